This design comes from an exercise in tuning for a short achievable clock period and few clock cycles on the open sky130 flow, not from production work.
At most, simulation tests tie the RTL to the original design; equivalence was not proved.
Runs are listed by start time; runs that overlapped did not see each other's results, and the first one shown may already differ from the original design.
Not every run is shown, and edits may drop behaviour that the tests do not exercise.
For runs 4 and 5, only the layout was checked, not whether the RTL still works.
Power is estimated from default activity; no workload was simulated.

## design/flow/constraint.sdc

```tcl
create_clock -name core_clock -period 6.5 [get_ports {clk}]
set_input_delay 1.3000 -clock core_clock [delete_from_list [all_inputs] [get_ports {clk}]]
set_output_delay 1.3000 -clock core_clock [all_outputs]
set_load 0.01 [all_outputs]
```

## design/flow/config.mk

```make
export PLATFORM = sky130hd
export DESIGN_NAME = PipelineCPU
export DESIGN_NICKNAME = PipelineCPU
export VERILOG_FILES = /design/flow/design.v
export SDC_FILE = /design/flow/constraint.sdc
export NUM_CORES = 4
export LEC_CHECK = 0
export CAP_MARGIN = 20
export CORE_MARGIN = 2
export CORE_UTILIZATION = 40
export SETUP_SLACK_MARGIN = 0.4
export SLEW_MARGIN = 20
```

## design/flow/design.v

```verilog
module ALU#(
  parameter WIDTH = 32
)(
  input [WIDTH - 1:0] a, b,
  input [2:0] m,
  output reg [WIDTH - 1:0] y,
  output reg cf, of, zf
);
  always @(*) begin
    case (m)
      3'b000: y = a + b;
      3'b001: y = a - b;
      3'b010: y = a & b;
      3'b011: y = a | b;
      3'b100: y = a ^ b;
      default: y = 0;
    endcase
  end
  always @(*) begin
    case ({m[0], a[WIDTH - 1], b[WIDTH - 1], y[WIDTH - 1]})
      4'b0111, 4'b0010, 4'b0100, 4'b1111, 4'b1001, 4'b1010: cf = 1;
      default: cf = 0;
    endcase
  end
  always @(*) begin
    case ({m[0], a[WIDTH - 1], b[WIDTH - 1], y[WIDTH - 1]})
      4'b0001, 4'b0110, 4'b1011, 4'b1100: of = 1;
      default: of = 0;
    endcase
  end
  always @(*) begin
    zf = ~(| y[0]);
  end
endmodule
module RegFile#(
  parameter WIDTH = 32
)(
  input clk, rst, we,
  input [4:0] ra0, ra1, wa,
  input [WIDTH - 1:0] wd,
  output reg [WIDTH - 1:0] rd0, rd1
);
  reg [WIDTH - 1:0] regvec[31:0];
  always @(*) begin
    rd0 = (we & (wa == ra0) & (| ra0)) ? wd : regvec[ra0];
    rd1 = (we & (wa == ra1) & (| ra1)) ? wd : regvec[ra1];
  end
  integer i;
  always @(posedge clk) begin
    if (rst) begin
      for (i = 0; i < 32; i = i + 1) begin
        regvec[i] <= 0;
      end
    end else begin
      if (we) begin
        if (wa != 0) begin
          regvec[wa] <= wd;
        end
      end
    end
  end
endmodule
module Ctl(
  input clk, rst,
  input [31:0] ins,
  output f_jmp, f_branch, f_rd, f_rw, f_m2r, f_mw, f_alus, f_aluo, f_choke
);
  wire [5:0] op;
  assign op = ins[31:26];
  wire [4:0] ra0;
  assign ra0 = ins[25:21];
  wire [4:0] ra1;
  assign ra1 = ins[20:16];
  reg [31:0] pre_ins;
  wire [5:0] pre_op;
  assign pre_op = pre_ins[31:26];
  wire [4:0] pre_wa;
  assign pre_wa = pre_ins[20:16];
  assign f_choke = (pre_op == 6'b000100) || (
    (pre_op == 6'b100011) && (| pre_wa) && (
      (
        (op != 6'b000010) && (ra0 == pre_wa)
      ) || (
        ((op == 6'b000000) || (op == 6'b000100) || (op == 6'b101011)) && (ra1 == pre_wa)
      )
    )
  );
  assign f_jmp = f_choke ? 0 : op == 6'b000010;
  always @(posedge clk) begin
    if (rst) begin
      pre_ins <= 0;
    end else begin
      pre_ins <= f_choke ? 0 : ins;
    end
  end
  reg ifid_branch, ifid_rd, ifid_rw, ifid_m2r, ifid_mw, ifid_alus, ifid_aluo;
  always @(posedge clk) begin
    if (f_choke || rst) begin
      ifid_branch <= 0;
      ifid_rw <= 0;
      ifid_m2r <= 0;
      ifid_mw <= 0;
      ifid_alus <= 0;
      ifid_aluo <= 0;
      ifid_rd <= 0;
    end else begin
      ifid_rw <= (op == 6'b000000) || (op == 6'b001000) || (op == 6'b100011);
      ifid_m2r <= op == 6'b100011;
      ifid_mw <= op == 6'b101011;
      ifid_alus <= (op == 6'b001000) || (op == 6'b100011) || (op == 6'b101011);
      ifid_aluo <= op == 6'b000100;
      ifid_branch <= op == 6'b000100;
      ifid_rd <= op == 6'b000000;
    end
  end
  assign f_rd = ifid_rd;
  assign f_branch = ifid_branch;
  reg idex_rw, idex_m2r, idex_mw, idex_alus, idex_aluo;
  always @(posedge clk) begin
    if (rst) begin
      idex_rw <= 0;
      idex_m2r <= 0;
      idex_mw <= 0;
      idex_alus <= 0;
      idex_aluo <= 0;
    end else begin
      idex_rw <= ifid_rw;
      idex_m2r <= ifid_m2r;
      idex_mw <= ifid_mw;
      idex_alus <= ifid_alus;
      idex_aluo <= ifid_aluo;
    end
  end
  assign f_alus = idex_alus;
  assign f_aluo = idex_aluo;
  reg exmem_rw, exmem_m2r, exmem_mw;
  always @(posedge clk) begin
    if (rst) begin
      exmem_rw <= 0;
      exmem_m2r <= 0;
      exmem_mw <= 0;
    end else begin
      exmem_rw <= idex_rw;
      exmem_m2r <= idex_m2r;
      exmem_mw <= idex_mw;
    end
  end
  assign f_mw = exmem_mw;
  reg memwb_rw, memwb_m2r;
  always @(posedge clk) begin
    if (rst) begin
      memwb_m2r <= 0;
      memwb_rw <= 0;
    end else begin
      memwb_m2r <= exmem_m2r;
      memwb_rw <= exmem_rw;
    end
  end
  assign f_m2r = memwb_m2r;
  assign f_rw = memwb_rw;
endmodule
module PipelineCPU(
  input clk, rst,
  output [8:0] imem_addr,
  input [31:0] imem_data,
  output [8:0] dmem_addr,
  output [31:0] dmem_wdata,
  output dmem_we,
  input [31:0] dmem_rdata
);
  wire [8:0] ins_a;
  wire [31:0] ins_spo;
  wire reg_we;
  wire [4:0] ra0, ra1, wa;
  wire [31:0] rd0, rd1, wd;
  RegFile#(.WIDTH(32)) reg_file(
    .clk(clk), .rst(rst), .we(reg_we), .ra0(ra0), .ra1(ra1), .wa(wa), .wd(wd),.rd0(rd0), .rd1(rd1));
  wire [31:0] a, b, y;
  wire [2:0] m;
  wire zf;
  ALU#(.WIDTH(32)) alu(.a(a), .b(b), .m(m), .y(y), .zf(zf));
  wire mem_we;
  wire [8:0] mem_a;
  wire [31:0] mem_d, mem_spo;
  assign imem_addr = ins_a;
  assign ins_spo = imem_data;
  assign dmem_addr = mem_a;
  assign dmem_wdata = mem_d;
  assign dmem_we = mem_we;
  assign mem_spo = dmem_rdata;
  wire [5:0] op;
  wire f_jmp, f_branch, f_rd, f_rw, f_m2r, f_mw, f_alus, f_aluo;
  wire f_choke;
  Ctl ctl(
    .clk(clk), .rst(rst), .ins(ins_spo),
    .f_jmp(f_jmp), .f_branch(f_branch), .f_rd(f_rd), .f_rw(f_rw),
    .f_m2r(f_m2r), .f_mw(f_mw), .f_alus(f_alus), .f_aluo(f_aluo),
    .f_choke(f_choke));
  reg [31:0] pc;
  assign ins_a = pc[10:0] >> 2;
  wire [31:0] npc_ser;
  assign npc_ser = pc + 4;
  wire [31:0] npc_j;
  assign npc_j = {npc_ser[31:28], ins_spo[25:0] << 2};
  assign op = ins_spo[31:26];
  reg [31:0] ifid_ins, ifid_npc_ser;
  reg ifid_valid;
  always @(posedge clk) begin
    if (rst) begin
      ifid_ins <= 0;
      ifid_valid <= 0;
    end else begin
      ifid_ins <= ins_spo;
      ifid_valid <= ~f_choke;
    end
    ifid_npc_ser <= npc_ser;
  end
  assign ra0 = ifid_ins[25:21];
  assign ra1 = ifid_ins[20:16];
  wire [4:0] wa_pre;
  assign wa_pre = f_rd ? ifid_ins[15:11] : ifid_ins[20:16];
  wire [31:0] imm;
  assign imm = {{16{ifid_ins[15]}}, ifid_ins[15:0]};
  wire w_ex2wb;
  assign w_ex2wb = ifid_valid && (((ifid_ins[31:26] == 6'b000000) && (| ifid_ins[15:11]))
    || ((ifid_ins[31:26] == 6'b001000) && (| ifid_ins[20:16])));
  wire w_mem2wb;
  assign w_mem2wb = ifid_valid && (ifid_ins[31:26] == 6'b100011) && (| ifid_ins[20:16]);
  reg [31:0] idex_rd0, idex_rd1, idex_imm, idex_npc_ser;
  reg [31:0] exmem_y;
  reg [4:0] idex_wa, exmem_wa;
  reg idex_w_ex2wb, exmem_w_ex2wb;
  reg idex_w_mem2wb, exmem_w_mem2wb;
  wire [31:0] rd0_bypass, rd1_bypass;
  assign rd0_bypass = (| ra0) ? (
    idex_w_ex2wb && (ra0 == idex_wa) ? y : (
      exmem_w_mem2wb && (ra0 == exmem_wa) ? mem_spo : (
        exmem_w_ex2wb && (ra0 == exmem_wa) ? exmem_y : rd0
      )
    )
  ) : 0;
  assign rd1_bypass = (| ra1) ? (
    idex_w_ex2wb && (ra1 == idex_wa) ? y : (
      exmem_w_mem2wb && (ra1 == exmem_wa) ? mem_spo : (
        exmem_w_ex2wb && (ra1 == exmem_wa) ? exmem_y : rd1
      )
    )
  ) : 0;
  wire [31:0] npc_beq;
  assign npc_beq = ifid_npc_ser + (imm << 2);
  wire beq_zf;
  assign beq_zf = rd0_bypass == rd1_bypass;
  wire [31:0] npc;
  assign npc = rst ? 0 : (
    f_jmp ? npc_j : (
      f_branch & beq_zf ? npc_beq : (
        f_choke ? pc : npc_ser
      )
    )
  );
  always @(posedge clk) begin
    idex_rd0 <= rd0_bypass;
    idex_rd1 <= rd1_bypass;
    idex_imm <= imm;
    idex_npc_ser <= ifid_npc_ser;
    idex_wa <= wa_pre;
    if (rst) begin
      idex_w_ex2wb <= 0;
      idex_w_mem2wb <= 0;
    end else begin
      idex_w_ex2wb <= w_ex2wb;
      idex_w_mem2wb <= w_mem2wb;
    end
  end
  assign a = idex_rd0;
  assign b = f_alus ? idex_imm : idex_rd1;
  assign m = f_aluo;
  always @(posedge clk) begin
    pc <= npc;
  end
  reg [31:0] exmem_mem_d;
  always @(posedge clk) begin
    exmem_y <= y;
    exmem_mem_d <= idex_rd1;
    exmem_wa <= idex_wa;
    if (rst) begin
      exmem_w_ex2wb <= 0;
      exmem_w_mem2wb <= 0;
    end else begin
      exmem_w_ex2wb <= idex_w_ex2wb;
      exmem_w_mem2wb <= idex_w_mem2wb;
    end
  end
  assign mem_a = exmem_y[10:0] >> 2;
  assign mem_d = exmem_mem_d;
  assign mem_we = f_mw;
  reg [31:0] memwb_mem_spo, memwb_y;
  reg [4:0] memwb_wa;
  always @(posedge clk) begin
    memwb_mem_spo <= mem_spo;
    memwb_y <= exmem_y;
    memwb_wa <= exmem_wa;
  end
  assign wa = memwb_wa;
  assign wd = f_m2r ? memwb_mem_spo : memwb_y;
  assign reg_we = f_rw;
endmodule
```

## design/flow/run.sh

```bash
#!/bin/bash
# synth_recipe.tcl (not shown) runs the flow's synth.tcl, then flattens the netlist and writes it again
# the make line also repeats each setting of config.mk as NAME=value (left out here)
make -C /OpenROAD-flow-scripts/flow DESIGN_CONFIG=/design/flow/config.mk WORK_HOME=/design/flow/orfs CLKGATE_MAP_FILE= SYNTH_SCRIPT=/design/flow/synth_recipe.tcl finish
```

==> summary.md, run 1 <==
| Metric | Value |
|---|---|
| Status | no timing/DRC/antenna violations |
| Placed cell area | 72000 sq um |
| Vias in the first global route | 49357 |
| Count of final hold-check violations | 0 |
| Yosys top cell area share | 45.6% |
| Warnings from Yosys | 4 |
| Via/cell ratio | 6.55 |
| Slew Viols, Final | 0 |
| Critical path peak fanout | 45 |
| Grt ovf | 0 |
| Ordered list of cells on the worst path | buf_12 -> nand3b_1 -> buf_4 -> o22ai_1 -> nor4_1 -> nor3_1 -> o22ai_1 -> xor2_1 -> a2111oi_4 -> nand4_1 -> nor4_4 -> nand3_2 -> nor4b_4 -> buf_12 -> buf_12 -> a2111oi_4 -> a221o_1 |
| Pre-antenna DRT Iters | 8 |
| I/O pin cnt | 117 |
| Cell with the most instances after synthesis | nor2_1 |
| Max-cap viol count | 0 |
| Total core area | 167000 sq um |
| Mapped Avg Cell Area | 12.5 sq um |
| Vias | 51199 |
| Syn Inst Count | 5390 |
| Unrepaired setup endpoints after global routing | true |
| Clock Latency Late Sink | 0.81 ns |
| F_max | 0.168 GHz |
| Clock Sinks | 1329 |
| Inserted Clock Buffers | 144 |
| Die Ht | 414 um |
| Synth top cells by count | nor2_1, edfxtp_1, mux4_2, clkbuf_1, dfxtp_1 |
| Routed wire per std cell | 35.0 um |
| Starting density of the core | 40.3% |
| Worst Hold Class | flop to flop |
| Die area | 172000 sq um |
| Most frequent CP cell | buf_12 |
| DRC | 0 |
| Maximum vdd drop | 0.301 mV |
| Rel. slew slack | 19.5% |
| Post-Synthesis Cell Area | 67400 sq um |
| Pin count of the biggest net entering global routing | 121 |
| Die width | 414 um |
| HPWL after DPL | 180000 um |
| Initial antenna violation count | 15 |
| Clock root cell | clkbuf_16 |
| Util after Layout | 46.2% |
| Overall Global Routing Usage | 31.1% |
| Share of cells above drive strength 1 | 21.0% |
| CTS clk-pin slew, worst paths | 0.06 ns |
| Worst Tran Pin Value | 1.21 ns |
| CP Data Required Time | 7.19 ns |
| WP data arrival | 6.63 ns |
| Reg-to-reg startpoint | ifid_ins[17] |
| Delay-heaviest family, CP | simple AND/OR/NAND/NOR gates |
| Critical path class | flop to flop |
| IO buf count | 116 |
| FF+latch count, synth | 1329 |
| Detailed Route Iter0 Violations | 8522 |
| Final Wtd Congestion | 0.979 |
| Synth area leaders | edfxtp_1, mux4_2, dfxtp_1, nor2_1, mux2i_1 |
| Final instance area | 77300 sq um |
| Post-synth EDFFs | 1024 |
| Placement row count | 150 |
| WP buf/inv | 4 |
| Primary FF master, synth | edfxtp_1 |
| H-tree depth | 4 |
| Crit path largest cell delay | 0.89 ns |
| Critical path launch point type | flop |
| Fin crit share | 91.4% |
| Crit. End Element | flop |
| Critical path startpoint | ifid_ins[17] |
| Antenna viol nets, final | 0 |
| Nets@finish | 5602 |
| Setup Viol. Count Final | 0 |
| Hold Startpoint | ifid_ins[10] |
| Minimum clock period | 5.94 ns |
| P&R area growth vs syn | 14.6% |
| Yosys cell types | 97 |
| First-pass GRT wire length | 381000 um |
| Clk_skew | 0.0254 ns |
| Max clock buf depth | 3 |
| Static Leak | 27.5 nW |
| WL final | 273000 um |
| Slowest stage cell, crit path | dfxtp_4 |
| Async SR Flop Fraction | 0% |
| CTS tree | done |
| Post-synthesis sequential area ratio | 54.7% |
| Synth area leader | edfxtp_1 |
| PwrDens | 303 nW/um^2 |
==> routing by layer <==
layer  vias to the layer above  GRT usage, %  part of all wire, %
met5                         -             0                0.019
li1                      20492             -                    -
met1                     26166          41.4                   37
met2                      3784          46.2                   44
met4                         8          17.7                  6.3
met3                       749          8.29                   12
==> layout make-up <==
cell class | instances | area [sq um]
fillers | 14878 | 90000
flip-flops and latches | 1329 | 36900
well taps | 2204 | 2760
inverters | 55 | 206
repair buffers | 418 | 3810
multi-input cells | 3545 | 29000
clock buffers | 186 | 3890
clock inverters | 71 | 618
diodes | 11 | 27.5
==> state kept, by name, indices dropped and copies added, names as in the netlist, 5 cells and up <==
register	cells
memwb_y	32
exmem_wa	5
idex_rd0	32
idex_wa	5
idex_rd1	32
exmem_mem_d	32
memwb_mem_spo	32
ifid_ins	32
memwb_wa	5
reg_file.regvec	1024
pc	9
exmem_y	32
ctl.pre_ins	11
ifid_npc_ser	9
idex_imm	16
==> logic make-up (layout without fill, tap and decap cells) <==
family / after synthesis / in the layout / share of synthesized area [%]
AOI/OAI and AO/OA: 774 / 774 / 8.02
DFF: 1329 / 1329 / 54.7
adders and majority gates: 43 / 43 / 0.821
buffers and inverters: 547 / 730 / 3.91
xor gates and xnor gates: 136 / 136 / 1.77
muxes: 732 / 732 / 18.9
and+or+nand+nor: 1828 / 1828 / 11.9
other: 1 / 43 / 0.00557
==> final timing paths <==
kind	end	slack (ns)	cells past startpoint
setup / recovery	pc[7]	0.56	17
setup reg to reg	pc[7]	0.56	17
hold reg to reg	idex_imm[10]	0.32	0
hold / removal	idex_imm[10]	0.32	0
==> layout by cell type, fill, tap and decap left out, types with 39 or more instances in the layout <==
cell | Yosys | final
buf_4 | 46 | 273
a22oi_1 | 61 | 61
nor2b_1 | 77 | 76
xor2_1 | 57 | 55
dfxtp_1 | 305 | 293
nand3_1 | 68 | 66
xnor2_1 | 79 | 71
nand2_1 | 208 | 174
a21oi_1 | 130 | 128
clkdlybuf4s50_1 | 0 | 115
clkbuf_16 | 0 | 149
o22ai_1 | 82 | 78
nor2_1 | 1162 | 1160
inv_1 | 52 | 52
o211ai_1 | 48 | 48
mux2i_1 | 249 | 215
mux2_2 | 61 | 61
o21ai_0 | 130 | 120
nand2b_1 | 70 | 39
edfxtp_1 | 1024 | 1024
mux4_2 | 402 | 402
nor3_1 | 61 | 54
==> stage by stage <==
stage	setup WS, ns	cells	hold WS (ns)	power [mW]	TNS [ns]
2_1_floorplan	0.412	5421	0.310	12.9	0
3_3_place_gp	-0.0236	7519	0.316	15.1	-0.0236
3_5_place_dp	-0.122	7520	0.316	15.1	-0.345
4_1_cts	0.402	7797	0.326	23.1	0
5_1_grt	0.283	7811	0.331	24.0	0
6_report	0.556	7819	0.323	23.4	0
==> where the power goes <==
group,switching (mW),internal (mW)
registers,0.567,9.72
clock network,3.55,4.55
logic,3.40,1.62
total,7.52,15.9
==> what timing repair did <==
item | in CTS | in global routing
gates resized for setup | 35 | 49
setup endpoints to repair | 9 | 9
pin swaps | 22 | 38
hold buffers | 0 | 0
gates cloned | 0 | 1
setup buffers | 20 | 7
Testbench counts, summed over its fixed seeds: cycles 79,718.
==> run 2, diff against run 1 <==
==> design/flow/design.v (replaced) <==
module ALU(
  input [31:0] a, b,
  output [31:0] y
);
  assign y = a + b;
endmodule
module RegFile(
  input clk, rst, we,
  input [4:0] ra0, ra1, wa,
  input [31:0] wd,
  output [31:0] rd0, rd1
);
  reg [31:0] regvec[31:1];
  assign rd0 = (ra0 == 5'd0) ? 32'd0 : regvec[ra0];
  assign rd1 = (ra1 == 5'd0) ? 32'd0 : regvec[ra1];
  integer i;
  always @(posedge clk) begin
    if (rst) begin
      for (i = 1; i < 32; i = i + 1) regvec[i] <= 32'd0;
    end else if (we && wa != 5'd0) begin
      regvec[wa] <= wd;
    end
  end
endmodule
module Ctl(
  input [5:0] op,
  output is_add, is_addi, is_lw, is_sw, is_beq, is_j
);
  assign is_add = op == 6'b000000;
  assign is_addi = op == 6'b001000;
  assign is_lw = op == 6'b100011;
  assign is_sw = op == 6'b101011;
  assign is_beq = op == 6'b000100;
  assign is_j = op == 6'b000010;
endmodule
module PipelineCPU(
  input clk, rst,
  output [8:0] imem_addr,
  input [31:0] imem_data,
  output [8:0] dmem_addr,
  output [31:0] dmem_wdata,
  output dmem_we,
  input [31:0] dmem_rdata
);
  reg [8:0] pc;
  assign imem_addr = pc;
  wire [31:0] ins = imem_data;
  wire [4:0] rs = ins[25:21];
  wire [4:0] rt = ins[20:16];
  wire d_add, d_addi, d_lw, d_sw, d_beq, d_j;
  Ctl ctl(.op(ins[31:26]), .is_add(d_add), .is_addi(d_addi), .is_lw(d_lw),
          .is_sw(d_sw), .is_beq(d_beq), .is_j(d_j));
  wire beq_always = d_beq & (rs == rt);
  wire beq_cond = d_beq & (rs != rt);
  wire use_rs = d_add | d_addi | d_lw | d_sw | beq_cond;
  wire use_rt = d_add | beq_cond;
  wire [4:0] dest = d_add ? ins[15:11] : rt;
  wire dest_nz = |dest;
  wire [31:0] rf_a, rf_b;
  reg ex_alu, ex_ld, ex_st, ex_br, ex_imm_sel;
  reg [4:0] ex_rs, ex_rt, ex_dest;
  reg [31:0] ex_a, ex_b, ex_imm;
  reg [8:0] ex_tgt;
  reg mem_alu, mem_ld, mem_st;
  reg [4:0] mem_dest;
  reg [31:0] mem_y, mem_wd;
  reg wb_wr;
  reg [4:0] wb_dest;
  reg [31:0] wb_val;
  wire taken;
  wire stall = ex_ld & ((use_rs & (rs == ex_dest)) | (use_rt & (rt == ex_dest)));
  wire issue = ~taken & ~stall;
  wire [8:0] pc1 = pc + 9'd1;
  wire [8:0] btgt = pc1 + ins[8:0];
  always @(posedge clk) begin
    if (rst) pc <= 9'd0;
    else if (taken) pc <= ex_tgt;
    else if (stall) pc <= pc;
    else if (d_j) pc <= ins[8:0];
    else if (beq_always) pc <= btgt;
    else pc <= pc1;
  end
  always @(posedge clk) begin
    if (rst | ~issue) begin
      ex_alu <= 1'b0;
      ex_ld <= 1'b0;
      ex_st <= 1'b0;
      ex_br <= 1'b0;
    end else begin
      ex_alu <= (d_add | d_addi) & dest_nz;
      ex_ld <= d_lw & dest_nz;
      ex_st <= d_sw;
      ex_br <= beq_cond;
    end
    ex_imm_sel <= ~d_add;
    ex_rs <= rs;
    ex_rt <= rt;
    ex_dest <= dest;
    ex_a <= rf_a;
    ex_b <= rf_b;
    ex_imm <= {{16{ins[15]}}, ins[15:0]};
    ex_tgt <= btgt;
  end
  wire a_m = mem_alu & (ex_rs == mem_dest);
  wire a_w = wb_wr & (ex_rs == wb_dest);
  wire b_m = mem_alu & (ex_rt == mem_dest);
  wire b_w = wb_wr & (ex_rt == wb_dest);
  wire [31:0] a = a_m ? mem_y : a_w ? wb_val : ex_a;
  wire [31:0] b = b_m ? mem_y : b_w ? wb_val : ex_b;
  wire [31:0] y;
  ALU alu(.a(a), .b(ex_imm_sel ? ex_imm : b), .y(y));
  assign taken = ex_br & (a == b);
  wire s_ld = mem_ld & (ex_rt == mem_dest);
  wire [31:0] sd = s_ld ? dmem_rdata : b;
  always @(posedge clk) begin
    if (rst) begin
      mem_alu <= 1'b0;
      mem_ld <= 1'b0;
      mem_st <= 1'b0;
    end else begin
      mem_alu <= ex_alu;
      mem_ld <= ex_ld;
      mem_st <= ex_st;
    end
    mem_dest <= ex_dest;
    mem_y <= y;
    mem_wd <= sd;
  end
  assign dmem_addr = mem_y[10:2];
  assign dmem_wdata = mem_wd;
  assign dmem_we = mem_st;
  wire wr = mem_alu | mem_ld;
  wire [31:0] wd = mem_ld ? dmem_rdata : mem_y;
  always @(posedge clk) begin
    wb_wr <= ~rst & wr;
    wb_dest <= mem_dest;
    wb_val <= wd;
  end
  RegFile reg_file(.clk(clk), .rst(rst), .we(wr), .wa(mem_dest), .wd(wd),
                   .ra0(rs), .ra1(rt), .rd0(rf_a), .rd1(rf_b));
endmodule
==> run 2 against run 1 <==
Still clean; synthesized area decreased by 7.6%; synthesized cell count decreased by 19%; clock power decreased by 4.3%; wire length decreased by 24%; die area decreased by 7.6%; via count decreased by 21%; worst setup slack improved by 0.67 ns; critical endpoint is now mem_y[28]; largest cell class unchanged; highest routed layer is now met4.
==> summary.md, run 2 <==
| Metric | Value |
|---|---|
| Clock Sinks | 1252 |
| Overall Global Routing Usage | 26.0% |
| Initial antenna violation count | 3 |
| F_max | 0.190 GHz |
| Total core area | 154000 sq um |
| CTS clk-pin slew, worst paths | 0.07 ns |
| CP Data Required Time | 7.20 ns |
| Status | no timing/DRC/antenna violations |
| Async SR Flop Fraction | 0% |
| Most frequent cells in the layout | nor2_1, edfxtp_1, mux4_2 |
| Max clock buf depth | 3 |
| HPWL after DPL | 127000 um |
| Main combinational cell family by area after synthesis | multiplexers |
| Pre-antenna DRT Iters | 6 |
| Clk_skew | 0.0308 ns |
| Placement row count | 144 |
| Post CTS Setup Buffer Count | 0 |
| Met2 wire length | 95800 um |
| Synth Area in XOR/XNOR | 1.53% |
| Most common cell after layout, fill and taps aside | nor2_1 |
| Detailed Route Iter0 Violations | 5736 |
| Slew Viols, Final | 0 |
| Critical path class | flop to flop |
| Post-synthesis sequential area ratio | 56.7% |
| First-pass GRT wire length | 293000 um |
| Warnings from Yosys | 2 |
| Routed wire per std cell | 31.7 um |
| Power, Total | 21.5 mW |
| Nets@finish | 4499 |
| Via/cell ratio | 6.20 |
| Mapped Avg Cell Area | 14.2 sq um |
| Placed cells | 6294 |
| WL met3 | 24900 um |
| Primary FF master, synth | edfxtp_1 |
| Share of cells above drive strength 1 | 25.1% |
| Hold Buf Count CTS | 0 |
| Vias | 40594 |
| Synth Area in Compound Gates | 3.19% |
| Grt ovf | 0 |
| Final Wtd Congestion | 0.911 |
| Met1 WL | 80900 um |
| Post-Synth Adder-Cell Area | 0.868% |
| Cell with the most instances after synthesis | nor2_1 |
| FF+latch count, synth | 1252 |
| CTS tree | done |
| Yosys top cell area share | 49.4% |
| Crit. End Element | flop |
| Min-Delay Path Depth | 0 |
| Count of final hold-check violations | 0 |
| P&R area growth vs syn | 13.9% |
| Synth top cells by count | nor2_1, edfxtp_1, mux4_2, clkbuf_1, dfxtp_1 |
| Delay-heaviest family, CP | compound AO/OA/AOI/OAI gates |
| Register-to-Register Path Depth | 19 |
| Yosys cell types | 72 |
| I/O pin cnt | 117 |
| Die Ht | 398 um |
| Post-Place Worst Slack | 1.31 ns |
| Worst Hold Class | flop to flop |
| Critical path peak fanout | 25 |
| Post-synthesis simple-gate area fraction | 9.04% |
| PwrDens | 303 nW/um^2 |
| Rel. slew slack | 22.1% |
| Static Leak | 25.7 nW |
| Ordered list of cells on the worst path | xor2_1 -> or2b_2 -> nor2_2 -> buf_4 -> mux2i_1 -> nand2_1 -> o21ai_0 -> o21ai_0 -> fa_1 -> a211oi_1 -> o211ai_1 -> a41oi_1 -> nor2_1 -> o21a_1 -> a22oi_1 -> a21oi_1 -> a41oi_1 -> nor2b_1 -> xnor2_1 |
| WL final | 207000 um |
| Max FFs per register | 1024 |
| Fin crit share | 81.1% |
| Critical path launch point type | flop |
| Clock root cell | clkbuf_16 |
| Unrepaired setup endpoints after global routing | false |
| Max-cap viol count | 0 |
| Util after Layout | 46.0% |
| Slowest stage cell, crit path | or2b_2 |
| Starting density of the core | 40.4% |
| Die area | 159000 sq um |
| Syn Inst Count | 4375 |
| H-tree depth | 4 |
| DRC | 0 |
| WP data arrival | 5.97 ns |
| Post-synth EDFFs | 1024 |
| Minimum clock period | 5.27 ns |
| Setup Viol. Count Final | 0 |
| Vias in the first global route | 39973 |
| IO buf count | 116 |
| Synth area leader | edfxtp_1 |
| Uppermost layer routed | met4 |
| Maximum vdd drop | 0.298 mV |
| Setup ws final | 1.23 ns |
| Die width | 398 um |
| Antenna viol nets, final | 0 |
| Layout Cells excl Fill | 6545 |
| Pin count of the biggest net entering global routing | 76 |
| Clock Latency Late Sink | 0.79 ns |
| Post-Synthesis Cell Area | 62200 sq um |
| Crit path largest cell delay | 0.50 ns |
| WP depth | 19 |
| WP buf/inv | 1 |
| Most flops, register | reg_file.regvec |
| Post-cts resize count | 0 |
| Mux cell area share after synthesis | 25.7% |
| Setup_tns | 0 ns |
| Inserted Clock Buffers | 134 |
| Worst Tran Pin Value | 1.17 ns |
| Synth area leaders | edfxtp_1, mux4_2, dfxtp_1, nor2_1, mux2i_1 |
run 2: cell count changes in the layout (fill, tap and decap cells not counted), sizes merged, moves of 47 or more:
cell,delta
nand3,-52
mux2,-48
nand2,-73
mux2i,-112
a22oi,-60
o22ai,-82
nor2b,-60
mux4,+221
nor3,-51
buf,-143
dfxtp,-77
o211ai,-47
run 2: worst register-to-register path: cells and delay by family (launching register included):
kind / cells / cell delay (ns)
compound gates: 9 / 2.26
xor+xnor: 2 / 0.28
fa+ha+maj: 1 / 0.50
buf+inv: 1 / 0.27
flops: 1 / 0.33
mux: 1 / 0.44
simple gates: 5 / 1.10
run 2: logic make-up after synthesis:
| group | Yosys count |
|---|---|
| and+or+nand+nor | 1400 |
| DFF | 1252 |
| muxes | 793 |
| buffers and inverters | 458 |
| AOI/OAI and AO/OA | 320 |
| xor gates and xnor gates | 109 |
| adders and majority gates | 42 |
| other | 1 |
run 2: metal layers:
metal | vias to the layer above | GRT usage, %
met4 | 0 | 7.47
met5 | - | 0
met1 | 21116 | 35.9
met2 | 2561 | 40.4
li1 | 16570 | -
met3 | 347 | 7.10
run 2: where the power goes:
part | internal, mW | leakage (nW) | switching (mW)
registers | 9.24 | 12.5 | 0.487
logic | 1.49 | 11.1 | 2.54
clock network | 4.47 | 2.16 | 3.28
total | 15.2 | 25.7 | 6.31
run 2: area by class of cell:
cell class                 instances  area, sq um
multi-input combinational       2696        25800
clock inverter                    61          582
fill                           13533        83400
sequential                      1252        35300
clock buffer                     183         3810
antenna                            2         5.00
timing repair buffer             265         2630
tap                             2044         2560
inverter                          42          158
run 2: worst paths after layout:
check                                 from          end  slack, ns
worst max-delay path            wb_dest[1]    mem_y[28]       1.23
worst min register to register  ex_dest[1]  mem_dest[1]       0.43
worst max register to register  wb_dest[1]    mem_y[28]       1.23
worst min-delay path            ex_dest[1]  mem_dest[1]       0.43
run 2: through the flow:
stage                     cell area, sq um  hold slack [ns]
after detailed placement             66400            0.406
after CTS                            70800            0.432
after floorplan                      62400            0.326
after global routing                 70900            0.446
after global placement               66100            0.421
final                                70900            0.429
Testbench counts for the RTL of run 2, summed over its fixed seeds: cycles 71,745.
==> run 3, diff against run 2 <==
--- a/design/flow/config.mk
+++ b/design/flow/config.mk
@@ -8,5 +8,5 @@
 export CAP_MARGIN = 20
 export CORE_MARGIN = 2
 export CORE_UTILIZATION = 40
-export SETUP_SLACK_MARGIN = 0.4
+export SETUP_SLACK_MARGIN = 4.3
 export SLEW_MARGIN = 20
==> run 3 against run 2 <==
Still clean on timing, DRC and antenna; count of clock-buffer cells in the layout rose by 20; cell count rose by 11%; maximum frequency rose by 26%; register-to-register slack improved by 1.1 ns; sequential cell count did not move; cell area rose by 25%; synthesized area did not move; total power rose by 12%; critical path depth fell by 3; clock power rose by 4.6%; non-clock buffer count rose by 614; first-iteration DRC count rose by 76%.
==> summary.md, run 3 <==
| Metric | Value |
|---|---|
| Setup Viol. Count Final | 0 |
| CTS tree | done |
| Total core area | 154000 sq um |
| Clock Sinks | 1252 |
| DRC | 0 |
| FF+latch count, synth | 1252 |
| Clk_skew | 0.0397 ns |
| Primary FF master, synth | edfxtp_1 |
| Yosys top cell area share | 49.4% |
| Most frequent cells in the layout | edfxtp_1, nor2_1, mux4_2 |
| Most common cell after layout, fill and taps aside | edfxtp_1 |
| F_max | 0.239 GHz |
| P&R area growth vs syn | 41.9% |
| Most flops, register | reg_file.regvec |
| Cell with the most instances after synthesis | nor2_1 |
| Max-cap viol count | 0 |
| # fillers | 11286 |
| Starting density of the core | 40.4% |
| Minimum clock period | 4.18 ns |
| Max FFs per register | 1024 |
| Nets@finish | 5196 |
| Clock Latency Late Sink | 0.81 ns |
| Post-Synthesis Cell Area | 62200 sq um |
| Slew Viols, Final | 0 |
| Post-synth EDFFs | 1024 |
| Final Wtd Congestion | 0.940 |
| Fin crit share | 64.3% |
| Count of final hold-check violations | 0 |
| Overall Global Routing Usage | 32.8% |
| Share of cells above drive strength 1 | 48.6% |
| Grt ovf | 0 |
| I/O pin cnt | 117 |
| Register area | 35400 sq um |
| Setup_tns | 0 ns |
| First-pass GRT wire length | 358000 um |
| Multi-input combinational cell area | 31700 sq um |
| Max clock buf depth | 3 |
| Critical path class | flop to flop |
| Crit. End Element | flop |
| Post-synthesis sequential area ratio | 56.7% |
| WL final | 310000 um |
| Vias | 50521 |
| Pin count of the biggest net entering global routing | 83 |
| CP Data Required Time | 7.22 ns |
| H-tree depth | 4 |
| Maximum vdd drop | 0.269 mV |
| Synth area leaders | edfxtp_1, mux4_2, dfxtp_1, nor2_1, mux2i_1 |
| Routed wire per std cell | 42.7 um |
| Util after Layout | 57.3% |
| Vias in the first global route | 45155 |
| Mapped Avg Cell Area | 14.2 sq um |
| Detailed Route Iter0 Violations | 10099 |
| Critical path launch point type | flop |
| WP data arrival | 4.90 ns |
| Placement row count | 144 |
| Async SR Flop Fraction | 0% |
| Yosys cell types | 72 |
| Synth area leader | edfxtp_1 |
| Die width | 398 um |
| Worst Tran Pin Value | 1.11 ns |
| Status | no timing/DRC/antenna violations |
| Worst Hold Class | flop to flop |
| Initial antenna violation count | 15 |
| Antenna viol nets, final | 0 |
| Die area | 159000 sq um |
| Via/cell ratio | 6.97 |
| Rel. slew slack | 26.1% |
| Syn Inst Count | 4375 |
| PwrDens | 272 nW/um^2 |
| Unrepaired setup endpoints after global routing | true |
| CTS clk-pin slew, worst paths | 0.06 ns |
| Clock root cell | clkbuf_16 |
| Warnings from Yosys | 2 |
| Critical path peak fanout | 17 |
| Static Leak | 32.4 nW |
| Inserted Clock Buffers | 140 |
| IO buf count | 116 |
| Synth top cells by count | nor2_1, edfxtp_1, mux4_2, clkbuf_1, dfxtp_1 |
| Die Ht | 398 um |
| Pre-antenna DRT Iters | 8 |
| HPWL after DPL | 122000 um |
[run 3: cell counts after synthesis]
Identical to the previous run, type by type.
[run 3: critical path: stages (launching register included)]
cell,delay (ns)
dfxtp_1,0.38
xnor2_1,0.31
nand4_1,0.19
buf_4,0.22
nor2_4,0.20
buf_4,0.29
a21oi_1,0.06
a21oi_1,0.31
ha_2,0.40
a2111oi_2,0.32
a21oi_1,0.16
a211o_1,0.36
a22oi_2,0.28
a21oi_2,0.11
a41oi_2,0.22
nor2b_2,0.18
xnor2_1,0.11
[run 3: power breakdown]
| part | total [mW] | internal, mW | switching, mW |
|---|---|---|---|
| Clock | 8.11 | 4.63 | 3.48 |
| Sequential | 9.86 | 9.25 | 0.605 |
| Combinational | 6.01 | 2.28 | 3.73 |
| Total | 24.0 | 16.2 | 7.82 |
[run 3: worst paths after layout]
kind	from	endpoint	slack, ns	depth (start not counted)
min reg2reg	ex_dest[3]	mem_dest[3]	0.40	0
min	ex_dest[3]	mem_dest[3]	0.40	0
max	ex_rs[4]	mem_y[28]	2.32	16
max reg2reg	ex_rs[4]	mem_y[28]	2.32	16
[run 3: metrics by stage]
step	power (mW)	hold slack, ns	cells	cell area [sq um]	setup slack [ns]
after global placement	13.6	0.385	6236	66300	1.41
after CTS	22.6	0.402	6970	80300	2.61
after global routing	24.3	0.412	7245	88300	2.25
final	24.0	0.403	7249	88300	2.32
after floorplan	12.1	0.340	4406	64600	2.83
after detailed placement	13.6	0.384	6238	66400	1.37
[run 3: cell type report]
class	count	area share, %
flip-flops and latches	1252	40.1
multi-input cells	2773	35.9
repair buffers	879	15.8
clock buffers	203	4.66
well taps	2044	2.90
clock inverters	50	0.470
inverters	42	0.179
diodes	6	0.0170
[run 3: cells by family after synthesis]
logic type,synth area share [%]
xor+xnor,1.53
mux,25.7
simple gates,9.04
other cells,0.00602
compound gates,3.19
fa+ha+maj,0.868
buf+inv,2.94
flops,56.7
[run 3: repair_timing]
action,CTS,global route
cloned,145,84
pin swaps,78,82
endpoints found under the setup margin,2172,1626
resized for setup,869,1153
hold buffers,0,0
setup buffers,334,189
[run 3: layer usage]
metal | global-route usage [%] | up-vias | routed length [um]
met4 | 19.9 | 14 | 34400
met3 | 11.1 | 1679 | 53700
met2 | 48.3 | 5549 | 127000
met1 | 42.0 | 25065 | 94700
met5 | 0.878 | - | 132
li1 | - | 18214 | -
==> run 4, diff against run 3 <==
==> design/flow/design.v (replaced) <==
module ALU #(
  parameter W = 16
)(
  input [W-1:0] a, b,
  input ci,
  output [W-1:0] y,
  output co
);
  wire [W-1:0] p = a ^ b;
  wire [W-1:0] t = a | b;
  wire [W-1:0] gl [0:5];
  wire [W-1:0] tl [0:5];
  genvar i, k;
  generate
    for (i = 0; i < W; i = i + 1) begin : l1
      if (i >= 1) begin : s
        assign gl[1][i] = (a[i] & b[i]) | (a[i] & a[i-1] & b[i-1]) | (b[i] & a[i-1] & b[i-1]);
        assign tl[1][i] = t[i] & t[i-1];
      end else begin : n
        assign gl[1][i] = a[i] & b[i];
        assign tl[1][i] = t[i];
      end
    end
    for (k = 1; k < 5; k = k + 1) begin : lk
      for (i = 0; i < W; i = i + 1) begin : b
        if (i >= (1 << k)) begin : s
          assign gl[k+1][i] = gl[k][i] | (tl[k][i] & gl[k][i-(1<<k)]);
          assign tl[k+1][i] = tl[k][i] & tl[k][i-(1<<k)];
        end else begin : n
          assign gl[k+1][i] = gl[k][i];
          assign tl[k+1][i] = tl[k][i];
        end
      end
    end
  endgenerate
  wire [W:0] c = {gl[5] | (tl[5] & {W{ci}}), ci};
  assign y = p ^ c[W-1:0];
  assign co = c[W];
endmodule
module RegFile(
  input clk, rst, we,
  input [4:0] ra0, ra1, wa,
  input [31:0] wd,
  output [31:0] rd0, rd1
);
  reg [31:0] regvec[31:1];
  assign rd0 = (ra0 == 5'd0) ? 32'd0 : regvec[ra0];
  assign rd1 = (ra1 == 5'd0) ? 32'd0 : regvec[ra1];
  integer i;
  always @(posedge clk) begin
    if (rst) begin
      for (i = 1; i < 32; i = i + 1) regvec[i] <= 32'd0;
    end else if (we && wa != 5'd0) begin
      regvec[wa] <= wd;
    end
  end
endmodule
module Ctl(
  input [5:0] op,
  output is_add, is_addi, is_lw, is_sw, is_beq, is_j
);
  assign is_add = op == 6'b000000;
  assign is_addi = op == 6'b001000;
  assign is_lw = op == 6'b100011;
  assign is_sw = op == 6'b101011;
  assign is_beq = op == 6'b000100;
  assign is_j = op == 6'b000010;
endmodule
module PipelineCPU(
  input clk, rst,
  output [8:0] imem_addr,
  input [31:0] imem_data,
  output [8:0] dmem_addr,
  output [31:0] dmem_wdata,
  output dmem_we,
  input [31:0] dmem_rdata
);
  reg [8:0] pc;
  assign imem_addr = pc;
  wire [31:0] ins = imem_data;
  wire [4:0] rs = ins[25:21];
  wire [4:0] rt = ins[20:16];
  wire d_add, d_addi, d_lw, d_sw, d_beq, d_j;
  Ctl ctl(.op(ins[31:26]), .is_add(d_add), .is_addi(d_addi), .is_lw(d_lw),
          .is_sw(d_sw), .is_beq(d_beq), .is_j(d_j));
  wire beq_same = d_beq & (rs == rt);
  wire beq_cond = d_beq & (rs != rt);
  wire [4:0] dest = d_add ? ins[15:11] : rt;
  wire dest_nz = |dest;
  wire wr_alu = (d_add | d_addi) & dest_nz;
  wire wr_ld = d_lw & dest_nz;
  wire skippable = ~(wr_alu | wr_ld | d_sw | beq_cond);
  wire [31:0] rf_a, rf_b;
  reg ex_alu, ex_ld, ex_st, ex_br;
  reg f_am, f_bm, f_al, f_bl, f_sm, f_any;
  reg [4:0] ex_dest;
  reg [31:0] ex_a, ex_bs, ex_sd;
  reg [8:0] ex_tgt;
  reg mem_alu, mem_ld, mem_st, mem_br;
  reg [4:0] mem_dest;
  reg [15:0] mem_ylo, mem_ahi, mem_bhi;
  reg mem_c16, mem_fa, mem_fb, mem_eqlo;
  reg [31:0] mem_wd;
  reg [8:0] mem_tgt;
  reg wb_wr;
  reg [4:0] wb_dest;
  reg [31:0] wb_val;
  wire [15:0] wb_hi = wb_val[31:16];
  wire mem_taken, ex_zero;
  wire [8:0] pc1, btgt, pm1;
  wire pc1_co, btgt_co, pm1_co;
  ALU #(.W(9)) inc(.a(pc), .b(9'd0), .ci(1'b1), .y(pc1), .co(pc1_co));
  ALU #(.W(9)) badd(.a(pc), .b(ins[8:0]), .ci(1'b1), .y(btgt), .co(btgt_co));
  ALU #(.W(9)) dec(.a(pc), .b(9'h1ff), .ci(1'b0), .y(pm1), .co(pm1_co));
  wire [4:0] bz_reg = (rt == 5'd0) ? rs : rt;
  wire bz = beq_cond & ((rt == 5'd0) | (rs == 5'd0)) & ex_alu & ~f_any &
            (bz_reg == ex_dest);
  wire bz_taken = bz & ex_zero;
  reg fv [0:31];
  reg [3:0] ftag [0:31];
  reg [8:0] fsucc [0:31];
  wire fhit = fv[pc[4:0]] & (ftag[pc[4:0]] == pc[8:5]);
  wire [8:0] seqn = fhit ? fsucc[pc[4:0]] : pc1;
  wire [8:0] succ = d_j ? ins[8:0] : beq_same ? btgt : pc1;
  reg fw;
  reg [8:0] fw_key, fw_succ;
  always @(posedge clk) begin
    fw <= ~rst & skippable;
    fw_key <= pm1;
    fw_succ <= succ;
  end
  integer k;
  always @(posedge clk) begin
    if (rst) begin
      for (k = 0; k < 32; k = k + 1) fv[k] <= 1'b0;
    end else if (fw) begin
      fv[fw_key[4:0]] <= 1'b1;
      ftag[fw_key[4:0]] <= fw_key[8:5];
      fsucc[fw_key[4:0]] <= fw_succ;
    end
  end
  always @(posedge clk) begin
    if (rst) pc <= 9'd0;
    else if (mem_taken) pc <= mem_tgt;
    else if (d_j) pc <= ins[8:0];
    else if (beq_same | bz_taken) pc <= btgt;
    else pc <= seqn;
  end
  wire mem_wr = mem_alu | mem_ld;
  wire [15:0] ahi = mem_fa ? wb_hi : mem_ahi;
  wire [15:0] bhi = mem_fb ? wb_hi : mem_bhi;
  wire [15:0] yhi;
  wire co_hi;
  ALU #(.W(16)) alu_hi(.a(ahi), .b(bhi), .ci(mem_c16), .y(yhi), .co(co_hi));
  wire [31:0] mem_val = mem_ld ? dmem_rdata : {yhi, mem_ylo};
  wire [31:0] op_a = (mem_wr & (rs == mem_dest)) ? mem_val :
                     (wb_wr & (rs == wb_dest)) ? wb_val : rf_a;
  wire [31:0] op_b = (mem_wr & (rt == mem_dest)) ? mem_val :
                     (wb_wr & (rt == wb_dest)) ? wb_val : rf_b;
  always @(posedge clk) begin
    if (rst | mem_taken) begin
      ex_alu <= 1'b0;
      ex_ld <= 1'b0;
      ex_st <= 1'b0;
      ex_br <= 1'b0;
    end else begin
      ex_alu <= wr_alu;
      ex_ld <= wr_ld;
      ex_st <= d_sw;
      ex_br <= beq_cond & ~bz;
    end
    f_am <= ex_alu & (rs == ex_dest);
    f_bm <= ex_alu & (rt == ex_dest) & (d_add | d_beq);
    f_al <= ex_ld & (rs == ex_dest);
    f_bl <= ex_ld & (rt == ex_dest) & (d_add | d_beq);
    f_any <= (ex_alu | ex_ld) & ((rs == ex_dest) | (rt == ex_dest) & (d_add | d_beq));
    f_sm <= (ex_alu | ex_ld) & (rt == ex_dest);
    ex_dest <= dest;
    ex_a <= op_a;
    ex_bs <= (d_add | d_beq) ? op_b : {{16{ins[15]}}, ins[15:0]};
    ex_sd <= op_b;
    ex_tgt <= btgt;
  end
  wire [15:0] alo = f_am ? mem_ylo : f_al ? dmem_rdata[15:0] : ex_a[15:0];
  wire [15:0] blo = f_bm ? mem_ylo : f_bl ? dmem_rdata[15:0] : ex_bs[15:0];
  wire [15:0] ylo;
  wire c16;
  ALU #(.W(16)) alu_lo(.a(alo), .b(blo), .ci(1'b0), .y(ylo), .co(c16));
  assign ex_zero = ((ex_a ^ ex_bs) == {ex_a[30:0] | ex_bs[30:0], 1'b0});
  wire [31:0] sd = f_sm ? mem_val : ex_sd;
  always @(posedge clk) begin
    if (rst | mem_taken) begin
      mem_alu <= 1'b0;
      mem_ld <= 1'b0;
      mem_st <= 1'b0;
      mem_br <= 1'b0;
    end else begin
      mem_alu <= ex_alu;
      mem_ld <= ex_ld;
      mem_st <= ex_st;
      mem_br <= ex_br;
    end
    mem_dest <= ex_dest;
    mem_ylo <= ylo;
    mem_c16 <= c16;
    mem_ahi <= ex_a[31:16];
    mem_bhi <= ex_bs[31:16];
    mem_fa <= f_am | f_al;
    mem_fb <= f_bm | f_bl;
    mem_eqlo <= (alo == blo);
    mem_wd <= sd;
    mem_tgt <= ex_tgt;
  end
  assign dmem_addr = mem_ylo[10:2];
  assign dmem_wdata = mem_wd;
  assign dmem_we = mem_st;
  assign mem_taken = mem_br & mem_eqlo & (ahi == bhi);
  always @(posedge clk) begin
    wb_wr <= ~rst & mem_wr;
    wb_dest <= mem_dest;
    wb_val <= mem_val;
  end
  RegFile reg_file(.clk(clk), .rst(rst), .we(wb_wr), .wa(wb_dest), .wd(wb_val),
                   .ra0(rs), .ra1(rt), .rd0(rf_a), .rd1(rf_b));
endmodule
==> run 4 against run 3 <==
Register-to-register slack improved by 0.61 ns; still clean; total power rose by 28%; die area rose by 37%; wire length rose by 9.3%; worst hold slack got worse by 0.074 ns; synthesized cell count rose by 37%; sequential share of layout area rose by 4.3 points.
==> summary.md, run 4 <==
| Metric | Value |
|---|---|
| Synth top cells by count | edfxtp_1, and2_1, mux4_2, clkbuf_1, dfxtp_1 |
| Rel. slew slack | 7.74% |
| Hold Buf Count CTS | 0 |
| Inserted Clock Buffers | 180 |
| IO buf count | 116 |
| Setup ws final | 2.93 ns |
| Unrepaired setup endpoints after global routing | true |
| CP Data Required Time | 7.18 ns |
| Worst Tran Pin Value | 1.38 ns |
| Status | no timing/DRC/antenna violations |
| Post-synth EDFFs | 1440 |
| Nets@finish | 6897 |
| Routed wire per std cell | 34.8 um |
| Vias in the first global route | 59025 |
| Via/cell ratio | 6.25 |
| WP data arrival | 4.25 ns |
| R2r setup slk | 2.93 ns |
| CTS clk-pin slew, worst paths | 0.06 ns |
| Crit path largest cell delay | 0.60 ns |
| Die area | 218000 sq um |
| Primary FF master, synth | edfxtp_1 |
| Die width | 467 um |
| Async SR Flop Fraction | 0% |
| Most frequent cells in the layout | edfxtp_1, and2_1, mux4_2 |
| Post-synthesis simple-gate area fraction | 10.8% |
| Fin crit share | 55.0% |
| Worst Hold Class | flop to flop |
| CTS tree | done |
| Final Wtd Congestion | 0.877 |
| Maximum vdd drop | 0.290 mV |
| Static Leak | 41.2 nW |
| Post-Place Worst Slack | 1.61 ns |
| Critical path peak fanout | 8 |
| Yosys top cell area share | 50.4% |
| Cell with the most instances after synthesis | edfxtp_1 |
| FF+latch count, synth | 1760 |
| Crit. End Element | flop |
| F_max | 0.280 GHz |
| Multi-input combinational cell area | 37900 sq um |
| Vias | 60764 |
| Most flops, register | reg_file.regvec |
| HPWL after DPL | 173000 um |
| Mux cell area share after synthesis | 20.3% |
| Critical path startpoint | mem_fb |
| Critical path class | flop to flop |
| Detailed Route Iter0 Violations | 9119 |
| Max clock buf depth | 3 |
| Max FFs per register | 1024 |
| Reg-to-reg startpoint | mem_fb |
| DRC | 0 |
| Register area | 49800 sq um |
| Share of cells above drive strength 1 | 38.7% |
| Warnings from Yosys | 4 |
| Minimum clock period | 3.57 ns |
| Clock Sinks | 1760 |
| Count of final hold-check violations | 0 |
| PwrDens | 273 nW/um^2 |
| Grt ovf | 0 |
| Most common cell after layout, fill and taps aside | edfxtp_1 |
| Slew Viols, Final | 0 |
| Critical path launch point type | flop |
| First-pass GRT wire length | 456000 um |
| Synth Area in XOR/XNOR | 1.32% |
| Clk_skew | 0.0278 ns |
| Synth area leaders | edfxtp_1, mux4_2, dfxtp_1, and2_1, mux2i_1 |
| I/O pin cnt | 117 |
| # fillers | 17091 |
| Post-synthesis sequential area ratio | 57.9% |
| Ordered list of cells on the worst path | mux2i_4 -> buf_4 -> a211oi_2 -> or4_4 -> or4b_4 -> a311oi_4 -> o31ai_2 -> xnor2_2 -> o21a_1 -> a21oi_1 |
| Die Ht | 467 um |
| P&R area growth vs syn | 30.5% |
| Clock Latency Late Sink | 0.85 ns |
| Setup Viol. Count Final | 0 |
| Mapped Avg Cell Area | 14.4 sq um |
| WL final | 339000 um |
| Total core area | 214000 sq um |
| Post-Synth Adder-Cell Area | 1.63% |
| Main combinational cell family by area after synthesis | multiplexers |
| Hold Startpoint | ex_tgt[8] |
| Syn Inst Count | 5973 |
| Synth Area in Compound Gates | 4.66% |
| Starting density of the core | 40.1% |
| Initial antenna violation count | 36 |
| Max-cap viol count | 0 |
| Antenna viol nets, final | 0 |
| Overall Global Routing Usage | 29.8% |
| Clock root cell | clkbuf_16 |
| Pre-antenna DRT Iters | 6 |
| Util after Layout | 52.3% |
| H-tree depth | 4 |
| Synth area leader | edfxtp_1 |
| Placement row count | 170 |
| Setup_tns | 0 ns |
| Post-Synthesis Cell Area | 85800 sq um |
| Slowest stage cell, crit path | or4b_4 |
| Pin count of the biggest net entering global routing | 59 |
| Yosys cell types | 76 |
[run 4: cell count changes after synthesis, moves of 55 or more]
cell	delta
dfxtp_1	+92
and2_1	+1000
nor2_1	-868
o21ai_0	-85
o22ai_1	+78
inv_1	+175
edfxtp_1	+416
a221oi_1	+55
mux2_2	+76
a21oi_1	+86
buf_2	+72
mux2i_1	+156
ha_1	+70
[run 4: per-layer routing]
metal,share of wire [%],global-route usage [%],up-vias
li1,-,-,24055
met1,36,38.5,31181
met2,45,46.0,4457
met3,12,6.65,1057
met4,7.1,17.7,14
met5,0.045,0,-
[run 4: logic make-up (layout without fill, tap and decap cells)]
family,after synthesis,count (layout)
XOR/XNOR,129,129
AND/OR/NAND/NOR,1660,1693
other,1,47
flip-flops,1760,1760
AO/OA/AOI/OAI,590,590
adder cells (fa/ha/maj),111,111
multiplexers,978,978
buffers and inverters,744,1578
[run 4: final timing paths]
path                     end  depth (start not counted)
setup / recovery  mem_wd[30]                         10
hold / removal    mem_tgt[8]                          0
setup reg to reg  mem_wd[30]                         10
hold reg to reg   mem_tgt[8]                          0
[run 4: timing repair]
item / CTS / global route
resized for setup: 1228 / 280
setup endpoints to repair: 2579 / 1751
gates cloned: 85 / 24
buffers inserted: 485 / 174
hold endpoints to repair: 0 / 0
pin swaps: 208 / 194
[run 4: final cells by class]
class,instances,area share (%)
clock inverters,102,0.795
diodes,15,0.0335
inverters,223,0.814
multi-input cells,3533,33.9
clock buffers,231,4.40
flip-flops and latches,1760,44.5
well taps,2838,3.17
repair buffers,1022,12.4
[run 4: stage by stage]
step | hold slack [ns] | cell area, sq um | std cells | total power [mW]
5_1_grt | 0.337 | 112000 | 9715 | 31.3
3_3_place_gp | 0.310 | 91500 | 8608 | 18.5
2_1_floorplan | 0.310 | 88900 | 6004 | 16.6
6_report | 0.329 | 112000 | 9724 | 30.6
4_1_cts | 0.329 | 108000 | 9511 | 30.1
3_5_place_dp | 0.315 | 91500 | 8608 | 18.6
[run 4: worst max-delay path, delay by kind of cell, from the launching register on]
| kind | cells | cell delay [ns] |
|---|---|---|
| multiplexers | 1 | 0.34 |
| flip-flops | 1 | 0.47 |
| buffers and inverters | 1 | 0.18 |
| XOR/XNOR | 1 | 0.31 |
| AO/OA/AOI/OAI | 5 | 0.99 |
| AND/OR/NAND/NOR | 2 | 1.10 |
[run 4: where the power goes]
group	leakage, nW	internal, mW	switching [mW]	total (mW)
Sequential	17.0	13.0	0.714	13.7
Clock	2.86	5.78	4.65	10.4
Combinational	21.4	2.66	3.77	6.43
==> run 5, diff against run 4 <==
--- a/design/flow/design.v
+++ b/design/flow/design.v
@@ -92,20 +92,21 @@
   wire skippable = ~(wr_alu | wr_ld | d_sw | beq_cond);
   wire [31:0] rf_a, rf_b;
   reg ex_alu, ex_ld, ex_st, ex_br;
-  reg f_am, f_bm, f_al, f_bl, f_sm, f_any;
+  reg f_am, f_bm, f_al, f_bl, f_aw, f_bw, f_sm, f_sw, f_any;
   reg [4:0] ex_dest;
   reg [31:0] ex_a, ex_bs, ex_sd;
   reg [8:0] ex_tgt;
   reg mem_alu, mem_ld, mem_st, mem_br;
   reg [4:0] mem_dest;
   reg [15:0] mem_ylo, mem_ahi, mem_bhi;
-  reg mem_c16, mem_fa, mem_fb, mem_eqlo;
+  reg mem_c16, mem_fa, mem_fb, mem_fa2, mem_fb2, mem_eqlo;
   reg [31:0] mem_wd;
   reg [8:0] mem_tgt;
   reg wb_wr;
   reg [4:0] wb_dest;
   reg [31:0] wb_val;
   wire [15:0] wb_hi = wb_val[31:16];
+  reg [15:0] wb2_hi;
   wire mem_taken, ex_zero;
   wire [8:0] pc1, btgt, pm1;
   wire pc1_co, btgt_co, pm1_co;
@@ -147,16 +148,16 @@
     else pc <= seqn;
   end
   wire mem_wr = mem_alu | mem_ld;
-  wire [15:0] ahi = mem_fa ? wb_hi : mem_ahi;
-  wire [15:0] bhi = mem_fb ? wb_hi : mem_bhi;
+  wire [15:0] ahi = mem_fa ? wb_hi : mem_fa2 ? wb2_hi : mem_ahi;
+  wire [15:0] bhi = mem_fb ? wb_hi : mem_fb2 ? wb2_hi : mem_bhi;
   wire [15:0] yhi;
   wire co_hi;
   ALU #(.W(16)) alu_hi(.a(ahi), .b(bhi), .ci(mem_c16), .y(yhi), .co(co_hi));
   wire [31:0] mem_val = mem_ld ? dmem_rdata : {yhi, mem_ylo};
-  wire [31:0] op_a = (mem_wr & (rs == mem_dest)) ? mem_val :
-                     (wb_wr & (rs == wb_dest)) ? wb_val : rf_a;
-  wire [31:0] op_b = (mem_wr & (rt == mem_dest)) ? mem_val :
-                     (wb_wr & (rt == wb_dest)) ? wb_val : rf_b;
+  wire [31:0] op_a = (wb_wr & (rs == wb_dest)) ? wb_val : rf_a;
+  wire [31:0] op_b = (wb_wr & (rt == wb_dest)) ? wb_val : rf_b;
+  wire ex_wr = ex_alu | ex_ld;
+  wire use_b = d_add | d_beq;
   always @(posedge clk) begin
     if (rst | mem_taken) begin
       ex_alu <= 1'b0;
@@ -170,24 +171,28 @@
       ex_br <= beq_cond & ~bz;
     end
     f_am <= ex_alu & (rs == ex_dest);
-    f_bm <= ex_alu & (rt == ex_dest) & (d_add | d_beq);
+    f_bm <= ex_alu & (rt == ex_dest) & use_b;
     f_al <= ex_ld & (rs == ex_dest);
-    f_bl <= ex_ld & (rt == ex_dest) & (d_add | d_beq);
-    f_any <= (ex_alu | ex_ld) & ((rs == ex_dest) | (rt == ex_dest) & (d_add | d_beq));
-    f_sm <= (ex_alu | ex_ld) & (rt == ex_dest);
+    f_bl <= ex_ld & (rt == ex_dest) & use_b;
+    f_aw <= mem_wr & (rs == mem_dest) & ~(ex_wr & (rs == ex_dest));
+    f_bw <= mem_wr & (rt == mem_dest) & ~(ex_wr & (rt == ex_dest)) & use_b;
+    f_any <= ex_wr & ((rs == ex_dest) | (rt == ex_dest) & use_b) |
+             mem_wr & ((rs == mem_dest) | (rt == mem_dest) & use_b);
+    f_sm <= ex_wr & (rt == ex_dest);
+    f_sw <= mem_wr & (rt == mem_dest) & ~(ex_wr & (rt == ex_dest));
     ex_dest <= dest;
     ex_a <= op_a;
     ex_bs <= (d_add | d_beq) ? op_b : {{16{ins[15]}}, ins[15:0]};
     ex_sd <= op_b;
     ex_tgt <= btgt;
   end
-  wire [15:0] alo = f_am ? mem_ylo : f_al ? dmem_rdata[15:0] : ex_a[15:0];
-  wire [15:0] blo = f_bm ? mem_ylo : f_bl ? dmem_rdata[15:0] : ex_bs[15:0];
+  wire [15:0] alo = f_am ? mem_ylo : f_al ? dmem_rdata[15:0] : f_aw ? wb_val[15:0] : ex_a[15:0];
+  wire [15:0] blo = f_bm ? mem_ylo : f_bl ? dmem_rdata[15:0] : f_bw ? wb_val[15:0] : ex_bs[15:0];
   wire [15:0] ylo;
   wire c16;
   ALU #(.W(16)) alu_lo(.a(alo), .b(blo), .ci(1'b0), .y(ylo), .co(c16));
   assign ex_zero = ((ex_a ^ ex_bs) == {ex_a[30:0] | ex_bs[30:0], 1'b0});
-  wire [31:0] sd = f_sm ? mem_val : ex_sd;
+  wire [31:0] sd = f_sm ? mem_val : f_sw ? wb_val : ex_sd;
   always @(posedge clk) begin
     if (rst | mem_taken) begin
       mem_alu <= 1'b0;
@@ -207,6 +212,8 @@
     mem_bhi <= ex_bs[31:16];
     mem_fa <= f_am | f_al;
     mem_fb <= f_bm | f_bl;
+    mem_fa2 <= f_aw;
+    mem_fb2 <= f_bw;
     mem_eqlo <= (alo == blo);
     mem_wd <= sd;
     mem_tgt <= ex_tgt;
@@ -219,6 +226,7 @@
     wb_wr <= ~rst & mem_wr;
     wb_dest <= mem_dest;
     wb_val <= mem_val;
+    wb2_hi <= wb_hi;
   end
   RegFile reg_file(.clk(clk), .rst(rst), .we(wb_wr), .wa(wb_dest), .wd(wb_val),
                    .ra0(rs), .ra1(rt), .rd0(rf_a), .rd1(rf_b));
==> run 5 against run 4 <==
Synthesized cell count rose by 1.2%; clock skew rose by 0.062 ns; sequential power barely moved; via count rose by 4.7%; global-route usage rose by 0.27 points; combinational power fell by 5.3%; cell count rose by 2.0%; worst hold slack got worse by 0.0068 ns; wire length rose by 8.2%; non-clock buffer count rose by 91; register-to-register slack improved by 0.48 ns; sequential share of layout area fell by 1.5 points; largest cell class unchanged; largest power group unchanged; highest routed layer unchanged.
==> summary.md, run 5 <==
| Metric | Value |
|---|---|
| Post-synth EDFFs | 1440 |
| Post-Synthesis Cell Area | 87000 sq um |
| Warnings from Yosys | 4 |
| Die area | 221000 sq um |
| Synth top cells by count | edfxtp_1, and2_1, mux4_2, clkbuf_1, dfxtp_1 |
| WHS Endpoint | mem_tgt[2] |
| Vias | 63619 |
| Vias in the first global route | 60091 |
| First-pass GRT wire length | 467000 um |
| CTS clk-pin slew, worst paths | 0.07 ns |
| Worst Hold Class | flop to flop |
| I/O pin cnt | 117 |
| Met2 Use GR | 46.2% |
| IO buf count | 116 |
| Grt ovf | 0 |
| Fin crit share | 47.6% |
| Syn Inst Count | 6044 |
| Minimum clock period | 3.09 ns |
| Static Leak | 42.8 nW |
| Min-Delay Path Depth | 0 |
| Placed cells | 8641 |
| Starting density of the core | 40.2% |
| Critical path peak fanout | 7 |
| Rel. slew slack | 27.1% |
| Initial antenna violation count | 48 |
| # fillers | 16810 |
| HPWL after DPL | 166000 um |
| Most used routing layer | met2 |
| Post-synthesis sequential area ratio | 57.5% |
| FF+latch count, synth | 1781 |
| Placement row count | 171 |
| DRC | 0 |
| Slew Viols, Final | 0 |
| WP data arrival | 3.91 ns |
| Register-to-Register Path Depth | 11 |
| Total core area | 217000 sq um |
| Primary FF master, synth | edfxtp_1 |
| Routed wire per std cell | 36.9 um |
| Nets@finish | 7033 |
| WL final | 367000 um |
| Clock Sinks | 1781 |
| Met1 GRT Util | 38.0% |
| Pin count of the biggest net entering global routing | 101 |
| Max clock buf depth | 3 |
| Setup Viol. Count Final | 0 |
| Util after Layout | 54.0% |
| Worst Tran Pin Value | 1.08 ns |
| PwrDens | 261 nW/um^2 |
| Critical path class | flop to flop |
| H-tree depth | 4 |
| Crit. End Element | flop |
| Antenna viol nets, final | 0 |
| Layout Cells excl Fill | 9923 |
| Pre-antenna DRT Iters | 12 |
| Overall Global Routing Usage | 30.0% |
| Maximum vdd drop | 0.301 mV |
| Share of cells above drive strength 1 | 41.2% |
| Hold Buf Count CTS | 0 |
| Count of final hold-check violations | 0 |
| Yosys top cell area share | 49.7% |
| F_max | 0.323 GHz |
| Met3 Use GR | 7.70% |
| Final Wtd Congestion | 0.889 |
| Register area | 50200 sq um |
| Hold Startpoint | ex_tgt[2] |
| Status | no timing/DRC/antenna violations |
| Clock root cell | clkbuf_16 |
| Setup_tns | 0 ns |
| R2r setup slk | 3.41 ns |
| Clk_skew | 0.0894 ns |
| Die width | 470 um |
| Critical path startpoint | ex_a[8] |
| Die Ht | 470 um |
| Synth area leaders | edfxtp_1, mux4_2, dfxtp_1, and2_1, mux2i_1 |
| Unrepaired setup endpoints after global routing | true |
| Detailed Route Iter0 Violations | 10587 |
| Cell with the most instances after synthesis | edfxtp_1 |
| Critical path launch point type | flop |
| Mapped Avg Cell Area | 14.4 sq um |
| Reg-to-reg startpoint | ex_a[8] |
| Via/cell ratio | 6.41 |
| Multi-input combinational cell area | 39400 sq um |
| Post-Place Worst Slack | 1.86 ns |
| CTS tree | done |
| Yosys cell types | 78 |
| Async SR Flop Fraction | 0% |
| RR Endpoint | pc[3] |
| Clock Latency Late Sink | 0.90 ns |
| P&R area growth vs syn | 34.4% |
| Most frequent cells in the layout | edfxtp_1, and2_1, mux4_2 |
| Max-cap viol count | 0 |
| Setup ws final | 3.41 ns |
| Inserted Clock Buffers | 183 |
| Synth area leader | edfxtp_1 |
| Max FFs per register | 1024 |
| CP Data Required Time | 7.32 ns |
| Most common cell after layout, fill and taps aside | edfxtp_1 |
| Most flops, register | reg_file.regvec |
run 5: cell types whose count changed in the layout (fill, tap and decap cells not counted), sizes merged, moves of 25 or more:
cell    delta
nand2     +81
mux2      +25
diode     +40
o21ai     +76
a21oi     -89
o31ai     +50
buf       +54
clkbuf    +55
a211oi    -35
inv       -32
nor2      -41
run 5: critical path: stages (launching register included):
cell and delay (ns):
dfxtp_2 0.41, inv_1 0.08, ha_1 0.30, xnor2_1 0.27
nor4_2 0.41, nand4_1 0.22, nor4_4 0.44, a41o_4 0.37
nand2b_4 0.19, a211o_1 0.13, nand2_1 0.06, o21ai_1 0.12
run 5: stage by stage:
stage	power [mW]	area [sq um]	hold slack, ns
after global placement	18.0	92100	0.310
after CTS	29.9	112000	0.325
after global routing	31.1	117000	0.327
after detailed placement	18.0	92100	0.312
final	30.5	117000	0.322
after floorplan	16.2	89700	0.310
run 5: layer usage:
layer	part of all wire (%)	routed length (um)
met4	7.9	29100
met3	14	51900
met5	0.061	223
met2	44	160000
met1	34	126000
run 5: area by class of cell:
cell class / instances / area share, %
Multi-Input combinational cell: 3583 / 33.6
Timing Repair Buffer: 1113 / 14.4
Clock inverter: 89 / 0.902
Tap cell: 2854 / 3.05
Sequential cell: 1781 / 42.9
Inverter: 194 / 0.679
Clock buffer: 254 / 4.33
Antenna cell: 55 / 0.118
run 5: worst max path at each step:
stage / to / slack, ns / cells past startpoint
2_1_floorplan: ex_bs[11] / 3.25 / 8
3_3_place_gp: ex_bs[2] / 1.89 / 8
3_5_place_dp: ex_bs[2] / 1.86 / 8
4_1_cts: pc[8] / 3.48 / 11
5_1_grt: pc[5] / 3.32 / 12
6_report: pc[3] / 3.41 / 11
run 5: kinds of logic after synthesis:
group | synth area share (%)
other | 0.00431
xor gates and xnor gates | 1.35
and+or+nand+nor | 10.6
buffers and inverters | 3.53
AOI/OAI and AO/OA | 4.40
muxes | 21.0
adders and majority gates | 1.60
DFF | 57.5
run 5: what timing repair did:
action | CTS | global route
endpoints found under the setup margin | 2529 | 1705
buffers inserted | 507 | 192
gates cloned | 125 | 60
pin swaps | 208 | 188
resized for setup | 1312 | 519
run 5: where the power goes:
part / total [mW] / internal (mW) / switching, mW
sequential: 13.5 / 13.0 / 0.494
clock: 10.9 / 6.02 / 4.87
combinational: 6.09 / 2.44 / 3.65
==> run 6, diff against run 5 <==
--- a/design/flow/design.v
+++ b/design/flow/design.v
@@ -107,7 +107,9 @@
   reg [31:0] wb_val;
   wire [15:0] wb_hi = wb_val[31:16];
   reg [15:0] wb2_hi;
-  wire mem_taken, ex_zero;
+  wire ex_zero;
+  reg wb_taken;
+  reg [8:0] wb_tgt;
   wire [8:0] pc1, btgt, pm1;
   wire pc1_co, btgt_co, pm1_co;
   ALU #(.W(9)) inc(.a(pc), .b(9'd0), .ci(1'b1), .y(pc1), .co(pc1_co));
@@ -117,11 +119,11 @@
   wire bz = beq_cond & ((rt == 5'd0) | (rs == 5'd0)) & ex_alu & ~f_any &
             (bz_reg == ex_dest);
   wire bz_taken = bz & ex_zero;
-  reg fv [0:31];
-  reg [3:0] ftag [0:31];
-  reg [8:0] fsucc [0:31];
-  wire fhit = fv[pc[4:0]] & (ftag[pc[4:0]] == pc[8:5]);
-  wire [8:0] seqn = fhit ? fsucc[pc[4:0]] : pc1;
+  reg fv [0:15];
+  reg [4:0] ftag [0:15];
+  reg [8:0] fsucc [0:15];
+  wire fhit = fv[pc[3:0]] & (ftag[pc[3:0]] == pc[8:4]);
+  wire [8:0] seqn = fhit ? fsucc[pc[3:0]] : pc1;
   wire [8:0] succ = d_j ? ins[8:0] : beq_same ? btgt : pc1;
   reg fw;
   reg [8:0] fw_key, fw_succ;
@@ -133,16 +135,16 @@
   integer k;
   always @(posedge clk) begin
     if (rst) begin
-      for (k = 0; k < 32; k = k + 1) fv[k] <= 1'b0;
+      for (k = 0; k < 16; k = k + 1) fv[k] <= 1'b0;
     end else if (fw) begin
-      fv[fw_key[4:0]] <= 1'b1;
-      ftag[fw_key[4:0]] <= fw_key[8:5];
-      fsucc[fw_key[4:0]] <= fw_succ;
+      fv[fw_key[3:0]] <= 1'b1;
+      ftag[fw_key[3:0]] <= fw_key[8:4];
+      fsucc[fw_key[3:0]] <= fw_succ;
     end
   end
   always @(posedge clk) begin
     if (rst) pc <= 9'd0;
-    else if (mem_taken) pc <= mem_tgt;
+    else if (wb_taken) pc <= wb_tgt;
     else if (d_j) pc <= ins[8:0];
     else if (beq_same | bz_taken) pc <= btgt;
     else pc <= seqn;
@@ -159,7 +161,7 @@
   wire ex_wr = ex_alu | ex_ld;
   wire use_b = d_add | d_beq;
   always @(posedge clk) begin
-    if (rst | mem_taken) begin
+    if (rst | wb_taken) begin
       ex_alu <= 1'b0;
       ex_ld <= 1'b0;
       ex_st <= 1'b0;
@@ -194,7 +196,7 @@
   assign ex_zero = ((ex_a ^ ex_bs) == {ex_a[30:0] | ex_bs[30:0], 1'b0});
   wire [31:0] sd = f_sm ? mem_val : f_sw ? wb_val : ex_sd;
   always @(posedge clk) begin
-    if (rst | mem_taken) begin
+    if (rst | wb_taken) begin
       mem_alu <= 1'b0;
       mem_ld <= 1'b0;
       mem_st <= 1'b0;
@@ -220,10 +222,12 @@
   end
   assign dmem_addr = mem_ylo[10:2];
   assign dmem_wdata = mem_wd;
-  assign dmem_we = mem_st;
-  assign mem_taken = mem_br & mem_eqlo & (ahi == bhi);
-  always @(posedge clk) begin
-    wb_wr <= ~rst & mem_wr;
+  assign dmem_we = mem_st & ~wb_taken;
+  wire br_taken = mem_br & mem_eqlo & (ahi == bhi);
+  always @(posedge clk) begin
+    wb_wr <= ~rst & mem_wr & ~wb_taken;
+    wb_taken <= ~rst & br_taken & ~wb_taken;
+    wb_tgt <= mem_tgt;
     wb_dest <= mem_dest;
     wb_val <= mem_val;
     wb2_hi <= wb_hi;
==> run 6 against run 5 <==
Maximum frequency increased by 1.7%; register-to-register slack improved by 0.05 ns; cell count decreased by 7.3%; via count decreased by 9.9%; critical endpoint is now mem_wd[29]; critical path depth increased by 3; worst hold slack got worse by 0.0091 ns; global-route usage increased by 0.12 points; clock skew decreased by 0.010 ns.
==> summary.md, run 6 <==
| Metric | Value |
|---|---|
| Post-synth EDFFs | 1248 |
| Inserted Clock Buffers | 172 |
| Yosys cell types | 77 |
| Hold Startpoint | mem_tgt[8] |
| Slew Viols, Final | 0 |
| Synth area leader | edfxtp_1 |
| First-pass GRT wire length | 424000 um |
| RR Endpoint | mem_wd[29] |
| Synth top cells by count | edfxtp_1, and2_1, mux4_2, clkbuf_1, dfxtp_1 |
| Setup Viol. Count Final | 0 |
| Syn Inst Count | 5639 |
| Reg-to-reg startpoint | mem_fb2 |
| Rel. slew slack | 27.8% |
| Minimum clock period | 3.04 ns |
| Share of cells above drive strength 1 | 41.0% |
| Synth area leaders | edfxtp_1, mux4_2, dfxtp_1, and2_1, mux2i_1 |
| I/O pin cnt | 117 |
| Overall Global Routing Usage | 30.2% |
| PwrDens | 264 nW/um^2 |
| Post-synthesis sequential area ratio | 55.9% |
| Warnings from Yosys | 4 |
| Crit. End Element | flop |
| Worst Hold Class | flop to flop |
| FF+latch count, synth | 1583 |
| HPWL after DPL | 160000 um |
| Most flops, register | reg_file.regvec |
| DRC | 0 |
| Critical path launch point type | flop |
| Pre-antenna DRT Iters | 8 |
| Max-cap viol count | 0 |
| Die Ht | 448 um |
| R2r setup slk | 3.46 ns |
| Routed wire per std cell | 34.7 um |
| Post-Synthesis Cell Area | 79000 sq um |
| Clock root cell | clkbuf_16 |
| Hold slack | 0.313 ns |
| Unrepaired setup endpoints after global routing | true |
| Via/cell ratio | 6.23 |
| H-tree depth | 4 |
| Static Leak | 39.3 nW |
| Starting density of the core | 40.1% |
| CTS clk-pin slew, worst paths | 0.06 ns |
| Die area | 201000 sq um |
| Post-Place Worst Slack | 1.45 ns |
| Min-Delay Path Depth | 0 |
| Clk_skew | 0.0795 ns |
| CP Data Required Time | 7.23 ns |
| F_max | 0.329 GHz |
| Placement row count | 163 |
| Critical path class | flop to flop |
| Worst Tran Pin Value | 1.08 ns |
| Vias in the first global route | 54714 |
| P&R area growth vs syn | 35.2% |
| Most frequent cells in the layout | edfxtp_1, and2_1, mux4_2 |
| Grt ovf | 0 |
| Hold Buf Count CTS | 0 |
| Max clock buf depth | 3 |
| Fin crit share | 46.7% |
| Setup ws final | 3.46 ns |
| Most common cell after layout, fill and taps aside | edfxtp_1 |
| IO buf count | 116 |
| Antenna viol nets, final | 0 |
| Clock Sinks | 1583 |
| Status | no timing/DRC/antenna violations |
| Critical path peak fanout | 7 |
| Initial antenna violation count | 33 |
| WHS Endpoint | wb_tgt[8] |
| Die width | 448 um |
| Setup_tns | 0 ns |
| Max FFs per register | 1024 |
| Clock Latency Late Sink | 0.85 ns |
| Cell with the most instances after synthesis | edfxtp_1 |
| Yosys top cell area share | 47.4% |
| Final Wtd Congestion | 0.882 |
| Async SR Flop Fraction | 0% |
| Vias | 57344 |
| Count of final hold-check violations | 0 |
| WP data arrival | 3.77 ns |
| Maximum vdd drop | 0.283 mV |
| Pin count of the biggest net entering global routing | 67 |
| Total core area | 197000 sq um |
| Detailed Route Iter0 Violations | 8593 |
| Mapped Avg Cell Area | 14.0 sq um |
| Nets@finish | 6578 |
| Primary FF master, synth | edfxtp_1 |
| Register-to-Register Path Depth | 14 |
| WL final | 319000 um |
| CTS tree | done |
run 6: cell count changes in the layout (fill, tap and decap cells not counted), sizes merged, moves of 42 or more:
cell    change
mux2i      -45
clkbuf     -46
mux4       -47
or2        -65
diode      -42
buf        -53
edfxtp    -192
run 6: cell type report:
| cell class | instances | area, sq um |
|---|---|---|
| flip-flops and latches | 1583 | 44400 |
| well taps | 2640 | 3300 |
| multi-input cells | 3428 | 38000 |
| fillers | 15205 | 90000 |
| clock buffers | 227 | 4660 |
| repair inverters | 2 | 17.5 |
| inverters | 170 | 697 |
| diodes | 13 | 32.5 |
| clock inverters | 91 | 925 |
| repair buffers | 1044 | 14800 |
run 6: cell families after synthesis:
group / count (synthesis) / synth area share, %
simple gates: 1639 / 11.5
flops: 1583 / 55.9
mux: 918 / 20.8
buf+inv: 693 / 3.66
compound gates: 565 / 4.94
xor+xnor: 129 / 1.43
fa+ha+maj: 111 / 1.77
other cells: 1 / 0.00475
run 6: how the worst max path moves through the flow:
stage	cells past startpoint	to	start	slack, ns
after floorplan	12	pc[1]	imem_data[23]	3.08
after global placement	9	ex_bs[26]	imem_data[19]	1.00
after detailed placement	10	ex_bs[26]	imem_data[16]	1.45
after CTS	3	dmem_we	wb_taken	3.53
after global routing	12	mem_wd[31]	mem_fa2	3.34
final	14	mem_wd[29]	mem_fb2	3.46
run 6: critical path: stages (launching register included):
cell and delay, ns:
dfxtp_4 0.40, buf_12 0.14, buf_6 0.12, mux2_2 0.36
mux2i_4 0.26, inv_1 0.08, ha_1 0.23, nor3_1 0.25
a31oi_2 0.09, a311oi_2 0.24, buf_4 0.18, buf_12 0.11
xor2_4 0.18, o21ai_2 0.07, a21o_1 0.19
run 6: routing by layer:
layer | wire length (um) | vias up | track usage, %
li1 | - | 22748 | -
met4 | 24900 | 18 | 17.8
met2 | 143000 | 4125 | 46.3
met5 | 118 | - | 0
met3 | 37400 | 1004 | 6.60
met1 | 114000 | 29449 | 39.4
run 6: stage by stage:
stage               power [mW]  cell area, sq um  util, %  cells
global route              28.8            107000     54.2   9188
CTS                       27.6            102000     51.9   8937
global placement          16.4             84100     42.7   8043
floorplan                 14.7             82600        -   5670
finish                    28.2            107000     54.3   9198
detailed placement        16.4             84200     42.8   8046
run 6: repair_timing:
action | CTS | global route
buffers inserted | 465 | 211
pin swaps | 272 | 219
setup endpoints to repair | 2458 | 1340
gates cloned | 108 | 37
gates resized for setup | 1276 | 423
run 6: power by group:
part / internal, mW / switching, mW
logic: 2.49 / 3.55
clock network: 5.43 / 4.43
registers: 11.6 / 0.625
Testbench counts for the RTL of run 6, summed over its fixed seeds: cycles 62,884.
==> run 7, diff against run 6 <==
--- a/design/flow/design.v
+++ b/design/flow/design.v
@@ -115,21 +115,34 @@
   ALU #(.W(9)) inc(.a(pc), .b(9'd0), .ci(1'b1), .y(pc1), .co(pc1_co));
   ALU #(.W(9)) badd(.a(pc), .b(ins[8:0]), .ci(1'b1), .y(btgt), .co(btgt_co));
   ALU #(.W(9)) dec(.a(pc), .b(9'h1ff), .ci(1'b0), .y(pm1), .co(pm1_co));
-  wire [4:0] bz_reg = (rt == 5'd0) ? rs : rt;
-  wire bz = beq_cond & ((rt == 5'd0) | (rs == 5'd0)) & ex_alu & ~f_any &
-            (bz_reg == ex_dest);
+  wire bz = d_beq & ex_alu & ~f_any &
+            (((rt == 5'd0) & (rs == ex_dest)) | ((rs == 5'd0) & (rt == ex_dest)));
   wire bz_taken = bz & ex_zero;
   reg fv [0:15];
   reg [4:0] ftag [0:15];
   reg [8:0] fsucc [0:15];
-  wire fhit = fv[pc[3:0]] & (ftag[pc[3:0]] == pc[8:4]);
-  wire [8:0] seqn = fhit ? fsucc[pc[3:0]] : pc1;
+  reg [15:0] fidx;
+  reg [14:0] fsel;
+  integer e;
+  always @(*) begin
+    fsel = 15'd0;
+    for (e = 0; e < 16; e = e + 1)
+      fsel = fsel | ({15{fidx[e]}} & {fv[e], ftag[e], fsucc[e]});
+  end
+  wire fhit = fsel[14] & (fsel[13:9] == pc[8:4]);
+  wire [8:0] seqn = fhit ? fsel[8:0] : pc1;
   wire [8:0] succ = d_j ? ins[8:0] : beq_same ? btgt : pc1;
+  reg fu;
+  reg [8:0] fu_key;
+  always @(posedge clk) begin
+    fu <= ~rst & ~wb_taken & ~d_j & ~(beq_same | bz_taken) & fhit;
+    fu_key <= pc;
+  end
   reg fw;
   reg [8:0] fw_key, fw_succ;
   always @(posedge clk) begin
     fw <= ~rst & skippable;
-    fw_key <= pm1;
+    fw_key <= fu ? fu_key : pm1;
     fw_succ <= succ;
   end
   integer k;
@@ -142,12 +155,25 @@
       fsucc[fw_key[3:0]] <= fw_succ;
     end
   end
-  always @(posedge clk) begin
-    if (rst) pc <= 9'd0;
-    else if (wb_taken) pc <= wb_tgt;
-    else if (d_j) pc <= ins[8:0];
-    else if (beq_same | bz_taken) pc <= btgt;
-    else pc <= seqn;
+  function [15:0] onehot(input [3:0] v);
+    onehot = 16'd1 << v;
+  endfunction
+  reg [15:0] wb_tgt_oh;
+  wire [8:0] pc_next = wb_taken ? wb_tgt :
+                       d_j ? ins[8:0] :
+                       (beq_same | bz_taken) ? btgt : seqn;
+  wire [15:0] idx_next = wb_taken ? wb_tgt_oh :
+                         d_j ? onehot(ins[3:0]) :
+                         (beq_same | bz_taken) ? onehot(btgt[3:0]) :
+                         fhit ? onehot(fsel[3:0]) : onehot(pc1[3:0]);
+  always @(posedge clk) begin
+    if (rst) begin
+      pc <= 9'd0;
+      fidx <= 16'd1;
+    end else begin
+      pc <= pc_next;
+      fidx <= idx_next;
+    end
   end
   wire mem_wr = mem_alu | mem_ld;
   wire [15:0] ahi = mem_fa ? wb_hi : mem_fa2 ? wb2_hi : mem_ahi;
@@ -228,6 +254,7 @@
     wb_wr <= ~rst & mem_wr & ~wb_taken;
     wb_taken <= ~rst & br_taken & ~wb_taken;
     wb_tgt <= mem_tgt;
+    wb_tgt_oh <= onehot(mem_tgt[3:0]);
     wb_dest <= mem_dest;
     wb_val <= mem_val;
     wb2_hi <= wb_hi;
==> run 7 against run 6 <==
Still clean on timing, DRC and antenna; register-to-register slack got worse by 0.39 ns; wire length grew 7.3%; clock power barely moved; worst hold slack worse by 0.0055 ns; global-route usage rose by 1.3 points; critical path depth shrank 2; non-clock buffer count increased by 106; die area about the same; count of clock-buffer cells in the layout grew 11; first-iteration DRC count increased by 5.9%; critical endpoint is now fidx[8]; largest cell class unchanged.
==> summary.md, run 7 <==
| Metric | Value |
|---|---|
| Status | no timing/DRC/antenna violations |
| PwrDens | 263 nW/um^2 |
| Critical path class | flop to flop |
| Antenna viol nets, final | 0 |
| Most flops, register | reg_file.regvec |
| P&R area growth vs syn | 39.8% |
| WP data arrival | 4.18 ns |
| Clock Sinks | 1625 |
| Grt ovf | 0 |
| Setup Viol. Count Final | 0 |
| Max clock buf depth | 3 |
| Die width | 448 um |
| Vias | 57631 |
| Share of cells above drive strength 1 | 47.2% |
| Clk_skew | 0.0484 ns |
| Crit. End Element | flop |
| Pre-antenna DRT Iters | 8 |
| Critical path launch point type | flop |
| Worst Tran Pin Value | 0.903 ns |
| Max FFs per register | 1024 |
| Hold Startpoint | mem_tgt[7] |
| Vias in the first global route | 54196 |
| Most frequent cells in the layout | edfxtp_1, mux4_2, and2_1 |
| Detailed Route Iter0 Violations | 9097 |
| R2r setup slk | 3.08 ns |
| Rel. slew slack | 39.8% |
| Power, Total | 29.0 mW |
| Fin crit share | 52.7% |
| Util after Layout | 56.1% |
| Post-Synthesis Cell Area | 79000 sq um |
| Minimum clock period | 3.42 ns |
| Syn Inst Count | 5423 |
| Slew Viols, Final | 0 |
| Initial antenna violation count | 22 |
| I/O pin cnt | 117 |
| Post-synthesis sequential area ratio | 57.0% |
| Clock root cell | clkbuf_16 |
| Reg-to-reg startpoint | ex_bs[21] |
| Post-synth EDFFs | 1248 |
| Overall Global Routing Usage | 31.4% |
| IO buf count | 116 |
| Unrepaired setup endpoints after global routing | true |
| Maximum vdd drop | 0.209 mV |
| Via/cell ratio | 6.32 |
| Starting density of the core | 40.1% |
| Most common cell after layout, fill and taps aside | edfxtp_1 |
| Mapped Avg Cell Area | 14.6 sq um |
| First-pass GRT wire length | 435000 um |
| Yosys cell types | 68 |
| Count of final hold-check violations | 0 |
| Placement row count | 163 |
| Hold Buf Count CTS | 0 |
| CP Data Required Time | 7.25 ns |
| Setup_tns | 0 ns |
| Primary FF master, synth | edfxtp_1 |
| Routed wire per std cell | 37.6 um |
| Final Wtd Congestion | 0.849 |
| CTS tree | done |
| DRC | 0 |
| H-tree depth | 4 |
| Critical path peak fanout | 5 |
| HPWL after DPL | 154000 um |
| Register-to-Register Path Depth | 12 |
| Clock Latency Late Sink | 0.86 ns |
| Synth area leaders | edfxtp_1, mux4_2, dfxtp_1, and2_1, mux2i_1 |
| Cell with the most instances after synthesis | edfxtp_1 |
| Pin count of the biggest net entering global routing | 54 |
| Post-Place Worst Slack | 1.65 ns |
| Total core area | 197000 sq um |
| F_max | 0.292 GHz |
| Worst Hold Class | flop to flop |
| WL final | 342000 um |
| Static Leak | 41.3 nW |
| Warnings from Yosys | 4 |
| Yosys top cell area share | 47.5% |
| Synth top cells by count | edfxtp_1, and2_1, mux4_2, dfxtp_1, clkbuf_1 |
| Die area | 201000 sq um |
| Async SR Flop Fraction | 0% |
| Max-cap viol count | 0 |
| Nets@finish | 6493 |
| Setup ws final | 3.08 ns |
| Min-Delay Path Depth | 0 |
| CTS clk-pin slew, worst paths | 0.06 ns |
| Synth area leader | edfxtp_1 |
| FF+latch count, synth | 1625 |
| Die Ht | 448 um |
| Inserted Clock Buffers | 173 |
| RR Endpoint | fidx[8] |
| WHS Endpoint | wb_tgt[7] |
run 7: cells by family (layout without fill, tap and decap cells):
logic type / count (synthesis) / count (layout) / share of synthesized area, %
adder cells (fa/ha/maj): 112 / 112 / 1.78
XOR/XNOR: 124 / 124 / 1.38
other: 1 / 43 / 0.00475
AND/OR/NAND/NOR: 1538 / 1555 / 11.0
multiplexers: 875 / 875 / 21.4
AO/OA/AOI/OAI: 506 / 509 / 4.34
flip-flops: 1625 / 1625 / 57.0
buffers and inverters: 642 / 1633 / 3.12
run 7: metal layers:
layer  global-route usage [%]  vias up  part of all wire (%)
met5                        0        -                 0.027
met4                     19.2       12                   8.7
met3                     9.48     1320                    13
met2                     48.3     4669                    44
met1                     39.1    29278                    34
li1                         -    22352                     -
run 7: power breakdown:
part	total (mW)	switching, mW	internal (mW)
sequential	12.5	0.517	11.9
clock	10.2	4.53	5.72
combinational	6.32	3.75	2.57
total	29.0	8.79	20.2
run 7: how the worst max path moves through the flow:
stage | from | to | slack [ns]
finish | ex_bs[21] | fidx[8] | 3.08
CTS | ex_bs[30] | fidx[2] | 3.11
global placement | imem_data[27] | fidx[1] | 1.70
global route | ex_bs[21] | fidx[7] | 3.12
detailed placement | imem_data[27] | fidx[12] | 1.65
floorplan | imem_data[27] | fidx[14] | 2.55
run 7: worst max-delay path, stage by stage, from the launching register on:
cell and delay, ns:
dfxtp_2 0.35, inv_2 0.05, ha_4 0.25, xnor2_4 0.14
nor4_4 0.45, nand4_1 0.32, or4_4 0.54, o31a_4 0.35
o21ai_2 0.16, o21ba_4 0.19, and3_1 0.19, a32oi_1 0.25
nor2_1 0.07
run 7: metrics by stage:
stage / cell area (sq um) / instances / hold WS, ns
finish: 110000 / 9116 / 0.307
global placement: 84300 / 7883 / 0.310
CTS: 104000 / 8868 / 0.302
global route: 110000 / 9107 / 0.303
floorplan: 82100 / 5454 / 0.310
detailed placement: 84300 / 7886 / 0.313
run 7: final cells by class:
type / count / area [sq um]
repair inverters: 2 / 32.5
repair buffers: 1150 / 18800
fillers: 14521 / 86400
clock inverters: 87 / 917
multi-input cells: 3207 / 36600
diodes: 11 / 27.5
well taps: 2640 / 3300
flip-flops and latches: 1625 / 45200
inverters: 156 / 663
clock buffers: 238 / 4920
run 7: what timing repair did:
item	in CTS	in global routing
hold endpoints to repair	0	0
resized for setup	1340	843
gates cloned	171	60
setup buffers	486	177
pin swaps	193	184
endpoints found under the setup margin	2475	2328
Testbench counts for the RTL of run 7, summed over its fixed seeds: cycles 62,604.
==> run 8, diff against run 7 <==
--- a/design/flow/design.v
+++ b/design/flow/design.v
@@ -92,14 +92,14 @@
   wire skippable = ~(wr_alu | wr_ld | d_sw | beq_cond);
   wire [31:0] rf_a, rf_b;
   reg ex_alu, ex_ld, ex_st, ex_br;
-  reg f_am, f_bm, f_al, f_bl, f_aw, f_bw, f_sm, f_sw, f_any;
+  reg f_am, f_bm, f_al, f_bl, f_aw, f_bw, f_an, f_bn, f_sm, f_sw, f_sn, f_any;
   reg [4:0] ex_dest;
   reg [31:0] ex_a, ex_bs, ex_sd;
   reg [8:0] ex_tgt;
   reg mem_alu, mem_ld, mem_st, mem_br;
   reg [4:0] mem_dest;
   reg [15:0] mem_ylo, mem_ahi, mem_bhi;
-  reg mem_c16, mem_fa, mem_fb, mem_fa2, mem_fb2, mem_eqlo;
+  reg mem_c16, mem_fa, mem_fb, mem_fa2, mem_fb2, mem_fan, mem_fbn, mem_eqlo;
   reg [31:0] mem_wd;
   reg [8:0] mem_tgt;
   reg wb_wr;
@@ -117,25 +117,17 @@
   ALU #(.W(9)) dec(.a(pc), .b(9'h1ff), .ci(1'b0), .y(pm1), .co(pm1_co));
   wire bz = d_beq & ex_alu & ~f_any &
             (((rt == 5'd0) & (rs == ex_dest)) | ((rs == 5'd0) & (rt == ex_dest)));
-  wire bz_taken = bz & ex_zero;
+  wire bz_go = bz & ex_zero & ~wb_taken;
   reg fv [0:15];
   reg [4:0] ftag [0:15];
   reg [8:0] fsucc [0:15];
-  reg [15:0] fidx;
-  reg [14:0] fsel;
-  integer e;
-  always @(*) begin
-    fsel = 15'd0;
-    for (e = 0; e < 16; e = e + 1)
-      fsel = fsel | ({15{fidx[e]}} & {fv[e], ftag[e], fsucc[e]});
-  end
-  wire fhit = fsel[14] & (fsel[13:9] == pc[8:4]);
-  wire [8:0] seqn = fhit ? fsel[8:0] : pc1;
+  wire fhit = fv[pc[3:0]] & (ftag[pc[3:0]] == pc[8:4]);
+  wire [8:0] seqn = fhit ? fsucc[pc[3:0]] : pc1;
   wire [8:0] succ = d_j ? ins[8:0] : beq_same ? btgt : pc1;
   reg fu;
   reg [8:0] fu_key;
   always @(posedge clk) begin
-    fu <= ~rst & ~wb_taken & ~d_j & ~(beq_same | bz_taken) & fhit;
+    fu <= ~rst & ~wb_taken & ~d_j & ~beq_same & ~bz_go & fhit;
     fu_key <= pc;
   end
   reg fw;
@@ -155,29 +147,18 @@
       fsucc[fw_key[3:0]] <= fw_succ;
     end
   end
-  function [15:0] onehot(input [3:0] v);
-    onehot = 16'd1 << v;
-  endfunction
-  reg [15:0] wb_tgt_oh;
-  wire [8:0] pc_next = wb_taken ? wb_tgt :
+  wire [8:0] pc_base = wb_taken ? wb_tgt :
                        d_j ? ins[8:0] :
-                       (beq_same | bz_taken) ? btgt : seqn;
-  wire [15:0] idx_next = wb_taken ? wb_tgt_oh :
-                         d_j ? onehot(ins[3:0]) :
-                         (beq_same | bz_taken) ? onehot(btgt[3:0]) :
-                         fhit ? onehot(fsel[3:0]) : onehot(pc1[3:0]);
-  always @(posedge clk) begin
-    if (rst) begin
-      pc <= 9'd0;
-      fidx <= 16'd1;
-    end else begin
-      pc <= pc_next;
-      fidx <= idx_next;
-    end
+                       beq_same ? btgt : seqn;
+  wire [8:0] pc_next = bz_go ? btgt : pc_base;
+  always @(posedge clk) begin
+    if (rst) pc <= 9'd0;
+    else pc <= pc_next;
   end
   wire mem_wr = mem_alu | mem_ld;
-  wire [15:0] ahi = mem_fa ? wb_hi : mem_fa2 ? wb2_hi : mem_ahi;
-  wire [15:0] bhi = mem_fb ? wb_hi : mem_fb2 ? wb2_hi : mem_bhi;
+  wire [15:0] ahi = {16{mem_fa}} & wb_hi | {16{mem_fa2}} & wb2_hi | {16{mem_fan}} & mem_ahi;
+  wire [15:0] bhi = {16{mem_fb}} & wb_hi | {16{mem_fb2}} & wb2_hi | {16{mem_fbn}} & mem_bhi;
+  wire br_taken = mem_br & mem_eqlo & (ahi == bhi);
   wire [15:0] yhi;
   wire co_hi;
   ALU #(.W(16)) alu_hi(.a(ahi), .b(bhi), .ci(mem_c16), .y(yhi), .co(co_hi));
@@ -206,21 +187,26 @@
     f_bw <= mem_wr & (rt == mem_dest) & ~(ex_wr & (rt == ex_dest)) & use_b;
     f_any <= ex_wr & ((rs == ex_dest) | (rt == ex_dest) & use_b) |
              mem_wr & ((rs == mem_dest) | (rt == mem_dest) & use_b);
+    f_an <= ~(ex_wr & (rs == ex_dest)) & ~(mem_wr & (rs == mem_dest));
+    f_bn <= ~(ex_wr & (rt == ex_dest) & use_b) & ~(mem_wr & (rt == mem_dest) & use_b);
     f_sm <= ex_wr & (rt == ex_dest);
     f_sw <= mem_wr & (rt == mem_dest) & ~(ex_wr & (rt == ex_dest));
+    f_sn <= ~(ex_wr & (rt == ex_dest)) & ~(mem_wr & (rt == mem_dest));
     ex_dest <= dest;
     ex_a <= op_a;
     ex_bs <= (d_add | d_beq) ? op_b : {{16{ins[15]}}, ins[15:0]};
     ex_sd <= op_b;
     ex_tgt <= btgt;
   end
-  wire [15:0] alo = f_am ? mem_ylo : f_al ? dmem_rdata[15:0] : f_aw ? wb_val[15:0] : ex_a[15:0];
-  wire [15:0] blo = f_bm ? mem_ylo : f_bl ? dmem_rdata[15:0] : f_bw ? wb_val[15:0] : ex_bs[15:0];
+  wire [15:0] alo = {16{f_am}} & mem_ylo | {16{f_al}} & dmem_rdata[15:0] |
+                    {16{f_aw}} & wb_val[15:0] | {16{f_an}} & ex_a[15:0];
+  wire [15:0] blo = {16{f_bm}} & mem_ylo | {16{f_bl}} & dmem_rdata[15:0] |
+                    {16{f_bw}} & wb_val[15:0] | {16{f_bn}} & ex_bs[15:0];
   wire [15:0] ylo;
   wire c16;
   ALU #(.W(16)) alu_lo(.a(alo), .b(blo), .ci(1'b0), .y(ylo), .co(c16));
   assign ex_zero = ((ex_a ^ ex_bs) == {ex_a[30:0] | ex_bs[30:0], 1'b0});
-  wire [31:0] sd = f_sm ? mem_val : f_sw ? wb_val : ex_sd;
+  wire [31:0] sd = {32{f_sm}} & mem_val | {32{f_sw}} & wb_val | {32{f_sn}} & ex_sd;
   always @(posedge clk) begin
     if (rst | wb_taken) begin
       mem_alu <= 1'b0;
@@ -230,7 +216,7 @@
     end else begin
       mem_alu <= ex_alu;
       mem_ld <= ex_ld;
-      mem_st <= ex_st;
+      mem_st <= ex_st & ~br_taken;
       mem_br <= ex_br;
     end
     mem_dest <= ex_dest;
@@ -242,19 +228,19 @@
     mem_fb <= f_bm | f_bl;
     mem_fa2 <= f_aw;
     mem_fb2 <= f_bw;
+    mem_fan <= f_an;
+    mem_fbn <= f_bn;
     mem_eqlo <= (alo == blo);
     mem_wd <= sd;
     mem_tgt <= ex_tgt;
   end
   assign dmem_addr = mem_ylo[10:2];
   assign dmem_wdata = mem_wd;
-  assign dmem_we = mem_st & ~wb_taken;
-  wire br_taken = mem_br & mem_eqlo & (ahi == bhi);
+  assign dmem_we = mem_st;
   always @(posedge clk) begin
     wb_wr <= ~rst & mem_wr & ~wb_taken;
     wb_taken <= ~rst & br_taken & ~wb_taken;
     wb_tgt <= mem_tgt;
-    wb_tgt_oh <= onehot(mem_tgt[3:0]);
     wb_dest <= mem_dest;
     wb_val <= mem_val;
     wb2_hi <= wb_hi;
==> run 8 against run 7 <==
Cell count fell by 6.4%; synthesized cell count fell by 4.5%; non-clock buffer count fell by 232; global-route usage fell by 2.5 points; sequential cell count fell by 27; die area fell by 1.3%; synthesized area fell by 1.3%; utilization fell by 3.9 points; largest cell class unchanged; highest routed layer unchanged.
==> summary.md, run 8 <==
| Metric | Value |
|---|---|
| Initial antenna violation count | 25 |
| Post-synthesis sequential area ratio | 57.1% |
| Pin count of the biggest net entering global routing | 53 |
| Max-cap viol count | 0 |
| Synth area leader | edfxtp_1 |
| First-pass GRT wire length | 401000 um |
| Minimum clock period | 3.40 ns |
| Max FFs per register | 1024 |
| Power, Total | 28.0 mW |
| Final Wtd Congestion | 0.933 |
| Status | no timing/DRC/antenna violations |
| Nets@finish | 6006 |
| Post-synthesis simple-gate area fraction | 10.6% |
| Yosys cell types | 79 |
| Maximum vdd drop | 0.236 mV |
| Placed cell area | 82900 sq um |
| Total core area | 194000 sq um |
| WP data arrival | 4.13 ns |
| WL final | 304000 um |
| Worst Hold Class | flop to flop |
| Max clock buf depth | 3 |
| Most common cell after layout, fill and taps aside | edfxtp_1 |
| Placement row count | 162 |
| FF+latch count, synth | 1598 |
| Pre-antenna DRT Iters | 9 |
| P&R area growth vs syn | 30.0% |
| DRC | 0 |
| Critical path peak fanout | 3 |
| I/O pin cnt | 117 |
| Main combinational cell family by area after synthesis | multiplexers |
| Async SR Flop Fraction | 0% |
| Share of cells above drive strength 1 | 38.9% |
| Overall Global Routing Usage | 29.0% |
| Crit. End Element | flop |
| H-tree depth | 4 |
| Die width | 445 um |
| Syn Inst Count | 5180 |
| Rel. slew slack | 21.7% |
| Setup Viol. Count Final | 0 |
| Most frequent cells in the layout | edfxtp_1, and2_1, mux4_2 |
| Warnings from Yosys | 4 |
| Via/cell ratio | 6.21 |
| Inserted Clock Buffers | 175 |
| Post-Synth Adder-Cell Area | 1.74% |
| Count of final hold-check violations | 0 |
| CTS clk-pin slew, worst paths | 0.06 ns |
| Mapped Avg Cell Area | 15.0 sq um |
| Grt ovf | 0 |
| F_max | 0.294 GHz |
| Antenna viol nets, final | 0 |
| Vias in the first global route | 51017 |
| Static Leak | 37.9 nW |
| Fin crit share | 52.3% |
| Routed wire per std cell | 35.6 um |
| Post-Synthesis Cell Area | 77900 sq um |
| Die area | 198000 sq um |
| Starting density of the core | 40.1% |
| Slew Viols, Final | 0 |
| CTS tree | done |
| Worst Tran Pin Value | 1.17 ns |
| Critical path launch point type | flop |
| Critical path class | flop to flop |
| Clk_skew | 0.0737 ns |
| Setup_tns | 0 ns |
| Primary FF master, synth | edfxtp_1 |
| Die Ht | 445 um |
| Register-to-Register Path Depth | 13 |
| Mux cell area share after synthesis | 22.2% |
| Min-Delay Path Depth | 0 |
| Clock root cell | clkbuf_16 |
| Clock Latency Late Sink | 0.86 ns |
| HPWL after DPL | 154000 um |
| Final instance area | 101000 sq um |
| CP Data Required Time | 7.23 ns |
| Vias | 52958 |
| PwrDens | 276 nW/um^2 |
| Most flops, register | reg_file.regvec |
| Yosys top cell area share | 48.1% |
| Post-synth EDFFs | 1248 |
| Synth Area in Compound Gates | 3.73% |
| Synth top cells by count | edfxtp_1, and2_1, mux4_2, clkbuf_1, dfxtp_1 |
| Cell with the most instances after synthesis | edfxtp_1 |
| Detailed Route Iter0 Violations | 7916 |
| Synth area leaders | edfxtp_1, mux4_2, dfxtp_1, and2_1, clkbuf_1 |
| Unrepaired setup endpoints after global routing | true |
| Synth Area in XOR/XNOR | 1.42% |
| Clock Sinks | 1598 |
| IO buf count | 116 |
run 8: cell types whose count changed after synthesis, sizes merged, moves of 22 or more:
| cell | change |
|---|---|
| mux2i | -77 |
| mux4 | +69 |
| a22o | -30 |
| dfxtp | -27 |
| a222oi | +53 |
| nand2 | -36 |
| clkbuf | +23 |
| o21ai | -26 |
| a221oi | -34 |
| mux2 | -33 |
| xor2 | +22 |
| nor2 | -53 |
| a21oi | -36 |
run 8: layer usage:
layer	track usage [%]	vias up	share of wire, %
li1	-	21113	-
met1	37.7	27332	36
met2	44.6	3705	45
met3	5.66	794	11
met4	18.4	14	7.8
met5	0	-	0.032
run 8: area by class of cell:
cell class	instances	area, sq um
Tap cell	2542	3180
Clock buffer	224	4820
Multi-Input combinational cell	2964	33800
Clock inverter	101	951
Sequential cell	1598	44600
Antenna cell	12	30.0
Inverter	173	706
Timing Repair inverter	2	32.5
Fill cell	15406	92900
Timing Repair Buffer	918	13100
run 8: critical path, stage by stage, from the launching register on:
cell and delay (ns):
dfxtp_4 0.35, buf_12 0.12, a222oi_1 0.37, buf_4 0.21, ha_2 0.19, or2_4 0.15
a2111oi_4 0.05, o41ai_4 0.48, o22ai_2 0.19, o31ai_4 0.33, nor3_2 0.07, or3_1 0.31
a31o_1 0.22, a21o_1 0.24
run 8: power by group:
part / internal [mW] / total (mW) / switching, mW
Sequential: 11.7 / 12.3 / 0.541
Combinational: 2.31 / 5.64 / 3.33
Clock: 5.67 / 10.1 / 4.40
Total: 19.7 / 28.0 / 8.26
run 8: path summary, 6_finish.rpt:
kind / end / from / slack (ns)
max reg2reg: mem_wd[30] / wb_val[19] / 3.10
max: mem_wd[30] / wb_val[19] / 3.10
min: wb_tgt[6] / mem_tgt[6] / 0.32
min reg2reg: wb_tgt[6] / mem_tgt[6] / 0.32
run 8: cells by family (layout without fill, tap and decap cells):
logic type | count (synthesis) | in the layout
AO/OA/AOI/OAI | 415 | 419
multiplexers | 834 | 834
flip-flops | 1598 | 1598
buffers and inverters | 668 | 1418
other | 1 | 44
AND/OR/NAND/NOR | 1430 | 1445
XOR/XNOR | 126 | 126
adder cells (fa/ha/maj) | 108 | 108
run 8: timing repair:
action	4_1_cts	5_1_grt
hold endpoints to repair	0	0
setup buffers	379	147
resized for setup	942	302
hold buffers	0	0
pin swaps	202	145
gates cloned	98	57
endpoints found under the setup margin	2472	1176
run 8: per-stage QoR:
step / cells / setup slack (ns) / hold WS, ns / util [%]
after floorplan: 5211 / 3.13 / 0.310 / -
after global placement: 7509 / 1.35 / 0.310 / 42.7
after detailed placement: 7516 / 1.30 / 0.312 / 42.7
after CTS: 8318 / 3.21 / 0.319 / 50.1
after global routing: 8526 / 3.08 / 0.318 / 52.1
final: 8534 / 3.10 / 0.318 / 52.2
Testbench counts for the RTL of run 8, summed over its fixed seeds: cycles 62,604.
==> run 9, diff against run 8 <==
--- a/design/flow/design.v
+++ b/design/flow/design.v
@@ -121,8 +121,16 @@
   reg fv [0:15];
   reg [4:0] ftag [0:15];
   reg [8:0] fsucc [0:15];
-  wire fhit = fv[pc[3:0]] & (ftag[pc[3:0]] == pc[8:4]);
-  wire [8:0] seqn = fhit ? fsucc[pc[3:0]] : pc1;
+  reg [15:0] fidx;
+  reg [14:0] fsel;
+  integer e;
+  always @(*) begin
+    fsel = 15'd0;
+    for (e = 0; e < 16; e = e + 1)
+      fsel = fsel | ({15{fidx[e]}} & {fv[e], ftag[e], fsucc[e]});
+  end
+  wire fhit = fsel[14] & (fsel[13:9] == pc[8:4]);
+  wire [8:0] seqn = fhit ? fsel[8:0] : pc1;
   wire [8:0] succ = d_j ? ins[8:0] : beq_same ? btgt : pc1;
   reg fu;
   reg [8:0] fu_key;
@@ -147,13 +155,27 @@
       fsucc[fw_key[3:0]] <= fw_succ;
     end
   end
+  function [15:0] onehot(input [3:0] v);
+    onehot = 16'd1 << v;
+  endfunction
+  reg [15:0] wb_tgt_oh;
   wire [8:0] pc_base = wb_taken ? wb_tgt :
                        d_j ? ins[8:0] :
                        beq_same ? btgt : seqn;
+  wire [15:0] idx_base = wb_taken ? wb_tgt_oh :
+                         d_j ? onehot(ins[3:0]) :
+                         beq_same ? onehot(btgt[3:0]) :
+                         fhit ? onehot(fsel[3:0]) : onehot(pc1[3:0]);
   wire [8:0] pc_next = bz_go ? btgt : pc_base;
-  always @(posedge clk) begin
-    if (rst) pc <= 9'd0;
-    else pc <= pc_next;
+  wire [15:0] idx_next = bz_go ? onehot(btgt[3:0]) : idx_base;
+  always @(posedge clk) begin
+    if (rst) begin
+      pc <= 9'd0;
+      fidx <= 16'd1;
+    end else begin
+      pc <= pc_next;
+      fidx <= idx_next;
+    end
   end
   wire mem_wr = mem_alu | mem_ld;
   wire [15:0] ahi = {16{mem_fa}} & wb_hi | {16{mem_fa2}} & wb2_hi | {16{mem_fan}} & mem_ahi;
@@ -241,6 +263,7 @@
     wb_wr <= ~rst & mem_wr & ~wb_taken;
     wb_taken <= ~rst & br_taken & ~wb_taken;
     wb_tgt <= mem_tgt;
+    wb_tgt_oh <= onehot(mem_tgt[3:0]);
     wb_dest <= mem_dest;
     wb_val <= mem_val;
     wb2_hi <= wb_hi;
==> run 9 against run 8 <==
Worst setup slack lost 0.059 ns; register-to-register slack lost 0.06 ns; sequential cell count up 32; wire length increased by 5.2%; count of clock-buffer cells in the layout increased by 27; sequential share of layout area shrank 0.43 points; utilization up 0.67 points; synthesized cell count is 5.0% higher; critical endpoint is now fidx[14].
==> summary.md, run 9 <==
| Metric | Value |
|---|---|
| Die width | 448 um |
| R2r setup slk | 3.04 ns |
| Post-Synthesis Cell Area | 78900 sq um |
| Antenna viol nets, final | 0 |
| WL final | 320000 um |
| Warnings from Yosys | 4 |
| Rel. slew slack | 23.7% |
| H-tree depth | 4 |
| Util after Layout | 52.8% |
| Min-Delay Path Depth | 0 |
| P&R area growth vs syn | 31.6% |
| Sw Ratio | 30.2% |
| Maximum vdd drop | 0.236 mV |
| Most frequent cells in the layout | edfxtp_1, and2_1, mux4_2 |
| Reg-to-reg startpoint | fidx[12] |
| Register-to-Register Path Depth | 10 |
| Most frequent CP cell | or4_4 |
| Status | no timing/DRC/antenna violations |
| Hold Startpoint | mem_tgt[4] |
| Initial antenna violation count | 29 |
| Yosys top cell area share | 47.5% |
| Syn Inst Count | 5437 |
| Setup_tns | 0 ns |
| CTS tree | done |
| Post-synthesis sequential area ratio | 57.2% |
| Hold Buf Count CTS | 0 |
| Clk pwr share | 35.0% |
| Critical path launch point type | flop |
| Yosys cell types | 66 |
| Static Leak | 38.6 nW |
| I/O pin cnt | 117 |
| Inserted Clock Buffers | 173 |
| Critical path class | flop to flop |
| Synth top cells by count | edfxtp_1, and2_1, mux4_2, clkbuf_1, dfxtp_1 |
| PwrDens | 272 nW/um^2 |
| Setup Viol. Count Final | 0 |
| Worst Hold Class | flop to flop |
| Die area | 201000 sq um |
| RR Endpoint | fidx[14] |
| Crit path largest cell delay | 0.57 ns |
| Worst Tran Pin Value | 1.14 ns |
| FF+latch count, synth | 1630 |
| Critical path peak fanout | 12 |
| Mapped Avg Cell Area | 14.5 sq um |
| Detailed Route Iter0 Violations | 8804 |
| CTS clk-pin slew, worst paths | 0.06 ns |
| WHS Endpoint | wb_tgt[4] |
| HPWL after DPL | 163000 um |
| Clock Sinks | 1630 |
| IO buf count | 116 |
| Pin count of the biggest net entering global routing | 50 |
| Slew Viols, Final | 0 |
| Max clock buf depth | 3 |
| Nets@finish | 6316 |
| Final Wtd Congestion | 0.918 |
| Total core area | 197000 sq um |
| Share of cells above drive strength 1 | 40.4% |
| Starting density of the core | 40.1% |
| Async SR Flop Fraction | 0% |
| Sequential power share | 44.1% |
| Clock root cell | clkbuf_16 |
| WP data arrival | 4.22 ns |
| CP Data Required Time | 7.26 ns |
| Vias | 56390 |
| Pre-antenna DRT Iters | 9 |
| Placement row count | 163 |
| Unrepaired setup endpoints after global routing | true |
| Max FFs per register | 1024 |
| DRC | 0 |
| Overall Global Routing Usage | 30.3% |
| Synth area leaders | edfxtp_1, mux4_2, dfxtp_1, and2_1, clkbuf_1 |
| Ordered list of cells on the worst path | buf_8 -> a22o_1 -> a221oi_2 -> nand4_1 -> xnor2_2 -> or4_4 -> or4_4 -> a221o_1 -> a211o_1 -> a21oi_2 |
| Slowest stage cell, crit path | or4_4 |
| Crit. End Element | flop |
| Primary FF master, synth | edfxtp_1 |
| Post-synth EDFFs | 1248 |
| Most common cell after layout, fill and taps aside | edfxtp_1 |
| Clk_skew | 0.0745 ns |
| Most flops, register | reg_file.regvec |
| Vias in the first global route | 53880 |
| Grt ovf | 0 |
| Routed wire per std cell | 35.8 um |
| Int Power | 19.7 mW |
| Clock Latency Late Sink | 0.85 ns |
| Cell with the most instances after synthesis | edfxtp_1 |
| Die Ht | 448 um |
| Minimum clock period | 3.46 ns |
| Via/cell ratio | 6.31 |
| Max-cap viol count | 0 |
| Synth area leader | edfxtp_1 |
| Count of final hold-check violations | 0 |
| F_max | 0.289 GHz |
| Fin crit share | 53.2% |
| Gate power share | 20.9% |
| First-pass GRT wire length | 422000 um |
| Sw Pwr | 8.54 mW |
## run 9: cell types whose count changed after synthesis, sizes merged, moves of 32 or more
| cell | previous run | this run |
|---|---|---|
| a22o | 11 | 48 |
| a221oi | 7 | 46 |
| dfxtp | 350 | 382 |
| mux4 | 709 | 640 |
| a22oi | 61 | 107 |
| nor2 | 105 | 141 |
## run 9: per-stage QoR
stage	cells	hold slack (ns)	power [mW]	cell area (sq um)	setup slack (ns)
floorplan	5468	0.310	15.1	81800	3.22
global placement	7880	0.310	16.9	84200	1.63
detailed placement	7884	0.312	16.9	84300	1.65
CTS	8758	0.325	27.8	100000	3.04
global route	8931	0.329	28.9	104000	3.00
finish	8936	0.322	28.3	104000	3.04
## run 9: timing repair
action,CTS,global route
setup buffers,460,123
gates cloned,95,42
setup endpoints to repair,2482,1250
resized for setup,1212,401
pin swaps,241,168
## run 9: how the worst max path moves through the flow
stage / from / endpoint / cells past startpoint
2_1_floorplan: imem_data[16] / ex_bs[11] / 8
3_3_place_gp: imem_data[16] / ex_bs[1] / 8
3_5_place_dp: imem_data[16] / ex_bs[1] / 8
4_1_cts: fidx[10] / fidx[14] / 10
5_1_grt: fidx[4] / fidx[14] / 11
6_report: fidx[12] / fidx[14] / 10
## run 9: cell type report
type                    instances  area [sq um]
diodes                         13          32.5
clock buffers                 251          4970
clock inverters                68           636
fillers                     15606         92700
inverters                     179           712
multi-input cells            3175         35300
flip-flops and latches       1630         45300
well taps                    2640          3300
repair buffers                979         13500
repair inverters                1          8.76
## run 9: worst max-delay path, delay by kind of cell (launching register included)
kind / cells / cell delay, ns
AOI/OAI and AO/OA: 5 / 1.20
buffers and inverters: 1 / 0.17
and+or+nand+nor: 3 / 1.39
DFF: 1 / 0.36
xor gates and xnor gates: 1 / 0.23
## run 9: kinds of logic after synthesis
group / after synthesis / synth area share, %
flops: 1630 / 57.2
compound gates: 600 / 5.49
xor+xnor: 125 / 1.39
simple gates: 1530 / 11.0
buf+inv: 684 / 3.31
fa+ha+maj: 111 / 1.77
other cells: 1 / 0.00475
mux: 756 / 19.8
## run 9: metal layers
| layer | track usage, % | vias to the layer above | wire [um] |
|---|---|---|---|
| met4 | 16.9 | 14 | 23100 |
| met1 | 39.3 | 28851 | 112000 |
| met3 | 7.98 | 996 | 40600 |
| li1 | - | 22191 | - |
| met5 | 0 | - | 229 |
| met2 | 46.3 | 4338 | 143000 |
## run 9: power groups by stage
| stage | Sequential, mW | Clock [mW] | Combinational [mW] |
|---|---|---|---|
| 2_1_floorplan | 12.4 | 0 | 2.65 |
| 3_3_place_gp | 12.7 | 0 | 4.24 |
| 3_5_place_dp | 12.7 | 0 | 4.26 |
| 4_1_cts | 12.4 | 9.94 | 5.38 |
| 5_1_grt | 12.5 | 10.4 | 6.02 |
| 6_report | 12.5 | 9.91 | 5.90 |
Testbench counts for the RTL of run 9, summed over its fixed seeds: cycles 62,604.
==> run 10, diff against run 9 <==
--- a/design/flow/design.v
+++ b/design/flow/design.v
@@ -41,11 +41,20 @@
   input clk, rst, we,
   input [4:0] ra0, ra1, wa,
   input [31:0] wd,
-  output [31:0] rd0, rd1
+  output reg [31:0] rd0, rd1
 );
   reg [31:0] regvec[31:1];
-  assign rd0 = (ra0 == 5'd0) ? 32'd0 : regvec[ra0];
-  assign rd1 = (ra1 == 5'd0) ? 32'd0 : regvec[ra1];
+  wire [31:0] dec0 = 32'd1 << ra0;
+  wire [31:0] dec1 = 32'd1 << ra1;
+  integer r;
+  always @(*) begin
+    rd0 = 32'd0;
+    rd1 = 32'd0;
+    for (r = 1; r < 32; r = r + 1) begin
+      rd0 = rd0 | ({32{dec0[r]}} & regvec[r]);
+      rd1 = rd1 | ({32{dec1[r]}} & regvec[r]);
+    end
+  end
   integer i;
   always @(posedge clk) begin
     if (rst) begin
@@ -92,21 +101,20 @@
   wire skippable = ~(wr_alu | wr_ld | d_sw | beq_cond);
   wire [31:0] rf_a, rf_b;
   reg ex_alu, ex_ld, ex_st, ex_br;
-  reg f_am, f_bm, f_al, f_bl, f_aw, f_bw, f_an, f_bn, f_sm, f_sw, f_sn, f_any;
+  reg f_am, f_bm, f_al, f_bl, f_aw, f_bw, f_an, f_bn, f_sm, f_sw, f_any;
   reg [4:0] ex_dest;
   reg [31:0] ex_a, ex_bs, ex_sd;
   reg [8:0] ex_tgt;
   reg mem_alu, mem_ld, mem_st, mem_br;
   reg [4:0] mem_dest;
   reg [15:0] mem_ylo, mem_ahi, mem_bhi;
-  reg mem_c16, mem_fa, mem_fb, mem_fa2, mem_fb2, mem_fan, mem_fbn, mem_eqlo;
+  reg mem_c16, mem_fa, mem_fb, mem_sfw, mem_eqlo;
   reg [31:0] mem_wd;
   reg [8:0] mem_tgt;
   reg wb_wr;
   reg [4:0] wb_dest;
   reg [31:0] wb_val;
   wire [15:0] wb_hi = wb_val[31:16];
-  reg [15:0] wb2_hi;
   wire ex_zero;
   reg wb_taken;
   reg [8:0] wb_tgt;
@@ -115,19 +123,18 @@
   ALU #(.W(9)) inc(.a(pc), .b(9'd0), .ci(1'b1), .y(pc1), .co(pc1_co));
   ALU #(.W(9)) badd(.a(pc), .b(ins[8:0]), .ci(1'b1), .y(btgt), .co(btgt_co));
   ALU #(.W(9)) dec(.a(pc), .b(9'h1ff), .ci(1'b0), .y(pm1), .co(pm1_co));
-  wire bz = d_beq & ex_alu & ~f_any &
-            (((rt == 5'd0) & (rs == ex_dest)) | ((rs == 5'd0) & (rt == ex_dest)));
+  wire bz = d_beq & ex_alu & ~f_any & (rt == 5'd0) & (rs == ex_dest);
   wire bz_go = bz & ex_zero & ~wb_taken;
   reg fv [0:15];
   reg [4:0] ftag [0:15];
   reg [8:0] fsucc [0:15];
-  reg [15:0] fidx;
+  wire [15:0] fdec = 16'd1 << pc[3:0];
   reg [14:0] fsel;
   integer e;
   always @(*) begin
     fsel = 15'd0;
     for (e = 0; e < 16; e = e + 1)
-      fsel = fsel | ({15{fidx[e]}} & {fv[e], ftag[e], fsucc[e]});
+      fsel = fsel | ({15{fdec[e]}} & {fv[e], ftag[e], fsucc[e]});
   end
   wire fhit = fsel[14] & (fsel[13:9] == pc[8:4]);
   wire [8:0] seqn = fhit ? fsel[8:0] : pc1;
@@ -155,31 +162,17 @@
       fsucc[fw_key[3:0]] <= fw_succ;
     end
   end
-  function [15:0] onehot(input [3:0] v);
-    onehot = 16'd1 << v;
-  endfunction
-  reg [15:0] wb_tgt_oh;
   wire [8:0] pc_base = wb_taken ? wb_tgt :
                        d_j ? ins[8:0] :
                        beq_same ? btgt : seqn;
-  wire [15:0] idx_base = wb_taken ? wb_tgt_oh :
-                         d_j ? onehot(ins[3:0]) :
-                         beq_same ? onehot(btgt[3:0]) :
-                         fhit ? onehot(fsel[3:0]) : onehot(pc1[3:0]);
   wire [8:0] pc_next = bz_go ? btgt : pc_base;
-  wire [15:0] idx_next = bz_go ? onehot(btgt[3:0]) : idx_base;
-  always @(posedge clk) begin
-    if (rst) begin
-      pc <= 9'd0;
-      fidx <= 16'd1;
-    end else begin
-      pc <= pc_next;
-      fidx <= idx_next;
-    end
+  always @(posedge clk) begin
+    if (rst) pc <= 9'd0;
+    else pc <= pc_next;
   end
   wire mem_wr = mem_alu | mem_ld;
-  wire [15:0] ahi = {16{mem_fa}} & wb_hi | {16{mem_fa2}} & wb2_hi | {16{mem_fan}} & mem_ahi;
-  wire [15:0] bhi = {16{mem_fb}} & wb_hi | {16{mem_fb2}} & wb2_hi | {16{mem_fbn}} & mem_bhi;
+  wire [15:0] ahi = mem_fa ? wb_hi : mem_ahi;
+  wire [15:0] bhi = mem_fb ? wb_hi : mem_bhi;
   wire br_taken = mem_br & mem_eqlo & (ahi == bhi);
   wire [15:0] yhi;
   wire co_hi;
@@ -213,7 +206,6 @@
     f_bn <= ~(ex_wr & (rt == ex_dest) & use_b) & ~(mem_wr & (rt == mem_dest) & use_b);
     f_sm <= ex_wr & (rt == ex_dest);
     f_sw <= mem_wr & (rt == mem_dest) & ~(ex_wr & (rt == ex_dest));
-    f_sn <= ~(ex_wr & (rt == ex_dest)) & ~(mem_wr & (rt == mem_dest));
     ex_dest <= dest;
     ex_a <= op_a;
     ex_bs <= (d_add | d_beq) ? op_b : {{16{ins[15]}}, ins[15:0]};
@@ -228,7 +220,7 @@
   wire c16;
   ALU #(.W(16)) alu_lo(.a(alo), .b(blo), .ci(1'b0), .y(ylo), .co(c16));
   assign ex_zero = ((ex_a ^ ex_bs) == {ex_a[30:0] | ex_bs[30:0], 1'b0});
-  wire [31:0] sd = {32{f_sm}} & mem_val | {32{f_sw}} & wb_val | {32{f_sn}} & ex_sd;
+  wire [31:0] sd = f_sw ? wb_val : ex_sd;
   always @(posedge clk) begin
     if (rst | wb_taken) begin
       mem_alu <= 1'b0;
@@ -244,29 +236,24 @@
     mem_dest <= ex_dest;
     mem_ylo <= ylo;
     mem_c16 <= c16;
-    mem_ahi <= ex_a[31:16];
-    mem_bhi <= ex_bs[31:16];
+    mem_ahi <= f_aw ? wb_val[31:16] : ex_a[31:16];
+    mem_bhi <= f_bw ? wb_val[31:16] : ex_bs[31:16];
+    mem_sfw <= f_sm;
     mem_fa <= f_am | f_al;
     mem_fb <= f_bm | f_bl;
-    mem_fa2 <= f_aw;
-    mem_fb2 <= f_bw;
-    mem_fan <= f_an;
-    mem_fbn <= f_bn;
     mem_eqlo <= (alo == blo);
     mem_wd <= sd;
     mem_tgt <= ex_tgt;
   end
   assign dmem_addr = mem_ylo[10:2];
-  assign dmem_wdata = mem_wd;
+  assign dmem_wdata = mem_sfw ? wb_val : mem_wd;
   assign dmem_we = mem_st;
   always @(posedge clk) begin
     wb_wr <= ~rst & mem_wr & ~wb_taken;
     wb_taken <= ~rst & br_taken & ~wb_taken;
     wb_tgt <= mem_tgt;
-    wb_tgt_oh <= onehot(mem_tgt[3:0]);
     wb_dest <= mem_dest;
     wb_val <= mem_val;
-    wb2_hi <= wb_hi;
   end
   RegFile reg_file(.clk(clk), .rst(rst), .we(wb_wr), .wa(wb_dest), .wd(wb_val),
                    .ra0(rs), .ra1(rt), .rd0(rf_a), .rd1(rf_b));
--- a/design/flow/config.mk
+++ b/design/flow/config.mk
@@ -7,6 +7,8 @@
 export LEC_CHECK = 0
 export CAP_MARGIN = 20
 export CORE_MARGIN = 2
-export CORE_UTILIZATION = 40
+export CORE_UTILIZATION = 50
+export PLACE_DENSITY = 0.65
 export SETUP_SLACK_MARGIN = 4.3
 export SLEW_MARGIN = 20
+export TNS_END_PERCENT = 100
==> run 10 against run 9 <==
The flow now stops in 5_1_grt; synthesized area down 8.2%; synthesized cell count up 13%.
==> summary.md, run 10 <==
| Metric | Value |
|---|---|
| Post-synth EDFFs | 1216 |
| Final Wtd Congestion | 1.04 |
| Hold Buf Count CTS | 0 |
| Clock Sinks | 1546 |
| HPWL after DPL | 220000 um |
| Clock root cell | clkbuf_16 |
| Placed cell area | 78200 sq um |
| Die width | 385 um |
| Cell with the most instances after synthesis | edfxtp_1 |
| Warnings from Yosys | 4 |
| Pin count of the biggest net entering global routing | 47 |
| Placement row count | 139 |
| Synth area leader | edfxtp_1 |
| Async SR Flop Fraction | 0% |
| Error Message | [ERROR GRT-0232] Routing congestion too high. Check the congestion heatmap in the GUI. |
| Post-synthesis sequential area ratio | 59.5% |
| IO buf count | 116 |
| Synth top cells by count | edfxtp_1, and2_1, a22oi_1, clkbuf_1, dfxtp_1 |
| Die Ht | 385 um |
| Inserted Clock Buffers | 165 |
| Syn Inst Count | 6145 |
| Yosys cell types | 80 |
| Status | stopped before the end |
| Overall Global Routing Usage | 69.3% |
| Halt Stage | 5_1_grt |
| H-tree depth | 4 |
| Starting density of the core | 50.4% |
| Post-Synthesis Cell Area | 72400 sq um |
| Primary FF master, synth | edfxtp_1 |
| Max clock buf depth | 3 |
| Mapped Avg Cell Area | 11.8 sq um |
| Yosys top cell area share | 50.4% |
| Grt ovf | 3 |
| I/O pin cnt | 117 |
| Synth area leaders | edfxtp_1, dfxtp_1, and2_1, a22oi_1, clkbuf_1 |
| FF+latch count, synth | 1546 |
| Post-Place Worst Slack | 0.752 ns |
run 10: changes by cell type after synthesis, sizes merged, moves of 91 or more:
cell,previous run,this run
a221oi,46,149
a22o,48,146
a22oi,107,708
clkbuf,400,511
mux4,640,0
nand2,179,295
nand4,32,123
nor2,141,245
run 10: power groups by stage:
stage / combinational (mW) / clock (mW) / sequential, mW
after detailed placement: 3.33 / 0 / 12.0
after floorplan: 1.95 / 0 / 11.7
after CTS: 4.54 / 9.50 / 11.8
after global placement: 3.31 / 0 / 12.0
run 10: through the flow:
| step | total power [mW] | hold slack (ns) | utilization, % | std cells |
|---|---|---|---|---|
| floorplan | 13.6 | 0.310 | - | 6145 |
| global placement | 15.3 | 0.310 | 54.4 | 7846 |
| detailed placement | 15.3 | 0.312 | 54.5 | 7852 |
| CTS | 25.9 | 0.315 | 69.8 | 9047 |
run 10: layer usage:
layer	global-route usage [%]	GRT overflow
met5	39.0	0
met4	61.3	2
met3	59.8	0
met2	81.0	1
met1	71.4	0
run 10: timing repair:
item / 4_1_cts
gates cloned: 117
endpoints found under the hold margin: 0
pin swaps: 484
buffers inserted: 774
endpoints found under the setup margin: 2445
gates resized for setup: 1841
run 10: cells by family after synthesis:
family | after synthesis | synth area share (%)
xor+xnor | 122 | 1.48
compound gates | 1475 | 15.4
mux | 176 | 2.64
simple gates | 1984 | 15.1
fa+ha+maj | 116 | 2.01
flops | 1546 | 59.5
buf+inv | 726 | 3.86
run 10: how the worst min path moves through the flow:
stage	from	endpoint	depth (start not counted)
CTS	mem_tgt[1]	wb_tgt[1]	0
detailed placement	mem_tgt[0]	wb_tgt[0]	0
global placement	ex_tgt[6]	mem_tgt[6]	0
floorplan	f_sm	mem_sfw	0
Testbench counts for the RTL of run 10, summed over its fixed seeds: cycles 62,604.
==> run 11, diff against run 10 <==
--- a/design/flow/design.v
+++ b/design/flow/design.v
@@ -41,20 +41,11 @@
   input clk, rst, we,
   input [4:0] ra0, ra1, wa,
   input [31:0] wd,
-  output reg [31:0] rd0, rd1
+  output [31:0] rd0, rd1
 );
   reg [31:0] regvec[31:1];
-  wire [31:0] dec0 = 32'd1 << ra0;
-  wire [31:0] dec1 = 32'd1 << ra1;
-  integer r;
-  always @(*) begin
-    rd0 = 32'd0;
-    rd1 = 32'd0;
-    for (r = 1; r < 32; r = r + 1) begin
-      rd0 = rd0 | ({32{dec0[r]}} & regvec[r]);
-      rd1 = rd1 | ({32{dec1[r]}} & regvec[r]);
-    end
-  end
+  assign rd0 = (ra0 == 5'd0) ? 32'd0 : regvec[ra0];
+  assign rd1 = (ra1 == 5'd0) ? 32'd0 : regvec[ra1];
   integer i;
   always @(posedge clk) begin
     if (rst) begin
@@ -95,9 +86,10 @@
   wire beq_same = d_beq & (rs == rt);
   wire beq_cond = d_beq & (rs != rt);
   wire [4:0] dest = d_add ? ins[15:11] : rt;
-  wire dest_nz = |dest;
-  wire wr_alu = (d_add | d_addi) & dest_nz;
-  wire wr_ld = d_lw & dest_nz;
+  wire rd_nz = |ins[15:11];
+  wire rt_nz = |rt;
+  wire wr_alu = d_add & rd_nz | d_addi & rt_nz;
+  wire wr_ld = d_lw & rt_nz;
   wire skippable = ~(wr_alu | wr_ld | d_sw | beq_cond);
   wire [31:0] rf_a, rf_b;
   reg ex_alu, ex_ld, ex_st, ex_br;
@@ -108,7 +100,7 @@
   reg mem_alu, mem_ld, mem_st, mem_br;
   reg [4:0] mem_dest;
   reg [15:0] mem_ylo, mem_ahi, mem_bhi;
-  reg mem_c16, mem_fa, mem_fb, mem_sfw, mem_eqlo;
+  reg mem_c16, mem_fa, mem_fb, mem_eqlo;
   reg [31:0] mem_wd;
   reg [8:0] mem_tgt;
   reg wb_wr;
@@ -118,13 +110,27 @@
   wire ex_zero;
   reg wb_taken;
   reg [8:0] wb_tgt;
-  wire [8:0] pc1, btgt, pm1;
-  wire pc1_co, btgt_co, pm1_co;
-  ALU #(.W(9)) inc(.a(pc), .b(9'd0), .ci(1'b1), .y(pc1), .co(pc1_co));
-  ALU #(.W(9)) badd(.a(pc), .b(ins[8:0]), .ci(1'b1), .y(btgt), .co(btgt_co));
-  ALU #(.W(9)) dec(.a(pc), .b(9'h1ff), .ci(1'b0), .y(pm1), .co(pm1_co));
+  function [8:0] add9(input [8:0] a, input [8:0] b, input ci);
+    reg [8:0] p, gg, tt;
+    integer d, i;
+    begin
+      p = a ^ b;
+      gg = a & b;
+      tt = a | b;
+      for (d = 1; d < 9; d = d * 2)
+        for (i = 8; i >= d; i = i - 1) begin
+          gg[i] = gg[i] | (tt[i] & gg[i-d]);
+          tt[i] = tt[i] & tt[i-d];
+        end
+      add9 = p ^ {gg[7:0] | (tt[7:0] & {8{ci}}), ci};
+    end
+  endfunction
+  wire [8:0] pc1 = add9(pc, 9'd0, 1'b1);
+  wire [8:0] btgt = add9(pc, ins[8:0], 1'b1);
+  wire [8:0] pm1 = add9(pc, 9'h1ff, 1'b0);
   wire bz = d_beq & ex_alu & ~f_any & (rt == 5'd0) & (rs == ex_dest);
   wire bz_go = bz & ex_zero & ~wb_taken;
+  wire hold = d_sw & ex_alu & (rt == ex_dest);
   reg fv [0:15];
   reg [4:0] ftag [0:15];
   reg [8:0] fsucc [0:15];
@@ -142,7 +148,7 @@
   reg fu;
   reg [8:0] fu_key;
   always @(posedge clk) begin
-    fu <= ~rst & ~wb_taken & ~d_j & ~beq_same & ~bz_go & fhit;
+    fu <= ~rst & ~wb_taken & ~hold & ~d_j & ~beq_same & ~bz_go & fhit;
     fu_key <= pc;
   end
   reg fw;
@@ -163,6 +169,7 @@
     end
   end
   wire [8:0] pc_base = wb_taken ? wb_tgt :
+                       hold ? pc :
                        d_j ? ins[8:0] :
                        beq_same ? btgt : seqn;
   wire [8:0] pc_next = bz_go ? btgt : pc_base;
@@ -183,7 +190,7 @@
   wire ex_wr = ex_alu | ex_ld;
   wire use_b = d_add | d_beq;
   always @(posedge clk) begin
-    if (rst | wb_taken) begin
+    if (rst | wb_taken | hold) begin
       ex_alu <= 1'b0;
       ex_ld <= 1'b0;
       ex_st <= 1'b0;
@@ -204,7 +211,7 @@
              mem_wr & ((rs == mem_dest) | (rt == mem_dest) & use_b);
     f_an <= ~(ex_wr & (rs == ex_dest)) & ~(mem_wr & (rs == mem_dest));
     f_bn <= ~(ex_wr & (rt == ex_dest) & use_b) & ~(mem_wr & (rt == mem_dest) & use_b);
-    f_sm <= ex_wr & (rt == ex_dest);
+    f_sm <= ex_ld & (rt == ex_dest);
     f_sw <= mem_wr & (rt == mem_dest) & ~(ex_wr & (rt == ex_dest));
     ex_dest <= dest;
     ex_a <= op_a;
@@ -220,7 +227,7 @@
   wire c16;
   ALU #(.W(16)) alu_lo(.a(alo), .b(blo), .ci(1'b0), .y(ylo), .co(c16));
   assign ex_zero = ((ex_a ^ ex_bs) == {ex_a[30:0] | ex_bs[30:0], 1'b0});
-  wire [31:0] sd = f_sw ? wb_val : ex_sd;
+  wire [31:0] sd = f_sm ? dmem_rdata : f_sw ? wb_val : ex_sd;
   always @(posedge clk) begin
     if (rst | wb_taken) begin
       mem_alu <= 1'b0;
@@ -238,7 +245,6 @@
     mem_c16 <= c16;
     mem_ahi <= f_aw ? wb_val[31:16] : ex_a[31:16];
     mem_bhi <= f_bw ? wb_val[31:16] : ex_bs[31:16];
-    mem_sfw <= f_sm;
     mem_fa <= f_am | f_al;
     mem_fb <= f_bm | f_bl;
     mem_eqlo <= (alo == blo);
@@ -246,7 +252,7 @@
     mem_tgt <= ex_tgt;
   end
   assign dmem_addr = mem_ylo[10:2];
-  assign dmem_wdata = mem_sfw ? wb_val : mem_wd;
+  assign dmem_wdata = mem_wd;
   assign dmem_we = mem_st;
   always @(posedge clk) begin
     wb_wr <= ~rst & mem_wr & ~wb_taken;
--- a/design/flow/config.mk
+++ b/design/flow/config.mk
@@ -7,8 +7,6 @@
 export LEC_CHECK = 0
 export CAP_MARGIN = 20
 export CORE_MARGIN = 2
-export CORE_UTILIZATION = 50
-export PLACE_DENSITY = 0.65
+export CORE_UTILIZATION = 40
 export SETUP_SLACK_MARGIN = 4.3
 export SLEW_MARGIN = 20
-export TNS_END_PERCENT = 100
==> run 11 against run 10 <==
Now clean on timing, DRC and antenna; synthesized area increased by 8.9%; synthesized cell count decreased by 4.0%.
==> summary.md, run 11 <==
| Metric | Value |
|---|---|
| Status | no timing/DRC/antenna violations |
| Clock root cell | clkbuf_16 |
| Static Leak | 41.5 nW |
| Vias in the first global route | 57651 |
| Util after Layout | 56.5% |
| Layout Cells excl Fill | 9588 |
| Slowest stage cell, crit path | o211ai_1 |
| First-pass GRT wire length | 451000 um |
| Worst Hold Class | flop to flop |
| Grt ovf | 0 |
| Detailed Route Iter0 Violations | 11005 |
| I/O pin cnt | 117 |
| Ordered list of cells on the worst path | buf_16 -> buf_16 -> nor2_4 -> buf_12 -> buf_8 -> buf_12 -> buf_16 -> buf_6 -> a221oi_4 -> nor2_1 -> o211ai_1 -> o21ai_2 -> o21ai_1 |
| Clk pwr share | 32.8% |
| RR Endpoint | pc[7] |
| Most frequent cells in the layout | edfxtp_1, and2_1, mux4_2 |
| Yosys top cell area share | 47.5% |
| Syn Inst Count | 5899 |
| Primary FF master, synth | edfxtp_1 |
| Inserted Clock Buffers | 168 |
| Nets@finish | 6980 |
| Clock Latency Late Sink | 0.87 ns |
| Slew Viols, Final | 0 |
| Most flops, register | reg_file.regvec |
| Critical path class | input pin to flop |
| # fillers | 14672 |
| Die width | 448 um |
| Clock Sinks | 1577 |
| WP data arrival | 4.21 ns |
| Starting density of the core | 40.3% |
| Pre-antenna DRT Iters | 10 |
| Warnings from Yosys | 3 |
| Fin crit share | 52.8% |
| Hold Startpoint | mem_tgt[0] |
| Unrepaired setup endpoints after global routing | true |
| CTS clk-pin slew, worst paths | 0.06 ns |
| Placed cell area | 84000 sq um |
| Max-cap viol count | 0 |
| Gate power share | 25.5% |
| Minimum clock period | 3.43 ns |
| Worst Tran Pin Value | 1.30 ns |
| F_max | 0.291 GHz |
| P&R area growth vs syn | 39.9% |
| Routed wire per std cell | 38.1 um |
| Register-to-Register Path Depth | 13 |
| Sw Ratio | 32.3% |
| CTS tree | done |
| Count of final hold-check violations | 0 |
| Setup_tns | 0 ns |
| Cell with the most instances after synthesis | edfxtp_1 |
| Setup Viol. Count Final | 0 |
| Die Ht | 448 um |
| Synth area leaders | edfxtp_1, mux4_2, dfxtp_1, and2_1, mux2i_1 |
| IO buf count | 116 |
| Placed cells | 8280 |
| Max clock buf depth | 3 |
| HPWL after DPL | 162000 um |
| Initial antenna violation count | 41 |
| Share of cells above drive strength 1 | 42.1% |
| Post-synth EDFFs | 1248 |
| Most common cell after layout, fill and taps aside | edfxtp_1 |
| H-tree depth | 4 |
| Final instance area | 110000 sq um |
| Sequential power share | 41.7% |
| R2r setup slk | 3.19 ns |
| DRC | 0 |
| Total core area | 195000 sq um |
| Reg-to-reg startpoint | pc[0] |
| Die area | 201000 sq um |
| WHS Endpoint | wb_tgt[0] |
| Sw Pwr | 9.62 mW |
| Overall Global Routing Usage | 32.2% |
| Synth area leader | edfxtp_1 |
| Hold slack | 0.323 ns |
| Most frequent CP cell | buf_16 |
| Min-Delay Path Depth | 0 |
| CP Data Required Time | 7.28 ns |
| FF+latch count, synth | 1577 |
| Antenna viol nets, final | 0 |
| PwrDens | 270 nW/um^2 |
| Max FFs per register | 1024 |
| Maximum vdd drop | 0.272 mV |
| Yosys cell types | 82 |
| Clk_skew | 0.0624 ns |
| Critical path launch point type | input pin |
| Placement row count | 162 |
| WP buf/inv | 7 |
| Via/cell ratio | 6.56 |
| Critical path peak fanout | 5 |
| Crit path largest cell delay | 0.73 ns |
| Delay-heaviest family, CP | compound AO/OA/AOI/OAI gates |
| Post-synthesis sequential area ratio | 55.9% |
| Post-Synthesis Cell Area | 78800 sq um |
| Mapped Avg Cell Area | 13.4 sq um |
| Final Wtd Congestion | 0.893 |
| Vias | 62912 |
| Int Power | 20.2 mW |
| Synth top cells by count | edfxtp_1, and2_1, mux4_2, clkbuf_1, o21ai_0 |
| Pin count of the biggest net entering global routing | 65 |
| Crit. End Element | flop |
| Async SR Flop Fraction | 0% |
| WL final | 365000 um |
| Rel. slew slack | 12.6% |
run 11: cell families after synthesis:
family / count (synthesis) / synth area share (%)
adders and majority gates: 117 / 1.87
buffers and inverters: 709 / 3.61
muxes: 867 / 18.4
DFF: 1577 / 55.9
and+or+nand+nor: 1620 / 11.5
other: 1 / 0.00476
AOI/OAI and AO/OA: 888 / 7.45
xor gates and xnor gates: 120 / 1.33
run 11: power groups by stage:
stage / clock network [mW] / registers, mW / logic, mW
global route: 10.1 / 12.5 / 7.71
detailed placement: 0 / 12.6 / 4.83
CTS: 9.63 / 12.4 / 6.66
floorplan: 0 / 12.3 / 3.13
finish: 9.76 / 12.4 / 7.61
global placement: 0 / 12.6 / 4.80
run 11: layer usage:
layer | global-route usage [%] | vias to the layer above | routed length, um
li1 | - | 24015 | -
met1 | 41.3 | 31307 | 123000
met2 | 47.6 | 5895 | 152000
met3 | 8.72 | 1669 | 55900
met4 | 21.8 | 26 | 34400
met5 | 0.144 | - | 276
run 11: worst max-delay path by stage:
stage,startpoint,end,slack (ns),cells after the start
5_1_grt,pc[0],pc[7],3.11,13
3_3_place_gp,rst,reg_file.regvec[29][13],1.73,7
6_report,imem_data[23],ex_a[0],3.07,13
4_1_cts,pc[0],pc[7],3.31,13
3_5_place_dp,rst,reg_file.regvec[29][13],1.65,7
2_1_floorplan,imem_data[0],pc[8],3.23,10
run 11: stage by stage:
| step | setup slack (ns) | total power, mW |
|---|---|---|
| 6_report | 3.07 | 29.8 |
| 5_1_grt | 3.11 | 30.3 |
| 4_1_cts | 3.31 | 28.6 |
| 3_5_place_dp | 1.65 | 17.4 |
| 3_3_place_gp | 1.73 | 17.4 |
| 2_1_floorplan | 3.23 | 15.4 |
run 11: area by class of cell:
type | instances | area (sq um) | share of cell area (%)
multi-input cells | 3660 | 37100 | 33.6
repair buffers | 1230 | 19500 | 17.7
clock inverters | 78 | 797 | 0.722
well taps | 2624 | 3280 | 2.98
flip-flops and latches | 1577 | 44200 | 40.1
diodes | 29 | 72.6 | 0.0658
repair inverters | 2 | 32.5 | 0.0295
inverters | 158 | 659 | 0.598
clock buffers | 230 | 4600 | 4.17
run 11: timing repair:
action | 4_1_cts | 5_1_grt
hold buffers | 0 | 0
gates resized for setup | 1417 | 776
endpoints found under the setup margin | 2436 | 2106
gates cloned | 148 | 87
pin swaps | 248 | 253
setup buffers | 558 | 176
Testbench counts for the RTL of run 11, summed over its fixed seeds: cycles 63,165.
==> run 12, diff against run 11 <==
--- a/design/flow/design.v
+++ b/design/flow/design.v
@@ -135,20 +135,22 @@
   reg [4:0] ftag [0:15];
   reg [8:0] fsucc [0:15];
   wire [15:0] fdec = 16'd1 << pc[3:0];
-  reg [14:0] fsel;
+  reg [15:0] fmatch;
+  reg [8:0] fsel;
   integer e;
   always @(*) begin
-    fsel = 15'd0;
-    for (e = 0; e < 16; e = e + 1)
-      fsel = fsel | ({15{fdec[e]}} & {fv[e], ftag[e], fsucc[e]});
-  end
-  wire fhit = fsel[14] & (fsel[13:9] == pc[8:4]);
-  wire [8:0] seqn = fhit ? fsel[8:0] : pc1;
+    fsel = 9'd0;
+    for (e = 0; e < 16; e = e + 1) begin
+      fmatch[e] = fdec[e] & fv[e] & (ftag[e] == pc[8:4]);
+      fsel = fsel | ({9{fdec[e]}} & fsucc[e]);
+    end
+  end
+  wire fhit = |fmatch;
   wire [8:0] succ = d_j ? ins[8:0] : beq_same ? btgt : pc1;
   reg fu;
   reg [8:0] fu_key;
   always @(posedge clk) begin
-    fu <= ~rst & ~wb_taken & ~hold & ~d_j & ~beq_same & ~bz_go & fhit;
+    fu <= ~rst & fold;
     fu_key <= pc;
   end
   reg fw;
@@ -171,8 +173,9 @@
   wire [8:0] pc_base = wb_taken ? wb_tgt :
                        hold ? pc :
                        d_j ? ins[8:0] :
-                       beq_same ? btgt : seqn;
-  wire [8:0] pc_next = bz_go ? btgt : pc_base;
+                       beq_same ? btgt : pc1;
+  wire fold = fhit & ~wb_taken & ~hold & ~d_j & ~beq_same & ~bz_go;
+  wire [8:0] pc_next = fold ? fsel : bz_go ? btgt : pc_base;
   always @(posedge clk) begin
     if (rst) pc <= 9'd0;
     else pc <= pc_next;
==> run 12 against run 11 <==
Synthesized area is 0.20% higher; cell count is 0.80% lower; sequential cell count stayed put; largest power group unchanged; highest routed layer unchanged.
==> summary.md, run 12 <==
| Metric | Value |
|---|---|
| Status | no timing/DRC/antenna violations |
| First-pass GRT wire length | 431000 um |
| Max FFs per register | 1024 |
| Worst Tran Pin Value | 1.13 ns |
| Crit. End Element | flop |
| Antenna viol nets, final | 0 |
| Setup ws final | 3.39 ns |
| Post-synthesis sequential area ratio | 55.8% |
| Pre-antenna DRT Iters | 6 |
| Rel. slew slack | 24.4% |
| Vias in the first global route | 56599 |
| Critical path launch point type | input pin |
| Final instance area | 108000 sq um |
| Mapped Avg Cell Area | 13.3 sq um |
| CTS clk-pin slew, worst paths | 0.06 ns |
| Clock Latency Late Sink | 0.86 ns |
| Critical path startpoint | imem_data[17] |
| Min-Delay Path Depth | 0 |
| RR Endpoint | pc[3] |
| Overall Global Routing Usage | 30.5% |
| Static Leak | 40.1 nW |
| I/O pin cnt | 117 |
| Post-Place Worst Slack | 1.69 ns |
| Yosys top cell area share | 47.4% |
| PwrDens | 261 nW/um^2 |
| Worst Hold Class | flop to flop |
| IO buf count | 116 |
| DRC | 0 |
| Clock root cell | clkbuf_16 |
| R2r setup slk | 3.46 ns |
| Most frequent cells in the layout | edfxtp_1, and2_1, mux4_2 |
| Via/cell ratio | 6.31 |
| FF+latch count, synth | 1577 |
| Clock Sinks | 1577 |
| F_max | 0.322 GHz |
| Fin crit share | 47.9% |
| Most flops, register | reg_file.regvec |
| Unrepaired setup endpoints after global routing | true |
| Count of final hold-check violations | 0 |
| Reg-to-reg startpoint | ex_a[21] |
| Cell with the most instances after synthesis | edfxtp_1 |
| Final Wtd Congestion | 0.932 |
| Placed cells | 8332 |
| Setup Viol. Count Final | 0 |
| Placement row count | 163 |
| Grt ovf | 0 |
| Post-Synthesis Cell Area | 79000 sq um |
| Async SR Flop Fraction | 0% |
| Die area | 201000 sq um |
| Slew Viols, Final | 0 |
| Synth area leader | edfxtp_1 |
| HPWL after DPL | 157000 um |
| Vias | 60003 |
| Primary FF master, synth | edfxtp_1 |
| WL final | 335000 um |
| Hold slack | 0.323 ns |
| Max clock buf depth | 3 |
| Synth area leaders | edfxtp_1, mux4_2, dfxtp_1, and2_1, mux2i_1 |
| Max-cap viol count | 0 |
| Yosys cell types | 73 |
| WP data arrival | 3.83 ns |
| Placed cell area | 84400 sq um |
| Minimum clock period | 3.11 ns |
| H-tree depth | 4 |
| Hold Buf Count CTS | 0 |
| Post-synth EDFFs | 1248 |
| Critical path class | input pin to flop |
| Initial antenna violation count | 26 |
| Inserted Clock Buffers | 168 |
| Critical path peak fanout | 6 |
| Routed wire per std cell | 35.2 um |
| CP Data Required Time | 7.22 ns |
| Worst setup endpoint | pc[5] |
| Starting density of the core | 40.1% |
| Nets@finish | 6902 |
| Register-to-Register Path Depth | 9 |
| Total core area | 197000 sq um |
| P&R area growth vs syn | 36.6% |
| Layout Cells excl Fill | 9511 |
| Detailed Route Iter0 Violations | 9568 |
| Pin count of the biggest net entering global routing | 65 |
| Clk_skew | 0.0733 ns |
| Setup_tns | 0 ns |
| Die Ht | 448 um |
| Synth top cells by count | edfxtp_1, and2_1, mux4_2, clkbuf_1, o21ai_0 |
| CTS tree | done |
| Most common cell after layout, fill and taps aside | edfxtp_1 |
| Syn Inst Count | 5929 |
| Share of cells above drive strength 1 | 39.6% |
| Maximum vdd drop | 0.270 mV |
| Warnings from Yosys | 3 |
| Die width | 448 um |
==> run 12: cell count changes in the layout (fill, tap and decap cells not counted), moves of 34 or more <==
cell     delta
buf_6      -58
buf_4      +70
and2_1    +225
and2_4    -226
a22oi_1    -34
o21ai_1    -41
buf_12     -48
xnor2_1    +96
==> run 12: power breakdown <==
part,switching (mW),total [mW],internal [mW]
clock,4.31,9.88,5.57
sequential,0.617,12.2,11.6
combinational,3.63,6.11,2.48
total,8.55,28.2,19.6
==> run 12: per-stage QoR <==
step	power, mW	utilization (%)
final	28.2	54.8
after detailed placement	16.2	42.9
after floorplan	14.6	-
after CTS	27.4	51.8
after global routing	28.7	54.8
after global placement	16.2	42.8
==> run 12: layout make-up <==
| class | instances | area, sq um |
|---|---|---|
| antenna | 14 | 35.0 |
| clock buffer | 222 | 4550 |
| clock inverter | 86 | 1040 |
| fill | 15210 | 88900 |
| inverter | 159 | 651 |
| multi-input combinational | 3703 | 37500 |
| sequential | 1577 | 44200 |
| tap | 2640 | 3300 |
| timing repair buffer | 1110 | 16600 |
==> run 12: per-layer routing <==
| layer | up-vias | part of all wire (%) | global-route usage (%) |
|---|---|---|---|
| li1 | 23869 | - | - |
| met1 | 30459 | 36 | 39.6 |
| met2 | 4520 | 43 | 45.9 |
| met3 | 1149 | 13 | 6.62 |
| met4 | 6 | 8.3 | 20.2 |
| met5 | - | 0.011 | 0 |
==> run 12: cell families (layout without fill, tap and decap cells) <==
family,count (synthesis),count (layout),synth area share [%]
xor gates and xnor gates,198,198,2.20
and+or+nand+nor,1635,1659,11.6
muxes,877,877,18.5
adders and majority gates,117,117,1.86
other,1,46,0.00475
AOI/OAI and AO/OA,816,820,6.65
buffers and inverters,708,1577,3.47
DFF,1577,1577,55.8
==> run 12: how the worst min path moves through the flow <==
stage               slack, ns         end       start
floorplan                0.31  mem_tgt[0]   ex_tgt[0]
global placement         0.31   wb_tgt[6]  mem_tgt[6]
detailed placement       0.31  mem_tgt[5]   ex_tgt[5]
CTS                      0.32   wb_tgt[4]  mem_tgt[4]
global route             0.33   wb_tgt[8]  mem_tgt[8]
finish                   0.32   wb_tgt[4]  mem_tgt[4]
==> run 12: what timing repair did <==
action                                  in CTS  in global routing
gates resized for setup                   1362                591
hold endpoints to repair                     0                  0
pin swaps                                  231                225
gates cloned                               119                 80
setup buffers                              475                183
endpoints found under the setup margin    2435               1527
==> run 12: worst max-delay path, stage by stage <==
cell	delay (ns)
buf_16	0.14
or4_4	0.55
nor3_4	0.13
or4b_4	0.50
buf_6	0.15
or4_4	0.50
nor2_1	0.12
o31ai_1	0.07
a211oi_1	0.26
nor3_1	0.11
Testbench counts for the RTL of run 12, summed over its fixed seeds: cycles 63,165.
==> run 13, diff against run 12 <==
--- a/design/flow/design.v
+++ b/design/flow/design.v
@@ -131,17 +131,17 @@
   wire bz = d_beq & ex_alu & ~f_any & (rt == 5'd0) & (rs == ex_dest);
   wire bz_go = bz & ex_zero & ~wb_taken;
   wire hold = d_sw & ex_alu & (rt == ex_dest);
-  reg fv [0:15];
-  reg [4:0] ftag [0:15];
-  reg [8:0] fsucc [0:15];
-  wire [15:0] fdec = 16'd1 << pc[3:0];
-  reg [15:0] fmatch;
+  reg fv [0:7];
+  reg [5:0] ftag [0:7];
+  reg [8:0] fsucc [0:7];
+  wire [7:0] fdec = 8'd1 << pc[2:0];
+  reg [7:0] fmatch;
   reg [8:0] fsel;
   integer e;
   always @(*) begin
     fsel = 9'd0;
-    for (e = 0; e < 16; e = e + 1) begin
-      fmatch[e] = fdec[e] & fv[e] & (ftag[e] == pc[8:4]);
+    for (e = 0; e < 8; e = e + 1) begin
+      fmatch[e] = fdec[e] & fv[e] & (ftag[e] == pc[8:3]);
       fsel = fsel | ({9{fdec[e]}} & fsucc[e]);
     end
   end
@@ -163,11 +163,11 @@
   integer k;
   always @(posedge clk) begin
     if (rst) begin
-      for (k = 0; k < 16; k = k + 1) fv[k] <= 1'b0;
+      for (k = 0; k < 8; k = k + 1) fv[k] <= 1'b0;
     end else if (fw) begin
-      fv[fw_key[3:0]] <= 1'b1;
-      ftag[fw_key[3:0]] <= fw_key[8:4];
-      fsucc[fw_key[3:0]] <= fw_succ;
+      fv[fw_key[2:0]] <= 1'b1;
+      ftag[fw_key[2:0]] <= fw_key[8:3];
+      fsucc[fw_key[2:0]] <= fw_succ;
     end
   end
   wire [8:0] pc_base = wb_taken ? wb_tgt :
==> run 13 against run 12 <==
Still clean; count of clock-buffer cells in the layout down 12; cell area shrank 8.3%; critical path depth increased by 4; sequential share of layout area rose by 0.37 points; combinational power is 3.4% lower; wire length fell by 8.7%; sequential cell count decreased by 112; total power fell by 6.7%; worst hold slack got worse by 0.011 ns; sequential power shrank 8%; non-clock buffer count is 148 lower; highest routed layer unchanged.
==> summary.md, run 13 <==
| Metric | Value |
|---|---|
| Met2 wire length | 135000 um |
| Synth area leaders | edfxtp_1, mux4_2, dfxtp_1, and2_1, mux2i_1 |
| Clock Latency Late Sink | 0.85 ns |
| Sw Pwr | 8.04 mW |
| WP data arrival | 3.78 ns |
| Final instance area | 99000 sq um |
| Routed wire per std cell | 34.3 um |
| WP depth | 14 |
| Uppermost layer routed | met5 |
| P&R area growth vs syn | 32.6% |
| Via/cell ratio | 6.25 |
| Total core area | 185000 sq um |
| Most flops, register | reg_file.regvec |
| Vias in the first global route | 54387 |
| Most frequent cells in the layout | edfxtp_1, and2_1, mux4_2 |
| Yosys top cell area share | 46.0% |
| Clk pwr share | 34.8% |
| Critical path peak fanout | 3 |
| Hold slack | 0.312 ns |
| Post-synth EDFFs | 1144 |
| WP buf/inv | 8 |
| Die area | 190000 sq um |
| Syn Inst Count | 5651 |
| Setup Viol. Count Final | 0 |
| Synth area leader | edfxtp_1 |
| FF+latch count, synth | 1465 |
| Clock root cell | clkbuf_16 |
| Util after Layout | 53.4% |
| IO buf count | 116 |
| Crit. End Element | flop |
| Clk_skew | 0.0591 ns |
| Power, Total | 26.3 mW |
| Die Ht | 436 um |
| Pin count of the biggest net entering global routing | 65 |
| Critical path class | input pin to flop |
| CTS clk-pin slew, worst paths | 0.06 ns |
| Delay-heaviest family, CP | simple AND/OR/NAND/NOR gates |
| Static Leak | 37.0 nW |
| DRC | 0 |
| Ordered list of cells on the worst path | buf_8 -> or4_4 -> buf_6 -> nor4_4 -> buf_4 -> nand2_4 -> or4b_1 -> nand4_1 -> buf_4 -> buf_6 -> buf_6 -> buf_6 -> buf_6 -> a21o_1 |
| Setup ws final | 3.46 ns |
| Yosys cell types | 82 |
| Count of final hold-check violations | 0 |
| Hold Buf Count CTS | 0 |
| R2r setup slk | 3.50 ns |
| Placement row count | 158 |
| F_max | 0.329 GHz |
| Primary FF master, synth | edfxtp_1 |
| Sequential power share | 42.8% |
| Max-cap viol count | 0 |
| RR Endpoint | pc[4] |
| Grt ovf | 0 |
| Reg-to-reg startpoint | pc[0] |
| Overall Global Routing Usage | 31.1% |
| Critical path launch point type | input pin |
| Most frequent CP cell | buf_6 |
| Cell with the most instances after synthesis | edfxtp_1 |
| Int Power | 18.2 mW |
| Maximum vdd drop | 0.227 mV |
| Mapped Avg Cell Area | 13.2 sq um |
| Max FFs per register | 1024 |
| PwrDens | 265 nW/um^2 |
| WHS Endpoint | wb_tgt[0] |
| Pre-antenna DRT Iters | 6 |
| Detailed Route Iter0 Violations | 8332 |
| Slew Viols, Final | 0 |
| Met1 WL | 111000 um |
| Synth top cells by count | edfxtp_1, and2_1, mux4_2, clkbuf_1, dfxtp_1 |
| I/O pin cnt | 117 |
| HPWL after DPL | 155000 um |
| Status | no timing/DRC/antenna violations |
| Gate power share | 22.4% |
| CTS tree | done |
| Worst Hold Class | flop to flop |
| Slowest stage cell, crit path | or4_4 |
| Die width | 436 um |
| Minimum clock period | 3.04 ns |
| Final Wtd Congestion | 0.944 |
| Post-Place Worst Slack | 1.57 ns |
| Fin crit share | 46.8% |
| Worst Tran Pin Value | 1.02 ns |
| Initial antenna violation count | 25 |
| Hold Startpoint | mem_tgt[0] |
| Starting density of the core | 40.3% |
| Sw Ratio | 30.6% |
| # fillers | 14798 |
| Clock Sinks | 1465 |
| WL met3 | 37200 um |
| Crit path largest cell delay | 0.54 ns |
| Share of cells above drive strength 1 | 37.3% |
| Inserted Clock Buffers | 158 |
| Post-Synthesis Cell Area | 74700 sq um |
| Layout Cells excl Fill | 8907 |
| Warnings from Yosys | 3 |
| Placed cell area | 79900 sq um |
| Setup_tns | 0 ns |
| Max clock buf depth | 3 |
| First-pass GRT wire length | 418000 um |
| WL final | 306000 um |
| Antenna viol nets, final | 0 |
| Rel. slew slack | 31.8% |
| Vias | 55706 |
| Register-to-Register Path Depth | 11 |
| Nets@finish | 6465 |
| Most common cell after layout, fill and taps aside | edfxtp_1 |
| Unrepaired setup endpoints after global routing | true |
| Post-synthesis sequential area ratio | 54.6% |
| Async SR Flop Fraction | 0% |
| Placed cells | 7906 |
| H-tree depth | 4 |
| CP Data Required Time | 7.24 ns |
| Min-Delay Path Depth | 0 |
[run 13: cell count changes in the layout (fill, tap and decap cells not counted), sizes merged, moves of 9 or more]
cell    previous run  this run
clkbuf           288       220
edfxtp          1248      1144
nor3              42        23
bufbuf            23        32
xnor2            146       106
buf              986       884
nand2            261       239
mux2i            300       289
o21ai            342       328
nand4             31        22
a21o              24        11
mux2             126       116
a222oi            14         0
[run 13: power groups by stage]
stage	clock network [mW]	registers (mW)	logic, mW
after floorplan	0	11.2	2.58
after global placement	0	11.4	3.97
after detailed placement	0	11.4	4.00
after CTS	9.14	11.2	5.39
after global routing	9.52	11.3	6.03
final	9.13	11.2	5.90
[run 13: area by class of cell]
cell class	count	area (sq um)	area share (%)
Antenna cell	12	30.0	0.0303
Sequential cell	1465	40900	41.4
Multi-Input combinational cell	3536	35900	36.3
Inverter	159	653	0.660
Clock inverter	83	821	0.829
Tap cell	2480	3100	3.13
Timing Repair Buffer	962	13200	13.3
Clock buffer	210	4320	4.37
[run 13: worst reg2reg max path, stage by stage, from the launching register on]
cell,delay [ns]
dfxtp_4,0.41
clkinvlp_4,0.23
ha_4,0.24
nor2b_4,0.13
buf_4,0.13
o311a_4,0.38
o211ai_1,0.27
a31oi_1,0.15
mux2i_1,0.32
mux2i_1,0.15
o311ai_2,0.33
a211oi_2,0.13
[run 13: repair_timing]
action                                   CTS  global route
endpoints found under the setup margin  2317          1277
buffers inserted                         434           127
cloned                                   127             8
pin swaps                                262           225
resized for setup                       1156           351
[run 13: cell families (layout without fill, tap and decap cells)]
| logic type | after synthesis | in the layout | synth area share [%] |
|---|---|---|---|
| AOI/OAI and AO/OA | 776 | 776 | 6.65 |
| xor gates and xnor gates | 165 | 165 | 1.94 |
| adders and majority gates | 117 | 117 | 1.97 |
| buffers and inverters | 693 | 1414 | 3.60 |
| DFF | 1465 | 1465 | 54.6 |
| muxes | 859 | 859 | 19.3 |
| other | 1 | 44 | 0.00502 |
| and+or+nand+nor | 1575 | 1587 | 11.9 |
[run 13: worst max-delay path by stage]
stage / to / start / slack (ns)
2_1_floorplan: pc[7] / imem_data[27] / 3.10
3_3_place_gp: ex_bs[1] / imem_data[16] / 1.59
3_5_place_dp: ex_bs[23] / imem_data[17] / 1.57
4_1_cts: pc[7] / imem_data[30] / 3.53
5_1_grt: pc[7] / ex_bs[7] / 3.43
6_report: fw_succ[7] / imem_data[26] / 3.46
[run 13: routing by layer]
metal  GRT usage, %  vias up
met5              0        -
met4           19.0       10
met3           8.16      972
met2           46.8     4110
met1           40.2    28248
li1               -    22366
Testbench counts for the RTL of run 13, summed over its fixed seeds: cycles 63,462.
==> run 14, diff against run 13 <==
--- a/design/flow/design.v
+++ b/design/flow/design.v
@@ -86,71 +86,49 @@
   wire beq_same = d_beq & (rs == rt);
   wire beq_cond = d_beq & (rs != rt);
   wire [4:0] dest = d_add ? ins[15:11] : rt;
-  wire rd_nz = |ins[15:11];
-  wire rt_nz = |rt;
-  wire wr_alu = d_add & rd_nz | d_addi & rt_nz;
-  wire wr_ld = d_lw & rt_nz;
+  wire dest_nz = |dest;
+  wire wr_alu = (d_add | d_addi) & dest_nz;
+  wire wr_ld = d_lw & dest_nz;
   wire skippable = ~(wr_alu | wr_ld | d_sw | beq_cond);
   wire [31:0] rf_a, rf_b;
   reg ex_alu, ex_ld, ex_st, ex_br;
-  reg f_am, f_bm, f_al, f_bl, f_aw, f_bw, f_an, f_bn, f_sm, f_sw, f_any;
+  reg f_am, f_bm, f_al, f_bl, f_aw, f_bw, f_sm, f_sw, f_any;
   reg [4:0] ex_dest;
   reg [31:0] ex_a, ex_bs, ex_sd;
   reg [8:0] ex_tgt;
   reg mem_alu, mem_ld, mem_st, mem_br;
   reg [4:0] mem_dest;
   reg [15:0] mem_ylo, mem_ahi, mem_bhi;
-  reg mem_c16, mem_fa, mem_fb, mem_eqlo;
+  reg mem_c16, mem_fa, mem_fb, mem_fa2, mem_fb2, mem_eqlo;
   reg [31:0] mem_wd;
   reg [8:0] mem_tgt;
   reg wb_wr;
   reg [4:0] wb_dest;
   reg [31:0] wb_val;
   wire [15:0] wb_hi = wb_val[31:16];
+  reg [15:0] wb2_hi;
   wire ex_zero;
   reg wb_taken;
   reg [8:0] wb_tgt;
-  function [8:0] add9(input [8:0] a, input [8:0] b, input ci);
-    reg [8:0] p, gg, tt;
-    integer d, i;
-    begin
-      p = a ^ b;
-      gg = a & b;
-      tt = a | b;
-      for (d = 1; d < 9; d = d * 2)
-        for (i = 8; i >= d; i = i - 1) begin
-          gg[i] = gg[i] | (tt[i] & gg[i-d]);
-          tt[i] = tt[i] & tt[i-d];
-        end
-      add9 = p ^ {gg[7:0] | (tt[7:0] & {8{ci}}), ci};
-    end
-  endfunction
-  wire [8:0] pc1 = add9(pc, 9'd0, 1'b1);
-  wire [8:0] btgt = add9(pc, ins[8:0], 1'b1);
-  wire [8:0] pm1 = add9(pc, 9'h1ff, 1'b0);
-  wire bz = d_beq & ex_alu & ~f_any & (rt == 5'd0) & (rs == ex_dest);
-  wire bz_go = bz & ex_zero & ~wb_taken;
-  wire hold = d_sw & ex_alu & (rt == ex_dest);
-  reg fv [0:7];
-  reg [5:0] ftag [0:7];
-  reg [8:0] fsucc [0:7];
-  wire [7:0] fdec = 8'd1 << pc[2:0];
-  reg [7:0] fmatch;
-  reg [8:0] fsel;
-  integer e;
-  always @(*) begin
-    fsel = 9'd0;
-    for (e = 0; e < 8; e = e + 1) begin
-      fmatch[e] = fdec[e] & fv[e] & (ftag[e] == pc[8:3]);
-      fsel = fsel | ({9{fdec[e]}} & fsucc[e]);
-    end
-  end
-  wire fhit = |fmatch;
+  wire [8:0] pc1, btgt, pm1;
+  wire pc1_co, btgt_co, pm1_co;
+  ALU #(.W(9)) inc(.a(pc), .b(9'd0), .ci(1'b1), .y(pc1), .co(pc1_co));
+  ALU #(.W(9)) badd(.a(pc), .b(ins[8:0]), .ci(1'b1), .y(btgt), .co(btgt_co));
+  ALU #(.W(9)) dec(.a(pc), .b(9'h1ff), .ci(1'b0), .y(pm1), .co(pm1_co));
+  wire [4:0] bz_reg = (rt == 5'd0) ? rs : rt;
+  wire bz = beq_cond & ((rt == 5'd0) | (rs == 5'd0)) & ex_alu & ~f_any &
+            (bz_reg == ex_dest);
+  wire bz_taken = bz & ex_zero;
+  reg fv [0:15];
+  reg [4:0] ftag [0:15];
+  reg [8:0] fsucc [0:15];
+  wire fhit = fv[pc[3:0]] & (ftag[pc[3:0]] == pc[8:4]);
+  wire [8:0] seqn = fhit ? fsucc[pc[3:0]] : pc1;
   wire [8:0] succ = d_j ? ins[8:0] : beq_same ? btgt : pc1;
   reg fu;
   reg [8:0] fu_key;
   always @(posedge clk) begin
-    fu <= ~rst & fold;
+    fu <= ~rst & ~wb_taken & ~d_j & ~(beq_same | bz_taken) & fhit;
     fu_key <= pc;
   end
   reg fw;
@@ -163,27 +141,23 @@
   integer k;
   always @(posedge clk) begin
     if (rst) begin
-      for (k = 0; k < 8; k = k + 1) fv[k] <= 1'b0;
+      for (k = 0; k < 16; k = k + 1) fv[k] <= 1'b0;
     end else if (fw) begin
-      fv[fw_key[2:0]] <= 1'b1;
-      ftag[fw_key[2:0]] <= fw_key[8:3];
-      fsucc[fw_key[2:0]] <= fw_succ;
-    end
-  end
-  wire [8:0] pc_base = wb_taken ? wb_tgt :
-                       hold ? pc :
-                       d_j ? ins[8:0] :
-                       beq_same ? btgt : pc1;
-  wire fold = fhit & ~wb_taken & ~hold & ~d_j & ~beq_same & ~bz_go;
-  wire [8:0] pc_next = fold ? fsel : bz_go ? btgt : pc_base;
+      fv[fw_key[3:0]] <= 1'b1;
+      ftag[fw_key[3:0]] <= fw_key[8:4];
+      fsucc[fw_key[3:0]] <= fw_succ;
+    end
+  end
   always @(posedge clk) begin
     if (rst) pc <= 9'd0;
-    else pc <= pc_next;
+    else if (wb_taken) pc <= wb_tgt;
+    else if (d_j) pc <= ins[8:0];
+    else if (beq_same | bz_taken) pc <= btgt;
+    else pc <= seqn;
   end
   wire mem_wr = mem_alu | mem_ld;
-  wire [15:0] ahi = mem_fa ? wb_hi : mem_ahi;
-  wire [15:0] bhi = mem_fb ? wb_hi : mem_bhi;
-  wire br_taken = mem_br & mem_eqlo & (ahi == bhi);
+  wire [15:0] ahi = mem_fa ? wb_hi : mem_fa2 ? wb2_hi : mem_ahi;
+  wire [15:0] bhi = mem_fb ? wb_hi : mem_fb2 ? wb2_hi : mem_bhi;
   wire [15:0] yhi;
   wire co_hi;
   ALU #(.W(16)) alu_hi(.a(ahi), .b(bhi), .ci(mem_c16), .y(yhi), .co(co_hi));
@@ -193,7 +167,7 @@
   wire ex_wr = ex_alu | ex_ld;
   wire use_b = d_add | d_beq;
   always @(posedge clk) begin
-    if (rst | wb_taken | hold) begin
+    if (rst | wb_taken) begin
       ex_alu <= 1'b0;
       ex_ld <= 1'b0;
       ex_st <= 1'b0;
@@ -212,9 +186,7 @@
     f_bw <= mem_wr & (rt == mem_dest) & ~(ex_wr & (rt == ex_dest)) & use_b;
     f_any <= ex_wr & ((rs == ex_dest) | (rt == ex_dest) & use_b) |
              mem_wr & ((rs == mem_dest) | (rt == mem_dest) & use_b);
-    f_an <= ~(ex_wr & (rs == ex_dest)) & ~(mem_wr & (rs == mem_dest));
-    f_bn <= ~(ex_wr & (rt == ex_dest) & use_b) & ~(mem_wr & (rt == mem_dest) & use_b);
-    f_sm <= ex_ld & (rt == ex_dest);
+    f_sm <= ex_wr & (rt == ex_dest);
     f_sw <= mem_wr & (rt == mem_dest) & ~(ex_wr & (rt == ex_dest));
     ex_dest <= dest;
     ex_a <= op_a;
@@ -222,15 +194,13 @@
     ex_sd <= op_b;
     ex_tgt <= btgt;
   end
-  wire [15:0] alo = {16{f_am}} & mem_ylo | {16{f_al}} & dmem_rdata[15:0] |
-                    {16{f_aw}} & wb_val[15:0] | {16{f_an}} & ex_a[15:0];
-  wire [15:0] blo = {16{f_bm}} & mem_ylo | {16{f_bl}} & dmem_rdata[15:0] |
-                    {16{f_bw}} & wb_val[15:0] | {16{f_bn}} & ex_bs[15:0];
+  wire [15:0] alo = f_am ? mem_ylo : f_al ? dmem_rdata[15:0] : f_aw ? wb_val[15:0] : ex_a[15:0];
+  wire [15:0] blo = f_bm ? mem_ylo : f_bl ? dmem_rdata[15:0] : f_bw ? wb_val[15:0] : ex_bs[15:0];
   wire [15:0] ylo;
   wire c16;
   ALU #(.W(16)) alu_lo(.a(alo), .b(blo), .ci(1'b0), .y(ylo), .co(c16));
   assign ex_zero = ((ex_a ^ ex_bs) == {ex_a[30:0] | ex_bs[30:0], 1'b0});
-  wire [31:0] sd = f_sm ? dmem_rdata : f_sw ? wb_val : ex_sd;
+  wire [31:0] sd = f_sm ? mem_val : f_sw ? wb_val : ex_sd;
   always @(posedge clk) begin
     if (rst | wb_taken) begin
       mem_alu <= 1'b0;
@@ -240,29 +210,33 @@
     end else begin
       mem_alu <= ex_alu;
       mem_ld <= ex_ld;
-      mem_st <= ex_st & ~br_taken;
+      mem_st <= ex_st;
       mem_br <= ex_br;
     end
     mem_dest <= ex_dest;
     mem_ylo <= ylo;
     mem_c16 <= c16;
-    mem_ahi <= f_aw ? wb_val[31:16] : ex_a[31:16];
-    mem_bhi <= f_bw ? wb_val[31:16] : ex_bs[31:16];
+    mem_ahi <= ex_a[31:16];
+    mem_bhi <= ex_bs[31:16];
     mem_fa <= f_am | f_al;
     mem_fb <= f_bm | f_bl;
+    mem_fa2 <= f_aw;
+    mem_fb2 <= f_bw;
     mem_eqlo <= (alo == blo);
     mem_wd <= sd;
     mem_tgt <= ex_tgt;
   end
   assign dmem_addr = mem_ylo[10:2];
   assign dmem_wdata = mem_wd;
-  assign dmem_we = mem_st;
+  assign dmem_we = mem_st & ~wb_taken;
+  wire br_taken = mem_br & mem_eqlo & (ahi == bhi);
   always @(posedge clk) begin
     wb_wr <= ~rst & mem_wr & ~wb_taken;
     wb_taken <= ~rst & br_taken & ~wb_taken;
     wb_tgt <= mem_tgt;
     wb_dest <= mem_dest;
     wb_val <= mem_val;
+    wb2_hi <= wb_hi;
   end
   RegFile reg_file(.clk(clk), .rst(rst), .we(wb_wr), .wa(wb_dest), .wd(wb_val),
                    .ra0(rs), .ra1(rt), .rd0(rf_a), .rd1(rf_b));
==> run 14 against run 13 <==
Still clean; via count rose by 4.0%; critical path depth fell by 1; wire length rose by 5.3%; highest routed layer unchanged.
==> summary.md, run 14 <==
| Metric | Value |
|---|---|
| Primary FF master, synth | edfxtp_1 |
| Share of cells above drive strength 1 | 42.1% |
| Pin count of the biggest net entering global routing | 55 |
| CP Data Required Time | 7.28 ns |
| H-tree depth | 4 |
| Cell with the most instances after synthesis | edfxtp_1 |
| Final instance area | 108000 sq um |
| Most flops, register | reg_file.regvec |
| Crit. End Element | flop |
| Via/cell ratio | 6.27 |
| Routed wire per std cell | 34.8 um |
| Max-cap viol count | 0 |
| HPWL after DPL | 157000 um |
| Overall Global Routing Usage | 29.3% |
| Yosys cell types | 68 |
| Setup_tns | 0 ns |
| WL final | 322000 um |
| Clock Sinks | 1593 |
| Grt ovf | 0 |
| CTS clk-pin slew, worst paths | 0.07 ns |
| DRC | 0 |
| Critical path class | input pin to flop |
| Post-synthesis sequential area ratio | 56.1% |
| Setup ws final | 3.39 ns |
| I/O pin cnt | 117 |
| PwrDens | 257 nW/um^2 |
| Warnings from Yosys | 4 |
| Clock Latency Late Sink | 0.84 ns |
| Fin crit share | 47.8% |
| F_max | 0.322 GHz |
| Synth top cells by count | edfxtp_1, and2_1, mux4_2, clkbuf_1, dfxtp_1 |
| Total core area | 197000 sq um |
| Rel. slew slack | 35.5% |
| Starting density of the core | 40.2% |
| Post-synth EDFFs | 1248 |
| Clock root cell | clkbuf_16 |
| Detailed Route Iter0 Violations | 8494 |
| Yosys top cell area share | 47.3% |
| FF+latch count, synth | 1593 |
| Util after Layout | 54.7% |
| Maximum vdd drop | 0.255 mV |
| Most frequent CP cell | buf_4 |
| Ordered list of cells on the worst path | buf_16 -> buf_4 -> buf_4 -> nor3_1 -> a311oi_1 -> o22ai_1 -> nor4_2 -> buf_4 -> a21oi_4 -> nand2b_4 -> or2_1 -> a31o_2 -> a21oi_2 |
| Die area | 202000 sq um |
| Vias in the first global route | 54951 |
| Vias | 57930 |
| WP data arrival | 3.89 ns |
| P&R area growth vs syn | 36.1% |
| Slew Viols, Final | 0 |
| Placement row count | 163 |
| Inserted Clock Buffers | 166 |
| Worst Tran Pin Value | 0.966 ns |
| Post-Synthesis Cell Area | 79200 sq um |
| Minimum clock period | 3.11 ns |
| Synth area leader | edfxtp_1 |
| Critical path peak fanout | 8 |
| Post-Place Worst Slack | 1.40 ns |
| CTS tree | done |
| Status | no timing/DRC/antenna violations |
| Nets@finish | 6628 |
| Static Leak | 39.9 nW |
| Worst Hold Class | flop to flop |
| Die Ht | 449 um |
| Most frequent cells in the layout | edfxtp_1, and2_1, mux4_2 |
| Slowest stage cell, crit path | a21oi_4 |
| Final Wtd Congestion | 0.871 |
| Placed cell area | 84400 sq um |
| Clk_skew | 0.0344 ns |
| Crit path largest cell delay | 0.41 ns |
| First-pass GRT wire length | 419000 um |
| Async SR Flop Fraction | 0% |
| Critical path launch point type | input pin |
| Count of final hold-check violations | 0 |
| Unrepaired setup endpoints after global routing | true |
| Pre-antenna DRT Iters | 8 |
| IO buf count | 116 |
| Die width | 449 um |
| Most common cell after layout, fill and taps aside | edfxtp_1 |
| Max FFs per register | 1024 |
| Syn Inst Count | 5709 |
| Synth area leaders | edfxtp_1, mux4_2, dfxtp_1, and2_1, mux2i_1 |
| Setup Viol. Count Final | 0 |
| Initial antenna violation count | 29 |
| Antenna viol nets, final | 0 |
| Mapped Avg Cell Area | 13.9 sq um |
| Max clock buf depth | 3 |
==> run 14: changes by cell type in the layout (fill, tap and decap cells not counted), sizes merged, moves of 48 or more <==
cell / before / now
mux4: 454 / 569
nor2: 167 / 222
clkbuf: 220 / 278
edfxtp: 1144 / 1248
a22oi: 141 / 0
o31ai: 7 / 55
o21ai: 328 / 153
o22ai: 4 / 59
nand2: 239 / 295
a221oi: 73 / 22
==> run 14: final timing paths <==
path	start	end	slack, ns	cells after the start
hold / removal	mem_tgt[4]	wb_tgt[4]	0.32	0
setup reg to reg	mem_fb2	mem_wd[31]	3.42	13
hold reg to reg	mem_tgt[4]	wb_tgt[4]	0.32	0
setup / recovery	imem_data[17]	pc[7]	3.39	13
==> run 14: cells by family (layout without fill, tap and decap cells) <==
| kind of cell | count (synthesis) | in the layout | synth area share [%] |
|---|---|---|---|
| simple gates | 1685 | 1706 | 11.7 |
| flops | 1593 | 1593 | 56.1 |
| mux | 903 | 903 | 20.5 |
| buf+inv | 699 | 1524 | 3.55 |
| compound gates | 591 | 593 | 4.99 |
| xor+xnor | 126 | 126 | 1.39 |
| fa+ha+maj | 111 | 111 | 1.76 |
| other cells | 1 | 45 | 0.00474 |
==> run 14: timing repair <==
action | CTS | global route
gates cloned | 122 | 66
pin swaps | 254 | 226
endpoints found under the setup margin | 2427 | 1938
hold buffers | 0 | 0
buffers inserted | 419 | 193
gates resized for setup | 1390 | 595
==> run 14: critical path, delay by kind of cell <==
family          cells  cell delay [ns]
compound gates      5             1.17
simple gates        4             0.84
buf+inv             4             0.57
==> run 14: through the flow <==
stage | hold WS [ns] | power [mW] | cells
5_1_grt | 0.325 | 28.3 | 9232
2_1_floorplan | 0.310 | 14.8 | 5740
3_3_place_gp | 0.311 | 16.3 | 8122
3_5_place_dp | 0.313 | 16.4 | 8123
6_report | 0.319 | 27.7 | 9241
4_1_cts | 0.325 | 27.0 | 8969
==> run 14: where the power goes <==
group,switching (mW),internal (mW),total [mW]
logic,3.35,2.44,5.80
registers,0.607,11.7,12.3
clock network,4.32,5.24,9.55
==> run 14: layout make-up <==
type | count | area (sq um)
Clock buffer | 225 | 4590
Timing Repair Buffer | 1047 | 15700
Multi-Input combinational cell | 3471 | 38000
Timing Repair inverter | 3 | 26.3
Antenna cell | 13 | 32.5
Inverter | 169 | 693
Tap cell | 2640 | 3300
Fill cell | 15289 | 89300
Clock inverter | 80 | 758
Sequential cell | 1593 | 44600
==> run 14: metal layers <==
| layer | vias to the layer above | share of wire (%) | track usage (%) |
|---|---|---|---|
| met4 | 16 | 7.2 | 16.5 |
| met1 | 29647 | 36 | 38.6 |
| met2 | 4196 | 44 | 44.6 |
| met5 | - | 0.037 | 0 |
| met3 | 1114 | 13 | 6.73 |
| li1 | 22957 | - | - |
Testbench counts for the RTL of run 14, summed over its fixed seeds: cycles 62,604.
==> run 15, diff against run 14 <==
--- a/design/flow/design.v
+++ b/design/flow/design.v
@@ -86,27 +86,27 @@
   wire beq_same = d_beq & (rs == rt);
   wire beq_cond = d_beq & (rs != rt);
   wire [4:0] dest = d_add ? ins[15:11] : rt;
-  wire dest_nz = |dest;
-  wire wr_alu = (d_add | d_addi) & dest_nz;
-  wire wr_ld = d_lw & dest_nz;
+  wire rd_nz = |ins[15:11];
+  wire rt_nz = |rt;
+  wire wr_alu = d_add & rd_nz | d_addi & rt_nz;
+  wire wr_ld = d_lw & rt_nz;
   wire skippable = ~(wr_alu | wr_ld | d_sw | beq_cond);
   wire [31:0] rf_a, rf_b;
   reg ex_alu, ex_ld, ex_st, ex_br;
-  reg f_am, f_bm, f_al, f_bl, f_aw, f_bw, f_sm, f_sw, f_any;
+  reg f_am, f_bm, f_al, f_bl, f_aw, f_bw, f_an, f_bn, f_sm, f_sw, f_sn, f_any;
   reg [4:0] ex_dest;
   reg [31:0] ex_a, ex_bs, ex_sd;
   reg [8:0] ex_tgt;
   reg mem_alu, mem_ld, mem_st, mem_br;
   reg [4:0] mem_dest;
   reg [15:0] mem_ylo, mem_ahi, mem_bhi;
-  reg mem_c16, mem_fa, mem_fb, mem_fa2, mem_fb2, mem_eqlo;
+  reg mem_c16, mem_fa, mem_fb, mem_eqlo;
   reg [31:0] mem_wd;
   reg [8:0] mem_tgt;
   reg wb_wr;
   reg [4:0] wb_dest;
   reg [31:0] wb_val;
   wire [15:0] wb_hi = wb_val[31:16];
-  reg [15:0] wb2_hi;
   wire ex_zero;
   reg wb_taken;
   reg [8:0] wb_tgt;
@@ -115,10 +115,9 @@
   ALU #(.W(9)) inc(.a(pc), .b(9'd0), .ci(1'b1), .y(pc1), .co(pc1_co));
   ALU #(.W(9)) badd(.a(pc), .b(ins[8:0]), .ci(1'b1), .y(btgt), .co(btgt_co));
   ALU #(.W(9)) dec(.a(pc), .b(9'h1ff), .ci(1'b0), .y(pm1), .co(pm1_co));
-  wire [4:0] bz_reg = (rt == 5'd0) ? rs : rt;
-  wire bz = beq_cond & ((rt == 5'd0) | (rs == 5'd0)) & ex_alu & ~f_any &
-            (bz_reg == ex_dest);
-  wire bz_taken = bz & ex_zero;
+  wire bz = d_beq & ex_alu & ~f_any &
+            (((rt == 5'd0) & (rs == ex_dest)) | ((rs == 5'd0) & (rt == ex_dest)));
+  wire bz_go = bz & ex_zero & ~wb_taken;
   reg fv [0:15];
   reg [4:0] ftag [0:15];
   reg [8:0] fsucc [0:15];
@@ -128,7 +127,7 @@
   reg fu;
   reg [8:0] fu_key;
   always @(posedge clk) begin
-    fu <= ~rst & ~wb_taken & ~d_j & ~(beq_same | bz_taken) & fhit;
+    fu <= ~rst & ~wb_taken & ~d_j & ~beq_same & ~bz_go & fhit;
     fu_key <= pc;
   end
   reg fw;
@@ -148,16 +147,18 @@
       fsucc[fw_key[3:0]] <= fw_succ;
     end
   end
+  wire [8:0] pc_base = wb_taken ? wb_tgt :
+                       d_j ? ins[8:0] :
+                       beq_same ? btgt : seqn;
+  wire [8:0] pc_next = bz_go ? btgt : pc_base;
   always @(posedge clk) begin
     if (rst) pc <= 9'd0;
-    else if (wb_taken) pc <= wb_tgt;
-    else if (d_j) pc <= ins[8:0];
-    else if (beq_same | bz_taken) pc <= btgt;
-    else pc <= seqn;
+    else pc <= pc_next;
   end
   wire mem_wr = mem_alu | mem_ld;
-  wire [15:0] ahi = mem_fa ? wb_hi : mem_fa2 ? wb2_hi : mem_ahi;
-  wire [15:0] bhi = mem_fb ? wb_hi : mem_fb2 ? wb2_hi : mem_bhi;
+  wire [15:0] ahi = mem_fa ? wb_hi : mem_ahi;
+  wire [15:0] bhi = mem_fb ? wb_hi : mem_bhi;
+  wire br_taken = mem_br & mem_eqlo & (ahi == bhi);
   wire [15:0] yhi;
   wire co_hi;
   ALU #(.W(16)) alu_hi(.a(ahi), .b(bhi), .ci(mem_c16), .y(yhi), .co(co_hi));
@@ -186,21 +187,26 @@
     f_bw <= mem_wr & (rt == mem_dest) & ~(ex_wr & (rt == ex_dest)) & use_b;
     f_any <= ex_wr & ((rs == ex_dest) | (rt == ex_dest) & use_b) |
              mem_wr & ((rs == mem_dest) | (rt == mem_dest) & use_b);
+    f_an <= ~(ex_wr & (rs == ex_dest)) & ~(mem_wr & (rs == mem_dest));
+    f_bn <= ~(ex_wr & (rt == ex_dest) & use_b) & ~(mem_wr & (rt == mem_dest) & use_b);
     f_sm <= ex_wr & (rt == ex_dest);
     f_sw <= mem_wr & (rt == mem_dest) & ~(ex_wr & (rt == ex_dest));
+    f_sn <= ~(ex_wr & (rt == ex_dest)) & ~(mem_wr & (rt == mem_dest));
     ex_dest <= dest;
     ex_a <= op_a;
     ex_bs <= (d_add | d_beq) ? op_b : {{16{ins[15]}}, ins[15:0]};
     ex_sd <= op_b;
     ex_tgt <= btgt;
   end
-  wire [15:0] alo = f_am ? mem_ylo : f_al ? dmem_rdata[15:0] : f_aw ? wb_val[15:0] : ex_a[15:0];
-  wire [15:0] blo = f_bm ? mem_ylo : f_bl ? dmem_rdata[15:0] : f_bw ? wb_val[15:0] : ex_bs[15:0];
+  wire [15:0] alo = {16{f_am}} & mem_ylo | {16{f_al}} & dmem_rdata[15:0] |
+                    {16{f_aw}} & wb_val[15:0] | {16{f_an}} & ex_a[15:0];
+  wire [15:0] blo = {16{f_bm}} & mem_ylo | {16{f_bl}} & dmem_rdata[15:0] |
+                    {16{f_bw}} & wb_val[15:0] | {16{f_bn}} & ex_bs[15:0];
   wire [15:0] ylo;
   wire c16;
   ALU #(.W(16)) alu_lo(.a(alo), .b(blo), .ci(1'b0), .y(ylo), .co(c16));
   assign ex_zero = ((ex_a ^ ex_bs) == {ex_a[30:0] | ex_bs[30:0], 1'b0});
-  wire [31:0] sd = f_sm ? mem_val : f_sw ? wb_val : ex_sd;
+  wire [31:0] sd = {32{f_sm}} & mem_val | {32{f_sw}} & wb_val | {32{f_sn}} & ex_sd;
   always @(posedge clk) begin
     if (rst | wb_taken) begin
       mem_alu <= 1'b0;
@@ -216,12 +222,10 @@
     mem_dest <= ex_dest;
     mem_ylo <= ylo;
     mem_c16 <= c16;
-    mem_ahi <= ex_a[31:16];
-    mem_bhi <= ex_bs[31:16];
+    mem_ahi <= f_aw ? wb_val[31:16] : ex_a[31:16];
+    mem_bhi <= f_bw ? wb_val[31:16] : ex_bs[31:16];
     mem_fa <= f_am | f_al;
     mem_fb <= f_bm | f_bl;
-    mem_fa2 <= f_aw;
-    mem_fb2 <= f_bw;
     mem_eqlo <= (alo == blo);
     mem_wd <= sd;
     mem_tgt <= ex_tgt;
@@ -229,14 +233,12 @@
   assign dmem_addr = mem_ylo[10:2];
   assign dmem_wdata = mem_wd;
   assign dmem_we = mem_st & ~wb_taken;
-  wire br_taken = mem_br & mem_eqlo & (ahi == bhi);
   always @(posedge clk) begin
     wb_wr <= ~rst & mem_wr & ~wb_taken;
     wb_taken <= ~rst & br_taken & ~wb_taken;
     wb_tgt <= mem_tgt;
     wb_dest <= mem_dest;
     wb_val <= mem_val;
-    wb2_hi <= wb_hi;
   end
   RegFile reg_file(.clk(clk), .rst(rst), .we(wb_wr), .wa(wb_dest), .wd(wb_val),
                    .ra0(rs), .ra1(rt), .rd0(rf_a), .rd1(rf_b));
==> run 15 against run 14 <==
Synthesized cell count decreased by 8.4%; first-iteration DRC count increased by 6.9%; via count decreased by 3.3%; combinational power increased by 6.7%; global-route usage increased by 0.73 points; critical endpoint is now ex_a[1]; die area decreased by 1.8%.
==> summary.md, run 15 <==
| Metric | Value |
|---|---|
| Clk_skew | 0.0610 ns |
| Post-synthesis sequential area ratio | 56.7% |
| Count of final hold-check violations | 0 |
| Most frequent cells in the layout | edfxtp_1, and2_1, mux4_2 |
| Crit. End Element | flop |
| Layout Cells excl Fill | 8686 |
| Sw Pwr | 8.55 mW |
| Hold Startpoint | mem_tgt[1] |
| Warnings from Yosys | 4 |
| Clock Latency Late Sink | 0.85 ns |
| Power, Total | 28.2 mW |
| Delay-heaviest family, CP | multiplexers |
| Die area | 198000 sq um |
| WHS Endpoint | wb_tgt[1] |
| Detailed Route Iter0 Violations | 9084 |
| HPWL after DPL | 155000 um |
| Post-Place Worst Slack | 1.62 ns |
| Register-to-Register Path Depth | 12 |
| Setup_tns | 0 ns |
| Minimum clock period | 3.11 ns |
| Min-Delay Path Depth | 0 |
| Met1 GRT Util | 38.9% |
| Reg-to-reg startpoint | mem_fa |
| Clk pwr share | 35.4% |
| Mapped Avg Cell Area | 14.9 sq um |
| Critical path class | input pin to flop |
| Yosys cell types | 67 |
| Fin crit share | 47.9% |
| Syn Inst Count | 5228 |
| Hold Buf Count CTS | 0 |
| IO buf count | 116 |
| I/O pin cnt | 117 |
| Antenna viol nets, final | 0 |
| Crit path largest cell delay | 0.66 ns |
| Rel. slew slack | 29.7% |
| Met2 Use GR | 46.1% |
| WP data arrival | 3.80 ns |
| Final Wtd Congestion | 0.844 |
| DRC | 0 |
| Vias | 55997 |
| # fillers | 14607 |
| Vias in the first global route | 52819 |
| Placed cell area | 82900 sq um |
| Most common cell after layout, fill and taps aside | edfxtp_1 |
| Nets@finish | 6178 |
| CTS clk-pin slew, worst paths | 0.06 ns |
| Multi-input combinational cell area | 35100 sq um |
| Most used routing layer | met2 |
| Ordered list of cells on the worst path | buf_16 -> buf_6 -> buf_8 -> buf_12 -> buf_16 -> mux4_2 -> mux4_2 -> mux2i_4 -> o21ai_1 |
| Final instance area | 105000 sq um |
| Synth top cells by count | edfxtp_1, and2_1, mux4_2, clkbuf_1, dfxtp_1 |
| Register area | 44200 sq um |
| R2r setup slk | 3.40 ns |
| Max FFs per register | 1024 |
| Clock Sinks | 1578 |
| Share of cells above drive strength 1 | 44.1% |
| Critical path launch point type | input pin |
| Slowest stage cell, crit path | mux4_2 |
| Cell with the most instances after synthesis | edfxtp_1 |
| Pre-antenna DRT Iters | 8 |
| Setup Viol. Count Final | 0 |
| Post-Synthesis Cell Area | 77700 sq um |
| Setup ws final | 3.39 ns |
| CTS tree | done |
| Met3 Use GR | 6.88% |
| Total core area | 193000 sq um |
| PwrDens | 267 nW/um^2 |
| Worst Tran Pin Value | 1.05 ns |
| Overall Global Routing Usage | 30.0% |
| Placed cells | 7558 |
| Synth area leaders | edfxtp_1, mux4_2, dfxtp_1, and2_1, clkbuf_1 |
| Int Power | 19.6 mW |
| Max clock buf depth | 3 |
| Starting density of the core | 40.3% |
| Grt ovf | 0 |
| Sequential power share | 42.6% |
| Gate power share | 22.0% |
| Initial antenna violation count | 23 |
| Worst Hold Class | flop to flop |
| F_max | 0.322 GHz |
| Slew Viols, Final | 0 |
| WP buf/inv | 5 |
| Static Leak | 39.3 nW |
| Primary FF master, synth | edfxtp_1 |
| Maximum vdd drop | 0.241 mV |
| Yosys top cell area share | 48.2% |
| Die Ht | 445 um |
| RR Endpoint | mem_wd[27] |
| Most flops, register | reg_file.regvec |
| Inserted Clock Buffers | 169 |
| Max-cap viol count | 0 |
| Post-synth EDFFs | 1248 |
| Async SR Flop Fraction | 0% |
| Routed wire per std cell | 37.4 um |
| FF+latch count, synth | 1578 |
| Placement row count | 161 |
| P&R area growth vs syn | 35.6% |
| Critical path peak fanout | 10 |
| Status | no timing/DRC/antenna violations |
| Via/cell ratio | 6.45 |
| Die width | 445 um |
| Synth area leader | edfxtp_1 |
| Pin count of the biggest net entering global routing | 51 |
| Critical path startpoint | imem_data[21] |
| First-pass GRT wire length | 414000 um |
| Sw Ratio | 30.3% |
| Unrepaired setup endpoints after global routing | true |
| WL final | 325000 um |
| Clock root cell | clkbuf_16 |
| CP Data Required Time | 7.19 ns |
| H-tree depth | 4 |
run 15: cell count changes in the layout (fill, tap and decap cells not counted), sizes merged, moves of 28 or more:
cell and delta:
mux2i -149, mux4 +138, nand2 -104, nor2 -100, a22oi +61, o22ai -50
o31ai -49, o221ai -40, mux2 -38, a21oi -35, nor2b -28
run 15: kinds of logic after synthesis:
family	count (synthesis)	synth area share, %
and+or+nand+nor	1434	10.6
adders and majority gates	111	1.80
xor gates and xnor gates	134	1.51
DFF	1578	56.7
AOI/OAI and AO/OA	419	3.49
other	1	0.00482
buffers and inverters	697	3.47
muxes	854	22.4
run 15: routing by layer:
metal / vias to the layer above / wire length [um]
li1: 21404 / -
met1: 28716 / 114000
met2: 4681 / 144000
met3: 1186 / 42500
met4: 10 / 24500
met5: - / 58
run 15: worst max path at each step:
stage / to / slack, ns / depth (start not counted)
detailed placement: ex_bs[30] / 1.62 / 8
CTS: mem_wd[27] / 3.23 / 12
global placement: ex_bs[30] / 1.61 / 8
floorplan: pc[2] / 2.94 / 9
finish: ex_a[1] / 3.39 / 9
global route: mem_wd[27] / 3.30 / 12
run 15: repair_timing:
action	CTS	global route
gates cloned	128	73
pin swaps	183	168
gates resized for setup	1168	575
setup buffers	464	133
endpoints found under the setup margin	2461	1886
run 15: power groups by stage:
| stage | Sequential, mW | Combinational (mW) | Clock, mW |
|---|---|---|---|
| 3_5_place_dp | 12.3 | 4.31 | 0 |
| 6_report | 12.0 | 6.19 | 9.98 |
| 2_1_floorplan | 12.0 | 2.74 | 0 |
| 4_1_cts | 12.0 | 5.63 | 9.95 |
| 3_3_place_gp | 12.2 | 4.30 | 0 |
| 5_1_grt | 12.1 | 6.29 | 10.4 |
run 15: final cells by class:
cell class | instances | area share (%)
clock buffer | 222 | 4.36
antenna | 14 | 0.0332
timing repair buffer | 1045 | 15.6
tap | 2526 | 3.00
inverter | 201 | 0.769
multi-input combinational | 3004 | 33.3
timing repair inverter | 2 | 0.0190
clock inverter | 94 | 0.972
sequential | 1578 | 42.0
run 15: through the flow:
step | hold WS, ns | utilization [%]
finish | 0.323 | 54.7
detailed placement | 0.312 | 43.0
global route | 0.334 | 54.7
CTS | 0.318 | 51.9
global placement | 0.311 | 43.0
floorplan | 0.310 | -
Testbench counts for the RTL of run 15, summed over its fixed seeds: cycles 62,604.

[port drivers added, routing unchanged]
Ports are ideal in the flow. The routed layouts listed here were re-timed in OpenROAD. Step 1 (the two cells are an assumption about what drives the block):
set clk [get_ports {clk}]
set_driving_cell -lib_cell sky130_fd_sc_hd__clkbuf_16 $clk
set_driving_cell -lib_cell sky130_fd_sc_hd__buf_2 [delete_from_list [all_inputs] $clk]
Step 2 also shifts input and output timing later by t, the mid clock arrival at the registers, as if the neighbouring blocks saw the same clock. Slacks: ideal / step 1 / step 2; pairs: ideal / step 1.
run | t, ns | setup slack, ns | hold slack, ns | worst register clock-pin slew, ns | worst data-port slew with drivers (ns)
run 1 | 0.873 | 0.556 / 0.556 / 0.556 | 0.323 / 0.323 / 0.323 | 0.07 / 0.07 | 0.11
run 2 | 0.859 | 1.227 / 1.227 / 1.227 | 0.429 / 0.429 / 0.429 | 0.07 / 0.07 | 0.09
run 3 | 0.869 | 2.318 / 2.318 / 2.318 | 0.403 / 0.403 / 0.403 | 0.07 / 0.07 | 0.49
run 4 | 0.919 | 2.928 / 2.928 / 2.033 | 0.329 / 0.329 / 0.329 | 0.07 / 0.07 | 0.63
run 5 | 0.947 | 3.409 / 3.178 / 2.231 | 0.322 / 0.322 / 0.322 | 0.07 / 0.07 | 0.63
run 6 | 0.899 | 3.462 / 3.144 / 2.245 | 0.313 / 0.313 / 0.313 | 0.07 / 0.07 | 0.57
run 7 | 0.926 | 3.075 / 3.060 / 2.134 | 0.307 / 0.307 / 0.307 | 0.07 / 0.07 | 0.51
run 8 | 0.910 | 3.103 / 3.103 / 2.309 | 0.318 / 0.318 / 0.318 | 0.07 / 0.07 | 0.51
run 9 | 0.903 | 3.044 / 3.044 / 2.353 | 0.322 / 0.322 / 0.322 | 0.07 / 0.07 | 0.42
run 11 | 0.927 | 3.069 / 2.840 / 1.913 | 0.323 / 0.323 / 0.323 | 0.08 / 0.08 | 0.68
run 12 | 0.903 | 3.390 / 3.196 / 2.293 | 0.323 / 0.323 / 0.323 | 0.07 / 0.07 | 0.45
run 13 | 0.907 | 3.461 / 2.806 / 1.899 | 0.312 / 0.312 / 0.312 | 0.07 / 0.07 | 1.07
run 14 | 0.913 | 3.394 / 3.216 / 2.302 | 0.319 / 0.319 / 0.319 | 0.07 / 0.07 | 0.50
run 15 | 0.915 | 3.390 / 3.028 / 2.113 | 0.323 / 0.323 / 0.323 | 0.08 / 0.08 | 0.71
After both steps every run listed still meets setup and hold. For run 13, which loses most, drivers alone change the setup slack by -0.655 ns; drivers and shift together by -1.562 ns.
